Context: an optimization exercise on an open-source flow, tuned for a short achievable clock period and few clock cycles. The choices shown serve that exercise and are no tape-out recipe. In this exercise RTL edits were held to simulation tests only and were not proved equivalent to the original. The runs stand in the order in which they began. Some may have run side by side, so a run need not build on the results above it, and the first need not be the original design. The series may have gaps, and a smaller design here may also do less where the tests do not look. Power figures rest on the tool's default switching activity, not on a simulated workload.

==> flow/design.v <==
module Registrador (
    input  wire        Clk,
    input  wire        Reset,
    input  wire        Load,
    input  wire [31:0] Entrada,
    output reg  [31:0] Saida
);
  always @(posedge Clk) begin
    if (Reset)
      Saida <= 32'b0;
    else if (Load)
      Saida <= Entrada;
  end
endmodule
module Instr_Reg (
    input  wire        Clk,
    input  wire        Reset,
    input  wire        Load_ir,
    input  wire [31:0] Entrada,
    output reg  [5:0]  Instr31_26,
    output reg  [4:0]  Instr25_21,
    output reg  [4:0]  Instr20_16,
    output reg  [15:0] Instr15_0
);
  always @(posedge Clk) begin
    if (Reset) begin
      Instr31_26 <= 6'b0;
      Instr25_21 <= 5'b0;
      Instr20_16 <= 5'b0;
      Instr15_0  <= 16'b0;
    end else if (Load_ir) begin
      Instr31_26 <= Entrada[31:26];
      Instr25_21 <= Entrada[25:21];
      Instr20_16 <= Entrada[20:16];
      Instr15_0  <= Entrada[15:0];
    end
  end
endmodule
module Banco_reg (
    input  wire        Clk,
    input  wire        Reset,
    input  wire        RegWrite,
    input  wire [4:0]  ReadReg1,
    input  wire [4:0]  ReadReg2,
    input  wire [4:0]  WriteReg,
    input  wire [31:0] WriteData,
    output wire [31:0] ReadData1,
    output wire [31:0] ReadData2
);
  reg [31:0] Cluster [0:31];
  integer i;
  assign ReadData1 = Cluster[ReadReg1];
  assign ReadData2 = Cluster[ReadReg2];
  always @(posedge Clk) begin
    if (Reset) begin
      for (i = 0; i < 32; i = i + 1)
        Cluster[i] <= 32'b0;
    end else if (RegWrite) begin
      Cluster[WriteReg] <= WriteData;
    end
  end
endmodule
module RegDesloc (
    input  wire        Clk,
    input  wire        Reset,
    input  wire [2:0]  Shift,
    input  wire [4:0]  N,
    input  wire [31:0] Entrada,
    output wire [31:0] Saida
);
  reg [31:0] temp;
  reg [4:0]  n_shift;
  assign Saida = temp;
  always @(posedge Clk) begin
    if (Reset) begin
      temp <= 32'b0;
    end else begin
      case (Shift)
        3'b001: begin
          temp    <= Entrada;
          n_shift <= N;
        end
        3'b010: temp <= temp << n_shift;
        3'b011: temp <= temp >> n_shift;
        3'b100: temp <= $signed(temp) >>> n_shift;
        3'b101: temp <= (temp >> n_shift) | (temp << (6'd32 - {1'b0, n_shift}));
        3'b110: temp <= (temp << n_shift) | (temp >> (6'd32 - {1'b0, n_shift}));
        default: temp <= temp;
      endcase
    end
  end
endmodule
module Ula32 (
    input  wire [31:0] A,
    input  wire [31:0] B,
    input  wire [2:0]  Seletor,
    output wire [31:0] S,
    output wire        Overflow,
    output wire        Negativo,
    output wire        z,
    output wire        Igual,
    output wire        Maior,
    output wire        Menor
);
  reg  [31:0] s_temp;
  reg  [31:0] novo_B;
  wire [31:0] soma_temp;
  wire [31:0] carry_temp;
  wire        overflow_temp;
  wire        igual_temp;
  always @(*) begin
    case (Seletor)
      3'b000: s_temp = A;
      3'b001: s_temp = soma_temp;
      3'b010: s_temp = soma_temp;
      3'b011: s_temp = A & B;
      3'b110: s_temp = A ^ B;
      3'b101: s_temp = ~A;
      3'b100: s_temp = soma_temp;
      default: s_temp = 32'b0;
    endcase
  end
  always @(*) begin
    case (Seletor)
      3'b001: novo_B = B;
      3'b100: novo_B = 32'd1;
      default: novo_B = ~B;
    endcase
  end
  assign S        = s_temp;
  assign Negativo = s_temp[31];
  assign z        = (s_temp == 32'b0);
  assign soma_temp[0]  = A[0] ^ novo_B[0] ^ Seletor[1];
  assign carry_temp[0] = (Seletor[1] & (A[0] | novo_B[0])) | (A[0] & novo_B[0]);
  genvar k;
  generate
    for (k = 1; k < 32; k = k + 1) begin : g_ripple
      assign soma_temp[k]  = A[k] ^ novo_B[k] ^ carry_temp[k-1];
      assign carry_temp[k] = (carry_temp[k-1] & (A[k] | novo_B[k])) | (A[k] & novo_B[k]);
    end
  endgenerate
  assign overflow_temp = carry_temp[31] ^ carry_temp[30];
  assign Overflow      = overflow_temp;
  assign igual_temp    = (soma_temp == 32'b0) ? ~overflow_temp : 1'b0;
  assign Igual         = igual_temp;
  assign Maior = ((~soma_temp[31] & ~overflow_temp) | (overflow_temp & ~A[31])) & ~igual_temp;
  assign Menor = (soma_temp[31] & ~overflow_temp) | (overflow_temp & A[31]);
endmodule
module cut_function(
  input wire [15:0] offset,
  output wire [5:0] funct
);
  assign funct = offset[5:0];
endmodule
module load_size(
  input wire[1:0] ls_crtl,
  input wire[31:0] data_in,
  output wire[31:0] data_out
);
  assign data_out = (ls_crtl == 2'b10) ? {24'b0, data_in[7:0]}               :
                    (ls_crtl == 2'b01) ? {16'b0, data_in[15:0]}              :
                    (ls_crtl == 2'b00) ? data_in                             :
                    32'b0;
endmodule
module mux_Iord_muxInSfht (
    input wire   [1:0]     selector,
    input wire   [31:0]    data_0,
    input wire   [31:0]    data_1,
    input wire   [31:0]    data_2,
    output wire  [31:0]    out_data
);
    assign out_data = (selector == 2'b00) ? data_0 :
                      (selector == 2'b01) ? data_1 :
                      (selector == 2'b10) ? data_2 :
                      32'b0;
endmodule
module mux_AluA (
    input wire                 selector,
    input wire     [31:0]      data_0,
    input wire     [31:0]      data_1,
    output wire    [31:0]      out_data
);
assign out_data = (selector) ? data_1 : data_0;
endmodule
module mux_aluB (
    input wire    [1:0]        selector,
    input wire    [31:0]       data_0,
    input wire    [31:0]       data_2,
    input wire    [31:0]       data_3,
    output wire   [31:0]       out_data
);
    assign out_data = (selector == 2'b00) ? data_0:
                      (selector == 2'b01) ? 32'b00000000000000000000000000000100 :
                      (selector == 2'b10) ? data_2:
                      (selector == 2'b11) ? data_3:
                      32'b0;
endmodule
module mux_error(
    input wire       [1:0]       selector,
    output wire      [31:0]      out_data
);
    assign out_data = (selector == 2'b00) ? 32'b00000000000000000000000011111101 :
                      (selector == 2'b01) ? 32'b00000000000000000000000011111110 :
                      (selector == 2'b10) ? 32'b00000000000000000000000011111111 :
                      32'b0;
endmodule
module mux_memToReg (
    input wire    [3:0]       selector,
    input wire    [31:0]      data_1,
    input wire    [31:0]      data_2,
    input wire    [31:0]      data_3,
    input wire    [31:0]      data_4,
    input wire    [31:0]      data_5,
    input wire    [31:0]      data_6,
    input wire    [31:0]      data_7,
    input wire    [31:0]      data_8,
    input wire    [31:0]      data_9,
    input wire    [31:0]      data_10,
    output wire   [31:0]      out_data
);
    assign out_data = (selector == 4'b0000) ? 32'b00000000000000000000000011100011 :
                      (selector == 4'b0001) ? data_1 :
                      (selector == 4'b0010) ? data_2 :
                      (selector == 4'b0011) ? data_3 :
                      (selector == 4'b0100) ? data_4 :
                      (selector == 4'b0101) ? data_5 :
                      (selector == 4'b0110) ? data_6 :
                      (selector == 4'b0111) ? data_7 :
                      (selector == 4'b1000) ? data_8 :
                      (selector == 4'b1001) ? data_9 :
                      (selector == 4'b1010) ? data_10 :
                      32'b0;
endmodule
module mux_muxShft (
    input wire      [1:0]       selector,
    input wire      [31:0]      data_0,
    input wire      [31:0]      data_2,
    input wire      [31:0]      data_3,
    output wire     [4:0]      out_data
);
    assign out_data = (selector == 2'b00) ? data_0[10:6]                         :
                      (selector == 2'b01) ? 5'b10000                             :
                      (selector == 2'b10) ? data_2[4:0]                          :
                      data_3[4:0];
endmodule
module mux_pcSource (
    input wire      [2:0]       selector,
    input wire      [31:0]      data_0,
    input wire      [31:0]      data_1,
    input wire      [31:0]      data_2,
    input wire      [31:0]      data_3,
    input wire      [31:0]      data_4,
    input wire      [31:0]      data_5,
    input wire      [31:0]      data_6,
    output wire     [31:0]      out_data
);
    assign out_data = (selector == 3'b000) ? data_0 :
                      (selector == 3'b001) ? data_1 :
                      (selector == 3'b010) ? data_2 :
                      (selector == 3'b011) ? data_3 :
                      (selector == 3'b100) ? data_4 :
                      (selector == 3'b101) ? data_5 :
                      data_6;
endmodule
module mux_regDst (
    input wire   [2:0]      selector,
    input wire   [4:0]      data_0,
    input wire   [4:0]      data_1,
    input wire   [4:0]      data_3,
    output wire  [4:0]      out_data
);
    assign out_data = (selector == 3'b000) ? data_0   :
                      (selector == 3'b001) ? data_1   :
                      (selector == 3'b010) ? 5'b11101 :
                      (selector == 3'b011) ? data_3   :
                      (selector == 3'b100) ? 5'b11111 :
                      5'b00000;
endmodule
module shift_left(
    input [31:0] data_in, 
    output [31:0] data_out
);
    assign data_out = data_in << 2;
endmodule
module shift_left_two(
  input wire [31:0] PC_in,
  input wire [4:0] RS,         
  input wire [4:0] RT,         
  input wire [15:0] OFFSET,   
  output wire [31:0] data_out
);
  wire [27:0] temp;
  assign temp = {2'b0, RS, RT, OFFSET} << 2;
  assign data_out = {PC_in[31:28], temp};
endmodule
module sign_xtend (
    input wire [15:0] Data_in,
    output wire [31:0] Data_out
);
    assign Data_out = (Data_in[15]) ? {{16{1'b1}}, Data_in} : {{16{1'b0}}, Data_in};
endmodule
module store_size(
  input wire[1:0] ss_crtl,
  input wire[31:0] data_in,
  output wire[31:0] data_out
);
  wire[31:0] mux_w1, mux_w2;
  assign data_out = (ss_crtl == 2'b10) ? {24'b0, data_in[7:0]}               :
                    (ss_crtl == 2'b01) ? {16'b0, data_in[15:0]}              :
                    (ss_crtl == 2'b00) ? data_in                             :
                    32'b0;
endmodule
module xtend_to_32(
    input wire Data_in,
    output wire [31:0] Data_out
);
    assign Data_out = {31'b0, Data_in};
endmodule
module multi_div (
    input wire              clk,
    input wire              set_md,
    input wire              reset,
    input wire  [31:0]      data_a,
    input wire  [31:0]      data_b,
    input wire              start,
    output wire [31:0]      out_high,
    output wire [31:0]      out_low,
    output wire             zero
);
    reg [31:0] result_high;  
    reg [31:0] result_low;  
    reg [6:0]  cycle_counter;  
    reg        zero_flag;
    reg [31:0] A;
    reg [31:0] M_negative;  
    reg        q_minus_one;  
    reg [64:0] mult_aux;  
    reg [31:0] M;  
    reg [31:0] Q;  
    reg [31:0] acumulator_div;  
    reg [63:0] div_aux;  
    reg [31:0] complemento_2_div;  
    reg [31:0] data_a_aux_div;  
    reg [31:0] data_b_aux_div;  
    reg inverter_quociente;  
    reg inverter_resto;  
    reg [31:0] dividendo;
    reg [31:0] divisor;
    reg [31:0] rh;  
    reg [31:0] rl;  
    reg        zf;  
    always @(posedge clk) begin
        if (reset || start == 1'b0) begin
            zero_flag <= 0;
            result_high <= 0;
            result_low <= 0;
            cycle_counter <= 0;
        end else begin
          rh = result_high;
          rl = result_low;
          zf = zero_flag;
          if (cycle_counter < 33) begin
            if (set_md) begin  
              if (cycle_counter == 0) begin
                if (data_b == 0) begin
                    zf = 1;
                end
                data_a_aux_div = data_a;
                data_b_aux_div = data_b;
                inverter_quociente = 0;  
                inverter_resto = 0;
                if(data_a[31] == 1 && data_b[31] == 1) begin  
                  data_a_aux_div = ~data_a + 1;
                  data_b_aux_div = ~data_b + 1;
                  inverter_resto = 1;
                end
                if(data_a[31] == 1 && data_b[31] == 0) begin  
                  data_a_aux_div = ~data_a + 1;
                  inverter_quociente = 1;  
                  inverter_resto = 1;  
                end
                if(data_a[31] == 0 && data_b[31] == 1) begin  
                  data_b_aux_div = ~data_b + 1;
                  inverter_quociente = 1;  
                end
                acumulator_div = 0;  
                dividendo = data_a_aux_div;  
                divisor = data_b_aux_div;  
                complemento_2_div = ~divisor + 1;  
              end else begin
                div_aux = {acumulator_div, dividendo};
                div_aux = div_aux << 1;  
                acumulator_div = div_aux[63:32];
                dividendo = div_aux[31:0];
                acumulator_div = acumulator_div + complemento_2_div;  
                if (acumulator_div[31] == 1) begin
                dividendo[0] = 0;
                acumulator_div = acumulator_div + divisor;  
                end else begin
                dividendo[0] = 1;
                end
                if (cycle_counter == 32) begin
                  if (inverter_quociente == 1) begin
                    rl = ~dividendo + 1;  
                  end else begin
                    rl = dividendo;  
                  end
                  if (inverter_resto == 1) begin
                    rh = ~acumulator_div + 1;  
                  end else begin
                    rh = acumulator_div;  
                  end
                end
              end
            end else begin  
              if (cycle_counter == 0) begin
                A = 0;  
                q_minus_one = 0;  
                M = data_a;  
                Q = data_b;  
                M_negative = ~M + 1;  
              end
              if (cycle_counter < 32) begin  
                if (Q[0] == q_minus_one) begin
                    A = A;
                end else if (Q[0] == 0 && q_minus_one == 1) begin
                    A = A + M;
                end else if (Q[0] == 1 && q_minus_one == 0) begin
                    A = A + M_negative;
                end
                mult_aux = {A, Q, q_minus_one};
                mult_aux = $signed(mult_aux) >>> 1;
                A = mult_aux[64:33];
                Q = mult_aux[32:1];
                q_minus_one = mult_aux[0];
                rh = A;
                rl = Q;
              end
            end
            cycle_counter <= cycle_counter + 1;
          end
          result_high <= rh;
          result_low <= rl;
          zero_flag <= zf;
        end
    end
    assign {out_high, out_low} = {result_high, result_low};
    assign zero = zero_flag;
endmodule
module crtl_unit(
  input wire clk,
  input wire reset,
  input wire [5:0] FUNCT,
  input wire [5:0] OPCODE,
  input wire eq,
  input wire gt,
  input wire overflow,
  input wire zero,
  output reg [1:0] crtl_error,
  output reg [1:0] crtl_iord,
  output reg [1:0] crtl_insfht, 
  output reg [1:0] crtl_ss,
  output reg crtl_memwrite,
  output reg crtl_irwrite,
  output reg [2:0] crtl_regdst,
  output reg [3:0] crtl_memtoreg,
  output reg crtl_regwrite,
  output reg crtl_ulasrca,
  output reg [1:0] crtl_ulasrcb,
  output reg [2:0] crtl_pcsource,
  output reg [1:0] crtl_ls,
  output reg [1:0] crtl_muxshf,
  output reg [2:0] crtl_aluop,
  output reg crtl_setmd,
  output reg crtl_pcwritecond,
  output reg crtl_pcwrite,
  output reg [2:0] crtl_sideshifter,
  output reg crtl_memDataRegWrite,
  output reg crtl_rega,
  output reg crtl_regb,
  output reg crtl_regaluout,
  output reg crtl_regepc,
  output reg crtl_reghigh,
  output reg crtl_reglow,
  output reg out_reset,
  output reg out_start
);
reg [5:0] STATE;  
reg [5:0] COUNTER;  
  parameter ST_COMMON = 6'b000000;
  parameter ST_ADDI = 6'b000001;
  parameter ST_ADDIU = 6'b000010;
  parameter ST_BEQ = 6'b000011;
  parameter ST_BNE = 6'b000100;
  parameter ST_BLE = 6'b000101;
  parameter ST_BGT = 6'b000110;
  parameter ST_SRAM = 6'b000111;
  parameter ST_LB = 6'b001000;
  parameter ST_LH = 6'b001001;
  parameter ST_LUI = 6'b001010;
  parameter ST_LW = 6'b001011;
  parameter ST_SB = 6'b001100;
  parameter ST_SH = 6'b001101;
  parameter ST_SLTI = 6'b001110;
  parameter ST_SW = 6'b001111;
  parameter ST_J = 6'b010000;
  parameter ST_JAL = 6'b010001; 
  parameter ST_ADD = 6'b010010;
  parameter ST_AND = 6'b010011;
  parameter ST_DIV = 6'b010100;
  parameter ST_MULT = 6'b010101;
  parameter ST_JR = 6'b010110;
  parameter ST_MFHI = 6'b010111;
  parameter ST_MFLO = 6'b011000;
  parameter ST_SLL = 6'b011001;
  parameter ST_SLLV = 6'b011010;
  parameter ST_SLT = 6'b011011;
  parameter ST_SRA = 6'b011100;
  parameter ST_SRAV = 6'b011101;
  parameter ST_SRL = 6'b011110;
  parameter ST_SUB = 6'b011111;
  parameter ST_BREAK = 6'b100000;
  parameter ST_RTE = 6'b100001;
  parameter ST_XCHG = 6'b100010;
  parameter ST_RESET = 6'b100011;
  parameter ST_OPERROR = 6'b100100;
  parameter ST_ZERO = 6'b100101;
  parameter ST_OVERFLOW = 6'b100110;
  parameter TIPO_R = 6'b000000;
  parameter ADDI = 6'b001000;
  parameter ADDIU = 6'b001001;
  parameter BEQ = 6'b000100;
  parameter BNE = 6'b000101;
  parameter BLE = 6'b000110;
  parameter BGT = 6'b000111;
  parameter SRAM = 6'b000001;
  parameter LB = 6'b100000;
  parameter LH = 6'b100001;
  parameter LUI = 6'b001111;
  parameter LW = 6'b100011;
  parameter SB = 6'b101000;
  parameter SH = 6'b101001;
  parameter SLTI = 6'b001010;
  parameter SW = 6'b101011;
  parameter J = 6'b000010;
  parameter JAL = 6'b000011;
  parameter ADD = 6'b100000;
  parameter AND = 6'b100100;
  parameter DIV = 6'b011010;
  parameter MULT = 6'b011000;
  parameter JR = 6'b001000;
  parameter MFHI = 6'b010000;
  parameter MFLO = 6'b010010;
  parameter SLL = 6'b000000;
  parameter SLLV = 6'b000100;
  parameter SLT = 6'b101010;
  parameter SRA = 6'b000011;
  parameter SRAV = 6'b000111;
  parameter SRL = 6'b000010;
  parameter SUB = 6'b100010;
  parameter BREAK = 6'b001101;
  parameter RTE = 6'b010011;
  parameter XCHG = 6'b000101;
always @(posedge clk) begin
  if (reset == 1'b1 || out_reset == 1'b1) begin
      if (reset == 1'b1) begin   
        STATE <= ST_RESET;
        crtl_ulasrca <= 1'b0;      
        crtl_ulasrcb <= 2'b00;         
        crtl_aluop <= 3'b000;                     
        crtl_pcsource <= 3'b000;     
        crtl_iord <= 2'b00;          
        crtl_memwrite <= 1'b0;       
        crtl_error <= 2'b00;
        crtl_insfht <= 2'b00;
        crtl_ss <= 2'b00;
        crtl_irwrite <= 1'b0;        
        crtl_regdst <= 3'b000;         
        crtl_memtoreg <= 4'b0000;      
        crtl_regwrite <= 1'b0;           
        crtl_ls <= 2'b00;
        crtl_muxshf <= 2'b00;
        crtl_setmd <= 1'b0;
        crtl_pcwritecond <= 1'b0;
        crtl_pcwrite <= 1'b0;        
        crtl_sideshifter <= 3'b000;
        crtl_memDataRegWrite <= 1'b0;
        crtl_rega <= 1'b0;             
        crtl_regb <= 1'b0;             
        crtl_regaluout <= 1'b0;        
        crtl_regepc <= 1'b0;
        crtl_reghigh <= 1'b0;
        crtl_reglow <= 1'b0;
        out_reset <= 1'b1;
        out_start <= 0;
        COUNTER <= 0;
      end
      else begin
        STATE <= ST_COMMON;
        crtl_ulasrca <= 1'b0;          
        crtl_ulasrcb <= 2'b00;         
        crtl_aluop <= 3'b000;                     
        crtl_pcsource <= 3'b000;     
        crtl_iord <= 2'b00;          
        crtl_memwrite <= 1'b0;       
        crtl_error <= 2'b00;
        crtl_insfht <= 2'b00;
        crtl_ss <= 2'b00;
        crtl_irwrite <= 1'b0;        
        crtl_regdst <= 3'b000;         
        crtl_memtoreg <= 4'b0000;      
        crtl_regwrite <= 1'b0;           
        crtl_ls <= 2'b00;
        crtl_muxshf <= 2'b00;
        crtl_setmd <= 1'b0;
        crtl_pcwritecond <= 1'b0;
        crtl_pcwrite <= 1'b0;        
        crtl_sideshifter <= 3'b000;
        crtl_memDataRegWrite <= 1'b0;
        crtl_rega <= 1'b0;             
        crtl_regb <= 1'b0;             
        crtl_regaluout <= 1'b0;        
        crtl_regepc <= 1'b0;
        crtl_reghigh <= 1'b0;
        crtl_reglow <= 1'b0;
        out_reset <= 1'b0;
        out_start <= 0;
        COUNTER <= 0;
      end
  end
  else begin
    case (STATE)
      ST_COMMON: begin
        if (COUNTER == 6'b000000 || COUNTER == 6'b000001 ) begin
          STATE <= ST_COMMON;
          crtl_ulasrca <= 1'b0;         
          crtl_ulasrcb <= 2'b01;        
          crtl_aluop <= 3'b001;         
          crtl_pcsource <= 3'b000;      
          crtl_iord <= 2'b00;           
          crtl_memwrite <= 1'b0;        
          crtl_error <= 2'b00;
          crtl_insfht <= 2'b00;
          crtl_ss <= 2'b00;
          crtl_irwrite <= 1'b1;
          crtl_regdst <= 3'b000;
          crtl_memtoreg <= 4'b0000;
          crtl_regwrite <= 1'b0;
          crtl_ls <= 2'b00;
          crtl_muxshf <= 2'b00;
          crtl_setmd <= 1'b0;
          crtl_pcwritecond <= 1'b0;
          crtl_pcwrite <= 1'b0;
          crtl_sideshifter <= 3'b000;
          crtl_memDataRegWrite <= 1'b0;
          crtl_rega <= 1'b0;
          crtl_regb <= 1'b0;
          crtl_regaluout <= 1'b0;
          crtl_regepc <= 1'b0;
          crtl_reghigh <= 1'b0;
          crtl_reglow <= 1'b0;
          out_start <= 0;
          COUNTER <= COUNTER + 1;
        end
        else if (COUNTER == 6'b000010) begin
          STATE <= ST_COMMON;
          crtl_ulasrca <= 1'b0;         
          crtl_ulasrcb <= 2'b01;        
          crtl_aluop <= 3'b001;         
          crtl_pcsource <= 3'b000;      
          crtl_iord <= 2'b00;           
          crtl_memwrite <= 1'b0;        
          crtl_error <= 2'b00;
          crtl_insfht <= 2'b00;
          crtl_ss <= 2'b00;
          crtl_irwrite <= 1'b1;         
          crtl_regdst <= 3'b000;
          crtl_memtoreg <= 4'b0000;
          crtl_regwrite <= 1'b0;
          crtl_ls <= 2'b00;
          crtl_muxshf <= 2'b00;
          crtl_setmd <= 1'b0;
          crtl_pcwritecond <= 1'b0;
          crtl_pcwrite <= 1'b1;         
          crtl_sideshifter <= 3'b000;
          crtl_memDataRegWrite <= 1'b0;
          crtl_rega <= 1'b0;
          crtl_regb <= 1'b0;
          crtl_regaluout <= 1'b0;
          crtl_regepc <= 1'b0;
          crtl_reghigh <= 1'b0;
          crtl_reglow <= 1'b0;
          out_start <= 0;
          COUNTER <= COUNTER + 1;
        end
        else if (COUNTER == 6'b000011) begin
          case (OPCODE)
            ADDI: STATE <= ST_ADDI;
            ADDIU: STATE <= ST_ADDIU;
            BEQ: STATE <= ST_BEQ;
            BNE: STATE <= ST_BNE;
            BLE: STATE <= ST_BLE;
            BGT: STATE <= ST_BGT;
            SRAM: STATE <= ST_SRAM;
            LB: STATE <= ST_LB;
            LH: STATE <= ST_LH;
            LUI: STATE <= ST_LUI;
            LW: STATE <= ST_LW;
            SB: STATE <= ST_SB;
            SH: STATE <= ST_SH;
            SLTI: STATE <= ST_SLTI;
            SW: STATE <= ST_SW;
            J: STATE <= ST_J;
            JAL: STATE <= ST_JAL;
            TIPO_R: begin
              case(FUNCT)
              ADD: STATE <= ST_ADD;
              AND: STATE <= ST_AND;
              DIV: STATE <= ST_DIV;
              MULT: STATE <= ST_MULT;
              JR: STATE <= ST_JR;
              MFHI: STATE <= ST_MFHI;
              MFLO: STATE <= ST_MFLO;
              SLL: STATE <= ST_SLL;
              SLLV: STATE <= ST_SLLV;
              SLT: STATE <= ST_SLT;
              SRA: STATE <= ST_SRA;
              SRAV: STATE <= ST_SRAV;
              SRL: STATE <= ST_SRL;
              SUB: STATE <= ST_SUB;
              BREAK: STATE <= ST_BREAK;
              RTE: STATE <= ST_RTE;
              XCHG: STATE <= ST_XCHG;
              default: STATE <= ST_OPERROR;
              endcase
            end
            default: STATE <= ST_OPERROR;
          endcase
          crtl_ulasrca <= 1'b0;        
          crtl_ulasrcb <= 2'b00;         
          crtl_aluop <= 3'b000;          
          crtl_pcsource <= 3'b000;     
          crtl_iord <= 2'b00;          
          crtl_memwrite <= 1'b0;       
          crtl_error <= 2'b00;
          crtl_insfht <= 2'b00;
          crtl_ss <= 2'b00;
          crtl_irwrite <= 1'b0;         
          crtl_regdst <= 3'b000;
          crtl_memtoreg <= 4'b0000;
          crtl_regwrite <= 1'b0;
          crtl_ls <= 2'b00;
          crtl_muxshf <= 2'b00;
          crtl_setmd <= 1'b0;
          crtl_pcwritecond <= 1'b0;
          crtl_pcwrite <= 1'b0;         
          crtl_sideshifter <= 3'b000;
          crtl_memDataRegWrite <= 1'b0;
          crtl_rega <= 1'b0;
          crtl_regb <= 1'b0;
          crtl_regaluout <= 1'b0;
          crtl_regepc <= 1'b0;
          crtl_reghigh <= 1'b0;
          crtl_reglow <= 1'b0;
          out_start <= 0;
          COUNTER <= 6'b000000;
        end
      end
      ST_ADD: begin
        if (COUNTER == 6'b000000) begin
          STATE <= ST_ADD;
          crtl_ulasrca <= 1'b0;            
          crtl_ulasrcb <= 2'b00;            
          crtl_aluop <= 3'b000;          
          crtl_pcsource <= 3'b000;     
          crtl_iord <= 2'b00;          
          crtl_memwrite <= 1'b0;       
          crtl_error <= 2'b00;
          crtl_insfht <= 2'b00;
          crtl_ss <= 2'b00;
          crtl_irwrite <= 1'b0;        
          crtl_regdst <= 3'b000;
          crtl_memtoreg <= 4'b0000;
          crtl_regwrite <= 1'b0;          
          crtl_ls <= 2'b00;
          crtl_muxshf <= 2'b00;
          crtl_setmd <= 1'b0;
          crtl_pcwritecond <= 1'b0;
          crtl_pcwrite <= 1'b0;        
          crtl_sideshifter <= 3'b000;
          crtl_memDataRegWrite <= 1'b0;
          crtl_rega <= 1'b1;              
          crtl_regb <= 1'b1;              
          crtl_regaluout <= 1'b0;
          crtl_regepc <= 1'b0;
          crtl_reghigh <= 1'b0;
          crtl_reglow <= 1'b0;
          COUNTER <= COUNTER + 1;
        end
        else if (COUNTER == 6'b000001) begin
          STATE <= ST_ADD;
          crtl_ulasrca <= 1'b1;          
          crtl_ulasrcb <= 2'b00;          
          crtl_aluop <= 3'b001;            
          crtl_pcsource <= 3'b000;     
          crtl_iord <= 2'b00;          
          crtl_memwrite <= 1'b0;       
          crtl_error <= 2'b00;
          crtl_insfht <= 2'b00;
          crtl_ss <= 2'b00;
          crtl_irwrite <= 1'b0;        
          crtl_regdst <= 3'b000;
          crtl_memtoreg <= 4'b0000;
          crtl_regwrite <= 1'b0;          
          crtl_ls <= 2'b00;
          crtl_muxshf <= 2'b00;
          crtl_setmd <= 1'b0;
          crtl_pcwritecond <= 1'b0;
          crtl_pcwrite <= 1'b0;        
          crtl_sideshifter <= 3'b000;
          crtl_memDataRegWrite <= 1'b0;
          crtl_rega <= 1'b0;              
          crtl_regb <= 1'b0;              
          crtl_regaluout <= 1'b1;         
          crtl_regepc <= 1'b0;
          crtl_reghigh <= 1'b0;
          crtl_reglow <= 1'b0;
          COUNTER <= COUNTER + 1;
        end else if (overflow) begin
          STATE <= ST_OVERFLOW;
          COUNTER <= 0;
        end
        else if (COUNTER == 6'b000010) begin
          STATE <= ST_COMMON;
          crtl_ulasrca <= 1'b1;          
          crtl_ulasrcb <= 2'b00;         
          crtl_aluop <=3'b001;                     
          crtl_pcsource <= 3'b000;     
          crtl_iord <= 2'b00;          
          crtl_memwrite <= 1'b0;       
          crtl_error <= 2'b00;
          crtl_insfht <= 2'b00;
          crtl_ss <= 2'b00;
          crtl_irwrite <= 1'b0;        
          crtl_regdst <= 3'b011;          
          crtl_memtoreg <= 4'b0010;       
          crtl_regwrite <= 1'b1;          
          crtl_ls <= 2'b00;
          crtl_muxshf <= 2'b00;
          crtl_setmd <= 1'b0;
          crtl_pcwritecond <= 1'b0;
          crtl_pcwrite <= 1'b0;        
          crtl_sideshifter <= 3'b000;
          crtl_memDataRegWrite <= 1'b0;
          crtl_rega <= 1'b0;             
          crtl_regb <= 1'b0;             
          crtl_regaluout <= 1'b0;         
          crtl_regepc <= 1'b0;
          crtl_reghigh <= 1'b0;
          crtl_reglow <= 1'b0;
          COUNTER <= 0;
        end
      end
      ST_RTE: begin
        if (COUNTER == 6'b000000) begin  
          STATE <= ST_RTE;
          crtl_ulasrca <= 1'b0;          
          crtl_ulasrcb <= 2'b00;         
          crtl_aluop <= 3'b000;                     
          crtl_pcsource <= 3'b001;         
          crtl_iord <= 2'b00;          
          crtl_memwrite <= 1'b0;       
          crtl_error <= 2'b00;
          crtl_insfht <= 2'b00;
          crtl_ss <= 2'b00;
          crtl_irwrite <= 1'b0;        
          crtl_regdst <= 3'b000;         
          crtl_memtoreg <= 4'b0000;      
          crtl_regwrite <= 1'b0;           
          crtl_ls <= 2'b00;
          crtl_muxshf <= 2'b00;
          crtl_setmd <= 1'b0;
          crtl_pcwritecond <= 1'b0;
          crtl_pcwrite <= 1'b1;             
          crtl_sideshifter <= 3'b000;
          crtl_memDataRegWrite <= 1'b0;
          crtl_rega <= 1'b0;             
          crtl_regb <= 1'b0;             
          crtl_regaluout <= 1'b0;        
          crtl_regepc <= 1'b0;
          crtl_reghigh <= 1'b0;
          crtl_reglow <= 1'b0;
          COUNTER <= COUNTER + 1;
        end else if (COUNTER == 6'b000001) begin
          STATE <= ST_COMMON;
          crtl_ulasrca <= 1'b0;        
          crtl_ulasrcb <= 2'b00;        
          crtl_aluop <= 3'b000;          
          crtl_pcsource <= 3'b000;     
          crtl_iord <= 2'b00;          
          crtl_memwrite <= 1'b0;       
          crtl_error <= 2'b00;
          crtl_insfht <= 2'b00;
          crtl_ss <= 2'b00;
          crtl_irwrite <= 1'b0;        
          crtl_regdst <= 3'b000;
          crtl_memtoreg <= 4'b0000;
          crtl_regwrite <= 1'b0;
          crtl_ls <= 2'b00;
          crtl_muxshf <= 2'b00;
          crtl_setmd <= 1'b0;
          crtl_pcwritecond <= 1'b0;
          crtl_pcwrite <= 1'b0;        
          crtl_sideshifter <= 3'b000;
          crtl_memDataRegWrite <= 1'b0;
          crtl_rega <= 1'b0;
          crtl_regb <= 1'b0;
          crtl_regaluout <= 1'b0;
          crtl_regepc <= 1'b0;
          crtl_reghigh <= 1'b0;
          crtl_reglow <= 1'b0;
          COUNTER <= 0;
        end
      end 
      ST_SUB: begin
        if (COUNTER == 6'b000000) begin
          STATE <= ST_SUB;
          crtl_ulasrca <= 1'b0;          
          crtl_ulasrcb <= 2'b00;         
          crtl_aluop <= 3'b000;                     
          crtl_pcsource <= 3'b000;     
          crtl_iord <= 2'b00;          
          crtl_memwrite <= 1'b0;       
          crtl_error <= 2'b00;
          crtl_insfht <= 2'b00;
          crtl_ss <= 2'b00;
          crtl_irwrite <= 1'b0;        
          crtl_regdst <= 3'b000;         
          crtl_memtoreg <= 4'b0000;      
          crtl_regwrite <= 1'b0;               
          crtl_ls <= 2'b00;
          crtl_muxshf <= 2'b00;
          crtl_setmd <= 1'b0;
          crtl_pcwritecond <= 1'b0;
          crtl_pcwrite <= 1'b0;        
          crtl_sideshifter <= 3'b000;
          crtl_memDataRegWrite <= 1'b0;
          crtl_rega <= 1'b1;                    
          crtl_regb <= 1'b1;                    
          crtl_regaluout <= 1'b0;        
          crtl_regepc <= 1'b0;
          crtl_reghigh <= 1'b0;
          crtl_reglow <= 1'b0;
          COUNTER <= COUNTER + 1;
        end else if (COUNTER == 6'b000001) begin
          STATE <= ST_SUB;
          crtl_ulasrca <= 1'b1;             
          crtl_ulasrcb <= 2'b00;            
          crtl_aluop <= 3'b010;             
          crtl_pcsource <= 3'b000;         
          crtl_iord <= 2'b00;          
          crtl_memwrite <= 1'b0;       
          crtl_error <= 2'b00;
          crtl_insfht <= 2'b00;
          crtl_ss <= 2'b00;
          crtl_irwrite <= 1'b0;        
          crtl_regdst <= 3'b000;         
          crtl_memtoreg <= 4'b0000;      
          crtl_regwrite <= 1'b0;           
          crtl_ls <= 2'b00;
          crtl_muxshf <= 2'b00;
          crtl_setmd <= 1'b0;
          crtl_pcwritecond <= 1'b0;
          crtl_pcwrite <= 1'b0;        
          crtl_sideshifter <= 3'b000;
          crtl_memDataRegWrite <= 1'b0;
          crtl_rega <= 1'b0;                
          crtl_regb <= 1'b0;                
          crtl_regaluout <= 1'b1;           
          crtl_regepc <= 1'b0;
          crtl_reghigh <= 1'b0;
          crtl_reglow <= 1'b0;
          COUNTER <= COUNTER + 1;
        end else if (overflow) begin
          STATE <= ST_OVERFLOW;
          COUNTER <= 0;
        end else if (COUNTER == 6'b000010) begin
          STATE <= ST_COMMON;
          crtl_ulasrca <= 1'b1;          
          crtl_ulasrcb <= 2'b00;        
          crtl_aluop <= 3'b000;                     
          crtl_pcsource <= 3'b000;     
          crtl_iord <= 2'b00;          
          crtl_memwrite <= 1'b0;       
          crtl_error <= 2'b00;
          crtl_insfht <= 2'b00;
          crtl_ss <= 2'b00;
          crtl_irwrite <= 1'b0;        
          crtl_regdst <= 3'b011;          
          crtl_memtoreg <= 4'b0010;       
          crtl_regwrite <= 1'b1;          
          crtl_ls <= 2'b00;
          crtl_muxshf <= 2'b00;
          crtl_setmd <= 1'b0;
          crtl_pcwritecond <= 1'b0;
          crtl_pcwrite <= 1'b0;        
          crtl_sideshifter <= 3'b000;
          crtl_memDataRegWrite <= 1'b0;
          crtl_rega <= 1'b0;             
          crtl_regb <= 1'b0;             
          crtl_regaluout <= 1'b0;         
          crtl_regepc <= 1'b0;
          crtl_reghigh <= 1'b0;
          crtl_reglow <= 1'b0;
          COUNTER <= 0;
        end
      end
      ST_AND: begin
        if (COUNTER == 6'b000000) begin
          STATE <= ST_AND;
          crtl_ulasrca <= 1'b0;          
          crtl_ulasrcb <= 2'b00;         
          crtl_aluop <= 3'b000;                     
          crtl_pcsource <= 3'b000;     
          crtl_iord <= 2'b00;          
          crtl_memwrite <= 1'b0;       
          crtl_error <= 2'b00;
          crtl_insfht <= 2'b00;
          crtl_ss <= 2'b00;
          crtl_irwrite <= 1'b0;        
          crtl_regdst <= 3'b000;         
          crtl_memtoreg <= 4'b0000;      
          crtl_regwrite <= 1'b0;               
          crtl_ls <= 2'b00;
          crtl_muxshf <= 2'b00;
          crtl_setmd <= 1'b0;
          crtl_pcwritecond <= 1'b0;
          crtl_pcwrite <= 1'b0;        
          crtl_sideshifter <= 3'b000;
          crtl_memDataRegWrite <= 1'b0;
          crtl_rega <= 1'b1;                    
          crtl_regb <= 1'b1;                    
          crtl_regaluout <= 1'b0;        
          crtl_regepc <= 1'b0;
          crtl_reghigh <= 1'b0;
          crtl_reglow <= 1'b0;
          COUNTER <= COUNTER + 1;
        end else if (COUNTER == 6'b000001) begin
          STATE <= ST_AND;
          crtl_ulasrca <= 1'b1;             
          crtl_ulasrcb <= 2'b00;            
          crtl_aluop <= 3'b011;             
          crtl_pcsource <= 3'b000;         
          crtl_iord <= 2'b00;          
          crtl_memwrite <= 1'b0;       
          crtl_error <= 2'b00;
          crtl_insfht <= 2'b00;
          crtl_ss <= 2'b00;
          crtl_irwrite <= 1'b0;        
          crtl_regdst <= 3'b000;         
          crtl_memtoreg <= 4'b0000;      
          crtl_regwrite <= 1'b0;           
          crtl_ls <= 2'b00;
          crtl_muxshf <= 2'b00;
          crtl_setmd <= 1'b0;
          crtl_pcwritecond <= 1'b0;
          crtl_pcwrite <= 1'b0;        
          crtl_sideshifter <= 3'b000;
          crtl_memDataRegWrite <= 1'b0;
          crtl_rega <= 1'b0;                
          crtl_regb <= 1'b0;                
          crtl_regaluout <= 1'b1;           
          crtl_regepc <= 1'b0;
          crtl_reghigh <= 1'b0;
          crtl_reglow <= 1'b0;
          COUNTER <= COUNTER + 1;
        end else if (COUNTER == 6'b000010) begin
          STATE <= ST_COMMON;
          crtl_ulasrca <= 1'b1;          
          crtl_ulasrcb <= 2'b00;        
          crtl_aluop <= 3'b000;                     
          crtl_pcsource <= 3'b000;     
          crtl_iord <= 2'b00;          
          crtl_memwrite <= 1'b0;       
          crtl_error <= 2'b00;
          crtl_insfht <= 2'b00;
          crtl_ss <= 2'b00;
          crtl_irwrite <= 1'b0;        
          crtl_regdst <= 3'b011;          
          crtl_memtoreg <= 4'b0010;       
          crtl_regwrite <= 1'b1;          
          crtl_ls <= 2'b00;
          crtl_muxshf <= 2'b00;
          crtl_setmd <= 1'b0;
          crtl_pcwritecond <= 1'b0;
          crtl_pcwrite <= 1'b0;        
          crtl_sideshifter <= 3'b000;
          crtl_memDataRegWrite <= 1'b0;
          crtl_rega <= 1'b0;             
          crtl_regb <= 1'b0;             
          crtl_regaluout <= 1'b0;         
          crtl_regepc <= 1'b0;
          crtl_reghigh <= 1'b0;
          crtl_reglow <= 1'b0;
          COUNTER <= 0;
        end
      end
      ST_XCHG: begin
        if(COUNTER == 6'b000000) begin
          STATE <= ST_XCHG;
          crtl_ulasrca <= 1'b0;        
          crtl_ulasrcb <= 2'b00;      
          crtl_aluop <= 3'b000;         
          crtl_pcsource <= 3'b000;    
          crtl_iord <= 2'b00;         
          crtl_memwrite <= 1'b0;      
          crtl_error <= 2'b00;
          crtl_insfht <= 2'b00;
          crtl_ss <= 2'b00;
          crtl_irwrite <= 1'b0;       
          crtl_regdst <= 3'b000;
          crtl_memtoreg <= 4'b0000;
          crtl_regwrite <= 1'b0;              
          crtl_ls <= 2'b00;
          crtl_muxshf <= 2'b00;
          crtl_setmd <= 1'b0;
          crtl_pcwritecond <= 1'b0;
          crtl_pcwrite <= 1'b0;       
          crtl_sideshifter <= 3'b000;
          crtl_memDataRegWrite <= 1'b0;
          crtl_rega <= 1'b1;                   
          crtl_regb <= 1'b1;                   
          crtl_regaluout <= 1'b0;
          crtl_regepc <= 1'b0;
          crtl_reghigh <= 1'b0;
          crtl_reglow <= 1'b0;
          COUNTER <= COUNTER + 1;
        end else if (COUNTER == 6'b000001) begin
          STATE <= ST_XCHG;
          crtl_ulasrca <= 1'b0;        
          crtl_ulasrcb <= 2'b00;        
          crtl_aluop <= 3'b000;          
          crtl_pcsource <= 3'b000;     
          crtl_iord <= 2'b00;          
          crtl_memwrite <= 1'b0;       
          crtl_error <= 2'b00;
          crtl_insfht <= 2'b00;
          crtl_ss <= 2'b00;
          crtl_irwrite <= 1'b0;        
          crtl_regdst <= 3'b000;                
          crtl_memtoreg <= 4'b0100;             
          crtl_regwrite <= 1'b1;                
          crtl_ls <= 2'b00;
          crtl_muxshf <= 2'b00;
          crtl_setmd <= 1'b0;
          crtl_pcwritecond <= 1'b0;
          crtl_pcwrite <= 1'b0;        
          crtl_sideshifter <= 3'b000;
          crtl_memDataRegWrite <= 1'b0;
          crtl_rega <= 1'b0;                    
          crtl_regb <= 1'b0;                    
          crtl_regaluout <= 1'b0;
          crtl_regepc <= 1'b0;
          crtl_reghigh <= 1'b0;
          crtl_reglow <= 1'b0;
          COUNTER <= COUNTER + 1;
        end else if (COUNTER == 6'b000010) begin
          STATE <= ST_COMMON;
          crtl_ulasrca <= 1'b0;        
          crtl_ulasrcb <= 2'b00;        
          crtl_aluop <= 3'b000;          
          crtl_pcsource <= 3'b000;     
          crtl_iord <= 2'b00;          
          crtl_memwrite <= 1'b0;       
          crtl_error <= 2'b00;
          crtl_insfht <= 2'b00;
          crtl_ss <= 2'b00;
          crtl_irwrite <= 1'b0;        
          crtl_regdst <= 3'b001;              
          crtl_memtoreg <= 4'b0001;           
          crtl_regwrite <= 1'b1;              
          crtl_ls <= 2'b00;
          crtl_muxshf <= 2'b00;
          crtl_setmd <= 1'b0;
          crtl_pcwritecond <= 1'b0;
          crtl_pcwrite <= 1'b0;        
          crtl_sideshifter <= 3'b000;
          crtl_memDataRegWrite <= 1'b0;
          crtl_rega <= 1'b0;
          crtl_regb <= 1'b0;
          crtl_regaluout <= 1'b0;
          crtl_regepc <= 1'b0;
          crtl_reghigh <= 1'b0;
          crtl_reglow <= 1'b0;
          COUNTER <= 0;
        end
      end
      ST_BREAK: begin
        if(COUNTER == 6'b000000) begin
          STATE <= ST_BREAK;
          crtl_ulasrca <= 1'b0;               
          crtl_ulasrcb <= 2'b01;              
          crtl_aluop <= 3'b010;               
          crtl_pcsource <= 3'b000;            
          crtl_iord <= 2'b00;          
          crtl_memwrite <= 1'b0;       
          crtl_error <= 2'b00;
          crtl_insfht <= 2'b00;
          crtl_ss <= 2'b00;
          crtl_irwrite <= 1'b0;        
          crtl_regdst <= 3'b000;
          crtl_memtoreg <= 4'b0000;
          crtl_regwrite <= 1'b0;
          crtl_ls <= 2'b00;
          crtl_muxshf <= 2'b00;
          crtl_setmd <= 1'b0;
          crtl_pcwritecond <= 1'b0;
          crtl_pcwrite <= 1'b1;                 
          crtl_sideshifter <= 3'b000;
          crtl_memDataRegWrite <= 1'b0;
          crtl_rega <= 1'b0;
          crtl_regb <= 1'b0;
          crtl_regaluout <= 1'b0;
          crtl_regepc <= 1'b0;
          crtl_reghigh <= 1'b0;
          crtl_reglow <= 1'b0;
          COUNTER <= COUNTER+1;
        end else if(COUNTER == 6'b000001) begin
            STATE <= ST_COMMON;
            crtl_pcwrite <= 1'b0;                 
            COUNTER <= 0;
        end
      end
      ST_JR: begin
        if(COUNTER == 6'b000000) begin
          STATE <= ST_JR;
          crtl_ulasrca <= 1'b0;      
          crtl_ulasrcb <= 2'b00;         
          crtl_aluop <= 3'b000;                     
          crtl_pcsource <= 3'b000;     
          crtl_iord <= 2'b00;          
          crtl_memwrite <= 1'b0;       
          crtl_error <= 2'b00;
          crtl_insfht <= 2'b00;
          crtl_ss <= 2'b00;
          crtl_irwrite <= 1'b0;        
          crtl_regdst <= 3'b000;         
          crtl_memtoreg <= 4'b0000;      
          crtl_regwrite <= 1'b0;     
          crtl_ls <= 2'b00;
          crtl_muxshf <= 2'b00;
          crtl_setmd <= 1'b0;
          crtl_pcwritecond <= 1'b0;
          crtl_pcwrite <= 1'b0;        
          crtl_sideshifter <= 3'b000;
          crtl_memDataRegWrite <= 1'b0;
          crtl_rega <= 1'b1;         
          crtl_regb <= 1'b0;             
          crtl_regaluout <= 1'b0;        
          crtl_regepc <= 1'b0;
          crtl_reghigh <= 1'b0;
          crtl_reglow <= 1'b0;
          COUNTER <= COUNTER + 1;       
        end
        else if(COUNTER == 6'b000001) begin
          STATE <= ST_JR;
          crtl_ulasrca <= 1'b0;      
          crtl_ulasrcb <= 2'b00;         
          crtl_aluop <= 3'b000;                     
          crtl_pcsource <= 3'b011;   
          crtl_iord <= 2'b00;          
          crtl_memwrite <= 1'b0;       
          crtl_error <= 2'b00;
          crtl_insfht <= 2'b00;
          crtl_ss <= 2'b00;
          crtl_irwrite <= 1'b0;        
          crtl_regdst <= 3'b000;         
          crtl_memtoreg <= 4'b0000;      
          crtl_regwrite <= 1'b0;        
          crtl_ls <= 2'b00;
          crtl_muxshf <= 2'b00;
          crtl_setmd <= 1'b0;
          crtl_pcwritecond <= 1'b0;
          crtl_pcwrite <= 1'b1;      
          crtl_sideshifter <= 3'b000;
          crtl_memDataRegWrite <= 1'b0;
          crtl_rega <= 1'b0;         
          crtl_regb <= 1'b0;             
          crtl_regaluout <= 1'b0;        
          crtl_regepc <= 1'b0;
          crtl_reghigh <= 1'b0;
          crtl_reglow <= 1'b0;
          COUNTER <= COUNTER+1;      
        end else if(COUNTER == 6'b000010) begin
          STATE <= ST_COMMON;
          COUNTER <= 0;
        end
      end
      ST_MFHI: begin
        if(COUNTER == 6'b000000) begin
          STATE <= ST_COMMON;
          crtl_ulasrca <= 1'b0;      
          crtl_ulasrcb <= 2'b00;         
          crtl_aluop <= 3'b000;                     
          crtl_pcsource <= 3'b000;     
          crtl_iord <= 2'b00;          
          crtl_memwrite <= 1'b0;       
          crtl_error <= 2'b00;
          crtl_insfht <= 2'b00;
          crtl_ss <= 2'b00;
          crtl_irwrite <= 1'b0;        
          crtl_regdst <= 3'b011;          
          crtl_memtoreg <= 4'b0111;       
          crtl_regwrite <= 1'b1;          
          crtl_ls <= 2'b00;
          crtl_muxshf <= 2'b00;
          crtl_setmd <= 1'b0;
          crtl_pcwritecond <= 1'b0;
          crtl_pcwrite <= 1'b0;        
          crtl_sideshifter <= 3'b000;
          crtl_memDataRegWrite <= 1'b0;
          crtl_rega <= 1'b0;             
          crtl_regb <= 1'b0;             
          crtl_regaluout <= 1'b0;        
          crtl_regepc <= 1'b0;
          crtl_reghigh <= 1'b0;
          crtl_reglow <= 1'b0;
          COUNTER <= 0;
        end
      end
      ST_MFLO: begin
        if(COUNTER == 6'b000000) begin
          STATE <= ST_COMMON;
          crtl_ulasrca <= 1'b0;      
          crtl_ulasrcb <= 2'b00;         
          crtl_aluop <= 3'b000;                     
          crtl_pcsource <= 3'b000;     
          crtl_iord <= 2'b00;          
          crtl_memwrite <= 1'b0;       
          crtl_error <= 2'b00;
          crtl_insfht <= 2'b00;
          crtl_ss <= 2'b00;
          crtl_irwrite <= 1'b0;        
          crtl_regdst <= 3'b011;           
          crtl_memtoreg <= 4'b1000;        
          crtl_regwrite <= 1'b1;           
          crtl_ls <= 2'b00;
          crtl_muxshf <= 2'b00;
          crtl_setmd <= 1'b0;
          crtl_pcwritecond <= 1'b0;
          crtl_pcwrite <= 1'b0;        
          crtl_sideshifter <= 3'b000;
          crtl_memDataRegWrite <= 1'b0;
          crtl_rega <= 1'b0;             
          crtl_regb <= 1'b0;             
          crtl_regaluout <= 1'b0;        
          crtl_regepc <= 1'b0;
          crtl_reghigh <= 1'b0;
          crtl_reglow <= 1'b0;
          COUNTER <= 0;
        end
      end
      ST_MULT: begin
        if(COUNTER == 6'b000000) begin
          STATE <= ST_MULT;
          crtl_ulasrca <= 1'b0;        
          crtl_ulasrcb <= 2'b00;        
          crtl_aluop <= 3'b000;          
          crtl_pcsource <= 3'b000;     
          crtl_iord <= 2'b00;          
          crtl_memwrite <= 1'b0;       
          crtl_error <= 2'b00;
          crtl_insfht <= 2'b00;
          crtl_ss <= 2'b00;
          crtl_irwrite <= 1'b0;        
          crtl_regdst <= 3'b000;
          crtl_memtoreg <= 4'b0000;
          crtl_regwrite <= 1'b0;            
          crtl_ls <= 2'b00;
          crtl_muxshf <= 2'b00;
          crtl_setmd <= 1'b0;
          crtl_pcwritecond <= 1'b0;
          crtl_pcwrite <= 1'b0;        
          crtl_sideshifter <= 3'b000;
          crtl_memDataRegWrite <= 1'b0;
          crtl_rega <= 1'b1;                
          crtl_regb <= 1'b1;                
          crtl_regaluout <= 1'b0;
          crtl_regepc <= 1'b0;
          crtl_reghigh <= 1'b0;
          crtl_reglow <= 1'b0;
          out_start <= 1'b0;                
          COUNTER <= COUNTER + 1;
        end else if (COUNTER < 6'b100001) begin
          STATE <= ST_MULT;
          crtl_ulasrca <= 1'b0;        
          crtl_ulasrcb <= 2'b00;        
          crtl_aluop <= 3'b000;          
          crtl_pcsource <= 3'b000;     
          crtl_iord <= 2'b00;          
          crtl_memwrite <= 1'b0;       
          crtl_error <= 2'b00;
          crtl_insfht <= 2'b00;
          crtl_ss <= 2'b00;
          crtl_irwrite <= 1'b0;        
          crtl_regdst <= 3'b000;
          crtl_memtoreg <= 4'b0000;
          crtl_regwrite <= 1'b0;
          crtl_ls <= 2'b00;
          crtl_muxshf <= 2'b00;
          crtl_setmd <= 1'b0;               
          crtl_pcwritecond <= 1'b0;
          crtl_pcwrite <= 1'b0;        
          crtl_sideshifter <= 3'b000;
          crtl_memDataRegWrite <= 1'b0;
          crtl_rega <= 1'b0;                 
          crtl_regb <= 1'b0;                 
          crtl_regaluout <= 1'b0;
          crtl_regepc <= 1'b0;
          crtl_reghigh <= 1'b1;
          crtl_reglow <= 1'b1;
          out_start <= 1'b1;                 
          COUNTER <= COUNTER + 1;
        end else if (COUNTER == 6'b100001) begin
          STATE <= ST_COMMON;
          crtl_ulasrca <= 1'b0;        
          crtl_ulasrcb <= 2'b00;        
          crtl_aluop <= 3'b000;          
          crtl_pcsource <= 3'b000;     
          crtl_iord <= 2'b00;          
          crtl_memwrite <= 1'b0;       
          crtl_error <= 2'b00;
          crtl_insfht <= 2'b00;
          crtl_ss <= 2'b00;
          crtl_irwrite <= 1'b0;        
          crtl_regdst <= 3'b000;
          crtl_memtoreg <= 4'b0000;
          crtl_regwrite <= 1'b0;
          crtl_ls <= 2'b00;
          crtl_muxshf <= 2'b00;
          crtl_setmd <= 1'b0;
          crtl_pcwritecond <= 1'b0;
          crtl_pcwrite <= 1'b0;        
          crtl_sideshifter <= 3'b000;
          crtl_memDataRegWrite <= 1'b0;
          crtl_rega <= 1'b0;
          crtl_regb <= 1'b0;             
          crtl_regaluout <= 1'b0;
          crtl_regepc <= 1'b0;
          crtl_reghigh <= 1'b1;             
          crtl_reglow <= 1'b1;              
          out_start <= 1'b0;                
          COUNTER <= 0;
        end
      end
      ST_DIV: begin
        if (COUNTER == 6'b000000) begin
          STATE <= ST_DIV;
          crtl_ulasrca <= 1'b0;        
          crtl_ulasrcb <= 2'b00;        
          crtl_aluop <= 3'b000;          
          crtl_pcsource <= 3'b000;     
          crtl_iord <= 2'b00;          
          crtl_memwrite <= 1'b0;       
          crtl_error <= 2'b00;
          crtl_insfht <= 2'b00;
          crtl_ss <= 2'b00;
          crtl_irwrite <= 1'b0;        
          crtl_regdst <= 3'b000;
          crtl_memtoreg <= 4'b0000;
          crtl_regwrite <= 1'b0;              
          crtl_ls <= 2'b00;
          crtl_muxshf <= 2'b00;
          crtl_setmd <= 1'b0;
          crtl_pcwritecond <= 1'b0;
          crtl_pcwrite <= 1'b0;        
          crtl_sideshifter <= 3'b000;
          crtl_memDataRegWrite <= 1'b0;
          crtl_rega <= 1'b1;                  
          crtl_regb <= 1'b1;                  
          crtl_regaluout <= 1'b0;
          crtl_regepc <= 1'b0;
          crtl_reghigh <= 1'b0;
          crtl_reglow <= 1'b0;
          COUNTER <= COUNTER + 1;
        end else if (zero) begin
          STATE <= ST_ZERO;
          out_start <= 1'b0;
          COUNTER <= 0;
        end else if (COUNTER < 6'b100010) begin
          STATE <= ST_DIV;
          crtl_ulasrca <= 1'b0;        
          crtl_ulasrcb <= 2'b00;        
          crtl_aluop <= 3'b000;          
          crtl_pcsource <= 3'b000;     
          crtl_iord <= 2'b00;          
          crtl_memwrite <= 1'b0;       
          crtl_error <= 2'b00;
          crtl_insfht <= 2'b00;
          crtl_ss <= 2'b00;
          crtl_irwrite <= 1'b0;        
          crtl_regdst <= 3'b000;
          crtl_memtoreg <= 4'b0000;
          crtl_regwrite <= 1'b0;
          crtl_ls <= 2'b00;
          crtl_muxshf <= 2'b00;
          crtl_setmd <= 1'b1;             
          crtl_pcwritecond <= 1'b0;
          crtl_pcwrite <= 1'b0;        
          crtl_sideshifter <= 3'b000;
          crtl_memDataRegWrite <= 1'b0;
          crtl_rega <= 1'b0;              
          crtl_regb <= 1'b0;              
          crtl_regaluout <= 1'b0;
          crtl_regepc <= 1'b0;
          crtl_reghigh <= 1'b1;
          crtl_reglow <= 1'b1;
          out_start <= 1'b1;                 
          COUNTER <= COUNTER + 1;
        end else if (COUNTER == 6'b100010) begin
          STATE <= ST_COMMON;
          crtl_ulasrca <= 1'b0;        
          crtl_ulasrcb <= 2'b00;        
          crtl_aluop <= 3'b000;          
          crtl_pcsource <= 3'b000;     
          crtl_iord <= 2'b00;          
          crtl_memwrite <= 1'b0;       
          crtl_error <= 2'b00;
          crtl_insfht <= 2'b00;
          crtl_ss <= 2'b00;
          crtl_irwrite <= 1'b0;        
          crtl_regdst <= 3'b000;
          crtl_memtoreg <= 4'b0000;
          crtl_regwrite <= 1'b0;
          crtl_ls <= 2'b00;
          crtl_muxshf <= 2'b00;
          crtl_setmd <= 1'b0;
          crtl_pcwritecond <= 1'b0;
          crtl_pcwrite <= 1'b0;        
          crtl_sideshifter <= 3'b000;
          crtl_memDataRegWrite <= 1'b0;
          crtl_rega <= 1'b0;
          crtl_regb <= 1'b0;
          crtl_regaluout <= 1'b0;
          crtl_regepc <= 1'b0;
          crtl_reghigh <= 1'b1;             
          crtl_reglow <= 1'b1;              
          out_start <= 1'b0;                 
          COUNTER <= 0;
        end
      end
      ST_SLT:begin
        if(COUNTER == 6'b000000) begin
          STATE <= ST_SLT;
          crtl_ulasrca <= 1'b0;        
          crtl_ulasrcb <= 2'b00;        
          crtl_aluop <= 3'b000;          
          crtl_pcsource <= 3'b000;     
          crtl_iord <= 2'b00;          
          crtl_memwrite <= 1'b0;       
          crtl_error <= 2'b00;
          crtl_insfht <= 2'b00;
          crtl_ss <= 2'b00;
          crtl_irwrite <= 1'b0;        
          crtl_regdst <= 3'b000;
          crtl_memtoreg <= 4'b0000;
          crtl_regwrite <= 1'b0;              
          crtl_ls <= 2'b00;
          crtl_muxshf <= 2'b00;
          crtl_setmd <= 1'b0;
          crtl_pcwritecond <= 1'b0;
          crtl_pcwrite <= 1'b0;        
          crtl_sideshifter <= 3'b000;
          crtl_memDataRegWrite <= 1'b0;
          crtl_rega <= 1'b1;                  
          crtl_regb <= 1'b1;                  
          crtl_regaluout <= 1'b0;
          crtl_regepc <= 1'b0;
          crtl_reghigh <= 1'b0;
          crtl_reglow <= 1'b0;
          COUNTER <= COUNTER + 1;
        end else if (COUNTER == 6'b000001) begin
          STATE <= ST_COMMON;
          crtl_ulasrca <= 1'b1;           
          crtl_ulasrcb <= 2'b00;          
          crtl_aluop <= 3'b111;           
          crtl_pcsource <= 3'b000;     
          crtl_iord <= 2'b00;          
          crtl_memwrite <= 1'b0;       
          crtl_error <= 2'b00;
          crtl_insfht <= 2'b00;
          crtl_ss <= 2'b00;
          crtl_irwrite <= 1'b0;        
          crtl_regdst <= 3'b011;          
          crtl_memtoreg <= 4'b0110;       
          crtl_regwrite <= 1'b1;          
          crtl_ls <= 2'b00;
          crtl_muxshf <= 2'b00;
          crtl_setmd <= 1'b0;
          crtl_pcwritecond <= 1'b0;
          crtl_pcwrite <= 1'b0;        
          crtl_sideshifter <= 3'b000;
          crtl_memDataRegWrite <= 1'b0;
          crtl_rega <= 1'b0;              
          crtl_regb <= 1'b0;              
          crtl_regaluout <= 1'b0;
          crtl_regepc <= 1'b0;
          crtl_reghigh <= 1'b0;
          crtl_reglow <= 1'b0;
          COUNTER <= 0;
        end
      end 
      ST_LB:begin
        if (COUNTER == 6'b000000) begin
          STATE <= ST_LB;
          crtl_ulasrca <= 1'b0;        
          crtl_ulasrcb <= 2'b00;        
          crtl_aluop <= 3'b000;          
          crtl_pcsource <= 3'b000;     
          crtl_iord <= 2'b00;          
          crtl_memwrite <= 1'b0;       
          crtl_error <= 2'b00;
          crtl_insfht <= 2'b00;
          crtl_ss <= 2'b00;
          crtl_irwrite <= 1'b0;        
          crtl_regdst <= 3'b000;
          crtl_memtoreg <= 4'b0000;
          crtl_regwrite <= 1'b0;           
          crtl_ls <= 2'b00;
          crtl_muxshf <= 2'b00;
          crtl_setmd <= 1'b0;
          crtl_pcwritecond <= 1'b0;
          crtl_pcwrite <= 1'b0;        
          crtl_sideshifter <= 3'b000;
          crtl_memDataRegWrite <= 1'b0;
          crtl_rega <= 1'b1;              
          crtl_regb <= 1'b0;
          crtl_regaluout <= 1'b0;
          crtl_regepc <= 1'b0;
          crtl_reghigh <= 1'b0;
          crtl_reglow <= 1'b0;
          COUNTER <= COUNTER + 1;
        end else if (COUNTER == 6'b000001) begin
          STATE <= ST_LB;
          crtl_ulasrca <= 1'b1;           
          crtl_ulasrcb <= 2'b10;          
          crtl_aluop <= 3'b001;           
          crtl_pcsource <= 3'b000;     
          crtl_iord <= 2'b00;          
          crtl_memwrite <= 1'b0;       
          crtl_error <= 2'b00;
          crtl_insfht <= 2'b00;
          crtl_ss <= 2'b00;
          crtl_irwrite <= 1'b0;        
          crtl_regdst <= 3'b000;
          crtl_memtoreg <= 4'b0000;
          crtl_regwrite <= 1'b0;
          crtl_ls <= 2'b00;
          crtl_muxshf <= 2'b00;
          crtl_setmd <= 1'b0;
          crtl_pcwritecond <= 1'b0;
          crtl_pcwrite <= 1'b0;        
          crtl_sideshifter <= 3'b000;
          crtl_memDataRegWrite <= 1'b0;
          crtl_rega <= 1'b0;                
          crtl_regb <= 1'b0;
          crtl_regaluout <= 1'b1;           
          crtl_regepc <= 1'b0;
          crtl_reghigh <= 1'b0;
          crtl_reglow <= 1'b0;
          COUNTER <= COUNTER + 1;
        end else if (COUNTER == 6'b000010 || COUNTER == 6'b000011) begin
          STATE <= ST_LB;
          crtl_ulasrca <= 1'b0;        
          crtl_ulasrcb <= 2'b00;        
          crtl_aluop <= 3'b000;          
          crtl_pcsource <= 3'b000;     
          crtl_iord <= 2'b10;           
          crtl_memwrite <= 1'b0;        
          crtl_error <= 2'b00;
          crtl_insfht <= 2'b00;
          crtl_ss <= 2'b00;
          crtl_irwrite <= 1'b0;        
          crtl_regdst <= 3'b000;
          crtl_memtoreg <= 4'b0000;
          crtl_regwrite <= 1'b0;
          crtl_ls <= 2'b00;
          crtl_muxshf <= 2'b00;
          crtl_setmd <= 1'b0;
          crtl_pcwritecond <= 1'b0;
          crtl_pcwrite <= 1'b0;        
          crtl_sideshifter <= 3'b000;
          crtl_memDataRegWrite <= 1'b0;
          crtl_rega <= 1'b0;
          crtl_regb <= 1'b0;
          crtl_regaluout <= 1'b0;         
          crtl_regepc <= 1'b0;
          crtl_reghigh <= 1'b0;
          crtl_reglow <= 1'b0;
          COUNTER <= COUNTER + 1;
        end else if (COUNTER == 6'b000100) begin
          STATE <= ST_LB;
          crtl_ulasrca <= 1'b0;        
          crtl_ulasrcb <= 2'b00;        
          crtl_aluop <= 3'b000;          
          crtl_pcsource <= 3'b000;     
          crtl_iord <= 2'b00;          
          crtl_memwrite <= 1'b0;       
          crtl_error <= 2'b00;
          crtl_insfht <= 2'b00;
          crtl_ss <= 2'b00;
          crtl_irwrite <= 1'b0;        
          crtl_regdst <= 3'b000;
          crtl_memtoreg <= 4'b0000;
          crtl_regwrite <= 1'b0;
          crtl_ls <= 2'b00;
          crtl_muxshf <= 2'b00;
          crtl_setmd <= 1'b0;
          crtl_pcwritecond <= 1'b0;
          crtl_pcwrite <= 1'b0;        
          crtl_sideshifter <= 3'b000;
          crtl_memDataRegWrite <= 1'b1;       
          crtl_rega <= 1'b0;
          crtl_regb <= 1'b0;
          crtl_regaluout <= 1'b0;
          crtl_regepc <= 1'b0;
          crtl_reghigh <= 1'b0;
          crtl_reglow <= 1'b0;
          COUNTER <= COUNTER + 1;
        end else if (COUNTER == 6'b000101) begin
          STATE <= ST_COMMON;
          crtl_ulasrca <= 1'b0;        
          crtl_ulasrcb <= 2'b00;        
          crtl_aluop <= 3'b000;          
          crtl_pcsource <= 3'b000;     
          crtl_iord <= 2'b00;          
          crtl_memwrite <= 1'b0;       
          crtl_error <= 2'b00;
          crtl_insfht <= 2'b00;
          crtl_ss <= 2'b00;
          crtl_irwrite <= 1'b0;        
          crtl_regdst <= 3'b000;                
          crtl_memtoreg <= 4'b1010;
          crtl_regwrite <= 1'b1;                
          crtl_ls <= 2'b10;                     
          crtl_muxshf <= 2'b00;
          crtl_setmd <= 1'b0;
          crtl_pcwritecond <= 1'b0;
          crtl_pcwrite <= 1'b0;        
          crtl_sideshifter <= 3'b000;
          crtl_memDataRegWrite <= 1'b0;         
          crtl_rega <= 1'b0;
          crtl_regb <= 1'b0;
          crtl_regaluout <= 1'b0;
          crtl_regepc <= 1'b0;
          crtl_reghigh <= 1'b0;
          crtl_reglow <= 1'b0;
          COUNTER <= 0;
        end
      end
      ST_SRAM: begin
        if(COUNTER == 6'b000000) begin
          STATE <= ST_SRAM;
          crtl_ulasrca <= 1'b0;      
          crtl_ulasrcb <= 2'b00;         
          crtl_aluop <= 3'b000;                     
          crtl_pcsource <= 3'b000;     
          crtl_iord <= 2'b00;          
          crtl_memwrite <= 1'b0;       
          crtl_error <= 2'b00;
          crtl_insfht <= 2'b00;
          crtl_ss <= 2'b00;
          crtl_irwrite <= 1'b0;        
          crtl_regdst <= 3'b000;         
          crtl_memtoreg <= 4'b0000;      
          crtl_regwrite <= 1'b0;    
          crtl_ls <= 2'b00;
          crtl_muxshf <= 2'b00;
          crtl_setmd <= 1'b0;
          crtl_pcwritecond <= 1'b0;
          crtl_pcwrite <= 1'b0;        
          crtl_sideshifter <= 3'b000;
          crtl_memDataRegWrite <= 1'b0;
          crtl_rega <= 1'b1;        
          crtl_regb <= 1'b1;        
          crtl_regaluout <= 1'b0;        
          crtl_regepc <= 1'b0;
          crtl_reghigh <= 1'b0;
          crtl_reglow <= 1'b0;
          COUNTER <= COUNTER+1;
        end
        else if (COUNTER == 6'b000001) begin
          STATE <= ST_SRAM;
          crtl_ulasrca <= 1'b1;       
          crtl_ulasrcb <= 2'b10;      
          crtl_aluop <= 3'b001;       
          crtl_pcsource <= 3'b000;     
          crtl_iord <= 2'b00;          
          crtl_memwrite <= 1'b0;       
          crtl_error <= 2'b00;
          crtl_insfht <= 2'b00;
          crtl_ss <= 2'b00;
          crtl_irwrite <= 1'b0;        
          crtl_regdst <= 3'b000;         
          crtl_memtoreg <= 4'b0000;      
          crtl_regwrite <= 1'b0;         
          crtl_ls <= 2'b00;
          crtl_muxshf <= 2'b00;
          crtl_setmd <= 1'b0;
          crtl_pcwritecond <= 1'b0;
          crtl_pcwrite <= 1'b0;        
          crtl_sideshifter <= 3'b000;
          crtl_memDataRegWrite <= 1'b0;
          crtl_rega <= 1'b0;        
          crtl_regb <= 1'b0;        
          crtl_regaluout <= 1'b1;   
          crtl_regepc <= 1'b0;
          crtl_reghigh <= 1'b0;
          crtl_reglow <= 1'b0;
          COUNTER <= COUNTER+1;
        end
        else if(COUNTER == 6'b000010) begin
          STATE <= ST_SRAM;
          crtl_ulasrca <= 1'b1;     
          crtl_ulasrcb <= 2'b10;        
          crtl_aluop <= 3'b001;               
          crtl_pcsource <= 3'b000;     
          crtl_iord <= 2'b10;       
          crtl_memwrite <= 1'b0;    
          crtl_error <= 2'b00;
          crtl_insfht <= 2'b00;
          crtl_ss <= 2'b00;
          crtl_irwrite <= 1'b0;        
          crtl_regdst <= 3'b000;         
          crtl_memtoreg <= 4'b0000;      
          crtl_regwrite <= 1'b0;         
          crtl_ls <= 2'b00;
          crtl_muxshf <= 2'b00;
          crtl_setmd <= 1'b0;
          crtl_pcwritecond <= 1'b0;
          crtl_pcwrite <= 1'b0;        
          crtl_sideshifter <= 3'b000;
          crtl_memDataRegWrite <= 1'b0;
          crtl_rega <= 1'b0;       
          crtl_regb <= 1'b0;       
          crtl_regaluout <= 1'b0;       
          crtl_regepc <= 1'b0;
          crtl_reghigh <= 1'b0;
          crtl_reglow <= 1'b0;
          COUNTER <= COUNTER+1;
        end
        else if(COUNTER == 6'b000011) begin
          STATE <= ST_SRAM;
          crtl_ulasrca <= 1'b1;     
          crtl_ulasrcb <= 2'b10;        
          crtl_aluop <= 3'b001;               
          crtl_pcsource <= 3'b000;     
          crtl_iord <= 2'b00;       
          crtl_memwrite <= 1'b0;    
          crtl_error <= 2'b00;
          crtl_insfht <= 2'b00;
          crtl_ss <= 2'b00;
          crtl_irwrite <= 1'b0;        
          crtl_regdst <= 3'b000;         
          crtl_memtoreg <= 4'b0000;      
          crtl_regwrite <= 1'b0;         
          crtl_ls <= 2'b00;
          crtl_muxshf <= 2'b00;
          crtl_setmd <= 1'b0;
          crtl_pcwritecond <= 1'b0;
          crtl_pcwrite <= 1'b0;        
          crtl_sideshifter <= 3'b000;
          crtl_memDataRegWrite <= 1'b1;    
          crtl_rega <= 1'b0;       
          crtl_regb <= 1'b0;       
          crtl_regaluout <= 1'b0;       
          crtl_regepc <= 1'b0;
          crtl_reghigh <= 1'b0;
          crtl_reglow <= 1'b0;
          COUNTER <= COUNTER+1;
        end
        else if(COUNTER == 6'b000100) begin
          STATE <= ST_SRAM;
          crtl_ulasrca <= 1'b1;     
          crtl_ulasrcb <= 2'b10;        
          crtl_aluop <= 3'b001;               
          crtl_pcsource <= 3'b000;     
          crtl_iord <= 2'b00;         
          crtl_memwrite <= 1'b0;       
          crtl_error <= 2'b00;
          crtl_insfht <= 2'b00;
          crtl_ss <= 2'b00;
          crtl_irwrite <= 1'b0;        
          crtl_regdst <= 3'b000;         
          crtl_memtoreg <= 4'b0000;      
          crtl_regwrite <= 1'b0;         
          crtl_ls <= 2'b00;
          crtl_muxshf <= 2'b00;
          crtl_setmd <= 1'b0;
          crtl_pcwritecond <= 1'b0;
          crtl_pcwrite <= 1'b0;        
          crtl_sideshifter <= 3'b000;
          crtl_memDataRegWrite <= 1'b1;    
          crtl_rega <= 1'b0;       
          crtl_regb <= 1'b0;       
          crtl_regaluout <= 1'b0;       
          crtl_regepc <= 1'b0;
          crtl_reghigh <= 1'b0;
          crtl_reglow <= 1'b0;
          COUNTER <= COUNTER+1;
        end
        else if(COUNTER == 6'b000101) begin
          STATE <= ST_SRAM;
          crtl_ulasrca <= 1'b1;     
          crtl_ulasrcb <= 2'b10;        
          crtl_aluop <= 3'b001;               
          crtl_pcsource <= 3'b000;     
          crtl_iord <= 2'b00;         
          crtl_memwrite <= 1'b0;       
          crtl_error <= 2'b00;
          crtl_insfht <= 2'b10;    
          crtl_ss <= 2'b00;
          crtl_irwrite <= 1'b0;        
          crtl_regdst <= 3'b000;         
          crtl_memtoreg <= 4'b0000;      
          crtl_regwrite <= 1'b0;         
          crtl_ls <= 2'b00;
          crtl_muxshf <= 2'b11;     
          crtl_setmd <= 1'b0;
          crtl_pcwritecond <= 1'b0;
          crtl_pcwrite <= 1'b0;        
          crtl_sideshifter <= 3'b001;  
          crtl_memDataRegWrite <= 1'b0;  
          crtl_rega <= 1'b0;       
          crtl_regb <= 1'b0;       
          crtl_regaluout <= 1'b0;       
          crtl_regepc <= 1'b0;
          crtl_reghigh <= 1'b0;
          crtl_reglow <= 1'b0;
          COUNTER <= COUNTER+1;
        end
          else if(COUNTER == 6'b000110) begin
          STATE <= ST_SRAM;
          crtl_ulasrca <= 1'b1;     
          crtl_ulasrcb <= 2'b10;        
          crtl_aluop <= 3'b001;               
          crtl_pcsource <= 3'b000;     
          crtl_iord <= 2'b00;         
          crtl_memwrite <= 1'b0;       
          crtl_error <= 2'b00;
          crtl_insfht <= 2'b10;    
          crtl_ss <= 2'b00;
          crtl_irwrite <= 1'b0;        
          crtl_regdst <= 3'b000;         
          crtl_memtoreg <= 4'b0000;      
          crtl_regwrite <= 1'b0;         
          crtl_ls <= 2'b00;
          crtl_muxshf <= 2'b11;    
          crtl_setmd <= 1'b0;
          crtl_pcwritecond <= 1'b0;
          crtl_pcwrite <= 1'b0;        
          crtl_sideshifter <= 3'b100;  
          crtl_memDataRegWrite <= 1'b0;  
          crtl_rega <= 1'b0;       
          crtl_regb <= 1'b0;       
          crtl_regaluout <= 1'b0;       
          crtl_regepc <= 1'b0;
          crtl_reghigh <= 1'b0;
          crtl_reglow <= 1'b0;
          COUNTER <= COUNTER+1;
        end
          else if(COUNTER == 6'b000111) begin
          STATE <= ST_COMMON;
          crtl_ulasrca <= 1'b1;     
          crtl_ulasrcb <= 2'b10;        
          crtl_aluop <= 3'b001;               
          crtl_pcsource <= 3'b000;     
          crtl_iord <= 2'b00;         
          crtl_memwrite <= 1'b0;       
          crtl_error <= 2'b00;
          crtl_insfht <= 2'b10;   
          crtl_ss <= 2'b00;
          crtl_irwrite <= 1'b0;        
          crtl_regdst <= 3'b000;     
          crtl_memtoreg <= 4'b0011;  
          crtl_regwrite <= 1'b1;     
          crtl_ls <= 2'b00;
          crtl_muxshf <= 2'b11;   
          crtl_setmd <= 1'b0;
          crtl_pcwritecond <= 1'b0;
          crtl_pcwrite <= 1'b0;        
          crtl_sideshifter <= 3'b000; 
          crtl_memDataRegWrite <= 1'b0;  
          crtl_rega <= 1'b0;       
          crtl_regb <= 1'b0;       
          crtl_regaluout <= 1'b0;       
          crtl_regepc <= 1'b0;
          crtl_reghigh <= 1'b0;
          crtl_reglow <= 1'b0;
          COUNTER <= 0;
        end
      end
      ST_BEQ: begin
        if(COUNTER == 6'b000000) begin
          STATE <= ST_BEQ;
          crtl_ulasrca <= 1'b0;       
          crtl_ulasrcb <= 2'b11;      
          crtl_aluop <= 3'b001;       
          crtl_pcsource <= 3'b000;     
          crtl_iord <= 2'b00;          
          crtl_memwrite <= 1'b0;       
          crtl_error <= 2'b00;
          crtl_insfht <= 2'b00;
          crtl_ss <= 2'b00;
          crtl_irwrite <= 1'b0;        
          crtl_regdst <= 3'b000;         
          crtl_memtoreg <= 4'b0000;      
          crtl_regwrite <= 1'b0;      
          crtl_ls <= 2'b00;
          crtl_muxshf <= 2'b00;
          crtl_setmd <= 1'b0;
          crtl_pcwritecond <= 1'b0;
          crtl_pcwrite <= 1'b0;        
          crtl_sideshifter <= 3'b000;
          crtl_memDataRegWrite <= 1'b0;
          crtl_rega <= 1'b1;         
          crtl_regb <= 1'b1;         
          crtl_regaluout <= 1'b1;    
          crtl_regepc <= 1'b0;
          crtl_reghigh <= 1'b0;
          crtl_reglow <= 1'b0;
          COUNTER <= COUNTER+1;
        end
        else if(COUNTER == 6'b000001) begin
          STATE <= ST_BEQ;
          crtl_ulasrca <= 1'b1;       
          crtl_ulasrcb <= 2'b00;      
          crtl_aluop <= 3'b111;       
          crtl_pcsource <= 3'b000;     
          crtl_iord <= 2'b00;          
          crtl_memwrite <= 1'b0;       
          crtl_error <= 2'b00;
          crtl_insfht <= 2'b00;
          crtl_ss <= 2'b00;
          crtl_irwrite <= 1'b0;        
          crtl_regdst <= 3'b000;         
          crtl_memtoreg <= 4'b0000;      
          crtl_regwrite <= 1'b0;          
          crtl_ls <= 2'b00;
          crtl_muxshf <= 2'b00;
          crtl_setmd <= 1'b0;
          crtl_pcwritecond <= 1'b0;
          crtl_pcwrite <= 1'b0;        
          crtl_sideshifter <= 3'b000;
          crtl_memDataRegWrite <= 1'b0;
          crtl_rega <= 1'b0;         
          crtl_regb <= 1'b0;         
          crtl_regaluout <= 1'b0;    
          crtl_regepc <= 1'b0;
          crtl_reghigh <= 1'b0;
          crtl_reglow <= 1'b0;
          COUNTER <= COUNTER+1;
        end
        else if(COUNTER == 6'b000010 && eq == 0) begin
          STATE <= ST_COMMON;
          crtl_ulasrca <= 1'b1;       
          crtl_ulasrcb <= 2'b00;      
          crtl_aluop <= 3'b111;       
          crtl_pcsource <= 3'b000;     
          crtl_iord <= 2'b00;          
          crtl_memwrite <= 1'b0;       
          crtl_error <= 2'b00;
          crtl_insfht <= 2'b00;
          crtl_ss <= 2'b00;
          crtl_irwrite <= 1'b0;        
          crtl_regdst <= 3'b000;         
          crtl_memtoreg <= 4'b0000;      
          crtl_regwrite <= 1'b0;          
          crtl_ls <= 2'b00;
          crtl_muxshf <= 2'b00;
          crtl_setmd <= 1'b0;
          crtl_pcwritecond <= 1'b0;
          crtl_pcwrite <= 1'b0;        
          crtl_sideshifter <= 3'b000;
          crtl_memDataRegWrite <= 1'b0;
          crtl_rega <= 1'b0;         
          crtl_regb <= 1'b0;         
          crtl_regaluout <= 1'b0;    
          crtl_regepc <= 1'b0;
          crtl_reghigh <= 1'b0;
          crtl_reglow <= 1'b0;
          COUNTER <= 0;
        end
        else if(COUNTER == 6'b000010 && eq == 1) begin
          STATE <= ST_BEQ;
          crtl_ulasrca <= 1'b1;      
          crtl_ulasrcb <= 2'b00;        
          crtl_aluop <= 3'b111;         
          crtl_pcsource <= 3'b010;      
          crtl_iord <= 2'b00;          
          crtl_memwrite <= 1'b0;       
          crtl_error <= 2'b00;
          crtl_insfht <= 2'b00;
          crtl_ss <= 2'b00;
          crtl_irwrite <= 1'b0;        
          crtl_regdst <= 3'b000;         
          crtl_memtoreg <= 4'b0000;      
          crtl_regwrite <= 1'b0;          
          crtl_ls <= 2'b00;
          crtl_muxshf <= 2'b00;
          crtl_setmd <= 1'b0;
          crtl_pcwritecond <= 1'b0;
          crtl_pcwrite <= 1'b1;        
          crtl_sideshifter <= 3'b000;
          crtl_memDataRegWrite <= 1'b0;
          crtl_rega <= 1'b0;            
          crtl_regb <= 1'b0;            
          crtl_regaluout <= 1'b0;    
          crtl_regepc <= 1'b0;
          crtl_reghigh <= 1'b0;
          crtl_reglow <= 1'b0;
          COUNTER <= COUNTER +1;
        end
       else if(COUNTER == 6'b000011 && eq == 1) begin
          STATE <= ST_COMMON;
          crtl_ulasrca <= 1'b1;      
          crtl_ulasrcb <= 2'b00;        
          crtl_aluop <= 3'b111;         
          crtl_pcsource <= 3'b010;      
          crtl_iord <= 2'b00;          
          crtl_memwrite <= 1'b0;       
          crtl_error <= 2'b00;
          crtl_insfht <= 2'b00;
          crtl_ss <= 2'b00;
          crtl_irwrite <= 1'b0;        
          crtl_regdst <= 3'b000;         
          crtl_memtoreg <= 4'b0000;      
          crtl_regwrite <= 1'b0;          
          crtl_ls <= 2'b00;
          crtl_muxshf <= 2'b00;
          crtl_setmd <= 1'b0;
          crtl_pcwritecond <= 1'b0;
          crtl_pcwrite <= 1'b1;        
          crtl_sideshifter <= 3'b000;
          crtl_memDataRegWrite <= 1'b0;
          crtl_rega <= 1'b0;            
          crtl_regb <= 1'b0;            
          crtl_regaluout <= 1'b0;    
          crtl_regepc <= 1'b0;
          crtl_reghigh <= 1'b0;
          crtl_reglow <= 1'b0;
          COUNTER <= 0;
        end
      end
      ST_ADDI: begin
        if (COUNTER == 6'b000000) begin
          STATE <= ST_ADDI;
          crtl_ulasrca <= 1'b0;        
          crtl_ulasrcb <= 2'b00;        
          crtl_aluop <= 3'b000;          
          crtl_pcsource <= 3'b000;     
          crtl_iord <= 2'b00;          
          crtl_memwrite <= 1'b0;       
          crtl_error <= 2'b00;
          crtl_insfht <= 2'b00;
          crtl_ss <= 2'b00;
          crtl_irwrite <= 1'b0;        
          crtl_regdst <= 3'b000;
          crtl_memtoreg <= 4'b0000;
          crtl_regwrite <= 1'b0;            
          crtl_ls <= 1'b0;
          crtl_muxshf <= 2'b00;
          crtl_setmd <= 1'b0;
          crtl_pcwritecond <= 1'b0;
          crtl_pcwrite <= 1'b0;        
          crtl_sideshifter <= 3'b000;
          crtl_memDataRegWrite <= 1'b0;
          crtl_rega <= 1'b1;                
          crtl_regb <= 1'b0;
          crtl_regaluout <= 1'b0;
          crtl_regepc <= 1'b0;
          crtl_reghigh <= 1'b0;
          crtl_reglow <= 1'b0;
          COUNTER <= COUNTER + 1;
        end else if (COUNTER == 6'b000001) begin
          STATE <= ST_ADDI;
          crtl_ulasrca <= 1'b1;        
          crtl_ulasrcb <= 2'b10;        
          crtl_aluop <= 3'b001;             
          crtl_pcsource <= 3'b000;     
          crtl_iord <= 2'b00;          
          crtl_memwrite <= 1'b0;       
          crtl_error <= 2'b00;
          crtl_insfht <= 2'b00;
          crtl_ss <= 2'b00;
          crtl_irwrite <= 1'b0;        
          crtl_regdst <= 3'b000;
          crtl_memtoreg <= 4'b0000;
          crtl_regwrite <= 1'b0;           
          crtl_ls <= 1'b0;
          crtl_muxshf <= 2'b00;
          crtl_setmd <= 1'b0;
          crtl_pcwritecond <= 1'b0;
          crtl_pcwrite <= 1'b0;        
          crtl_sideshifter <= 3'b000;
          crtl_memDataRegWrite <= 1'b0;
          crtl_rega <= 1'b0;                 
          crtl_regb <= 1'b0;
          crtl_regaluout <= 1'b1;            
          crtl_regepc <= 1'b0;
          crtl_reghigh <= 1'b0;
          crtl_reglow <= 1'b0;
          COUNTER <= COUNTER + 1;
        end else if (overflow) begin
          STATE <= ST_OVERFLOW;
          COUNTER <= 0;
        end else if (COUNTER == 6'b000010) begin
          STATE <= ST_COMMON;
          crtl_ulasrca <= 1'b1;        
          crtl_ulasrcb <= 2'b10;        
          crtl_aluop <= 3'b001;             
          crtl_pcsource <= 3'b000;     
          crtl_iord <= 2'b00;          
          crtl_memwrite <= 1'b0;       
          crtl_error <= 2'b00;
          crtl_insfht <= 2'b00;
          crtl_ss <= 2'b00;
          crtl_irwrite <= 1'b0;        
          crtl_regdst <= 3'b000;          
          crtl_memtoreg <= 4'b0010;       
          crtl_regwrite <= 1'b1;          
          crtl_ls <= 1'b0;
          crtl_muxshf <= 2'b00;
          crtl_setmd <= 1'b0;
          crtl_pcwritecond <= 1'b0;
          crtl_pcwrite <= 1'b0;        
          crtl_sideshifter <= 3'b000;
          crtl_memDataRegWrite <= 1'b0;
          crtl_rega <= 1'b0;     
          crtl_regb <= 1'b0;
          crtl_regaluout <= 1'b0;            
          crtl_regepc <= 1'b0;
          crtl_reghigh <= 1'b0;
          crtl_reglow <= 1'b0;
          COUNTER <= 0;
        end 
      end
      ST_BNE: begin
        if(COUNTER == 6'b000000) begin
          STATE <= ST_BNE;
          crtl_ulasrca <= 1'b0;               
          crtl_ulasrcb <= 2'b11;              
          crtl_aluop <= 3'b001;               
          crtl_pcsource <= 3'b000;     
          crtl_iord <= 2'b00;          
          crtl_memwrite <= 1'b0;       
          crtl_error <= 2'b00;
          crtl_insfht <= 2'b00;
          crtl_ss <= 2'b00;
          crtl_irwrite <= 1'b0;        
          crtl_regdst <= 3'b000;
          crtl_memtoreg <= 4'b0000;
          crtl_regwrite <= 1'b0;              
          crtl_ls <= 1'b0;
          crtl_muxshf <= 2'b00;
          crtl_setmd <= 1'b0;
          crtl_pcwritecond <= 1'b0;
          crtl_pcwrite <= 1'b0;        
          crtl_sideshifter <= 3'b000;
          crtl_memDataRegWrite <= 1'b0;
          crtl_rega <= 1'b1;                
          crtl_regb <= 1'b1;                
          crtl_regaluout <= 1'b1;           
          crtl_regepc <= 1'b0;
          crtl_reghigh <= 1'b0;
          crtl_reglow <= 1'b0;
          COUNTER <= COUNTER + 1;
        end else if (COUNTER == 6'b000001) begin
          STATE <= ST_BNE;
          crtl_ulasrca <= 1'b1;               
          crtl_ulasrcb <= 2'b00;              
          crtl_aluop <= 3'b111;               
          crtl_pcsource <= 3'b000;     
          crtl_iord <= 2'b00;          
          crtl_memwrite <= 1'b0;       
          crtl_error <= 2'b00;
          crtl_insfht <= 2'b00;
          crtl_ss <= 2'b00;
          crtl_irwrite <= 1'b0;        
          crtl_regdst <= 3'b000;
          crtl_memtoreg <= 4'b0000;
          crtl_regwrite <= 1'b0;
          crtl_ls <= 1'b0;
          crtl_muxshf <= 2'b00;
          crtl_setmd <= 1'b0;
          crtl_pcwritecond <= 1'b0;
          crtl_pcwrite <= 1'b0;        
          crtl_sideshifter <= 3'b000;
          crtl_memDataRegWrite <= 1'b0;
          crtl_rega <= 1'b0;                
          crtl_regb <= 1'b0;                
          crtl_regaluout <= 1'b0;           
          crtl_regepc <= 1'b0;
          crtl_reghigh <= 1'b0;
          crtl_reglow <= 1'b0;
          COUNTER <= COUNTER + 1;
        end else if (COUNTER == 6'b000010 && eq == 0) begin
          STATE <= ST_BNE;
          crtl_ulasrca <= 1'b0;        
          crtl_ulasrcb <= 2'b00;        
          crtl_aluop <= 3'b000;          
          crtl_pcsource <= 3'b010;            
          crtl_iord <= 2'b00;          
          crtl_memwrite <= 1'b0;       
          crtl_error <= 2'b00;
          crtl_insfht <= 2'b00;
          crtl_ss <= 2'b00;
          crtl_irwrite <= 1'b0;        
          crtl_regdst <= 3'b000;
          crtl_memtoreg <= 4'b0000;
          crtl_regwrite <= 1'b0;
          crtl_ls <= 1'b0;
          crtl_muxshf <= 2'b00;
          crtl_setmd <= 1'b0;
          crtl_pcwritecond <= 1'b0;
          crtl_pcwrite <= 1'b1;                 
          crtl_sideshifter <= 3'b000;
          crtl_memDataRegWrite <= 1'b0;
          crtl_rega <= 1'b0;
          crtl_regb <= 1'b0;
          crtl_regaluout <= 1'b0;
          crtl_regepc <= 1'b0;
          crtl_reghigh <= 1'b0;
          crtl_reglow <= 1'b0;
          COUNTER <= COUNTER+1;
        end else if (COUNTER == 6'b000011 && eq == 0) begin
          STATE <= ST_COMMON;
          crtl_ulasrca <= 1'b0;        
          crtl_ulasrcb <= 2'b00;        
          crtl_aluop <= 3'b000;          
          crtl_pcsource <= 3'b010;            
          crtl_iord <= 2'b00;          
          crtl_memwrite <= 1'b0;       
          crtl_error <= 2'b00;
          crtl_insfht <= 2'b00;
          crtl_ss <= 2'b00;
          crtl_irwrite <= 1'b0;        
          crtl_regdst <= 3'b000;
          crtl_memtoreg <= 4'b0000;
          crtl_regwrite <= 1'b0;
          crtl_ls <= 1'b0;
          crtl_muxshf <= 2'b00;
          crtl_setmd <= 1'b0;
          crtl_pcwritecond <= 1'b0;
          crtl_pcwrite <= 1'b1;                 
          crtl_sideshifter <= 3'b000;
          crtl_memDataRegWrite <= 1'b0;
          crtl_rega <= 1'b0;
          crtl_regb <= 1'b0;
          crtl_regaluout <= 1'b0;
          crtl_regepc <= 1'b0;
          crtl_reghigh <= 1'b0;
          crtl_reglow <= 1'b0;
          COUNTER <= 0;
        end else if (COUNTER == 6'b000010 && eq == 1) begin
          STATE <= ST_COMMON;
          crtl_ulasrca <= 1'b0;        
          crtl_ulasrcb <= 2'b00;        
          crtl_aluop <= 3'b000;          
          crtl_pcsource <= 3'b000;     
          crtl_iord <= 2'b00;          
          crtl_memwrite <= 1'b0;       
          crtl_error <= 2'b00;
          crtl_insfht <= 2'b00;
          crtl_ss <= 2'b00;
          crtl_irwrite <= 1'b0;        
          crtl_regdst <= 3'b000;
          crtl_memtoreg <= 4'b0000;
          crtl_regwrite <= 1'b0;
          crtl_ls <= 1'b0;
          crtl_muxshf <= 2'b00;
          crtl_setmd <= 1'b0;
          crtl_pcwritecond <= 1'b0;
          crtl_pcwrite <= 1'b0;        
          crtl_sideshifter <= 3'b000;
          crtl_memDataRegWrite <= 1'b0;
          crtl_rega <= 1'b0;
          crtl_regb <= 1'b0;
          crtl_regaluout <= 1'b0;
          crtl_regepc <= 1'b0;
          crtl_reghigh <= 1'b0;
          crtl_reglow <= 1'b0;
          COUNTER <= 0;
        end
      end
      ST_BLE: begin
        if (COUNTER == 6'b000000) begin
          STATE <= ST_BLE;
          crtl_ulasrca <= 1'b0;               
          crtl_ulasrcb <= 2'b11;              
          crtl_aluop <= 3'b001;               
          crtl_pcsource <= 3'b000;     
          crtl_iord <= 2'b00;          
          crtl_memwrite <= 1'b0;       
          crtl_error <= 2'b00;
          crtl_insfht <= 2'b00;
          crtl_ss <= 2'b00;
          crtl_irwrite <= 1'b0;        
          crtl_regdst <= 3'b000;
          crtl_memtoreg <= 4'b0000;
          crtl_regwrite <= 1'b0;              
          crtl_ls <= 1'b0;
          crtl_muxshf <= 2'b00;
          crtl_setmd <= 1'b0;
          crtl_pcwritecond <= 1'b0;
          crtl_pcwrite <= 1'b0;        
          crtl_sideshifter <= 3'b000;
          crtl_memDataRegWrite <= 1'b0;
          crtl_rega <= 1'b1;                  
          crtl_regb <= 1'b1;                  
          crtl_regaluout <= 1'b1;             
          crtl_regepc <= 1'b0;
          crtl_reghigh <= 1'b0;
          crtl_reglow <= 1'b0;
          COUNTER <= COUNTER + 1;
        end else if (COUNTER == 6'b000001) begin
          STATE <= ST_BLE;
          crtl_ulasrca <= 1'b1;             
          crtl_ulasrcb <= 2'b00;            
          crtl_aluop <= 3'b111;             
          crtl_pcsource <= 3'b000;     
          crtl_iord <= 2'b00;          
          crtl_memwrite <= 1'b0;       
          crtl_error <= 2'b00;
          crtl_insfht <= 2'b00;
          crtl_ss <= 2'b00;
          crtl_irwrite <= 1'b0;        
          crtl_regdst <= 3'b000;
          crtl_memtoreg <= 4'b0000;
          crtl_regwrite <= 1'b0;
          crtl_ls <= 1'b0;
          crtl_muxshf <= 2'b00;
          crtl_setmd <= 1'b0;
          crtl_pcwritecond <= 1'b0;
          crtl_pcwrite <= 1'b0;        
          crtl_sideshifter <= 3'b000;
          crtl_memDataRegWrite <= 1'b0;
          crtl_rega <= 1'b0;              
          crtl_regb <= 1'b0;              
          crtl_regaluout <= 1'b0;         
          crtl_regepc <= 1'b0;
          crtl_reghigh <= 1'b0;
          crtl_reglow <= 1'b0;
          COUNTER <= COUNTER + 1;
        end else if (COUNTER == 6'b000010 && gt == 0) begin
          STATE <= ST_BLE;
          crtl_ulasrca <= 1'b0;        
          crtl_ulasrcb <= 2'b00;        
          crtl_aluop <= 3'b000;          
          crtl_pcsource <= 3'b010;            
          crtl_iord <= 2'b00;          
          crtl_memwrite <= 1'b0;       
          crtl_error <= 2'b00;
          crtl_insfht <= 2'b00;
          crtl_ss <= 2'b00;
          crtl_irwrite <= 1'b0;        
          crtl_regdst <= 3'b000;
          crtl_memtoreg <= 4'b0000;
          crtl_regwrite <= 1'b0;
          crtl_ls <= 1'b0;
          crtl_muxshf <= 2'b00;
          crtl_setmd <= 1'b0;
          crtl_pcwritecond <= 1'b0;
          crtl_pcwrite <= 1'b1;               
          crtl_sideshifter <= 3'b000;
          crtl_memDataRegWrite <= 1'b0;
          crtl_rega <= 1'b0;
          crtl_regb <= 1'b0;
          crtl_regaluout <= 1'b0;
          crtl_regepc <= 1'b0;
          crtl_reghigh <= 1'b0;
          crtl_reglow <= 1'b0;
          COUNTER <=COUNTER+1;
        end else if(COUNTER == 6'b000011) begin
            STATE <= ST_COMMON;
            COUNTER <= 0;
        end else if (COUNTER == 6'b000010 && gt == 1) begin
          STATE <= ST_COMMON;
          crtl_ulasrca <= 1'b0;        
          crtl_ulasrcb <= 2'b00;        
          crtl_aluop <= 3'b000;          
          crtl_pcsource <= 3'b000;     
          crtl_iord <= 2'b00;          
          crtl_memwrite <= 1'b0;       
          crtl_error <= 2'b00;
          crtl_insfht <= 2'b00;
          crtl_ss <= 2'b00;
          crtl_irwrite <= 1'b0;        
          crtl_regdst <= 3'b000;
          crtl_memtoreg <= 4'b0000;
          crtl_regwrite <= 1'b0;
          crtl_ls <= 1'b0;
          crtl_muxshf <= 2'b00;
          crtl_setmd <= 1'b0;
          crtl_pcwritecond <= 1'b0;
          crtl_pcwrite <= 1'b0;        
          crtl_sideshifter <= 3'b000;
          crtl_memDataRegWrite <= 1'b0;
          crtl_rega <= 1'b0;
          crtl_regb <= 1'b0;
          crtl_regaluout <= 1'b0;
          crtl_regepc <= 1'b0;
          crtl_reghigh <= 1'b0;
          crtl_reglow <= 1'b0;
          COUNTER <= 0;
        end
      end
      ST_BGT: begin
        if (COUNTER == 6'b000000) begin
          STATE <= ST_BGT;
          crtl_ulasrca <= 1'b0;               
          crtl_ulasrcb <= 2'b11;              
          crtl_aluop <= 3'b001;               
          crtl_pcsource <= 3'b000;     
          crtl_iord <= 2'b00;          
          crtl_memwrite <= 1'b0;       
          crtl_error <= 2'b00;
          crtl_insfht <= 2'b00;
          crtl_ss <= 2'b00;
          crtl_irwrite <= 1'b0;        
          crtl_regdst <= 3'b000;
          crtl_memtoreg <= 4'b0000;
          crtl_regwrite <= 1'b0;              
          crtl_ls <= 1'b0;
          crtl_muxshf <= 2'b00;
          crtl_setmd <= 1'b0;
          crtl_pcwritecond <= 1'b0;
          crtl_pcwrite <= 1'b0;        
          crtl_sideshifter <= 3'b000;
          crtl_memDataRegWrite <= 1'b0;
          crtl_rega <= 1'b1;                  
          crtl_regb <= 1'b1;                  
          crtl_regaluout <= 1'b1;             
          crtl_regepc <= 1'b0;
          crtl_reghigh <= 1'b0;
          crtl_reglow <= 1'b0;
          COUNTER <= COUNTER + 1;
        end else if (COUNTER == 6'b000001) begin
          STATE <= ST_BGT;
          crtl_ulasrca <= 1'b1;             
          crtl_ulasrcb <= 2'b00;            
          crtl_aluop <= 3'b111;             
          crtl_pcsource <= 3'b000;     
          crtl_iord <= 2'b00;          
          crtl_memwrite <= 1'b0;       
          crtl_error <= 2'b00;
          crtl_insfht <= 2'b00;
          crtl_ss <= 2'b00;
          crtl_irwrite <= 1'b0;        
          crtl_regdst <= 3'b000;
          crtl_memtoreg <= 4'b0000;
          crtl_regwrite <= 1'b0;
          crtl_ls <= 1'b0;
          crtl_muxshf <= 2'b00;
          crtl_setmd <= 1'b0;
          crtl_pcwritecond <= 1'b0;
          crtl_pcwrite <= 1'b0;        
          crtl_sideshifter <= 3'b000;
          crtl_memDataRegWrite <= 1'b0;
          crtl_rega <= 1'b0;              
          crtl_regb <= 1'b0;              
          crtl_regaluout <= 1'b0;         
          crtl_regepc <= 1'b0;
          crtl_reghigh <= 1'b0;
          crtl_reglow <= 1'b0;
          COUNTER <= COUNTER + 1;
        end else if (COUNTER == 6'b000010 && gt == 1) begin
          STATE <= ST_BGT;
          crtl_ulasrca <= 1'b0;        
          crtl_ulasrcb <= 2'b00;        
          crtl_aluop <= 3'b000;          
          crtl_pcsource <= 3'b010;            
          crtl_iord <= 2'b00;          
          crtl_memwrite <= 1'b0;       
          crtl_error <= 2'b00;
          crtl_insfht <= 2'b00;
          crtl_ss <= 2'b00;
          crtl_irwrite <= 1'b0;        
          crtl_regdst <= 3'b000;
          crtl_memtoreg <= 4'b0000;
          crtl_regwrite <= 1'b0;
          crtl_ls <= 1'b0;
          crtl_muxshf <= 2'b00;
          crtl_setmd <= 1'b0;
          crtl_pcwritecond <= 1'b0;
          crtl_pcwrite <= 1'b1;               
          crtl_sideshifter <= 3'b000;
          crtl_memDataRegWrite <= 1'b0;
          crtl_rega <= 1'b0;
          crtl_regb <= 1'b0;
          crtl_regaluout <= 1'b0;
          crtl_regepc <= 1'b0;
          crtl_reghigh <= 1'b0;
          crtl_reglow <= 1'b0;
          COUNTER <= COUNTER+1;
        end else if(COUNTER == 6'b000011) begin
          STATE <= ST_COMMON;
          COUNTER <= 0;
        end else if (COUNTER == 6'b000010 && gt == 0) begin
          STATE <= ST_COMMON;
          crtl_ulasrca <= 1'b0;        
          crtl_ulasrcb <= 2'b00;        
          crtl_aluop <= 3'b000;          
          crtl_pcsource <= 3'b000;     
          crtl_iord <= 2'b00;          
          crtl_memwrite <= 1'b0;       
          crtl_error <= 2'b00;
          crtl_insfht <= 2'b00;
          crtl_ss <= 2'b00;
          crtl_irwrite <= 1'b0;        
          crtl_regdst <= 3'b000;
          crtl_memtoreg <= 4'b0000;
          crtl_regwrite <= 1'b0;
          crtl_ls <= 1'b0;
          crtl_muxshf <= 2'b00;
          crtl_setmd <= 1'b0;
          crtl_pcwritecond <= 1'b0;
          crtl_pcwrite <= 1'b0;        
          crtl_sideshifter <= 3'b000;
          crtl_memDataRegWrite <= 1'b0;
          crtl_rega <= 1'b0;
          crtl_regb <= 1'b0;
          crtl_regaluout <= 1'b0;
          crtl_regepc <= 1'b0;
          crtl_reghigh <= 1'b0;
          crtl_reglow <= 1'b0;
          COUNTER <= 0;
        end
      end
      ST_ADDIU: begin
        if (COUNTER == 6'b000000) begin
          STATE <= ST_ADDIU;
          crtl_ulasrca <= 1'b0;        
          crtl_ulasrcb <= 2'b00;        
          crtl_aluop <= 3'b000;          
          crtl_pcsource <= 3'b000;     
          crtl_iord <= 2'b00;          
          crtl_memwrite <= 1'b0;       
          crtl_error <= 2'b00;
          crtl_insfht <= 2'b00;
          crtl_ss <= 2'b00;
          crtl_irwrite <= 1'b0;        
          crtl_regdst <= 3'b000;
          crtl_memtoreg <= 4'b0000;
          crtl_regwrite <= 1'b0;            
          crtl_ls <= 1'b0;
          crtl_muxshf <= 2'b00;
          crtl_setmd <= 1'b0;
          crtl_pcwritecond <= 1'b0;
          crtl_pcwrite <= 1'b0;        
          crtl_sideshifter <= 3'b000;
          crtl_memDataRegWrite <= 1'b0;
          crtl_rega <= 1'b1;                
          crtl_regb <= 1'b0;
          crtl_regaluout <= 1'b0;
          crtl_regepc <= 1'b0;
          crtl_reghigh <= 1'b0;
          crtl_reglow <= 1'b0;
          COUNTER <= COUNTER + 1;
        end else if (COUNTER == 6'b000001) begin
          STATE <= ST_ADDIU;
          crtl_ulasrca <= 1'b1;        
          crtl_ulasrcb <= 2'b10;        
          crtl_aluop <= 3'b001;             
          crtl_pcsource <= 3'b000;     
          crtl_iord <= 2'b00;          
          crtl_memwrite <= 1'b0;       
          crtl_error <= 2'b00;
          crtl_insfht <= 2'b00;
          crtl_ss <= 2'b00;
          crtl_irwrite <= 1'b0;        
          crtl_regdst <= 3'b000;
          crtl_memtoreg <= 4'b0000;
          crtl_regwrite <= 1'b0;           
          crtl_ls <= 1'b0;
          crtl_muxshf <= 2'b00;
          crtl_setmd <= 1'b0;
          crtl_pcwritecond <= 1'b0;
          crtl_pcwrite <= 1'b0;        
          crtl_sideshifter <= 3'b000;
          crtl_memDataRegWrite <= 1'b0;
          crtl_rega <= 1'b0;                 
          crtl_regb <= 1'b0;
          crtl_regaluout <= 1'b1;            
          crtl_regepc <= 1'b0;
          crtl_reghigh <= 1'b0;
          crtl_reglow <= 1'b0;
          COUNTER <= COUNTER + 1;
        end else if (COUNTER == 6'b000010) begin
          STATE <= ST_COMMON;
          crtl_ulasrca <= 1'b1;        
          crtl_ulasrcb <= 2'b10;        
          crtl_aluop <= 3'b001;             
          crtl_pcsource <= 3'b000;     
          crtl_iord <= 2'b00;          
          crtl_memwrite <= 1'b0;       
          crtl_error <= 2'b00;
          crtl_insfht <= 2'b00;
          crtl_ss <= 2'b00;
          crtl_irwrite <= 1'b0;        
          crtl_regdst <= 3'b000;          
          crtl_memtoreg <= 4'b0010;       
          crtl_regwrite <= 1'b1;          
          crtl_ls <= 1'b0;
          crtl_muxshf <= 2'b00;
          crtl_setmd <= 1'b0;
          crtl_pcwritecond <= 1'b0;
          crtl_pcwrite <= 1'b0;        
          crtl_sideshifter <= 3'b000;
          crtl_memDataRegWrite <= 1'b0;
          crtl_rega <= 1'b0;     
          crtl_regb <= 1'b0;
          crtl_regaluout <= 1'b0;            
          crtl_regepc <= 1'b0;
          crtl_reghigh <= 1'b0;
          crtl_reglow <= 1'b0;
          COUNTER <= 0;
        end 
      end
      ST_LH:begin
        if (COUNTER == 6'b000000) begin
          STATE <= ST_LH;
          crtl_ulasrca <= 1'b0;        
          crtl_ulasrcb <= 2'b00;        
          crtl_aluop <= 3'b000;          
          crtl_pcsource <= 3'b000;     
          crtl_iord <= 2'b00;          
          crtl_memwrite <= 1'b0;       
          crtl_error <= 2'b00;
          crtl_insfht <= 2'b00;
          crtl_ss <= 2'b00;
          crtl_irwrite <= 1'b0;        
          crtl_regdst <= 3'b000;
          crtl_memtoreg <= 4'b0000;
          crtl_regwrite <= 1'b0;           
          crtl_ls <= 2'b00;
          crtl_muxshf <= 2'b00;
          crtl_setmd <= 1'b0;
          crtl_pcwritecond <= 1'b0;
          crtl_pcwrite <= 1'b0;        
          crtl_sideshifter <= 3'b000;
          crtl_memDataRegWrite <= 1'b0;
          crtl_rega <= 1'b1;              
          crtl_regb <= 1'b0;
          crtl_regaluout <= 1'b0;
          crtl_regepc <= 1'b0;
          crtl_reghigh <= 1'b0;
          crtl_reglow <= 1'b0;
          COUNTER <= COUNTER + 1;
        end else if (COUNTER == 6'b000001) begin
          STATE <= ST_LH;
          crtl_ulasrca <= 1'b1;           
          crtl_ulasrcb <= 2'b10;          
          crtl_aluop <= 3'b001;           
          crtl_pcsource <= 3'b000;     
          crtl_iord <= 2'b00;          
          crtl_memwrite <= 1'b0;       
          crtl_error <= 2'b00;
          crtl_insfht <= 2'b00;
          crtl_ss <= 2'b00;
          crtl_irwrite <= 1'b0;        
          crtl_regdst <= 3'b000;
          crtl_memtoreg <= 4'b0000;
          crtl_regwrite <= 1'b0;
          crtl_ls <= 2'b00;
          crtl_muxshf <= 2'b00;
          crtl_setmd <= 1'b0;
          crtl_pcwritecond <= 1'b0;
          crtl_pcwrite <= 1'b0;        
          crtl_sideshifter <= 3'b000;
          crtl_memDataRegWrite <= 1'b0;
          crtl_rega <= 1'b0;                
          crtl_regb <= 1'b0;
          crtl_regaluout <= 1'b1;           
          crtl_regepc <= 1'b0;
          crtl_reghigh <= 1'b0;
          crtl_reglow <= 1'b0;
          COUNTER <= COUNTER + 1;
        end else if (COUNTER == 6'b000010 || COUNTER == 6'b000011) begin
          STATE <= ST_LH;
          crtl_ulasrca <= 1'b0;        
          crtl_ulasrcb <= 2'b00;        
          crtl_aluop <= 3'b000;          
          crtl_pcsource <= 3'b000;     
          crtl_iord <= 2'b10;           
          crtl_memwrite <= 1'b0;        
          crtl_error <= 2'b00;
          crtl_insfht <= 2'b00;
          crtl_ss <= 2'b00;
          crtl_irwrite <= 1'b0;        
          crtl_regdst <= 3'b000;
          crtl_memtoreg <= 4'b0000;
          crtl_regwrite <= 1'b0;
          crtl_ls <= 2'b00;
          crtl_muxshf <= 2'b00;
          crtl_setmd <= 1'b0;
          crtl_pcwritecond <= 1'b0;
          crtl_pcwrite <= 1'b0;        
          crtl_sideshifter <= 3'b000;
          crtl_memDataRegWrite <= 1'b0;
          crtl_rega <= 1'b0;
          crtl_regb <= 1'b0;
          crtl_regaluout <= 1'b0;         
          crtl_regepc <= 1'b0;
          crtl_reghigh <= 1'b0;
          crtl_reglow <= 1'b0;
          COUNTER <= COUNTER + 1;
        end else if (COUNTER == 6'b000100) begin
          STATE <= ST_LH;
          crtl_ulasrca <= 1'b0;        
          crtl_ulasrcb <= 2'b00;        
          crtl_aluop <= 3'b000;          
          crtl_pcsource <= 3'b000;     
          crtl_iord <= 2'b00;          
          crtl_memwrite <= 1'b0;       
          crtl_error <= 2'b00;
          crtl_insfht <= 2'b00;
          crtl_ss <= 2'b00;
          crtl_irwrite <= 1'b0;        
          crtl_regdst <= 3'b000;
          crtl_memtoreg <= 4'b0000;
          crtl_regwrite <= 1'b0;
          crtl_ls <= 2'b00;
          crtl_muxshf <= 2'b00;
          crtl_setmd <= 1'b0;
          crtl_pcwritecond <= 1'b0;
          crtl_pcwrite <= 1'b0;        
          crtl_sideshifter <= 3'b000;
          crtl_memDataRegWrite <= 1'b1;       
          crtl_rega <= 1'b0;
          crtl_regb <= 1'b0;
          crtl_regaluout <= 1'b0;
          crtl_regepc <= 1'b0;
          crtl_reghigh <= 1'b0;
          crtl_reglow <= 1'b0;
          COUNTER <= COUNTER + 1;
        end else if (COUNTER == 6'b000101) begin
          STATE <= ST_COMMON;
          crtl_ulasrca <= 1'b0;        
          crtl_ulasrcb <= 2'b00;        
          crtl_aluop <= 3'b000;          
          crtl_pcsource <= 3'b000;     
          crtl_iord <= 2'b00;          
          crtl_memwrite <= 1'b0;       
          crtl_error <= 2'b00;
          crtl_insfht <= 2'b00;
          crtl_ss <= 2'b00;
          crtl_irwrite <= 1'b0;        
          crtl_regdst <= 3'b000;                
          crtl_memtoreg <= 4'b1010;
          crtl_regwrite <= 1'b1;                
          crtl_ls <= 2'b01;                     
          crtl_muxshf <= 2'b00;
          crtl_setmd <= 1'b0;
          crtl_pcwritecond <= 1'b0;
          crtl_pcwrite <= 1'b0;        
          crtl_sideshifter <= 3'b000;
          crtl_memDataRegWrite <= 1'b0;         
          crtl_rega <= 1'b0;
          crtl_regb <= 1'b0;
          crtl_regaluout <= 1'b0;
          crtl_regepc <= 1'b0;
          crtl_reghigh <= 1'b0;
          crtl_reglow <= 1'b0;
          COUNTER <= 0;
        end
      end
      ST_LW:begin
        if (COUNTER == 6'b000000) begin
          STATE <= ST_LW;
          crtl_ulasrca <= 1'b0;        
          crtl_ulasrcb <= 2'b00;        
          crtl_aluop <= 3'b000;          
          crtl_pcsource <= 3'b000;     
          crtl_iord <= 2'b00;          
          crtl_memwrite <= 1'b0;       
          crtl_error <= 2'b00;
          crtl_insfht <= 2'b00;
          crtl_ss <= 2'b00;
          crtl_irwrite <= 1'b0;        
          crtl_regdst <= 3'b000;
          crtl_memtoreg <= 4'b0000;
          crtl_regwrite <= 1'b0;           
          crtl_ls <= 2'b00;
          crtl_muxshf <= 2'b00;
          crtl_setmd <= 1'b0;
          crtl_pcwritecond <= 1'b0;
          crtl_pcwrite <= 1'b0;        
          crtl_sideshifter <= 3'b000;
          crtl_memDataRegWrite <= 1'b0;
          crtl_rega <= 1'b1;              
          crtl_regb <= 1'b0;
          crtl_regaluout <= 1'b0;
          crtl_regepc <= 1'b0;
          crtl_reghigh <= 1'b0;
          crtl_reglow <= 1'b0;
          COUNTER <= COUNTER + 1;
        end else if (COUNTER == 6'b000001) begin
          STATE <= ST_LW;
          crtl_ulasrca <= 1'b1;           
          crtl_ulasrcb <= 2'b10;          
          crtl_aluop <= 3'b001;           
          crtl_pcsource <= 3'b000;     
          crtl_iord <= 2'b00;          
          crtl_memwrite <= 1'b0;       
          crtl_error <= 2'b00;
          crtl_insfht <= 2'b00;
          crtl_ss <= 2'b00;
          crtl_irwrite <= 1'b0;        
          crtl_regdst <= 3'b000;
          crtl_memtoreg <= 4'b0000;
          crtl_regwrite <= 1'b0;
          crtl_ls <= 2'b00;
          crtl_muxshf <= 2'b00;
          crtl_setmd <= 1'b0;
          crtl_pcwritecond <= 1'b0;
          crtl_pcwrite <= 1'b0;        
          crtl_sideshifter <= 3'b000;
          crtl_memDataRegWrite <= 1'b0;
          crtl_rega <= 1'b0;                
          crtl_regb <= 1'b0;
          crtl_regaluout <= 1'b1;           
          crtl_regepc <= 1'b0;
          crtl_reghigh <= 1'b0;
          crtl_reglow <= 1'b0;
          COUNTER <= COUNTER + 1;
        end else if (COUNTER == 6'b000010 || COUNTER == 6'b000011) begin
          STATE <= ST_LW;
          crtl_ulasrca <= 1'b0;        
          crtl_ulasrcb <= 2'b00;        
          crtl_aluop <= 3'b000;          
          crtl_pcsource <= 3'b000;     
          crtl_iord <= 2'b10;           
          crtl_memwrite <= 1'b0;        
          crtl_error <= 2'b00;
          crtl_insfht <= 2'b00;
          crtl_ss <= 2'b00;
          crtl_irwrite <= 1'b0;        
          crtl_regdst <= 3'b000;
          crtl_memtoreg <= 4'b0000;
          crtl_regwrite <= 1'b0;
          crtl_ls <= 2'b00;
          crtl_muxshf <= 2'b00;
          crtl_setmd <= 1'b0;
          crtl_pcwritecond <= 1'b0;
          crtl_pcwrite <= 1'b0;        
          crtl_sideshifter <= 3'b000;
          crtl_memDataRegWrite <= 1'b0;
          crtl_rega <= 1'b0;
          crtl_regb <= 1'b0;
          crtl_regaluout <= 1'b0;         
          crtl_regepc <= 1'b0;
          crtl_reghigh <= 1'b0;
          crtl_reglow <= 1'b0;
          COUNTER <= COUNTER + 1;
        end else if (COUNTER == 6'b000100) begin
          STATE <= ST_LW;
          crtl_ulasrca <= 1'b0;        
          crtl_ulasrcb <= 2'b00;        
          crtl_aluop <= 3'b000;          
          crtl_pcsource <= 3'b000;     
          crtl_iord <= 2'b00;          
          crtl_memwrite <= 1'b0;       
          crtl_error <= 2'b00;
          crtl_insfht <= 2'b00;
          crtl_ss <= 2'b00;
          crtl_irwrite <= 1'b0;        
          crtl_regdst <= 3'b000;
          crtl_memtoreg <= 4'b0000;
          crtl_regwrite <= 1'b0;
          crtl_ls <= 2'b00;
          crtl_muxshf <= 2'b00;
          crtl_setmd <= 1'b0;
          crtl_pcwritecond <= 1'b0;
          crtl_pcwrite <= 1'b0;        
          crtl_sideshifter <= 3'b000;
          crtl_memDataRegWrite <= 1'b1;       
          crtl_rega <= 1'b0;
          crtl_regb <= 1'b0;
          crtl_regaluout <= 1'b0;
          crtl_regepc <= 1'b0;
          crtl_reghigh <= 1'b0;
          crtl_reglow <= 1'b0;
          COUNTER <= COUNTER + 1;
        end else if (COUNTER == 6'b000101) begin
          STATE <= ST_COMMON;
          crtl_ulasrca <= 1'b0;        
          crtl_ulasrcb <= 2'b00;        
          crtl_aluop <= 3'b000;          
          crtl_pcsource <= 3'b000;     
          crtl_iord <= 2'b00;          
          crtl_memwrite <= 1'b0;       
          crtl_error <= 2'b00;
          crtl_insfht <= 2'b00;
          crtl_ss <= 2'b00;
          crtl_irwrite <= 1'b0;        
          crtl_regdst <= 3'b000;                
          crtl_memtoreg <= 4'b1010;
          crtl_regwrite <= 1'b1;                
          crtl_ls <= 2'b00;                     
          crtl_muxshf <= 2'b00;
          crtl_setmd <= 1'b0;
          crtl_pcwritecond <= 1'b0;
          crtl_pcwrite <= 1'b0;        
          crtl_sideshifter <= 3'b000;
          crtl_memDataRegWrite <= 1'b0;         
          crtl_rega <= 1'b0;
          crtl_regb <= 1'b0;
          crtl_regaluout <= 1'b0;
          crtl_regepc <= 1'b0;
          crtl_reghigh <= 1'b0;
          crtl_reglow <= 1'b0;
          COUNTER <= 0;
        end
      end
      ST_LUI: begin
        if (COUNTER == 6'b000000) begin
          STATE <= ST_LUI;
          crtl_ulasrca <= 1'b0;        
          crtl_ulasrcb <= 2'b00;        
          crtl_aluop <= 3'b000;          
          crtl_pcsource <= 3'b000;     
          crtl_iord <= 2'b00;          
          crtl_memwrite <= 1'b0;       
          crtl_error <= 2'b00;
          crtl_insfht <= 2'b01;             
          crtl_ss <= 2'b00;
          crtl_irwrite <= 1'b0;        
          crtl_regdst <= 3'b000;
          crtl_memtoreg <= 4'b0000;
          crtl_regwrite <= 1'b0;
          crtl_ls <= 1'b0;
          crtl_muxshf <= 2'b01;
          crtl_setmd <= 1'b0;
          crtl_pcwritecond <= 1'b0;
          crtl_pcwrite <= 1'b0;        
          crtl_sideshifter <= 3'b001;       
          crtl_memDataRegWrite <= 1'b0;
          crtl_rega <= 1'b0;
          crtl_regb <= 1'b0;
          crtl_regaluout <= 1'b0;
          crtl_regepc <= 1'b0;
          crtl_reghigh <= 1'b0;
          crtl_reglow <= 1'b0;
          COUNTER <= COUNTER + 1;
        end else if (COUNTER == 6'b000001) begin
          STATE <= ST_LUI;
          crtl_ulasrca <= 1'b0;        
          crtl_ulasrcb <= 2'b00;        
          crtl_aluop <= 3'b000;          
          crtl_pcsource <= 3'b000;     
          crtl_iord <= 2'b00;          
          crtl_memwrite <= 1'b0;       
          crtl_error <= 2'b00;
          crtl_insfht <= 2'b01;         
          crtl_ss <= 2'b00;
          crtl_irwrite <= 1'b0;        
          crtl_regdst <= 3'b000;
          crtl_memtoreg <= 4'b0000;
          crtl_regwrite <= 1'b0;
          crtl_ls <= 1'b0;
          crtl_muxshf <= 2'b01;         
          crtl_setmd <= 1'b0;
          crtl_pcwritecond <= 1'b0;
          crtl_pcwrite <= 1'b0;        
          crtl_sideshifter <= 3'b010;    
          crtl_memDataRegWrite <= 1'b0;
          crtl_rega <= 1'b0;
          crtl_regb <= 1'b0;
          crtl_regaluout <= 1'b0;
          crtl_regepc <= 1'b0;
          crtl_reghigh <= 1'b0;
          crtl_reglow <= 1'b0;
          COUNTER <= COUNTER + 1;
        end else if (COUNTER == 6'b000010) begin
          STATE <= ST_COMMON;
          crtl_ulasrca <= 1'b0;        
          crtl_ulasrcb <= 2'b00;        
          crtl_aluop <= 3'b000;          
          crtl_pcsource <= 3'b000;     
          crtl_iord <= 2'b00;          
          crtl_memwrite <= 1'b0;       
          crtl_error <= 2'b00;
          crtl_insfht <= 2'b00;
          crtl_ss <= 2'b00;
          crtl_irwrite <= 1'b0;        
          crtl_regdst <= 3'b000;            
          crtl_memtoreg <= 4'b0011;         
          crtl_regwrite <= 1'b1;            
          crtl_ls <= 1'b0;
          crtl_muxshf <= 2'b00;
          crtl_setmd <= 1'b0;
          crtl_pcwritecond <= 1'b0;
          crtl_pcwrite <= 1'b0;        
          crtl_sideshifter <= 3'b000;       
          crtl_memDataRegWrite <= 1'b0;
          crtl_rega <= 1'b0;
          crtl_regb <= 1'b0;
          crtl_regaluout <= 1'b0;
          crtl_regepc <= 1'b0;
          crtl_reghigh <= 1'b0;
          crtl_reglow <= 1'b0;
          COUNTER <= 0;
        end
      end
      ST_SB: begin
        if (COUNTER == 6'b000000) begin
          STATE <= ST_SB;
          crtl_ulasrca <= 1'b0;        
          crtl_ulasrcb <= 2'b00;        
          crtl_aluop <= 3'b000;          
          crtl_pcsource <= 3'b000;     
          crtl_iord <= 2'b00;          
          crtl_memwrite <= 1'b0;       
          crtl_error <= 2'b00;
          crtl_insfht <= 2'b00;
          crtl_ss <= 2'b00;
          crtl_irwrite <= 1'b0;        
          crtl_regdst <= 3'b000;
          crtl_memtoreg <= 4'b0000;
          crtl_regwrite <= 1'b0;              
          crtl_ls <= 1'b0;
          crtl_muxshf <= 2'b00;
          crtl_setmd <= 1'b0;
          crtl_pcwritecond <= 1'b0;
          crtl_pcwrite <= 1'b0;        
          crtl_sideshifter <= 3'b000;
          crtl_memDataRegWrite <= 1'b0;
          crtl_rega <= 1'b1;                  
          crtl_regb <= 1'b1;                  
          crtl_regaluout <= 1'b0;
          crtl_regepc <= 1'b0;
          crtl_reghigh <= 1'b0;
          crtl_reglow <= 1'b0;
          COUNTER <= COUNTER + 1;
        end else if (COUNTER == 6'b000001) begin
          STATE <= ST_SB;
          crtl_ulasrca <= 1'b1;             
          crtl_ulasrcb <= 2'b10;            
          crtl_aluop <= 3'b001;             
          crtl_pcsource <= 3'b000;     
          crtl_iord <= 2'b00;          
          crtl_memwrite <= 1'b0;       
          crtl_error <= 2'b00;
          crtl_insfht <= 2'b00;
          crtl_ss <= 2'b00;
          crtl_irwrite <= 1'b0;        
          crtl_regdst <= 3'b000;
          crtl_memtoreg <= 4'b0000;
          crtl_regwrite <= 1'b0;
          crtl_ls <= 1'b0;
          crtl_muxshf <= 2'b00;
          crtl_setmd <= 1'b0;
          crtl_pcwritecond <= 1'b0;
          crtl_pcwrite <= 1'b0;        
          crtl_sideshifter <= 3'b000;
          crtl_memDataRegWrite <= 1'b0;
          crtl_rega <= 1'b0;                  
          crtl_regb <= 1'b0;                  
          crtl_regaluout <= 1'b1;             
          crtl_regepc <= 1'b0;
          crtl_reghigh <= 1'b0;
          crtl_reglow <= 1'b0;
          COUNTER <= COUNTER + 1;
        end else if (COUNTER == 6'b000010) begin
          STATE <= ST_SB;
          crtl_ulasrca <= 1'b0;        
          crtl_ulasrcb <= 2'b00;        
          crtl_aluop <= 3'b000;          
          crtl_pcsource <= 3'b000;     
          crtl_iord <= 2'b10;               
          crtl_memwrite <= 1'b1;            
          crtl_error <= 2'b00;
          crtl_insfht <= 2'b00;
          crtl_ss <= 2'b10;                 
          crtl_irwrite <= 1'b0;            
          crtl_regdst <= 3'b000;
          crtl_memtoreg <= 4'b0000;
          crtl_regwrite <= 1'b0;
          crtl_ls <= 1'b0;
          crtl_muxshf <= 2'b00;
          crtl_setmd <= 1'b0;
          crtl_pcwritecond <= 1'b0;
          crtl_pcwrite <= 1'b0;        
          crtl_sideshifter <= 3'b000;
          crtl_memDataRegWrite <= 1'b0;
          crtl_rega <= 1'b0;
          crtl_regb <= 1'b0;
          crtl_regaluout <= 1'b0;              
          crtl_regepc <= 1'b0;
          crtl_reghigh <= 1'b0;
          crtl_reglow <= 1'b0;
          COUNTER <= COUNTER + 1;
        end else if (COUNTER == 6'b000011) begin
          STATE <= ST_COMMON;
          crtl_ulasrca <= 1'b0;        
          crtl_ulasrcb <= 2'b00;        
          crtl_aluop <= 3'b000;          
          crtl_pcsource <= 3'b000;     
          crtl_iord <= 2'b00;          
          crtl_memwrite <= 1'b0;       
          crtl_error <= 2'b00;
          crtl_insfht <= 2'b00;
          crtl_ss <= 2'b00;
          crtl_irwrite <= 1'b0;        
          crtl_regdst <= 3'b000;
          crtl_memtoreg <= 4'b0000;
          crtl_regwrite <= 1'b0;
          crtl_ls <= 1'b0;
          crtl_muxshf <= 2'b00;
          crtl_setmd <= 1'b0;
          crtl_pcwritecond <= 1'b0;
          crtl_pcwrite <= 1'b0;        
          crtl_sideshifter <= 3'b000;
          crtl_memDataRegWrite <= 1'b0;
          crtl_rega <= 1'b0;
          crtl_regb <= 1'b0;
          crtl_regaluout <= 1'b0;
          crtl_regepc <= 1'b0;
          crtl_reghigh <= 1'b0;
          crtl_reglow <= 1'b0;
          COUNTER <= 0;
        end
      end
      ST_SH: begin
        if (COUNTER == 6'b000000) begin
          STATE <= ST_SH;
          crtl_ulasrca <= 1'b0;        
          crtl_ulasrcb <= 2'b00;        
          crtl_aluop <= 3'b000;          
          crtl_pcsource <= 3'b000;     
          crtl_iord <= 2'b00;          
          crtl_memwrite <= 1'b0;       
          crtl_error <= 2'b00;
          crtl_insfht <= 2'b00;
          crtl_ss <= 2'b00;
          crtl_irwrite <= 1'b0;        
          crtl_regdst <= 3'b000;
          crtl_memtoreg <= 4'b0000;
          crtl_regwrite <= 1'b0;              
          crtl_ls <= 1'b0;
          crtl_muxshf <= 2'b00;
          crtl_setmd <= 1'b0;
          crtl_pcwritecond <= 1'b0;
          crtl_pcwrite <= 1'b0;        
          crtl_sideshifter <= 3'b000;
          crtl_memDataRegWrite <= 1'b0;
          crtl_rega <= 1'b1;                  
          crtl_regb <= 1'b1;                  
          crtl_regaluout <= 1'b0;
          crtl_regepc <= 1'b0;
          crtl_reghigh <= 1'b0;
          crtl_reglow <= 1'b0;
          COUNTER <= COUNTER + 1;
        end else if (COUNTER == 6'b000001) begin
          STATE <= ST_SH;
          crtl_ulasrca <= 1'b1;             
          crtl_ulasrcb <= 2'b10;            
          crtl_aluop <= 3'b001;             
          crtl_pcsource <= 3'b000;     
          crtl_iord <= 2'b00;          
          crtl_memwrite <= 1'b0;       
          crtl_error <= 2'b00;
          crtl_insfht <= 2'b00;
          crtl_ss <= 2'b00;
          crtl_irwrite <= 1'b0;        
          crtl_regdst <= 3'b000;
          crtl_memtoreg <= 4'b0000;
          crtl_regwrite <= 1'b0;
          crtl_ls <= 1'b0;
          crtl_muxshf <= 2'b00;
          crtl_setmd <= 1'b0;
          crtl_pcwritecond <= 1'b0;
          crtl_pcwrite <= 1'b0;        
          crtl_sideshifter <= 3'b000;
          crtl_memDataRegWrite <= 1'b0;
          crtl_rega <= 1'b0;                  
          crtl_regb <= 1'b0;                  
          crtl_regaluout <= 1'b1;             
          crtl_regepc <= 1'b0;
          crtl_reghigh <= 1'b0;
          crtl_reglow <= 1'b0;
          COUNTER <= COUNTER + 1;
        end else if (COUNTER == 6'b000010) begin
          STATE <= ST_SH;
          crtl_ulasrca <= 1'b0;        
          crtl_ulasrcb <= 2'b00;        
          crtl_aluop <= 3'b000;          
          crtl_pcsource <= 3'b000;     
          crtl_iord <= 2'b10;               
          crtl_memwrite <= 1'b1;            
          crtl_error <= 2'b00;
          crtl_insfht <= 2'b00;
          crtl_ss <= 2'b01;                 
          crtl_irwrite <= 1'b0;            
          crtl_regdst <= 3'b000;
          crtl_memtoreg <= 4'b0000;
          crtl_regwrite <= 1'b0;
          crtl_ls <= 1'b0;
          crtl_muxshf <= 2'b00;
          crtl_setmd <= 1'b0;
          crtl_pcwritecond <= 1'b0;
          crtl_pcwrite <= 1'b0;        
          crtl_sideshifter <= 3'b000;
          crtl_memDataRegWrite <= 1'b0;
          crtl_rega <= 1'b0;
          crtl_regb <= 1'b0;
          crtl_regaluout <= 1'b0;              
          crtl_regepc <= 1'b0;
          crtl_reghigh <= 1'b0;
          crtl_reglow <= 1'b0;
          COUNTER <= COUNTER + 1;
        end else if (COUNTER == 6'b000011) begin
          STATE <= ST_COMMON;
          crtl_ulasrca <= 1'b0;        
          crtl_ulasrcb <= 2'b00;        
          crtl_aluop <= 3'b000;          
          crtl_pcsource <= 3'b000;     
          crtl_iord <= 2'b00;          
          crtl_memwrite <= 1'b0;       
          crtl_error <= 2'b00;
          crtl_insfht <= 2'b00;
          crtl_ss <= 2'b00;
          crtl_irwrite <= 1'b0;        
          crtl_regdst <= 3'b000;
          crtl_memtoreg <= 4'b0000;
          crtl_regwrite <= 1'b0;
          crtl_ls <= 1'b0;
          crtl_muxshf <= 2'b00;
          crtl_setmd <= 1'b0;
          crtl_pcwritecond <= 1'b0;
          crtl_pcwrite <= 1'b0;        
          crtl_sideshifter <= 3'b000;
          crtl_memDataRegWrite <= 1'b0;
          crtl_rega <= 1'b0;
          crtl_regb <= 1'b0;
          crtl_regaluout <= 1'b0;
          crtl_regepc <= 1'b0;
          crtl_reghigh <= 1'b0;
          crtl_reglow <= 1'b0;
          COUNTER <= 0;
        end
      end
      ST_SW: begin
        if (COUNTER == 6'b000000) begin
          STATE <= ST_SW;
          crtl_ulasrca <= 1'b0;        
          crtl_ulasrcb <= 2'b00;        
          crtl_aluop <= 3'b000;          
          crtl_pcsource <= 3'b000;     
          crtl_iord <= 2'b00;          
          crtl_memwrite <= 1'b0;       
          crtl_error <= 2'b00;
          crtl_insfht <= 2'b00;
          crtl_ss <= 2'b00;
          crtl_irwrite <= 1'b0;        
          crtl_regdst <= 3'b000;
          crtl_memtoreg <= 4'b0000;
          crtl_regwrite <= 1'b0;              
          crtl_ls <= 1'b0;
          crtl_muxshf <= 2'b00;
          crtl_setmd <= 1'b0;
          crtl_pcwritecond <= 1'b0;
          crtl_pcwrite <= 1'b0;        
          crtl_sideshifter <= 3'b000;
          crtl_memDataRegWrite <= 1'b0;
          crtl_rega <= 1'b1;                  
          crtl_regb <= 1'b1;                  
          crtl_regaluout <= 1'b0;
          crtl_regepc <= 1'b0;
          crtl_reghigh <= 1'b0;
          crtl_reglow <= 1'b0;
          COUNTER <= COUNTER + 1;
        end else if (COUNTER == 6'b000001) begin
          STATE <= ST_SW;
          crtl_ulasrca <= 1'b1;             
          crtl_ulasrcb <= 2'b10;            
          crtl_aluop <= 3'b001;             
          crtl_pcsource <= 3'b000;     
          crtl_iord <= 2'b00;          
          crtl_memwrite <= 1'b0;       
          crtl_error <= 2'b00;
          crtl_insfht <= 2'b00;
          crtl_ss <= 2'b00;
          crtl_irwrite <= 1'b0;        
          crtl_regdst <= 3'b000;
          crtl_memtoreg <= 4'b0000;
          crtl_regwrite <= 1'b0;
          crtl_ls <= 1'b0;
          crtl_muxshf <= 2'b00;
          crtl_setmd <= 1'b0;
          crtl_pcwritecond <= 1'b0;
          crtl_pcwrite <= 1'b0;        
          crtl_sideshifter <= 3'b000;
          crtl_memDataRegWrite <= 1'b0;
          crtl_rega <= 1'b0;                  
          crtl_regb <= 1'b0;                  
          crtl_regaluout <= 1'b1;             
          crtl_regepc <= 1'b0;
          crtl_reghigh <= 1'b0;
          crtl_reglow <= 1'b0;
          COUNTER <= COUNTER + 1;
        end else if (COUNTER == 6'b000010) begin
          STATE <= ST_SW;
          crtl_ulasrca <= 1'b0;        
          crtl_ulasrcb <= 2'b00;        
          crtl_aluop <= 3'b000;          
          crtl_pcsource <= 3'b000;     
          crtl_iord <= 2'b10;               
          crtl_memwrite <= 1'b1;            
          crtl_error <= 2'b00;
          crtl_insfht <= 2'b00;
          crtl_ss <= 2'b00;                 
          crtl_irwrite <= 1'b0;            
          crtl_regdst <= 3'b000;
          crtl_memtoreg <= 4'b0000;
          crtl_regwrite <= 1'b0;
          crtl_ls <= 1'b0;
          crtl_muxshf <= 2'b00;
          crtl_setmd <= 1'b0;
          crtl_pcwritecond <= 1'b0;
          crtl_pcwrite <= 1'b0;        
          crtl_sideshifter <= 3'b000;
          crtl_memDataRegWrite <= 1'b0;
          crtl_rega <= 1'b0;
          crtl_regb <= 1'b0;
          crtl_regaluout <= 1'b0;              
          crtl_regepc <= 1'b0;
          crtl_reghigh <= 1'b0;
          crtl_reglow <= 1'b0;
          COUNTER <= COUNTER + 1;
        end else if (COUNTER == 6'b000011) begin
          STATE <= ST_COMMON;
          crtl_ulasrca <= 1'b0;        
          crtl_ulasrcb <= 2'b00;        
          crtl_aluop <= 3'b000;          
          crtl_pcsource <= 3'b000;     
          crtl_iord <= 2'b00;          
          crtl_memwrite <= 1'b0;       
          crtl_error <= 2'b00;
          crtl_insfht <= 2'b00;
          crtl_ss <= 2'b00;
          crtl_irwrite <= 1'b0;        
          crtl_regdst <= 3'b000;
          crtl_memtoreg <= 4'b0000;
          crtl_regwrite <= 1'b0;
          crtl_ls <= 1'b0;
          crtl_muxshf <= 2'b00;
          crtl_setmd <= 1'b0;
          crtl_pcwritecond <= 1'b0;
          crtl_pcwrite <= 1'b0;        
          crtl_sideshifter <= 3'b000;
          crtl_memDataRegWrite <= 1'b0;
          crtl_rega <= 1'b0;
          crtl_regb <= 1'b0;
          crtl_regaluout <= 1'b0;
          crtl_regepc <= 1'b0;
          crtl_reghigh <= 1'b0;
          crtl_reglow <= 1'b0;
          COUNTER <= 0;
        end
      end
      ST_SLTI: begin
        if (COUNTER == 6'b000000) begin
          STATE <= ST_SLTI;
          crtl_ulasrca <= 1'b0;        
          crtl_ulasrcb <= 2'b00;        
          crtl_aluop <= 3'b000;          
          crtl_pcsource <= 3'b000;     
          crtl_iord <= 2'b00;          
          crtl_memwrite <= 1'b0;       
          crtl_error <= 2'b00;
          crtl_insfht <= 2'b00;
          crtl_ss <= 2'b00;
          crtl_irwrite <= 1'b0;        
          crtl_regdst <= 3'b000;
          crtl_memtoreg <= 4'b0110;
          crtl_regwrite <= 1'b1;            
          crtl_ls <= 1'b0;
          crtl_muxshf <= 2'b00;
          crtl_setmd <= 1'b0;
          crtl_pcwritecond <= 1'b0;
          crtl_pcwrite <= 1'b0;        
          crtl_sideshifter <= 3'b000;
          crtl_memDataRegWrite <= 1'b0;
          crtl_rega <= 1'b1;                  
          crtl_regb <= 1'b0;
          crtl_regaluout <= 1'b0;
          crtl_regepc <= 1'b0;
          crtl_reghigh <= 1'b0;
          crtl_reglow <= 1'b0;
          COUNTER <= COUNTER + 1;
        end else if (COUNTER == 6'b000001) begin
          STATE <= ST_COMMON;
          crtl_ulasrca <= 1'b1;             
          crtl_ulasrcb <= 2'b10;            
          crtl_aluop <= 3'b111;             
          crtl_pcsource <= 3'b000;     
          crtl_iord <= 2'b00;          
          crtl_memwrite <= 1'b0;       
          crtl_error <= 2'b00;
          crtl_insfht <= 2'b00;
          crtl_ss <= 2'b00;
          crtl_irwrite <= 1'b0;        
          crtl_regdst <= 3'b000;            
          crtl_memtoreg <= 4'b0110;        
          crtl_regwrite <= 1'b1;            
          crtl_ls <= 1'b0;
          crtl_muxshf <= 2'b00;
          crtl_setmd <= 1'b0;
          crtl_pcwritecond <= 1'b0;
          crtl_pcwrite <= 1'b0;        
          crtl_sideshifter <= 3'b000;
          crtl_memDataRegWrite <= 1'b0;
          crtl_rega <= 1'b0;                
          crtl_regb <= 1'b0;
          crtl_regaluout <= 1'b0;
          crtl_regepc <= 1'b0;
          crtl_reghigh <= 1'b0;
          crtl_reglow <= 1'b0;
          COUNTER <= 0;
        end
      end
      ST_J: begin
        if (COUNTER == 6'b000000) begin
          STATE <= ST_J;
          crtl_ulasrca <= 1'b0;        
          crtl_ulasrcb <= 2'b00;        
          crtl_aluop <= 3'b000;          
          crtl_pcsource <= 3'b100;            
          crtl_iord <= 2'b00;          
          crtl_memwrite <= 1'b0;       
          crtl_error <= 2'b00;
          crtl_insfht <= 2'b00;
          crtl_ss <= 2'b00;
          crtl_irwrite <= 1'b0;                       
          crtl_regdst <= 3'b000;
          crtl_memtoreg <= 4'b0000;
          crtl_regwrite <= 1'b0;
          crtl_ls <= 1'b0;
          crtl_muxshf <= 2'b00;
          crtl_setmd <= 1'b0;
          crtl_pcwritecond <= 1'b0;
          crtl_pcwrite <= 1'b1;               
          crtl_sideshifter <= 3'b000;
          crtl_memDataRegWrite <= 1'b0;
          crtl_rega <= 1'b0;
          crtl_regb <= 1'b0;
          crtl_regaluout <= 1'b0;
          crtl_regepc <= 1'b0;
          crtl_reghigh <= 1'b0;
          crtl_reglow <= 1'b0;
          COUNTER <= COUNTER+1;
        end else if(COUNTER == 6'b000001) begin
          STATE <= ST_COMMON;
          COUNTER <= 0;
        end
      end
      ST_JAL:begin
        if (COUNTER == 6'b000000) begin
          STATE <= ST_JAL;
          crtl_ulasrca <= 1'b0;        
          crtl_ulasrcb <= 2'b00;        
          crtl_aluop <= 3'b000;          
          crtl_pcsource <= 3'b100;          
          crtl_iord <= 2'b00;          
          crtl_memwrite <= 1'b0;       
          crtl_error <= 2'b00;
          crtl_insfht <= 2'b00;
          crtl_ss <= 2'b00;
          crtl_irwrite <= 1'b0;        
          crtl_regdst <= 3'b000;
          crtl_memtoreg <= 4'b0000;
          crtl_regwrite <= 1'b0;
          crtl_ls <= 1'b0;
          crtl_muxshf <= 2'b00;
          crtl_setmd <= 1'b0;
          crtl_pcwritecond <= 1'b0;
          crtl_pcwrite <= 1'b1;             
          crtl_sideshifter <= 3'b000;
          crtl_memDataRegWrite <= 1'b0;
          crtl_rega <= 1'b0;
          crtl_regb <= 1'b0;
          crtl_regaluout <= 1'b1;           
          crtl_regepc <= 1'b0;
          crtl_reghigh <= 1'b0;
          crtl_reglow <= 1'b0;
          COUNTER <= COUNTER + 1;
        end else if (COUNTER == 6'b000001) begin
          STATE <= ST_COMMON;
          crtl_ulasrca <= 1'b0;        
          crtl_ulasrcb <= 2'b00;        
          crtl_aluop <= 3'b000;          
          crtl_pcsource <= 3'b000;     
          crtl_iord <= 2'b00;          
          crtl_memwrite <= 1'b0;       
          crtl_error <= 2'b00;
          crtl_insfht <= 2'b00;
          crtl_ss <= 2'b00;
          crtl_irwrite <= 1'b0;        
          crtl_regdst <= 3'b100;            
          crtl_memtoreg <= 4'b0010;         
          crtl_regwrite <= 1'b1;            
          crtl_ls <= 1'b0;
          crtl_muxshf <= 2'b00;
          crtl_setmd <= 1'b0;
          crtl_pcwritecond <= 1'b0;
          crtl_pcwrite <= 1'b0;        
          crtl_sideshifter <= 3'b000;
          crtl_memDataRegWrite <= 1'b0;
          crtl_rega <= 1'b0;
          crtl_regb <= 1'b0;
          crtl_regaluout <= 1'b0;         
          crtl_regepc <= 1'b0;
          crtl_reghigh <= 1'b0;
          crtl_reglow <= 1'b0;
          COUNTER <= 0;
        end
      end
      ST_SRA:begin
        if (COUNTER == 6'b000000) begin
          STATE <= ST_SRA;
          crtl_ulasrca <= 1'b0;        
          crtl_ulasrcb <= 2'b00;        
          crtl_aluop <= 3'b000;          
          crtl_pcsource <= 3'b000;     
          crtl_iord <= 2'b00;          
          crtl_memwrite <= 1'b0;       
          crtl_error <= 2'b00;
          crtl_insfht <= 2'b00;
          crtl_ss <= 2'b00;
          crtl_irwrite <= 1'b0;        
          crtl_regdst <= 3'b000;
          crtl_memtoreg <= 4'b0000;
          crtl_regwrite <= 1'b0;            
          crtl_ls <= 1'b0;
          crtl_muxshf <= 2'b00;
          crtl_setmd <= 1'b0;
          crtl_pcwritecond <= 1'b0;
          crtl_pcwrite <= 1'b0;        
          crtl_sideshifter <= 3'b000;
          crtl_memDataRegWrite <= 1'b0;
          crtl_rega <= 1'b0;                
          crtl_regb <= 1'b1;                
          crtl_regaluout <= 1'b0;
          crtl_regepc <= 1'b0;
          crtl_reghigh <= 1'b0;
          crtl_reglow <= 1'b0;
          COUNTER <= COUNTER + 1;
        end else if (COUNTER == 6'b000001) begin
          STATE <= ST_SRA;
          crtl_ulasrca <= 1'b0;        
          crtl_ulasrcb <= 2'b00;        
          crtl_aluop <= 3'b000;          
          crtl_pcsource <= 3'b000;     
          crtl_iord <= 2'b00;          
          crtl_memwrite <= 1'b0;       
          crtl_error <= 2'b00;
          crtl_insfht <= 2'b10;               
          crtl_ss <= 2'b00;
          crtl_irwrite <= 1'b0;        
          crtl_regdst <= 3'b000;
          crtl_memtoreg <= 4'b0000;
          crtl_regwrite <= 1'b0;
          crtl_ls <= 1'b0;
          crtl_muxshf <= 2'b00;               
          crtl_setmd <= 1'b0;
          crtl_pcwritecond <= 1'b0;
          crtl_pcwrite <= 1'b0;        
          crtl_sideshifter <= 3'b001;         
          crtl_memDataRegWrite <= 1'b0;
          crtl_rega <= 1'b0;
          crtl_regb <= 1'b0;                  
          crtl_regaluout <= 1'b0;
          crtl_regepc <= 1'b0;
          crtl_reghigh <= 1'b0;
          crtl_reglow <= 1'b0;
          COUNTER <= COUNTER + 1;
        end else if (COUNTER == 6'b000010) begin
          STATE <= ST_SRA;
          crtl_ulasrca <= 1'b0;        
          crtl_ulasrcb <= 2'b00;        
          crtl_aluop <= 3'b000;          
          crtl_pcsource <= 3'b000;     
          crtl_iord <= 2'b00;          
          crtl_memwrite <= 1'b0;       
          crtl_error <= 2'b00;
          crtl_insfht <= 2'b00;
          crtl_ss <= 2'b00;
          crtl_irwrite <= 1'b0;        
          crtl_regdst <= 3'b000;
          crtl_memtoreg <= 4'b0000;
          crtl_regwrite <= 1'b0;
          crtl_ls <= 1'b0;
          crtl_muxshf <= 2'b00;             
          crtl_setmd <= 1'b0;
          crtl_pcwritecond <= 1'b0;
          crtl_pcwrite <= 1'b0;        
          crtl_sideshifter <= 3'b011;       
          crtl_memDataRegWrite <= 1'b0;
          crtl_rega <= 1'b0;
          crtl_regb <= 1'b0;
          crtl_regaluout <= 1'b0;
          crtl_regepc <= 1'b0;
          crtl_reghigh <= 1'b0;
          crtl_reglow <= 1'b0;
          COUNTER <= COUNTER + 1;
        end else if (COUNTER == 6'b000011) begin
          STATE <= ST_COMMON;
          crtl_ulasrca <= 1'b0;        
          crtl_ulasrcb <= 2'b00;        
          crtl_aluop <= 3'b000;          
          crtl_pcsource <= 3'b000;     
          crtl_iord <= 2'b00;          
          crtl_memwrite <= 1'b0;       
          crtl_error <= 2'b00;
          crtl_insfht <= 2'b00;
          crtl_ss <= 2'b00;
          crtl_irwrite <= 1'b0;        
          crtl_regdst <= 3'b011;            
          crtl_memtoreg <= 4'b0011;         
          crtl_regwrite <= 1'b1;            
          crtl_ls <= 1'b0;
          crtl_muxshf <= 2'b00;
          crtl_setmd <= 1'b0;
          crtl_pcwritecond <= 1'b0;
          crtl_pcwrite <= 1'b0;        
          crtl_sideshifter <= 3'b000;
          crtl_memDataRegWrite <= 1'b0;
          crtl_rega <= 1'b0;
          crtl_regb <= 1'b0;
          crtl_regaluout <= 1'b0;
          crtl_regepc <= 1'b0;
          crtl_reghigh <= 1'b0;
          crtl_reglow <= 1'b0;
          COUNTER <= 0;
        end
      end
      ST_SRL: begin
        if (COUNTER == 6'b000000) begin
          STATE <= ST_SRL;
          crtl_ulasrca <= 1'b0;        
          crtl_ulasrcb <= 2'b00;        
          crtl_aluop <= 3'b000;          
          crtl_pcsource <= 3'b000;     
          crtl_iord <= 2'b00;          
          crtl_memwrite <= 1'b0;       
          crtl_error <= 2'b00;
          crtl_insfht <= 2'b00;
          crtl_ss <= 2'b00;
          crtl_irwrite <= 1'b0;        
          crtl_regdst <= 3'b000;
          crtl_memtoreg <= 4'b0000;
          crtl_regwrite <= 1'b0;            
          crtl_ls <= 1'b0;
          crtl_muxshf <= 2'b00;
          crtl_setmd <= 1'b0;
          crtl_pcwritecond <= 1'b0;
          crtl_pcwrite <= 1'b0;        
          crtl_sideshifter <= 3'b000;
          crtl_memDataRegWrite <= 1'b0;
          crtl_rega <= 1'b0;                
          crtl_regb <= 1'b1;                
          crtl_regaluout <= 1'b0;
          crtl_regepc <= 1'b0;
          crtl_reghigh <= 1'b0;
          crtl_reglow <= 1'b0;
          COUNTER <= COUNTER + 1;
        end else if (COUNTER == 6'b000001) begin
          STATE <= ST_SRL;
          crtl_ulasrca <= 1'b0;        
          crtl_ulasrcb <= 2'b00;        
          crtl_aluop <= 3'b000;          
          crtl_pcsource <= 3'b000;     
          crtl_iord <= 2'b00;          
          crtl_memwrite <= 1'b0;       
          crtl_error <= 2'b00;
          crtl_insfht <= 2'b10;               
          crtl_ss <= 2'b00;
          crtl_irwrite <= 1'b0;        
          crtl_regdst <= 3'b000;
          crtl_memtoreg <= 4'b0000;
          crtl_regwrite <= 1'b0;
          crtl_ls <= 1'b0;
          crtl_muxshf <= 2'b00;               
          crtl_setmd <= 1'b0;
          crtl_pcwritecond <= 1'b0;
          crtl_pcwrite <= 1'b0;        
          crtl_sideshifter <= 3'b001;         
          crtl_memDataRegWrite <= 1'b0;
          crtl_rega <= 1'b0;
          crtl_regb <= 1'b0;                  
          crtl_regaluout <= 1'b0;
          crtl_regepc <= 1'b0;
          crtl_reghigh <= 1'b0;
          crtl_reglow <= 1'b0;
          COUNTER <= COUNTER + 1;
        end else if (COUNTER == 6'b000010) begin
          STATE <= ST_SRL;
          crtl_ulasrca <= 1'b0;        
          crtl_ulasrcb <= 2'b00;        
          crtl_aluop <= 3'b000;          
          crtl_pcsource <= 3'b000;     
          crtl_iord <= 2'b00;          
          crtl_memwrite <= 1'b0;       
          crtl_error <= 2'b00;
          crtl_insfht <= 2'b00;
          crtl_ss <= 2'b00;
          crtl_irwrite <= 1'b0;        
          crtl_regdst <= 3'b000;
          crtl_memtoreg <= 4'b0000;
          crtl_regwrite <= 1'b0;
          crtl_ls <= 1'b0;
          crtl_muxshf <= 2'b00;             
          crtl_setmd <= 1'b0;
          crtl_pcwritecond <= 1'b0;
          crtl_pcwrite <= 1'b0;        
          crtl_sideshifter <= 3'b011;       
          crtl_memDataRegWrite <= 1'b0;
          crtl_rega <= 1'b0;
          crtl_regb <= 1'b0;
          crtl_regaluout <= 1'b0;
          crtl_regepc <= 1'b0;
          crtl_reghigh <= 1'b0;
          crtl_reglow <= 1'b0;
          COUNTER <= COUNTER + 1;
        end else if (COUNTER == 6'b000011) begin
          STATE <= ST_COMMON;
          crtl_ulasrca <= 1'b0;        
          crtl_ulasrcb <= 2'b00;        
          crtl_aluop <= 3'b000;          
          crtl_pcsource <= 3'b000;     
          crtl_iord <= 2'b00;          
          crtl_memwrite <= 1'b0;       
          crtl_error <= 2'b00;
          crtl_insfht <= 2'b00;
          crtl_ss <= 2'b00;
          crtl_irwrite <= 1'b0;        
          crtl_regdst <= 3'b011;            
          crtl_memtoreg <= 4'b0011;         
          crtl_regwrite <= 1'b1;            
          crtl_ls <= 1'b0;
          crtl_muxshf <= 2'b00;
          crtl_setmd <= 1'b0;
          crtl_pcwritecond <= 1'b0;
          crtl_pcwrite <= 1'b0;        
          crtl_sideshifter <= 3'b000;
          crtl_memDataRegWrite <= 1'b0;
          crtl_rega <= 1'b0;
          crtl_regb <= 1'b0;
          crtl_regaluout <= 1'b0;
          crtl_regepc <= 1'b0;
          crtl_reghigh <= 1'b0;
          crtl_reglow <= 1'b0;
          COUNTER <= 0;
        end
      end
      ST_SLL: begin
        if (COUNTER == 6'b000000) begin
          STATE <= ST_SLL;
          crtl_ulasrca <= 1'b0;        
          crtl_ulasrcb <= 2'b00;        
          crtl_aluop <= 3'b000;          
          crtl_pcsource <= 3'b000;     
          crtl_iord <= 2'b00;          
          crtl_memwrite <= 1'b0;       
          crtl_error <= 2'b00;
          crtl_insfht <= 2'b00;
          crtl_ss <= 2'b00;
          crtl_irwrite <= 1'b0;        
          crtl_regdst <= 3'b000;
          crtl_memtoreg <= 4'b0000;
          crtl_regwrite <= 1'b0;            
          crtl_ls <= 1'b0;
          crtl_muxshf <= 2'b00;
          crtl_setmd <= 1'b0;
          crtl_pcwritecond <= 1'b0;
          crtl_pcwrite <= 1'b0;        
          crtl_sideshifter <= 3'b000;
          crtl_memDataRegWrite <= 1'b0;
          crtl_rega <= 1'b0;                
          crtl_regb <= 1'b1;                
          crtl_regaluout <= 1'b0;
          crtl_regepc <= 1'b0;
          crtl_reghigh <= 1'b0;
          crtl_reglow <= 1'b0;
          COUNTER <= COUNTER + 1;
        end else if (COUNTER == 6'b000001) begin
          STATE <= ST_SLL;
          crtl_ulasrca <= 1'b0;        
          crtl_ulasrcb <= 2'b00;        
          crtl_aluop <= 3'b000;          
          crtl_pcsource <= 3'b000;     
          crtl_iord <= 2'b00;          
          crtl_memwrite <= 1'b0;       
          crtl_error <= 2'b00;
          crtl_insfht <= 2'b10;               
          crtl_ss <= 2'b00;
          crtl_irwrite <= 1'b0;        
          crtl_regdst <= 3'b000;
          crtl_memtoreg <= 4'b0000;
          crtl_regwrite <= 1'b0;
          crtl_ls <= 1'b0;
          crtl_muxshf <= 2'b00;               
          crtl_setmd <= 1'b0;
          crtl_pcwritecond <= 1'b0;
          crtl_pcwrite <= 1'b0;        
          crtl_sideshifter <= 3'b001;         
          crtl_memDataRegWrite <= 1'b0;
          crtl_rega <= 1'b0;
          crtl_regb <= 1'b0;                  
          crtl_regaluout <= 1'b0;
          crtl_regepc <= 1'b0;
          crtl_reghigh <= 1'b0;
          crtl_reglow <= 1'b0;
          COUNTER <= COUNTER + 1;
        end else if (COUNTER == 6'b000010) begin
          STATE <= ST_SLL;
          crtl_ulasrca <= 1'b0;        
          crtl_ulasrcb <= 2'b00;        
          crtl_aluop <= 3'b000;          
          crtl_pcsource <= 3'b000;     
          crtl_iord <= 2'b00;          
          crtl_memwrite <= 1'b0;       
          crtl_error <= 2'b00;
          crtl_insfht <= 2'b00;
          crtl_ss <= 2'b00;
          crtl_irwrite <= 1'b0;        
          crtl_regdst <= 3'b000;
          crtl_memtoreg <= 4'b0000;
          crtl_regwrite <= 1'b0;
          crtl_ls <= 1'b0;
          crtl_muxshf <= 2'b00;             
          crtl_setmd <= 1'b0;
          crtl_pcwritecond <= 1'b0;
          crtl_pcwrite <= 1'b0;        
          crtl_sideshifter <= 3'b010;       
          crtl_memDataRegWrite <= 1'b0;
          crtl_rega <= 1'b0;
          crtl_regb <= 1'b0;
          crtl_regaluout <= 1'b0;
          crtl_regepc <= 1'b0;
          crtl_reghigh <= 1'b0;
          crtl_reglow <= 1'b0;
          COUNTER <= COUNTER + 1;
        end else if (COUNTER == 6'b000011) begin
          STATE <= ST_COMMON;
          crtl_ulasrca <= 1'b0;        
          crtl_ulasrcb <= 2'b00;        
          crtl_aluop <= 3'b000;          
          crtl_pcsource <= 3'b000;     
          crtl_iord <= 2'b00;          
          crtl_memwrite <= 1'b0;       
          crtl_error <= 2'b00;
          crtl_insfht <= 2'b00;
          crtl_ss <= 2'b00;
          crtl_irwrite <= 1'b0;        
          crtl_regdst <= 3'b011;            
          crtl_memtoreg <= 4'b0011;         
          crtl_regwrite <= 1'b1;            
          crtl_ls <= 1'b0;
          crtl_muxshf <= 2'b00;
          crtl_setmd <= 1'b0;
          crtl_pcwritecond <= 1'b0;
          crtl_pcwrite <= 1'b0;        
          crtl_sideshifter <= 3'b000;
          crtl_memDataRegWrite <= 1'b0;
          crtl_rega <= 1'b0;
          crtl_regb <= 1'b0;
          crtl_regaluout <= 1'b0;
          crtl_regepc <= 1'b0;
          crtl_reghigh <= 1'b0;
          crtl_reglow <= 1'b0;
          COUNTER <= 0;
        end
      end
      ST_SLLV: begin
        if (COUNTER == 6'b000000) begin
          STATE <= ST_SLLV;
          crtl_ulasrca <= 1'b0;        
          crtl_ulasrcb <= 2'b00;        
          crtl_aluop <= 3'b000;          
          crtl_pcsource <= 3'b000;     
          crtl_iord <= 2'b00;          
          crtl_memwrite <= 1'b0;       
          crtl_error <= 2'b00;
          crtl_insfht <= 2'b00;
          crtl_ss <= 2'b00;
          crtl_irwrite <= 1'b0;        
          crtl_regdst <= 3'b000;
          crtl_memtoreg <= 4'b0000;
          crtl_regwrite <= 1'b0;            
          crtl_ls <= 1'b0;
          crtl_muxshf <= 2'b00;
          crtl_setmd <= 1'b0;
          crtl_pcwritecond <= 1'b0;
          crtl_pcwrite <= 1'b0;        
          crtl_sideshifter <= 3'b000;
          crtl_memDataRegWrite <= 1'b0;
          crtl_rega <= 1'b1;                 
          crtl_regb <= 1'b1;                
          crtl_regaluout <= 1'b0;
          crtl_regepc <= 1'b0;
          crtl_reghigh <= 1'b0;
          crtl_reglow <= 1'b0;
          COUNTER <= COUNTER + 1;
        end else if (COUNTER == 6'b000001) begin
          STATE <= ST_SLLV;
          crtl_ulasrca <= 1'b0;        
          crtl_ulasrcb <= 2'b00;        
          crtl_aluop <= 3'b000;          
          crtl_pcsource <= 3'b000;     
          crtl_iord <= 2'b00;          
          crtl_memwrite <= 1'b0;       
          crtl_error <= 2'b00;
          crtl_insfht <= 2'b00;               
          crtl_ss <= 2'b00;
          crtl_irwrite <= 1'b0;        
          crtl_regdst <= 3'b000;
          crtl_memtoreg <= 4'b0000;
          crtl_regwrite <= 1'b0;
          crtl_ls <= 1'b0;
          crtl_muxshf <= 2'b10;               
          crtl_setmd <= 1'b0;
          crtl_pcwritecond <= 1'b0;
          crtl_pcwrite <= 1'b0;        
          crtl_sideshifter <= 3'b001;         
          crtl_memDataRegWrite <= 1'b0;
          crtl_rega <= 1'b0;                  
          crtl_regb <= 1'b0;                  
          crtl_regaluout <= 1'b0;
          crtl_regepc <= 1'b0;
          crtl_reghigh <= 1'b0;
          crtl_reglow <= 1'b0;
          COUNTER <= COUNTER + 1;
        end else if (COUNTER == 6'b000010) begin
          STATE <= ST_SLLV;
          crtl_ulasrca <= 1'b0;        
          crtl_ulasrcb <= 2'b00;        
          crtl_aluop <= 3'b000;          
          crtl_pcsource <= 3'b000;     
          crtl_iord <= 2'b00;          
          crtl_memwrite <= 1'b0;       
          crtl_error <= 2'b00;
          crtl_insfht <= 2'b00;
          crtl_ss <= 2'b00;
          crtl_irwrite <= 1'b0;        
          crtl_regdst <= 3'b000;
          crtl_memtoreg <= 4'b0000;
          crtl_regwrite <= 1'b0;
          crtl_ls <= 1'b0;
          crtl_muxshf <= 2'b10;             
          crtl_setmd <= 1'b0;
          crtl_pcwritecond <= 1'b0;
          crtl_pcwrite <= 1'b0;        
          crtl_sideshifter <= 3'b010;       
          crtl_memDataRegWrite <= 1'b0;
          crtl_rega <= 1'b0;
          crtl_regb <= 1'b0;
          crtl_regaluout <= 1'b0;
          crtl_regepc <= 1'b0;
          crtl_reghigh <= 1'b0;
          crtl_reglow <= 1'b0;
          COUNTER <= COUNTER + 1;
        end else if (COUNTER == 6'b000011) begin
          STATE <= ST_COMMON;
          crtl_ulasrca <= 1'b0;        
          crtl_ulasrcb <= 2'b00;        
          crtl_aluop <= 3'b000;          
          crtl_pcsource <= 3'b000;     
          crtl_iord <= 2'b00;          
          crtl_memwrite <= 1'b0;       
          crtl_error <= 2'b00;
          crtl_insfht <= 2'b00;
          crtl_ss <= 2'b00;
          crtl_irwrite <= 1'b0;        
          crtl_regdst <= 3'b011;            
          crtl_memtoreg <= 4'b0011;         
          crtl_regwrite <= 1'b1;            
          crtl_ls <= 1'b0;
          crtl_muxshf <= 2'b00;
          crtl_setmd <= 1'b0;
          crtl_pcwritecond <= 1'b0;
          crtl_pcwrite <= 1'b0;        
          crtl_sideshifter <= 3'b000;
          crtl_memDataRegWrite <= 1'b0;
          crtl_rega <= 1'b0;
          crtl_regb <= 1'b0;
          crtl_regaluout <= 1'b0;
          crtl_regepc <= 1'b0;
          crtl_reghigh <= 1'b0;
          crtl_reglow <= 1'b0;
          COUNTER <= 0;
        end
      end
      ST_SRAV: begin
        if (COUNTER == 6'b000000) begin
          STATE <= ST_SRAV;
          crtl_ulasrca <= 1'b0;        
          crtl_ulasrcb <= 2'b00;        
          crtl_aluop <= 3'b000;          
          crtl_pcsource <= 3'b000;     
          crtl_iord <= 2'b00;          
          crtl_memwrite <= 1'b0;       
          crtl_error <= 2'b00;
          crtl_insfht <= 2'b00;
          crtl_ss <= 2'b00;
          crtl_irwrite <= 1'b0;        
          crtl_regdst <= 3'b000;
          crtl_memtoreg <= 4'b0000;
          crtl_regwrite <= 1'b0;            
          crtl_ls <= 1'b0;
          crtl_muxshf <= 2'b00;
          crtl_setmd <= 1'b0;
          crtl_pcwritecond <= 1'b0;
          crtl_pcwrite <= 1'b0;        
          crtl_sideshifter <= 3'b000;
          crtl_memDataRegWrite <= 1'b0;
          crtl_rega <= 1'b1;                 
          crtl_regb <= 1'b1;                
          crtl_regaluout <= 1'b0;
          crtl_regepc <= 1'b0;
          crtl_reghigh <= 1'b0;
          crtl_reglow <= 1'b0;
          COUNTER <= COUNTER + 1;
        end else if (COUNTER == 6'b000001) begin
          STATE <= ST_SRAV;
          crtl_ulasrca <= 1'b0;        
          crtl_ulasrcb <= 2'b00;        
          crtl_aluop <= 3'b000;          
          crtl_pcsource <= 3'b000;     
          crtl_iord <= 2'b00;          
          crtl_memwrite <= 1'b0;       
          crtl_error <= 2'b00;
          crtl_insfht <= 2'b00;               
          crtl_ss <= 2'b00;
          crtl_irwrite <= 1'b0;        
          crtl_regdst <= 3'b000;
          crtl_memtoreg <= 4'b0000;
          crtl_regwrite <= 1'b0;
          crtl_ls <= 1'b0;
          crtl_muxshf <= 2'b10;               
          crtl_setmd <= 1'b0;
          crtl_pcwritecond <= 1'b0;
          crtl_pcwrite <= 1'b0;        
          crtl_sideshifter <= 3'b001;         
          crtl_memDataRegWrite <= 1'b0;
          crtl_rega <= 1'b0;                  
          crtl_regb <= 1'b0;                  
          crtl_regaluout <= 1'b0;
          crtl_regepc <= 1'b0;
          crtl_reghigh <= 1'b0;
          crtl_reglow <= 1'b0;
          COUNTER <= COUNTER + 1;
        end else if (COUNTER == 6'b000010) begin
          STATE <= ST_SRAV;
          crtl_ulasrca <= 1'b0;        
          crtl_ulasrcb <= 2'b00;        
          crtl_aluop <= 3'b000;          
          crtl_pcsource <= 3'b000;     
          crtl_iord <= 2'b00;          
          crtl_memwrite <= 1'b0;       
          crtl_error <= 2'b00;
          crtl_insfht <= 2'b00;
          crtl_ss <= 2'b00;
          crtl_irwrite <= 1'b0;        
          crtl_regdst <= 3'b000;
          crtl_memtoreg <= 4'b0000;
          crtl_regwrite <= 1'b0;
          crtl_ls <= 1'b0;
          crtl_muxshf <= 2'b10;             
          crtl_setmd <= 1'b0;
          crtl_pcwritecond <= 1'b0;
          crtl_pcwrite <= 1'b0;        
          crtl_sideshifter <= 3'b100;       
          crtl_memDataRegWrite <= 1'b0;
          crtl_rega <= 1'b0;
          crtl_regb <= 1'b0;
          crtl_regaluout <= 1'b0;
          crtl_regepc <= 1'b0;
          crtl_reghigh <= 1'b0;
          crtl_reglow <= 1'b0;
          COUNTER <= COUNTER + 1;
        end else if (COUNTER == 6'b000011) begin
          STATE <= ST_COMMON;
          crtl_ulasrca <= 1'b0;        
          crtl_ulasrcb <= 2'b00;        
          crtl_aluop <= 3'b000;          
          crtl_pcsource <= 3'b000;     
          crtl_iord <= 2'b00;          
          crtl_memwrite <= 1'b0;       
          crtl_error <= 2'b00;
          crtl_insfht <= 2'b00;
          crtl_ss <= 2'b00;
          crtl_irwrite <= 1'b0;        
          crtl_regdst <= 3'b011;            
          crtl_memtoreg <= 4'b0011;         
          crtl_regwrite <= 1'b1;            
          crtl_ls <= 1'b0;
          crtl_muxshf <= 2'b00;
          crtl_setmd <= 1'b0;
          crtl_pcwritecond <= 1'b0;
          crtl_pcwrite <= 1'b0;        
          crtl_sideshifter <= 3'b000;
          crtl_memDataRegWrite <= 1'b0;
          crtl_rega <= 1'b0;
          crtl_regb <= 1'b0;
          crtl_regaluout <= 1'b0;
          crtl_regepc <= 1'b0;
          crtl_reghigh <= 1'b0;
          crtl_reglow <= 1'b0;
          COUNTER <= 0;
        end
      end
      ST_OPERROR: begin
        if (COUNTER == 6'b000000) begin
          STATE <= ST_OPERROR;
          crtl_ulasrca <= 1'b0;             
          crtl_ulasrcb <= 2'b01;            
          crtl_aluop <= 3'b010;             
          crtl_pcsource <= 3'b000;     
          crtl_iord <= 2'b00;          
          crtl_memwrite <= 1'b0;       
          crtl_error <= 2'b00;
          crtl_insfht <= 2'b00;      
          crtl_ss <= 2'b00;
          crtl_irwrite <= 1'b0;        
          crtl_regdst <= 3'b000;
          crtl_memtoreg <= 4'b0000;
          crtl_regwrite <= 1'b0;
          crtl_ls <= 1'b0;
          crtl_muxshf <= 2'b00;
          crtl_setmd <= 1'b0;
          crtl_pcwritecond <= 1'b0;
          crtl_pcwrite <= 1'b0;        
          crtl_sideshifter <= 3'b000;
          crtl_memDataRegWrite <= 1'b0;
          crtl_rega <= 1'b0;
          crtl_regb <= 1'b0;
          crtl_regaluout <= 1'b0;
          crtl_regepc <= 1'b1;                 
          crtl_reghigh <= 1'b0;
          crtl_reglow <= 1'b0;
          COUNTER <= COUNTER + 1;
        end else if (COUNTER == 6'b000001) begin
          STATE <= ST_OPERROR;
          crtl_ulasrca <= 1'b0;        
          crtl_ulasrcb <= 2'b00;        
          crtl_aluop <= 3'b000;          
          crtl_pcsource <= 3'b000;     
          crtl_iord <= 2'b01;           
          crtl_memwrite <= 1'b0;       
          crtl_error <= 2'b00;          
          crtl_insfht <= 2'b00;
          crtl_ss <= 2'b00;
          crtl_irwrite <= 1'b0;        
          crtl_regdst <= 3'b000;
          crtl_memtoreg <= 4'b0000;
          crtl_regwrite <= 1'b0;
          crtl_ls <= 1'b0;
          crtl_muxshf <= 2'b00;
          crtl_setmd <= 1'b0;
          crtl_pcwritecond <= 1'b0;
          crtl_pcwrite <= 1'b0;        
          crtl_sideshifter <= 3'b000;
          crtl_memDataRegWrite <= 1'b0;
          crtl_rega <= 1'b0;
          crtl_regb <= 1'b0;
          crtl_regaluout <= 1'b0;
          crtl_regepc <= 1'b0;
          crtl_reghigh <= 1'b0;
          crtl_reglow <= 1'b0;
          COUNTER <= COUNTER + 1;
        end else if (COUNTER == 6'b000010 || COUNTER == 6'b000011) begin
          STATE <= ST_OPERROR;
          crtl_ulasrca <= 1'b0;        
          crtl_ulasrcb <= 2'b00;        
          crtl_aluop <= 3'b000;          
          crtl_pcsource <= 3'b000;     
          crtl_iord <= 2'b01;         
          crtl_memwrite <= 1'b0;      
          crtl_error <= 2'b00;        
          crtl_insfht <= 2'b00;
          crtl_ss <= 2'b00;
          crtl_irwrite <= 1'b0;        
          crtl_regdst <= 3'b000;
          crtl_memtoreg <= 4'b0000;
          crtl_regwrite <= 1'b0;
          crtl_ls <= 1'b0;
          crtl_muxshf <= 2'b00;
          crtl_setmd <= 1'b0;
          crtl_pcwritecond <= 1'b0;
          crtl_pcwrite <= 1'b0;        
          crtl_sideshifter <= 3'b000;
          crtl_memDataRegWrite <= 1'b0;
          crtl_rega <= 1'b0;
          crtl_regb <= 1'b0;
          crtl_regaluout <= 1'b0;
          crtl_regepc <= 1'b0;
          crtl_reghigh <= 1'b0;
          crtl_reglow <= 1'b0;
          COUNTER <= COUNTER + 1;
        end else if (COUNTER == 6'b000100) begin
          STATE <= ST_OPERROR;
          crtl_ulasrca <= 1'b0;        
          crtl_ulasrcb <= 2'b00;        
          crtl_aluop <= 3'b000;          
          crtl_pcsource <= 3'b000;     
          crtl_iord <= 2'b00;          
          crtl_memwrite <= 1'b0;       
          crtl_error <= 2'b00;
          crtl_insfht <= 2'b00;
          crtl_ss <= 2'b00;
          crtl_irwrite <= 1'b0;        
          crtl_regdst <= 3'b000;
          crtl_memtoreg <= 4'b0000;
          crtl_regwrite <= 1'b0;
          crtl_ls <= 1'b0;
          crtl_muxshf <= 2'b00;
          crtl_setmd <= 1'b0;
          crtl_pcwritecond <= 1'b0;
          crtl_pcwrite <= 1'b0;        
          crtl_sideshifter <= 3'b000;
          crtl_memDataRegWrite <= 1'b1;           
          crtl_rega <= 1'b0;
          crtl_regb <= 1'b0;
          crtl_regaluout <= 1'b0;
          crtl_regepc <= 1'b0;
          crtl_reghigh <= 1'b0;
          crtl_reglow <= 1'b0;
          COUNTER <= COUNTER + 1;
        end else if (COUNTER == 6'b000101) begin
          STATE <= ST_OPERROR;
          crtl_ulasrca <= 1'b0;        
          crtl_ulasrcb <= 2'b00;        
          crtl_aluop <= 3'b000;          
          crtl_pcsource <= 3'b101;     
          crtl_iord <= 2'b00;          
          crtl_memwrite <= 1'b0;       
          crtl_error <= 2'b00;
          crtl_insfht <= 2'b00;
          crtl_ss <= 2'b00;
          crtl_irwrite <= 1'b0;        
          crtl_regdst <= 3'b000;
          crtl_memtoreg <= 4'b0000;
          crtl_regwrite <= 1'b0;
          crtl_ls <= 2'b10;             
          crtl_muxshf <= 2'b00;
          crtl_setmd <= 1'b0;
          crtl_pcwritecond <= 1'b0;
          crtl_pcwrite <= 1'b1;         
          crtl_sideshifter <= 3'b000;
          crtl_memDataRegWrite <= 1'b0;
          crtl_rega <= 1'b0;
          crtl_regb <= 1'b0;
          crtl_regaluout <= 1'b0;
          crtl_regepc <= 1'b0;
          crtl_reghigh <= 1'b0;
          crtl_reglow <= 1'b0;
          COUNTER <= COUNTER + 1;
        end else if (COUNTER == 6'b000110) begin
          STATE <= ST_COMMON;
          crtl_ulasrca <= 1'b0;        
          crtl_ulasrcb <= 2'b00;        
          crtl_aluop <= 3'b000;          
          crtl_pcsource <= 3'b000;     
          crtl_iord <= 2'b00;          
          crtl_memwrite <= 1'b0;       
          crtl_error <= 2'b00;
          crtl_insfht <= 2'b00;
          crtl_ss <= 2'b00;
          crtl_irwrite <= 1'b0;        
          crtl_regdst <= 3'b000;
          crtl_memtoreg <= 4'b0000;
          crtl_regwrite <= 1'b0;
          crtl_ls <= 2'b00;
          crtl_muxshf <= 2'b00;
          crtl_setmd <= 1'b0;
          crtl_pcwritecond <= 1'b0;
          crtl_pcwrite <= 1'b0;        
          crtl_sideshifter <= 3'b000;
          crtl_memDataRegWrite <= 1'b0;
          crtl_rega <= 1'b0;
          crtl_regb <= 1'b0;
          crtl_regaluout <= 1'b0;
          crtl_regepc <= 1'b0;
          crtl_reghigh <= 1'b0;
          crtl_reglow <= 1'b0;
          COUNTER <= 0;
        end
      end
      ST_ZERO: begin
        if (COUNTER == 6'b000000) begin
          STATE <= ST_ZERO;
          crtl_ulasrca <= 1'b0;             
          crtl_ulasrcb <= 2'b01;            
          crtl_aluop <= 3'b010;             
          crtl_pcsource <= 3'b000;     
          crtl_iord <= 2'b00;          
          crtl_memwrite <= 1'b0;       
          crtl_error <= 2'b00;
          crtl_insfht <= 2'b00;      
          crtl_ss <= 2'b00;
          crtl_irwrite <= 1'b0;        
          crtl_regdst <= 3'b000;
          crtl_memtoreg <= 4'b0000;
          crtl_regwrite <= 1'b0;
          crtl_ls <= 1'b0;
          crtl_muxshf <= 2'b00;
          crtl_setmd <= 1'b0;
          crtl_pcwritecond <= 1'b0;
          crtl_pcwrite <= 1'b0;        
          crtl_sideshifter <= 3'b000;
          crtl_memDataRegWrite <= 1'b0;
          crtl_rega <= 1'b0;
          crtl_regb <= 1'b0;
          crtl_regaluout <= 1'b0;
          crtl_regepc <= 1'b1;                 
          crtl_reghigh <= 1'b0;
          crtl_reglow <= 1'b0;
          COUNTER <= COUNTER + 1;
        end else if (COUNTER == 6'b000001) begin
          STATE <= ST_ZERO;
          crtl_ulasrca <= 1'b0;        
          crtl_ulasrcb <= 2'b00;        
          crtl_aluop <= 3'b000;          
          crtl_pcsource <= 3'b000;     
          crtl_iord <= 2'b01;           
          crtl_memwrite <= 1'b0;       
          crtl_error <= 2'b10;          
          crtl_insfht <= 2'b00;
          crtl_ss <= 2'b00;
          crtl_irwrite <= 1'b0;        
          crtl_regdst <= 3'b000;
          crtl_memtoreg <= 4'b0000;
          crtl_regwrite <= 1'b0;
          crtl_ls <= 2'b00;
          crtl_muxshf <= 2'b00;
          crtl_setmd <= 1'b0;
          crtl_pcwritecond <= 1'b0;
          crtl_pcwrite <= 1'b0;        
          crtl_sideshifter <= 3'b000;
          crtl_memDataRegWrite <= 1'b0;
          crtl_rega <= 1'b0;
          crtl_regb <= 1'b0;
          crtl_regaluout <= 1'b0;
          crtl_regepc <= 1'b0;
          crtl_reghigh <= 1'b0;
          crtl_reglow <= 1'b0;
          COUNTER <= COUNTER + 1;
        end else if (COUNTER == 6'b000010 || COUNTER == 6'b000011) begin
          STATE <= ST_ZERO;
          crtl_ulasrca <= 1'b0;        
          crtl_ulasrcb <= 2'b00;        
          crtl_aluop <= 3'b000;          
          crtl_pcsource <= 3'b000;     
          crtl_iord <= 2'b01;         
          crtl_memwrite <= 1'b0;      
          crtl_error <= 2'b10;        
          crtl_insfht <= 2'b00;
          crtl_ss <= 2'b00;
          crtl_irwrite <= 1'b0;        
          crtl_regdst <= 3'b000;
          crtl_memtoreg <= 4'b0000;
          crtl_regwrite <= 1'b0;
          crtl_ls <= 2'b00;
          crtl_muxshf <= 2'b00;
          crtl_setmd <= 1'b0;
          crtl_pcwritecond <= 1'b0;
          crtl_pcwrite <= 1'b0;        
          crtl_sideshifter <= 3'b000;
          crtl_memDataRegWrite <= 1'b0;
          crtl_rega <= 1'b0;
          crtl_regb <= 1'b0;
          crtl_regaluout <= 1'b0;
          crtl_regepc <= 1'b0;
          crtl_reghigh <= 1'b0;
          crtl_reglow <= 1'b0;
          COUNTER <= COUNTER + 1;
        end else if (COUNTER == 6'b000100) begin
          STATE <= ST_ZERO;
          crtl_ulasrca <= 1'b0;        
          crtl_ulasrcb <= 2'b00;        
          crtl_aluop <= 3'b000;          
          crtl_pcsource <= 3'b000;     
          crtl_iord <= 2'b00;          
          crtl_memwrite <= 1'b0;       
          crtl_error <= 2'b00;
          crtl_insfht <= 2'b00;
          crtl_ss <= 2'b00;
          crtl_irwrite <= 1'b0;        
          crtl_regdst <= 3'b000;
          crtl_memtoreg <= 4'b0000;
          crtl_regwrite <= 1'b0;
          crtl_ls <= 2'b00;
          crtl_muxshf <= 2'b00;
          crtl_setmd <= 1'b0;
          crtl_pcwritecond <= 1'b0;
          crtl_pcwrite <= 1'b0;        
          crtl_sideshifter <= 3'b000;
          crtl_memDataRegWrite <= 1'b1;           
          crtl_rega <= 1'b0;
          crtl_regb <= 1'b0;
          crtl_regaluout <= 1'b0;
          crtl_regepc <= 1'b0;
          crtl_reghigh <= 1'b0;
          crtl_reglow <= 1'b0;
          COUNTER <= COUNTER + 1;
        end else if (COUNTER == 6'b000101) begin
          STATE <= ST_ZERO;
          crtl_ulasrca <= 1'b0;        
          crtl_ulasrcb <= 2'b00;        
          crtl_aluop <= 3'b000;          
          crtl_pcsource <= 3'b101;     
          crtl_iord <= 2'b00;          
          crtl_memwrite <= 1'b0;       
          crtl_error <= 2'b00;
          crtl_insfht <= 2'b00;
          crtl_ss <= 2'b00;
          crtl_irwrite <= 1'b0;        
          crtl_regdst <= 3'b000;
          crtl_memtoreg <= 4'b0000;
          crtl_regwrite <= 1'b0;
          crtl_ls <= 2'b10;             
          crtl_muxshf <= 2'b00;
          crtl_setmd <= 1'b0;
          crtl_pcwritecond <= 1'b0;
          crtl_pcwrite <= 1'b1;         
          crtl_sideshifter <= 3'b000;
          crtl_memDataRegWrite <= 1'b0;
          crtl_rega <= 1'b0;
          crtl_regb <= 1'b0;
          crtl_regaluout <= 1'b0;
          crtl_regepc <= 1'b0;
          crtl_reghigh <= 1'b0;
          crtl_reglow <= 1'b0;
          COUNTER <= COUNTER + 1;
        end else if (COUNTER == 6'b000110) begin
          STATE <= ST_COMMON;
          crtl_ulasrca <= 1'b0;        
          crtl_ulasrcb <= 2'b00;        
          crtl_aluop <= 3'b000;          
          crtl_pcsource <= 3'b000;     
          crtl_iord <= 2'b00;          
          crtl_memwrite <= 1'b0;       
          crtl_error <= 2'b00;
          crtl_insfht <= 2'b00;
          crtl_ss <= 2'b00;
          crtl_irwrite <= 1'b0;        
          crtl_regdst <= 3'b000;
          crtl_memtoreg <= 4'b0000;
          crtl_regwrite <= 1'b0;
          crtl_ls <= 2'b00;
          crtl_muxshf <= 2'b00;
          crtl_setmd <= 1'b0;
          crtl_pcwritecond <= 1'b0;
          crtl_pcwrite <= 1'b0;        
          crtl_sideshifter <= 3'b000;
          crtl_memDataRegWrite <= 1'b0;
          crtl_rega <= 1'b0;
          crtl_regb <= 1'b0;
          crtl_regaluout <= 1'b0;
          crtl_regepc <= 1'b0;
          crtl_reghigh <= 1'b0;
          crtl_reglow <= 1'b0;
          COUNTER <= 0;
        end
      end
      ST_OVERFLOW: begin
        if (COUNTER == 6'b000000) begin
          STATE <= ST_OVERFLOW;
          crtl_ulasrca <= 1'b0;             
          crtl_ulasrcb <= 2'b01;            
          crtl_aluop <= 3'b010;             
          crtl_pcsource <= 3'b000;     
          crtl_iord <= 2'b00;          
          crtl_memwrite <= 1'b0;       
          crtl_error <= 2'b00;
          crtl_insfht <= 2'b00;      
          crtl_ss <= 2'b00;
          crtl_irwrite <= 1'b0;        
          crtl_regdst <= 3'b000;
          crtl_memtoreg <= 4'b0000;
          crtl_regwrite <= 1'b0;
          crtl_ls <= 1'b0;
          crtl_muxshf <= 2'b00;
          crtl_setmd <= 1'b0;
          crtl_pcwritecond <= 1'b0;
          crtl_pcwrite <= 1'b0;        
          crtl_sideshifter <= 3'b000;
          crtl_memDataRegWrite <= 1'b0;
          crtl_rega <= 1'b0;
          crtl_regb <= 1'b0;
          crtl_regaluout <= 1'b0;
          crtl_regepc <= 1'b1;                 
          crtl_reghigh <= 1'b0;
          crtl_reglow <= 1'b0;
          COUNTER <= COUNTER + 1;
        end else if (COUNTER == 6'b000001) begin
          STATE <= ST_OVERFLOW;
          crtl_ulasrca <= 1'b0;        
          crtl_ulasrcb <= 2'b00;        
          crtl_aluop <= 3'b000;          
          crtl_pcsource <= 3'b000;     
          crtl_iord <= 2'b01;           
          crtl_memwrite <= 1'b0;       
          crtl_error <= 2'b01;          
          crtl_insfht <= 2'b00;
          crtl_ss <= 2'b00;
          crtl_irwrite <= 1'b0;        
          crtl_regdst <= 3'b000;
          crtl_memtoreg <= 4'b0000;
          crtl_regwrite <= 1'b0;
          crtl_ls <= 2'b00;
          crtl_muxshf <= 2'b00;
          crtl_setmd <= 1'b0;
          crtl_pcwritecond <= 1'b0;
          crtl_pcwrite <= 1'b0;        
          crtl_sideshifter <= 3'b000;
          crtl_memDataRegWrite <= 1'b0;
          crtl_rega <= 1'b0;
          crtl_regb <= 1'b0;
          crtl_regaluout <= 1'b0;
          crtl_regepc <= 1'b0;
          crtl_reghigh <= 1'b0;
          crtl_reglow <= 1'b0;
          COUNTER <= COUNTER + 1;
        end else if (COUNTER == 6'b000010 || COUNTER == 6'b000011) begin
          STATE <= ST_OVERFLOW;
          crtl_ulasrca <= 1'b0;        
          crtl_ulasrcb <= 2'b00;        
          crtl_aluop <= 3'b000;          
          crtl_pcsource <= 3'b000;     
          crtl_iord <= 2'b01;         
          crtl_memwrite <= 1'b0;      
          crtl_error <= 2'b01;        
          crtl_insfht <= 2'b00;
          crtl_ss <= 2'b00;
          crtl_irwrite <= 1'b0;        
          crtl_regdst <= 3'b000;
          crtl_memtoreg <= 4'b0000;
          crtl_regwrite <= 1'b0;
          crtl_ls <= 2'b00;
          crtl_muxshf <= 2'b00;
          crtl_setmd <= 1'b0;
          crtl_pcwritecond <= 1'b0;
          crtl_pcwrite <= 1'b0;        
          crtl_sideshifter <= 3'b000;
          crtl_memDataRegWrite <= 1'b0;
          crtl_rega <= 1'b0;
          crtl_regb <= 1'b0;
          crtl_regaluout <= 1'b0;
          crtl_regepc <= 1'b0;
          crtl_reghigh <= 1'b0;
          crtl_reglow <= 1'b0;
          COUNTER <= COUNTER + 1;
        end else if (COUNTER == 6'b000100) begin
          STATE <= ST_OVERFLOW;
          crtl_ulasrca <= 1'b0;        
          crtl_ulasrcb <= 2'b00;        
          crtl_aluop <= 3'b000;          
          crtl_pcsource <= 3'b000;     
          crtl_iord <= 2'b00;          
          crtl_memwrite <= 1'b0;       
          crtl_error <= 2'b00;
          crtl_insfht <= 2'b00;
          crtl_ss <= 2'b00;
          crtl_irwrite <= 1'b0;        
          crtl_regdst <= 3'b000;
          crtl_memtoreg <= 4'b0000;
          crtl_regwrite <= 1'b0;
          crtl_ls <= 2'b00;
          crtl_muxshf <= 2'b00;
          crtl_setmd <= 1'b0;
          crtl_pcwritecond <= 1'b0;
          crtl_pcwrite <= 1'b0;        
          crtl_sideshifter <= 3'b000;
          crtl_memDataRegWrite <= 1'b1;           
          crtl_rega <= 1'b0;
          crtl_regb <= 1'b0;
          crtl_regaluout <= 1'b0;
          crtl_regepc <= 1'b0;
          crtl_reghigh <= 1'b0;
          crtl_reglow <= 1'b0;
          COUNTER <= COUNTER + 1;
        end else if (COUNTER == 6'b000101) begin
          STATE <= ST_OVERFLOW;
          crtl_ulasrca <= 1'b0;        
          crtl_ulasrcb <= 2'b00;        
          crtl_aluop <= 3'b000;          
          crtl_pcsource <= 3'b101;     
          crtl_iord <= 2'b00;          
          crtl_memwrite <= 1'b0;       
          crtl_error <= 2'b00;
          crtl_insfht <= 2'b00;
          crtl_ss <= 2'b00;
          crtl_irwrite <= 1'b0;        
          crtl_regdst <= 3'b000;
          crtl_memtoreg <= 4'b0000;
          crtl_regwrite <= 1'b0;
          crtl_ls <= 2'b10;             
          crtl_muxshf <= 2'b00;
          crtl_setmd <= 1'b0;
          crtl_pcwritecond <= 1'b0;
          crtl_pcwrite <= 1'b1;         
          crtl_sideshifter <= 3'b000;
          crtl_memDataRegWrite <= 1'b0;
          crtl_rega <= 1'b0;
          crtl_regb <= 1'b0;
          crtl_regaluout <= 1'b0;
          crtl_regepc <= 1'b0;
          crtl_reghigh <= 1'b0;
          crtl_reglow <= 1'b0;
          COUNTER <= COUNTER + 1;
        end else if (COUNTER == 6'b000110) begin
          STATE <= ST_COMMON;
          crtl_ulasrca <= 1'b0;        
          crtl_ulasrcb <= 2'b00;        
          crtl_aluop <= 3'b000;          
          crtl_pcsource <= 3'b000;     
          crtl_iord <= 2'b00;          
          crtl_memwrite <= 1'b0;       
          crtl_error <= 2'b00;
          crtl_insfht <= 2'b00;
          crtl_ss <= 2'b00;
          crtl_irwrite <= 1'b0;        
          crtl_regdst <= 3'b000;
          crtl_memtoreg <= 4'b0000;
          crtl_regwrite <= 1'b0;
          crtl_ls <= 2'b00;
          crtl_muxshf <= 2'b00;
          crtl_setmd <= 1'b0;
          crtl_pcwritecond <= 1'b0;
          crtl_pcwrite <= 1'b0;        
          crtl_sideshifter <= 3'b000;
          crtl_memDataRegWrite <= 1'b0;
          crtl_rega <= 1'b0;
          crtl_regb <= 1'b0;
          crtl_regaluout <= 1'b0;
          crtl_regepc <= 1'b0;
          crtl_reghigh <= 1'b0;
          crtl_reglow <= 1'b0;
          COUNTER <= 0;
        end
      end
    endcase
  end
end
endmodule
module cpu_unit(
  input wire clk,
  input wire rst,
  output wire [31:0] mem_addr,
  output wire        mem_wr,
  output wire [31:0] mem_wdata,
  input  wire [31:0] mem_rdata
);
  wire [1:0] crtl_error;
  wire [1:0] crtl_iord;
  wire [1:0] crtl_insfht; 
  wire [1:0] crtl_ss;
  wire crtl_memwrite;
  wire crtl_irwrite;
  wire [2:0] crtl_regdst;
  wire [3:0] crtl_memtoreg;
  wire crtl_regwrite;
  wire crtl_ulasrca;
  wire [1:0] crtl_ulasrcb;
  wire [2:0] crtl_pcsource;
  wire [1:0] crtl_ls;
  wire [1:0] crtl_muxshf;
  wire crtl_setmd;
  wire crtl_pcwritecond;
  wire crtl_pcwrite;
  wire out_start;
  wire out_reset;
  wire [2:0] crtl_sideshifter;
  wire crtl_memDataRegWrite;
  wire crtl_rega;
  wire crtl_regb;
  wire crtl_regaluout;
  wire crtl_regepc;
  wire crtl_reghigh;
  wire crtl_reglow;
  wire PC_w;
  wire [31:0] MUX_PC_SOURCE_out;
  wire [31:0] PC_out;
  wire [31:0] MUX_error_out;
  wire [31:0] MUX_iord_out;
  wire [31:0] ALU_out;
  wire [31:0] STORE_SIZE_out;
  wire [31:0] MEM_out;
  wire [31:0] REG_A_out;
  wire [31:0] REG_B_out;
  wire [5:0] OPCODE;           
  wire [4:0] RS;               
  wire [4:0] RT;               
  wire [15:0] OFFSET;          
  wire [4:0] MUX_REG_DST_out;
  wire [31:0] MUX_MEM_TO_REG_out;
  wire [31:0] REG_DES_out;
  wire [31:0] MEM_DATA_REG_out; 
  wire [31:0] XTEND_TO_32_out;
  wire [31:0] REG_HIGH_out;
  wire [31:0] REG_LOW_out;
  wire [31:0] LOAD_SIZE_out;
  wire [31:0] READ_DATA_A_out;
  wire [31:0] READ_DATA_B_out;
  wire [31:0] MUX_ULA_A_out;
  wire [31:0] MUX_ULA_B_out;
  wire [31:0] XTEND_out;
  wire [31:0] SHIFT_LEFT_out;
  wire [31:0] SHIFT_LEFT_TWO_out;
  wire [31:0] EPC_out;
  wire [4:0] MUX_MUXSHFT_out;
  wire [31:0] MUX_INSFHT_out;
  wire [31:0] MULTI_DIV_HIGH_out;
  wire [31:0] MULTI_DIV_LOW_out;
  wire zero;
  wire [5:0] FUNCT;
  wire [2:0] crtl_aluop;
  wire [31:0] ULA_RESULT;  
  wire ULA_OVERFLOW;  
  wire ULA_NEGATIVO;  
  wire ULA_ZERO;  
  wire ULA_EQ;  
  wire ULA_GT;  
  wire ULA_LT;  
  crtl_unit CRTL_UNIT_(
    clk, 
    rst, 
    FUNCT,
    OPCODE, 
    ULA_EQ, 
    ULA_GT,
    ULA_OVERFLOW,
    zero,
    crtl_error,
    crtl_iord,
    crtl_insfht, 
    crtl_ss,
    crtl_memwrite,
    crtl_irwrite,
    crtl_regdst,
    crtl_memtoreg,
    crtl_regwrite,
    crtl_ulasrca,
    crtl_ulasrcb,
    crtl_pcsource,
    crtl_ls,
    crtl_muxshf,
    crtl_aluop,
    crtl_setmd,
    crtl_pcwritecond,
    crtl_pcwrite,
    crtl_sideshifter,
    crtl_memDataRegWrite,
    crtl_rega,
    crtl_regb,
    crtl_regaluout,
    crtl_regepc,
    crtl_reghigh,
    crtl_reglow,
    out_reset,
    out_start
    );
  assign PC_w = (crtl_pcwrite || (ULA_ZERO && crtl_pcwritecond));
  cut_function CUT_FUNCTION_(OFFSET, FUNCT);
  Registrador PC_(clk, out_reset, PC_w, MUX_PC_SOURCE_out, PC_out);   
  mux_error MUX_ERROR_(crtl_error, MUX_error_out);   
  mux_Iord_muxInSfht MUX_IORD_(crtl_iord, PC_out, MUX_error_out, ALU_out, MUX_iord_out);
  assign mem_addr  = MUX_iord_out;
  assign mem_wr    = crtl_memwrite;
  assign mem_wdata = STORE_SIZE_out;
  assign MEM_out   = mem_rdata;
  store_size STORE_SIZE_(crtl_ss, REG_B_out, STORE_SIZE_out); 
  Instr_Reg IR_(clk, out_reset, crtl_irwrite, MEM_out, OPCODE, RS, RT, OFFSET);  
  mux_regDst MUX_REG_DST_(crtl_regdst, RT, RS, OFFSET[15:11], MUX_REG_DST_out); 
  mux_memToReg MUX_MEM_TO_REG_(crtl_memtoreg, REG_B_out , ALU_out, REG_DES_out, REG_A_out, MEM_DATA_REG_out, XTEND_TO_32_out, REG_HIGH_out, REG_LOW_out , PC_out, LOAD_SIZE_out, MUX_MEM_TO_REG_out);
  Registrador MEM_DATA_REG_(clk, out_reset, crtl_memDataRegWrite,  MEM_out, MEM_DATA_REG_out);
  Banco_reg REG_BASE_(clk, out_reset, crtl_regwrite, RS, RT, MUX_REG_DST_out, MUX_MEM_TO_REG_out, READ_DATA_A_out, READ_DATA_B_out);
  Registrador REG_A_(clk, out_reset, crtl_rega, READ_DATA_A_out, REG_A_out);
  Registrador REG_B_(clk, out_reset, crtl_regb, READ_DATA_B_out, REG_B_out);
  mux_AluA MUX_ULA_A_(crtl_ulasrca, PC_out, REG_A_out, MUX_ULA_A_out);
  mux_aluB MUX_ULA_B_(crtl_ulasrcb, REG_B_out, XTEND_out, SHIFT_LEFT_out, MUX_ULA_B_out);
  sign_xtend XTEND_(OFFSET, XTEND_out);
  shift_left SHIFT_LEFT_(XTEND_out, SHIFT_LEFT_out);   
  Ula32 ULA_(MUX_ULA_A_out, MUX_ULA_B_out, crtl_aluop, ULA_RESULT, ULA_OVERFLOW, ULA_NEGATIVO, ULA_ZERO, ULA_EQ, ULA_GT, ULA_LT);
  shift_left_two SHIFT_LEFT_TWO_(PC_out, RS, RT, OFFSET, SHIFT_LEFT_TWO_out);
  xtend_to_32 XTEND_TO_32_(ULA_LT, XTEND_TO_32_out);
  Registrador REG_ALU_OUT_(clk, out_reset, crtl_regaluout, ULA_RESULT, ALU_out);
  Registrador REG_EPC_(clk, out_reset, crtl_regepc, ULA_RESULT, EPC_out);
  mux_pcSource MUX_PC_SOURCE_(crtl_pcsource, ULA_RESULT, EPC_out, ALU_out, REG_A_out, SHIFT_LEFT_TWO_out, LOAD_SIZE_out, MEM_DATA_REG_out, MUX_PC_SOURCE_out);
  load_size LOAD_SIZE_(crtl_ls, MEM_DATA_REG_out, LOAD_SIZE_out);
  mux_muxShft MUX_MUXSHFT_(crtl_muxshf, {16'b0, OFFSET}, REG_B_out, MEM_DATA_REG_out, MUX_MUXSHFT_out);
  mux_Iord_muxInSfht MUX_INSFHT_(crtl_insfht, REG_A_out, XTEND_out, REG_B_out , MUX_INSFHT_out);
  RegDesloc REG_DES_(clk, out_reset, crtl_sideshifter, MUX_MUXSHFT_out, MUX_INSFHT_out, REG_DES_out);
  Registrador REG_HIGH_(clk, out_reset, crtl_reghigh, MULTI_DIV_HIGH_out, REG_HIGH_out);
  Registrador REG_LOW_(clk, out_reset, crtl_reglow, MULTI_DIV_LOW_out, REG_LOW_out);
  multi_div MULTI_DIV_(clk, crtl_setmd, out_reset, REG_A_out, REG_B_out, out_start, MULTI_DIV_HIGH_out, MULTI_DIV_LOW_out, zero);
endmodule
==> flow/run.sh <==
#!/bin/bash
# synth_recipe.tcl (not shown) runs the flow's synth.tcl, then flattens the netlist and writes it again
# the make line also repeats each setting of config.mk as NAME=value (left out here)
make -C /OpenROAD-flow-scripts/flow DESIGN_CONFIG=/design/flow/config.mk WORK_HOME=/design/flow/orfs CLKGATE_MAP_FILE= SYNTH_SCRIPT=/design/flow/synth_recipe.tcl finish
==> flow/config.mk <==
export PLATFORM = sky130hd
export DESIGN_NAME = cpu_unit
export DESIGN_NICKNAME = cpu_unit
export VERILOG_FILES = /design/flow/design.v
export SDC_FILE = /design/flow/constraint.sdc
export NUM_CORES = 4
export LEC_CHECK = 0
export CAP_MARGIN = 20
export CORE_MARGIN = 2
export CORE_UTILIZATION = 40
export PLACE_DENSITY = 0.6
export SLEW_MARGIN = 20
==> flow/constraint.sdc <==
create_clock -name core_clock -period 15.0 [get_ports {clk}]
set_input_delay 3.0000 -clock core_clock [delete_from_list [all_inputs] [get_ports {clk}]]
set_output_delay 3.0000 -clock core_clock [all_outputs]
set_load 0.01 [all_outputs]
==> flow_summary.yaml, run 1 <==
worst_setup_path:
  path_class: "reg2reg"
  worstPathMaxFanout: 4
  rr_startpoint: "CRTL_UNIT_.crtl_aluop[0]"
  slowest_stage: "or4bb_1"
  crit_arrival_ns: 15.34
  r2r-end: "CRTL_UNIT_.crtl_error[1]"
  critPathLaunchType: "register"
  crit_path_frequent_cell: "fa_2"
  cp-end-kind: "register"
  max_stage_delay_ns: 0.55
  cp-startpoint: "CRTL_UNIT_.crtl_aluop[0]"
  reg2reg_slack_ns: 0.44
  cp.required_ns: 15.78
  r2r_cells: 58
  crit_end: "CRTL_UNIT_.crtl_error[1]"
power:
  static-leakage-power_nw: 41.3
  p_sw_mw: 8.41
  pwr-share-seq: 0.295
  peakVddDrop_v: 0.000109
  clkPwrFrac: 0.252
  power_density_nw_per_um2: 164
  p_sw_frac: 0.418
  power_frac_comb: 0.452
  p_int_mw: 11.7
detailed_routing:
  drc: 0
  via_per_inst: 6.65
  vias: 95100
  routedWlPerCell_um: 35.3
  finalWirelength_um: 505000
  drt-initial-drc-count: 14300
  ant_nets: 0
  dr.pass1.iters: 11
finish:
  area_growth_pct: 11.5
  finalNetCount: 10800
  fin_cells: 14300
  drive_gt1_frac: 0.164
  fin_util: 0.448
logic_synthesis:
  synthesis.area_sq_um: 110000
  netlist_top_cells_area: "edfxtp_1 (35%), mux4_2 (13%), dfxtp_1 (8.2%)"
  yosys_warnings: 7
  async_reset_ff_frac: 0
  synth_top_area_cell: "edfxtp_1"
  synth_top_cells_by_count: "nor2_1 (2028), edfxtp_1 (1293), nand2_1 (963)"
  syn-instance-count: 10800
  synth_cell_types: 105
  ys_ff_latch: 1742
  ys_seq_area_frac: 0.436
  yosys_most_used_dff: "edfxtp_1"
  yosysMostFrequentCell: "nor2_1"
  yosysTopAreaCellShare: 0.354
  syn_area_per_cell_sq_um: 10.2
  synth_fp_nets: 11000
  synth_edf_count: 1293
cts:
  htreeDepth: 4
  cts_tree: "yes"
  root_buffer: "clkbuf_16"
  clock_path_buffers: 4
  cts.sinks: 1742
  clk_pin_slew_worst_paths_ns: 0.06
  clkLatencyLatePin_ns: 0.95
  cts_made_buffers: 202
timing:
  hold_viol: 0
  finalMaxSlewViolations: 0
  rsz0062_at_grt: "no"
  worst_pin_slew_ns: 1.20
  fin_ws_ns: 0.441
  whs_ns: 0.455
  maxSlewHeadroom: 0.193
  finalSetupViolations: 0
  fin_worst_skew_ns: 0.0979
  min_period_ns: 14.56
  period_share: 0.971
  timing.fmax_mhz: 68.7
  final.setup.tns_ns: 0
floorplan:
  die_w_um: 528
  io_pins: 99
  coreArea_sq_um: 273000
  initial_core_util: 0.401
  die_area_sq_um: 279000
  row_count: 192
  die_y_um: 528
worst_hold_path:
  hp-class: "reg2reg"
global_route:
  grt_max_degree: 161
  grt_pass1_wl_um: 705000
  grt_pass1_vias: 90700
  antenna_found_initial: 24
  grt.overflow.total: 0
  grt_util_all_layers: 0.353
place:
  post-place-ws_ns: -0.546
  io_buffers: 98
  post-dp-hpwl_um: 339000
  dp.cells: 13900
  gp_congestion: 1.02
run:
  max_cap_viol_count: 0
status:
  outcome: "finished clean"
[power groups by stage]
stage,Clock [mW],Combinational [mW],Sequential [mW]
2_1_floorplan,0,5.54,5.82
3_3_place_gp,0,8.59,6.01
3_5_place_dp,0,8.66,6.03
4_1_cts,5.09,8.74,5.93
5_1_grt,5.27,9.52,5.97
6_report,5.07,9.10,5.94
[metrics by stage]
step                area, sq um  total power [mW]
global route             122000              20.8
detailed placement       116000              14.7
CTS                      122000              19.8
floorplan                110000              11.4
global placement         115000              14.6
finish                   122000              20.1
[worst min-delay path by stage]
stage / start / to / slack (ns) / cells past startpoint
5_1_grt: MULTI_DIV_.result_low[11] / MULTI_DIV_.result_low[11] / 0.48 / 2
3_5_place_dp: MULTI_DIV_.result_low[5] / MULTI_DIV_.result_low[5] / 0.45 / 2
6_report: MULTI_DIV_.result_low[5] / MULTI_DIV_.result_low[5] / 0.45 / 2
2_1_floorplan: REG_B_.Saida[0] / MULTI_DIV_.complemento_2_div[0] / 0.40 / 0
4_1_cts: MULTI_DIV_.result_low[5] / MULTI_DIV_.result_low[5] / 0.46 / 2
3_3_place_gp: MULTI_DIV_.result_low[9] / MULTI_DIV_.result_low[9] / 0.44 / 2
[final cells by class]
class | count | area [sq um]
antenna | 5 | 12.5
clock buffer | 256 | 5450
clock inverter | 111 | 1130
fill | 25700 | 151000
inverter | 122 | 458
multi-input combinational | 7941 | 58500
sequential | 1742 | 47900
tap | 3589 | 4490
timing repair buffer | 544 | 4440
[cells by family after synthesis]
group                      share of synthesized area
and+or+nand+nor                                0.148
AOI/OAI and AO/OA                              0.136
DFF                                            0.436
muxes                                          0.192
buffers and inverters                         0.0378
xor gates and xnor gates                      0.0229
adders and majority gates                     0.0270
[timing repair]
item	CTS	global route
hold buffers	0	0
pin swaps	8	20
setup buffers	5	2
cloned	0	1
resized for setup	24	16
setup endpoints to repair	53	56
[placed cells by master (no fill, tap or decap), drive strengths merged, types with 121 or more instances in the layout]
cell	n
a211oi	201
a21oi	666
buf	439
clkbuf	263
dfxtp	449
edfxtp	1293
ha	178
inv	121
mux2i	553
mux4	653
nand2	964
nand3	141
nor2	2029
nor3	133
o21ai	583
xnor2	147
xor2	140
[sequential cells by signal (all words and copies together), names as in the netlist, 16 cells and up, named ones only]
register                      flops
REG_BASE_.Cluster              1024
MEM_DATA_REG_.Saida              32
MULTI_DIV_.A                     32
MULTI_DIV_.M                     32
MULTI_DIV_.M_negative            32
MULTI_DIV_.Q                     32
MULTI_DIV_.complemento_2_div     32
MULTI_DIV_.dividendo             32
MULTI_DIV_.result_high           32
MULTI_DIV_.result_low            32
PC_.Saida                        32
REG_ALU_OUT_.Saida               32
REG_A_.Saida                     32
REG_B_.Saida                     32
REG_DES_.temp                    32
REG_EPC_.Saida                   32
REG_HIGH_.Saida                  32
REG_LOW_.Saida                   32
MULTI_DIV_.acumulator_div        31
MULTI_DIV_.divisor               31
IR_.Instr15_0                    16
[routing by layer]
layer  vias up  share of wire  GRT usage
met5         -        0.00029          0
met4        20          0.075      0.223
met3      1419           0.11     0.0778
met2      6582           0.44      0.535
met1     47500           0.37      0.459
li1      39600              -          -
[worst max-delay path: cells and delay by family (launching register included)]
family	cells	cell delay (ns)
and+or+nand+nor	12	2.06
DFF	1	0.37
buffers and inverters	9	0.97
adders and majority gates	32	10.16
AOI/OAI and AO/OA	5	0.88
Testbench counts, summed over its fixed seeds: cycles 72,419.
==> run 2: changes to the inputs <==
==> flow/design.v (replaced) <==
module cpu_unit(
  input  wire        clk,
  input  wire        rst,
  output wire [31:0] mem_addr,
  output wire        mem_wr,
  output wire [31:0] mem_wdata,
  input  wire [31:0] mem_rdata
);
  localparam K_NONE = 2'd0, K_FETCH = 2'd1, K_LOAD = 2'd2, K_EXC = 2'd3;
  localparam S_RUN = 3'd0, S_EXCW = 3'd1, S_EXCR = 3'd2, S_HANG = 3'd3, S_EXC0 = 3'd4;
  localparam QD = 5;
  reg  [31:0] maddr;
  reg         mwr;
  reg  [31:0] mwd;
  assign mem_addr  = maddr;
  assign mem_wr    = mwr;
  assign mem_wdata = mwd;
  reg  [1:0]  q0k, q1k, q2k;         
  reg  [31:0] q0pc, q1pc, q2pc;
  reg  [31:0] fq_i [0:QD-1];          
  reg  [31:0] fq_p [0:QD-1];
  reg  [31:0] fq_p4[0:QD-1];
  reg  [31:0] fq_sa[0:QD-1];          
  reg  [31:0] fq_sb[0:QD-1];
  reg  [2:0]  fq_n;
  reg  [31:0] lfa;                    
  reg         lfa_iss;
  reg  [2:0]  st;
  reg  [7:0]  exc_byte;
  reg  [1:0]  exc_cause;              
  reg         stc;                    
  reg  [7:0]  st_a;
  reg  [31:0] st_pc4;
  reg         rl_v;                   
  reg  [11:0] rl_pc;
  reg         ldp;                    
  reg  [4:0]  ld_rt;
  reg  [1:0]  ld_ty;                  
  reg  [31:0] ld_b;
  reg         mdr_v;
  reg  [31:0] mdr;
  reg  [31:0] HI, LO, EPC;
  reg         md_busy;
  reg  [31:0] rf [0:31];
  reg         e_v;
  reg  [31:0] e_pc, e_pc4, e_A, e_B;
  reg  [15:0] e_imm;
  reg  [4:0]  e_sh, e_dst, e_rs, e_rt;
  reg         e_wr, e_add, e_sub, e_and, e_slt, e_slti, e_lui, e_sll, e_srl, e_sllv, e_srav;
  reg         e_mfhi, e_mflo, e_mult, e_div, e_jal, e_xchg, e_addi, e_ld, e_st, e_inv;
  reg         e_useimm, e_dosub;
  reg  [1:0]  e_ldty, e_stty;
  wire [31:0] IR  = fq_i[0];
  wire [31:0] PC  = fq_p[0];
  wire [31:0] PC4 = fq_p4[0];
  wire        hv  = (fq_n != 3'd0);
  wire [5:0]  op  = IR[31:26];
  wire [4:0]  rs  = IR[25:21];
  wire [4:0]  rt  = IR[20:16];
  wire [4:0]  rd  = IR[15:11];
  wire [5:0]  fn  = IR[5:0];
  wire [15:0] imm = IR[15:0];
  wire is_r    = (op == 6'h00);
  wire i_sll   = is_r & (fn == 6'h00);
  wire i_srl   = is_r & (fn == 6'h02);
  wire i_sra   = is_r & (fn == 6'h03);
  wire i_sllv  = is_r & (fn == 6'h04);
  wire i_xchg  = is_r & (fn == 6'h05);
  wire i_srav  = is_r & (fn == 6'h07);
  wire i_jr    = is_r & (fn == 6'h08);
  wire i_brk   = is_r & (fn == 6'h0d);
  wire i_mfhi  = is_r & (fn == 6'h10);
  wire i_mflo  = is_r & (fn == 6'h12);
  wire i_rte   = is_r & (fn == 6'h13);
  wire i_mult  = is_r & (fn == 6'h18);
  wire i_div   = is_r & (fn == 6'h1a);
  wire i_add   = is_r & (fn == 6'h20);
  wire i_sub   = is_r & (fn == 6'h22);
  wire i_and   = is_r & (fn == 6'h24);
  wire i_slt   = is_r & (fn == 6'h2a);
  wire i_sram  = (op == 6'h01);
  wire i_j     = (op == 6'h02);
  wire i_jal   = (op == 6'h03);
  wire i_beq   = (op == 6'h04);
  wire i_bne   = (op == 6'h05);
  wire i_ble   = (op == 6'h06);
  wire i_bgt   = (op == 6'h07);
  wire i_addi  = (op == 6'h08);
  wire i_addiu = (op == 6'h09);
  wire i_slti  = (op == 6'h0a);
  wire i_lui   = (op == 6'h0f);
  wire i_lb    = (op == 6'h20);
  wire i_lh    = (op == 6'h21);
  wire i_lw    = (op == 6'h23);
  wire i_sb    = (op == 6'h28);
  wire i_sh    = (op == 6'h29);
  wire i_sw    = (op == 6'h2b);
  wire r_valid = i_sll | i_srl | i_sra | i_sllv | i_xchg | i_srav | i_jr | i_brk |
                 i_mfhi | i_mflo | i_rte | i_mult | i_div | i_add | i_sub | i_and | i_slt;
  wire i_inv   = is_r ? ~r_valid :
                 ~(i_sram | i_j | i_jal | i_beq | i_bne | i_ble | i_bgt | i_addi | i_addiu |
                   i_slti | i_lui | i_lb | i_lh | i_lw | i_sb | i_sh | i_sw);
  wire i_load  = i_lb | i_lh | i_lw | i_sram;
  wire i_store = i_sb | i_sh | i_sw;
  wire i_br    = i_beq | i_bne | i_ble | i_bgt;
  wire i_rdop  = i_br | i_jr | i_rte | i_brk | i_j;    
  wire uses_rs = i_add | i_sub | i_and | i_slt | i_sllv | i_srav | i_xchg | i_jr | i_mult |
                 i_div | i_sram | i_br | i_addi | i_addiu | i_slti | i_lb | i_lh | i_lw | i_store;
  wire uses_rt = i_add | i_sub | i_and | i_slt | i_sll | i_srl | i_sra | i_sllv | i_srav |
                 i_xchg | i_mult | i_div | i_sram | i_br | i_store;
  wire wr_rd   = i_add | i_sub | i_and | i_slt | i_sll | i_srl | i_sra | i_sllv | i_srav |
                 i_mfhi | i_mflo;
  wire wr_rt   = i_addi | i_addiu | i_slti | i_lui | i_xchg;
  wire [4:0] dst = i_jal ? 5'd31 : (wr_rd ? rd : rt);
  wire wr_p1   = wr_rd | wr_rt | i_jal;                
  wire wr_a    = wr_p1 | i_load;                       
  wire [4:0] dsta = i_load ? rt : dst;
  reg  [31:0] A_rf, B_rf;
  integer ri;
  always @(*) begin
    A_rf = 32'd0;
    B_rf = 32'd0;
    for (ri = 0; ri < 32; ri = ri + 1) begin
      A_rf = A_rf | ({32{fq_sa[0][ri]}} & rf[ri]);
      B_rf = B_rf | ({32{fq_sb[0][ri]}} & rf[ri]);
    end
  end
  wire [31:0] in_sa = 32'd1 << mem_rdata[25:21];
  wire [31:0] in_sb = 32'd1 << mem_rdata[20:16];
  wire        p1_v  = e_v & e_wr;
  wire        p2_ld = mdr_v;
  wire        p2_x  = e_v & e_xchg;
  wire [31:0] res;
  wire [31:0] ldv;
  wire f1a = p1_v & (e_dst == rs);
  wire f1b = p1_v & (e_dst == rt);
  wire f2a = (p2_ld & (ld_rt == rs)) | (p2_x & (e_rs == rs));
  wire f2b = (p2_ld & (ld_rt == rt)) | (p2_x & (e_rs == rt));
  wire [31:0] wd2 = p2_ld ? ldv : e_B;
  wire [31:0] A_cap = f1a ? res : f2a ? wd2 : A_rf;
  wire [31:0] B_cap = f1b ? res : f2b ? wd2 : B_rf;
  wire eld     = e_v & e_ld;
  wire ld_busy = ldp & ~mdr_v;
  wire rd_ld_haz = (ld_busy & ((uses_rs & (rs == ld_rt)) | (uses_rt & (rt == ld_rt)) |
                               (wr_a & (dsta == ld_rt)))) |
                   (eld & ((uses_rs & (rs == e_rt)) | (uses_rt & (rt == e_rt)) |
                           (wr_a & (dsta == e_rt))));
  wire rd_dep  = (f1a | f2a) & uses_rs | (f1b | f2b) & uses_rt |
                 (ldp & ((uses_rs & (rs == ld_rt)) | (uses_rt & (rt == ld_rt)))) |
                 (eld & ((uses_rs & (rs == e_rt)) | (uses_rt & (rt == e_rt))));
  wire        b_eq   = (A_rf == B_rf);
  wire        b_gt   = ($signed(A_rf) > $signed(B_rf));
  wire        b_take = (i_beq & b_eq) | (i_bne & ~b_eq) | (i_ble & ~b_gt) | (i_bgt & b_gt);
  wire [31:0] br_t   = PC4 + {{14{imm[15]}}, imm, 2'b00};
  wire        imm0   = (imm == 16'd0);
  wire        b_hang = ~b_eq & (B_rf == PC4 - 32'd1) & (PC4 != 32'h80000000);
  wire [31:0] e_sext = {{16{e_imm[15]}}, e_imm};
  wire [31:0] opb    = e_useimm ? e_sext : e_B;
  wire [31:0] opb2   = e_dosub ? ~opb : opb;
  wire [31:0] sum    = e_A + opb2 + {31'd0, e_dosub};
  wire        ovf    = (e_A[31] == opb2[31]) & (sum[31] != e_A[31]);
  wire        lt     = sum[31] ^ ovf;
  wire        sh_var = e_sllv | e_srav;
  wire [31:0] sh_in  = sh_var ? e_A : e_B;
  wire [4:0]  sh_n   = sh_var ? e_B[4:0] : e_sh;
  wire [31:0] shl    = sh_in << sh_n;
  wire [31:0] shr    = sh_in >> sh_n;
  wire [31:0] sha    = $signed(sh_in) >>> sh_n;
  reg  [31:0] res_r;
  always @(*) begin
    case (1'b1)
      e_and:           res_r = e_A & e_B;
      e_slt | e_slti:  res_r = {31'd0, lt};
      e_lui:           res_r = {e_imm, 16'd0};
      e_sll | e_sllv:  res_r = shl;
      e_srl:           res_r = shr;
      e_srav:          res_r = sha;
      e_mfhi:          res_r = HI;
      e_mflo:          res_r = LO;
      e_jal:           res_r = e_pc4;
      e_xchg:          res_r = e_A;
      default:         res_r = sum;
    endcase
  end
  assign res = res_r;
  function ovl;
    input [11:0] p;
    input [7:0]  wb;
    reg   [7:0]  pb;
    begin
      pb  = p[11:4];
      ovl = (pb == wb) | (pb + 8'd1 == wb) | (pb - 8'd1 == wb);
    end
  endfunction
  reg kill_any;
  integer k;
  always @(*) begin
    kill_any = rl_v & ovl(rl_pc, st_a);
    for (k = 0; k < QD; k = k + 1)
      if (k < fq_n && ovl(fq_p[k][11:0], st_a)) kill_any = 1'b1;
    if (q1k == K_FETCH && ovl(q1pc[11:0], st_a)) kill_any = 1'b1;
    if (q2k == K_FETCH && ovl(q2pc[11:0], st_a)) kill_any = 1'b1;
  end
  wire kill = stc & kill_any;
  wire ex_haz  = ((e_mfhi | e_mflo | e_mult | e_div) & md_busy) |
                 (e_ld & ldp & ~mdr_v) | (e_xchg & mdr_v);
  wire ex_go   = e_v & (st == S_RUN) & ~ex_haz;    
  wire ex_fire = ex_go & ~kill;
  wire divz    = e_div & (e_B == 32'd0);
  wire exc     = e_inv | ((e_add | e_sub | e_addi) & ovf) | divz;
  wire f_exc   = ex_fire & exc;
  wire f_ld    = ex_fire & e_ld;
  wire f_st    = ex_fire & e_st;
  wire f_mult  = ex_fire & e_mult;
  wire f_div   = ex_fire & e_div & ~divz;
  wire ex_free = ~e_v | ex_go;
  wire rd_ok   = hv & (st == S_RUN);
  wire rd_ret  = rd_ok & i_rdop & ~rd_dep & ~(i_bne & imm0 & e_v);    
  wire rd_hang = rd_ret & i_bne & imm0 & b_hang & ~kill;
  wire rd_adv  = rd_ok & ~i_rdop & ex_free & ~rd_ld_haz;
  wire r_br    = rd_ret & i_br & b_take & ~(i_bne & imm0);
  wire r_jr    = rd_ret & i_jr;
  wire r_rte   = rd_ret & i_rte;
  wire r_brk   = rd_ret & i_brk;
  wire rd_red  = r_br | r_jr | r_rte | r_brk;
  wire exc_red   = (st == S_EXCR);
  wire redir     = kill | exc_red | rd_red;
  wire flush_ex  = kill | f_exc;                  
  wire flush_q   = kill | f_exc | exc_red | rd_red | rd_hang;    
  wire        arr_f = (q2k == K_FETCH);
  wire        arr_j = arr_f & ((mem_rdata[31:26] == 6'h02) | (mem_rdata[31:26] == 6'h03));
  wire [31:0] q2pc4 = q2pc + 32'd4;
  wire [31:0] j_t   = {q2pc4[31:28], mem_rdata[25:0], 2'b00};
  wire        j_red = arr_j & ~flush_q;
  wire [31:0] seq   = lfa_iss ? (lfa + 32'd4) : lfa;
  reg  [31:0] ftgt_o;
  always @(*) begin
    if (kill)                ftgt_o = st_pc4;
    else if (exc_red)        ftgt_o = {24'd0, exc_byte};
    else if (r_jr)           ftgt_o = A_rf;
    else if (r_rte)          ftgt_o = EPC;
    else if (r_brk)          ftgt_o = PC;
    else if (j_red)          ftgt_o = j_t;
    else                     ftgt_o = seq;
  end
  wire        br_sel = r_br & ~kill & ~exc_red;
  wire [31:0] ftgt   = br_sel ? br_t : ftgt_o;
  wire [2:0] inflight = {2'b0, q0k == K_FETCH} + {2'b0, q1k == K_FETCH} + {2'b0, q2k == K_FETCH};
  wire       cap_ok   = ({1'b0, fq_n} + {1'b0, inflight}) < 4'd5;
  wire       port_dat = f_ld | f_st | (st == S_EXC0);
  wire       issue    = ~port_dat & (redir | ((st == S_RUN) & cap_ok));
  wire push = arr_f & ~flush_q & (st == S_RUN);
  wire pop  = rd_ret | rd_adv;
  reg         md_div;
  reg  [2:0]  md_ph;
  reg  [2:0]  mu_k;
  reg  [63:0] mu_a;            
  reg  [63:0] mu_an;           
  reg  [31:0] mu_b;            
  reg         mu_bp;           
  reg  [63:0] mu_s, mu_c;      
  reg         mu_ci;           
  reg  [31:0] mu_lo;
  reg         dv_na, dv_nb;
  reg  [31:0] dv_a, dv_b;
  reg  [31:0] dv_r, dv_d, dv_q;
  reg  [5:0]  dv_n;
  wire [8:0]  mu_bb = {mu_b[7:0], mu_bp};
  reg  [63:0] mu_row [0:3];
  reg  [63:0] mu_neg;
  integer mi;
  always @(*) begin
    mu_neg = 64'd0;
    for (mi = 0; mi < 4; mi = mi + 1) begin
      case (mu_bb[2*mi +: 3])
        3'b001, 3'b010: mu_row[mi] = mu_a << (2*mi);
        3'b011:         mu_row[mi] = mu_a << (2*mi + 1);
        3'b100:         mu_row[mi] = mu_an << (2*mi + 1);
        3'b101, 3'b110: mu_row[mi] = mu_an << (2*mi);
        default:        mu_row[mi] = 64'd0;
      endcase
      mu_neg[2*mi]     = mu_bb[2*mi+2] & (mu_bb[2*mi+1] ^ mu_bb[2*mi]);
      mu_neg[2*mi + 1] = mu_bb[2*mi+2] & ~mu_bb[2*mi+1] & ~mu_bb[2*mi];
    end
  end
  function [127:0] csa;
    input [63:0] x, y, z;
    begin
      csa[63:0]   = x ^ y ^ z;
      csa[127:64] = {((x[62:0] & y[62:0]) | (x[62:0] & z[62:0]) | (y[62:0] & z[62:0])), 1'b0};
    end
  endfunction
  wire [127:0] mu_l1a = csa(mu_row[0], mu_row[1], mu_row[2]);
  wire [63:0]  mu_negs = (mu_k[1:0] == 2'd0) ? mu_neg : (mu_k[1:0] == 2'd1) ? (mu_neg << 8) :
                         (mu_k[1:0] == 2'd2) ? (mu_neg << 16) : (mu_neg << 24);
  wire [63:0]  mu_keep = (mu_k == 3'd0) ? 64'hffff_ffff_ffff_ffff :
                         (mu_k == 3'd1) ? 64'hffff_ffff_ffff_ff00 :
                         (mu_k == 3'd2) ? 64'hffff_ffff_ffff_0000 :
                         (mu_k == 3'd3) ? 64'hffff_ffff_ff00_0000 : 64'hffff_ffff_0000_0000;
  wire [63:0]  mu_sk  = mu_s & mu_keep;
  wire [63:0]  mu_ck  = mu_c & mu_keep;
  wire [127:0] mu_l1b = csa(mu_row[3], mu_negs, mu_sk);
  wire [127:0] mu_l2  = csa(mu_l1a[63:0], mu_l1a[127:64], mu_l1b[63:0]);
  wire [127:0] mu_l3  = csa(mu_l2[63:0], mu_l2[127:64], mu_l1b[127:64]);
  wire [127:0] mu_l4  = csa(mu_l3[63:0], mu_l3[127:64], mu_ck);
  wire [63:0]  mu_sn  = mu_l4[63:0];
  wire [63:0]  mu_cn  = mu_l4[127:64];
  reg  [7:0]   mu_bs, mu_bc;
  always @(*) begin
    case (mu_k[1:0])
      2'd1: begin mu_bs = mu_s[7:0];   mu_bc = mu_c[7:0];   end
      2'd2: begin mu_bs = mu_s[15:8];  mu_bc = mu_c[15:8];  end
      2'd3: begin mu_bs = mu_s[23:16]; mu_bc = mu_c[23:16]; end
      default: begin mu_bs = mu_s[31:24]; mu_bc = mu_c[31:24]; end
    endcase
  end
  wire [8:0]   mu_byte = {1'b0, mu_bs} + {1'b0, mu_bc} + {8'd0, mu_ci};
  function [5:0] clz32;
    input [31:0] x;
    integer j;
    reg found;
    begin
      clz32 = 6'd32;
      found = 1'b0;
      for (j = 31; j >= 0; j = j - 1)
        if (!found && x[j]) begin
          clz32 = 31 - j;
          found = 1'b1;
        end
    end
  endfunction
  wire [5:0]  dv_ca = clz32(dv_a);
  wire [5:0]  dv_cb = clz32(dv_b);
  wire [5:0]  dv_s  = dv_cb - dv_ca;
  wire [32:0] dv_s1 = {1'b0, dv_r} - {1'b0, dv_d};
  wire        dv_g1 = ~dv_s1[32];
  wire [31:0] dv_r1 = dv_g1 ? dv_s1[31:0] : dv_r;
  wire [31:0] dv_d1 = dv_d >> 1;
  wire [31:0] ld_sra = $signed(ld_b) >>> mdr[4:0];
  assign ldv = (ld_ty == 2'd0) ? mdr :
               (ld_ty == 2'd1) ? {16'd0, mdr[15:0]} :
               (ld_ty == 2'd2) ? {24'd0, mdr[7:0]} : ld_sra;
  wire        we1 = ex_fire & ~exc & e_wr;
  wire        we2 = mdr_v | (ex_fire & e_xchg);
  wire [4:0]  wa2 = mdr_v ? ld_rt : e_rs;
  integer i;
  always @(posedge clk) begin
    if (rst) begin
      for (i = 0; i < 32; i = i + 1) rf[i] <= 32'd0;
    end else begin
      for (i = 0; i < 32; i = i + 1) begin
        if (we1 && e_dst == i) rf[i] <= res;
        else if (we2 && wa2 == i) rf[i] <= wd2;
      end
    end
  end
  always @(posedge clk) begin
    if (rst) begin
      maddr   <= 32'd0;
      mwr     <= 1'b0;
      mwd     <= 32'd0;
      q0k     <= K_FETCH;
      q0pc    <= 32'd0;
      q1k     <= K_NONE;
      q2k     <= K_NONE;
      q1pc    <= 32'd0;
      q2pc    <= 32'd0;
      fq_n    <= 3'd0;
      lfa     <= 32'd0;
      lfa_iss <= 1'b1;
      st      <= S_RUN;
      stc     <= 1'b0;
      rl_v    <= 1'b0;
      ldp     <= 1'b0;
      mdr_v   <= 1'b0;
      HI      <= 32'd0;
      LO      <= 32'd0;
      EPC     <= 32'd0;
      md_busy <= 1'b0;
      e_v     <= 1'b0;
    end else begin
      mwr <= 1'b0;
      stc <= 1'b0;
      if (f_ld) begin
        maddr <= sum;
        q0k   <= K_LOAD;
        q0pc  <= e_pc;
      end else if (f_st) begin
        maddr  <= sum;
        mwr    <= 1'b1;
        mwd    <= (e_stty == 2'd2) ? {24'd0, e_B[7:0]} :
                  (e_stty == 2'd1) ? {16'd0, e_B[15:0]} : e_B;
        q0k    <= K_NONE;
        stc    <= 1'b1;
        st_a   <= sum[11:4];
        st_pc4 <= e_pc4;
      end else if (st == S_EXC0) begin
        maddr <= {24'd0, 6'b111111, exc_cause};
        q0k   <= K_EXC;
      end else if (issue) begin
        maddr <= ftgt;
        q0k   <= K_FETCH;
        q0pc  <= ftgt;
      end else begin
        q0k   <= K_NONE;
      end
      lfa     <= ftgt;
      lfa_iss <= issue;
      q1k  <= ((flush_q | j_red) && q0k == K_FETCH) ? K_NONE : q0k;
      q1pc <= q0pc;
      q2k  <= ((flush_q | j_red) && q1k == K_FETCH) ? K_NONE : q1k;
      q2pc <= q1pc;
      if (flush_q) begin
        fq_n <= 3'd0;
      end else begin
        fq_n <= fq_n + {2'b0, push} - {2'b0, pop};
      end
      for (i = 0; i < QD; i = i + 1) begin
        if (pop) begin
          if (i + 1 < fq_n) begin
            fq_i[i]  <= fq_i[i+1 < QD ? i+1 : i];
            fq_p[i]  <= fq_p[i+1 < QD ? i+1 : i];
            fq_p4[i] <= fq_p4[i+1 < QD ? i+1 : i];
            fq_sa[i] <= fq_sa[i+1 < QD ? i+1 : i];
            fq_sb[i] <= fq_sb[i+1 < QD ? i+1 : i];
          end else if (i + 1 == fq_n) begin
            fq_i[i]  <= mem_rdata;
            fq_p[i]  <= q2pc;
            fq_p4[i] <= q2pc4;
            fq_sa[i] <= in_sa;
            fq_sb[i] <= in_sb;
          end
        end else if (i == fq_n) begin
          fq_i[i]  <= mem_rdata;
          fq_p[i]  <= q2pc;
          fq_p4[i] <= q2pc4;
          fq_sa[i] <= in_sa;
          fq_sb[i] <= in_sb;
        end
      end
      rl_v  <= pop;
      rl_pc <= PC[11:0];
      if (flush_ex)
        e_v <= 1'b0;
      else if (rd_adv)
        e_v <= 1'b1;
      else if (ex_fire)
        e_v <= 1'b0;
      if (rd_adv) begin
        e_pc     <= PC;
        e_pc4    <= PC4;
        e_A      <= A_cap;
        e_B      <= B_cap;
        e_imm    <= imm;
        e_sh     <= IR[10:6];
        e_dst    <= dst;
        e_rs     <= rs;
        e_rt     <= rt;
        e_wr     <= wr_p1;
        e_add    <= i_add;
        e_sub    <= i_sub;
        e_and    <= i_and;
        e_slt    <= i_slt;
        e_slti   <= i_slti;
        e_lui    <= i_lui;
        e_sll    <= i_sll;
        e_srl    <= i_srl | i_sra;
        e_sllv   <= i_sllv;
        e_srav   <= i_srav;
        e_mfhi   <= i_mfhi;
        e_mflo   <= i_mflo;
        e_mult   <= i_mult;
        e_div    <= i_div;
        e_jal    <= i_jal;
        e_xchg   <= i_xchg;
        e_addi   <= i_addi;
        e_ld     <= i_load;
        e_st     <= i_store;
        e_inv    <= i_inv;
        e_useimm <= i_addi | i_addiu | i_slti | i_load | i_store;
        e_dosub  <= i_sub | i_slt | i_slti;
        e_ldty   <= i_lw ? 2'd0 : i_lh ? 2'd1 : i_lb ? 2'd2 : 2'd3;
        e_stty   <= i_sw ? 2'd0 : i_sh ? 2'd1 : 2'd2;
      end
      case (st)
        S_EXCW: if (q2k == K_EXC) begin
                  exc_byte <= mem_rdata[7:0];
                  st <= S_EXCR;
                end
        S_EXCR: st <= S_RUN;
        default: ;
      endcase
      if (f_exc) begin
        st        <= S_EXC0;
        EPC       <= e_pc;
        exc_cause <= e_inv ? 2'd1 : divz ? 2'd3 : 2'd2;
      end
      if (st == S_EXC0) st <= S_EXCW;
      if (rd_hang) st <= S_HANG;
      if (q2k == K_LOAD) begin
        mdr   <= mem_rdata;
        mdr_v <= 1'b1;
      end else begin
        mdr_v <= 1'b0;
      end
      if (mdr_v) ldp <= 1'b0;
      if (f_ld) begin
        ldp   <= 1'b1;
        ld_rt <= e_rt;
        ld_ty <= e_ldty;
        ld_b  <= e_B;
      end
      if (ex_fire & divz) begin
        HI <= 32'd0;
        LO <= 32'd0;
      end
      if (f_mult) begin
        md_busy <= 1'b1;
        md_div  <= 1'b0;
        mu_k    <= 3'd0;
        mu_a    <= (e_A == 32'h80000000) ? 64'h0000_0000_8000_0000 : {{32{e_A[31]}}, e_A};
        mu_an   <= (e_A == 32'h80000000) ? 64'hffff_ffff_7fff_ffff : ~{{32{e_A[31]}}, e_A};
        mu_b    <= e_B;
        mu_bp   <= 1'b0;
        mu_s    <= 64'd0;
        mu_c    <= 64'd0;
        mu_ci   <= 1'b0;
      end else if (f_div) begin
        md_busy <= 1'b1;
        md_div  <= 1'b1;
        md_ph   <= 3'd1;
        dv_na   <= e_A[31];
        dv_nb   <= e_B[31];
        dv_a    <= e_A[31] ? (32'd0 - e_A) : e_A;
        dv_b    <= e_B[31] ? (32'd0 - e_B) : e_B;
      end else if (md_busy && !md_div) begin
        if (mu_k == 3'd5) begin
          HI      <= mu_s[63:32] + mu_c[63:32] + {31'd0, mu_ci};
          LO      <= mu_lo;
          md_busy <= 1'b0;
        end else begin
          if (mu_k != 3'd4) begin
            mu_s  <= mu_sn;
            mu_c  <= mu_cn;
          end
          mu_a  <= mu_a << 8;
          mu_an <= mu_an << 8;
          mu_b  <= mu_b >> 8;
          mu_bp <= mu_b[7];
          if (mu_k != 3'd0) begin
            mu_ci <= mu_byte[8];
            mu_lo <= {mu_byte[7:0], mu_lo[31:8]};
          end
          mu_k  <= mu_k + 3'd1;
        end
      end else if (md_busy && md_div) begin
        case (md_ph)
          3'd0: begin
            dv_a  <= dv_na ? (32'd0 - dv_a) : dv_a;
            dv_b  <= dv_nb ? (32'd0 - dv_b) : dv_b;
            md_ph <= 3'd1;
          end
          3'd1: begin
            dv_r  <= dv_a;
            dv_q  <= 32'd0;
            dv_d  <= dv_b << dv_s[4:0];
            dv_n  <= (dv_a < dv_b) ? 6'd0 : (dv_s + 6'd1);
            md_ph <= 3'd2;
          end
          3'd2: begin
            if (dv_n == 6'd0) begin
              HI      <= dv_na ? (32'd0 - dv_r) : dv_r;
              LO      <= (dv_na ^ dv_nb) ? (32'd0 - dv_q) : dv_q;
              md_busy <= 1'b0;
            end else begin
              dv_r <= dv_r1;
              dv_q <= {dv_q[30:0], dv_g1};
              dv_d <= dv_d1;
              dv_n <= dv_n - 6'd1;
            end
          end
          default: ;
        endcase
      end
    end
  end
endmodule
--- a/flow/config.mk
+++ b/flow/config.mk
@@ -5,8 +5,11 @@
 export SDC_FILE = /design/flow/constraint.sdc
 export NUM_CORES = 4
 export LEC_CHECK = 0
+export ABC_CLOCK_PERIOD_IN_PS = 4000
 export CAP_MARGIN = 20
 export CORE_MARGIN = 2
-export CORE_UTILIZATION = 40
-export PLACE_DENSITY = 0.6
+export CORE_UTILIZATION = 25
+export PLACE_DENSITY = 0.35
+export SETUP_SLACK_MARGIN = 5
 export SLEW_MARGIN = 20
+export TNS_END_PERCENT = 5
==> flow_summary.yaml, run 2 <==
finish:
  n_fill_cell: 71400
  final_common_cell: "nand2_1"
  finalNetCount: 18300
  drive_gt1_frac: 0.101
  final_cell_mix: "nand2_1 (2180), nor2_1 (1837), edfxtp_1 (1596)"
  largest_reg_flops: 1024
  largest_register: "rf"
  area_growth_pct: 14.6
place:
  post-dp-hpwl_um: 693000
  io_buffers: 98
  post-place-ws_ns: 7.33
  gp_congestion: 0.958
floorplan:
  die_area_sq_um: 690000
  coreArea_sq_um: 681000
  initial_core_util: 0.251
  die_y_um: 831
  row_count: 303
  io_pins: 99
  die_w_um: 831
logic_synthesis:
  syn_area_per_cell_sq_um: 9.26
  yosysMostFrequentCell: "nand2_1"
  syn-instance-count: 18400
  netlist_top_cells_area: "edfxtp_1 (28%), dfxtp_1 (16%), a211oi_1 (5.9%)"
  synthesis.area_sq_um: 171000
  yosys_most_used_dff: "edfxtp_1"
  synth_top_area_cell: "edfxtp_1"
  ys_ff_latch: 2927
  synth_top_cells_by_count: "nand2_1 (2201), nor2_1 (1884), edfxtp_1 (1596)"
  ys_seq_area_frac: 0.437
  yosys_warnings: 8
  synth_cell_types: 105
  async_reset_ff_frac: 0
  synth_edf_count: 1596
  synth_fp_nets: 19000
  yosysTopAreaCellShare: 0.281
worst_setup_path:
  crit_arrival_ns: 8.75
  path_class: "reg2reg"
  cp-end-kind: "register"
  reg2reg_slack_ns: 7.24
  worstPathMaxFanout: 29
  cp.required_ns: 15.99
  critPathLaunchType: "register"
detailed_routing:
  drc: 0
  dr.pass1.iters: 11
  via_per_inst: 5.82
  vias: 158000
  finalWirelength_um: 1020000
  ant_nets: 0
  routedWlPerCell_um: 37.5
  drt-initial-drc-count: 23200
power:
  power_frac_comb: 0.443
  p_sw_frac: 0.462
  p_sw_mw: 17.6
  pwr-share-seq: 0.304
  peakVddDrop_v: 0.000114
  p_int_mw: 20.5
  power_density_nw_per_um2: 194
  static-leakage-power_nw: 70.2
  clkPwrFrac: 0.252
cts:
  cts.sinks: 2927
  clkLatencyLatePin_ns: 1.09
  root_buffer: "clkbuf_16"
  cts_made_buffers: 376
  post_cts_resized: 0
  htreeDepth: 5
  holdBufCountCts: 0
  post_cts_buffers: 0
  clock_path_buffers: 4
  clk_pin_slew_worst_paths_ns: 0.06
  cts_tree: "yes"
worst_hold_path:
  hp-class: "reg2reg"
timing:
  finalMaxSlewViolations: 0
  fin_worst_skew_ns: 0.0732
  rsz0062_at_grt: "no"
  min_period_ns: 7.76
  final.setup.tns_ns: 0
  hold_viol: 0
  worst_pin_slew_ns: 1.31
  finalSetupViolations: 0
  maxSlewHeadroom: 0.124
  period_share: 0.517
  timing.fmax_mhz: 129
  fin_ws_ns: 7.24
global_route:
  antenna_found_initial: 104
  grt_util_all_layers: 0.281
  grt_pass1_vias: 147000
  grt_max_degree: 163
  grt.overflow.total: 0
  grt_pass1_wl_um: 1360000
run:
  max_cap_viol_count: 0
status:
  outcome: "finished clean"
## run 2: changes by cell type in the layout (fill, tap and decap cells not counted), sizes merged, moves of 278 or more
cell / delta
a211oi: +1132
nand2: +1238
o22ai: +343
dfxtp: +882
inv: +506
a22oi: +812
mux4: -565
clkbuf: +278
edfxtp: +303
## run 2: metrics by stage
stage / hold WS, ns / utilization / cell area (sq um) / instances / power [mW]
after CTS: 0.433 / 0.287 / 196000 / 27000 / 37.8
after global placement: 0.410 / 0.268 / 183000 / 26300 / 28.2
final: 0.434 / 0.287 / 196000 / 27100 / 38.1
after global routing: 0.433 / 0.287 / 196000 / 27000 / 39.4
after floorplan: 0.400 / - / 171000 / 18400 / 20.3
after detailed placement: 0.420 / 0.268 / 183000 / 26300 / 28.1
## run 2: cell families (layout without fill, tap and decap cells)
family,after synthesis,in the layout,synth area share
mux,755,755,0.0523
simple gates,5705,5705,0.147
flops,2927,2927,0.437
other cells,0,51,0
buf+inv,2424,2028,0.0546
compound gates,5426,5426,0.222
fa+ha+maj,578,578,0.0545
xor+xnor,622,622,0.0322
## run 2: layout make-up
type	count	area, sq um	share of cell area
inverters	618	2330	0.0119
diodes	51	128	0.000652
well taps	8997	11300	0.0575
flip-flops and latches	2927	74600	0.381
repair buffers	715	5840	0.0298
clock buffers	541	11000	0.0560
multi-input cells	13100	88800	0.454
clock inverters	154	1820	0.00928
## run 2: path summary, 6_finish.rpt
kind | from | endpoint | depth (start not counted)
setup / recovery | fq_sa[0][11] | maddr[8] | 20
hold / removal | e_ldty[0] | ld_ty[0] | 0
setup reg to reg | fq_sa[0][11] | maddr[8] | 20
hold reg to reg | e_ldty[0] | ld_ty[0] | 0
## run 2: power by group through the flow
stage	combinational, mW	sequential [mW]	clock, mW
global placement	16.5	11.7	0
floorplan	9.18	11.1	0
global route	17.7	11.6	10.1
CTS	16.5	11.5	9.78
detailed placement	16.4	11.7	0
finish	16.9	11.6	9.61
## run 2: worst max-delay path, cell delays in order, from the launching register on
cell	delay [ns]
edfxtp_1	0.83
buf_4	0.54
a221oi_1	0.37
nand3_1	0.12
or4_1	0.88
ha_1	0.46
nand4_1	0.15
nor3_1	0.35
nand2_1	0.26
or3_1	0.46
or2_1	0.31
nand2_1	0.10
mux2i_1	0.16
nor3_1	0.73
a2111oi_2	0.16
nand2_2	0.12
buf_4	0.42
mux2_2	0.25
nor2_1	0.04
o41ai_1	0.56
o221a_2	0.28
## run 2: layer usage
metal,wire (um),share of wire,global-route usage
met5,373,0.00037,0.00103
met4,55200,0.054,0.124
met3,88000,0.087,0.0590
met2,426000,0.42,0.415
met1,446000,0.44,0.394
Testbench counts for the RTL of run 2, summed over its fixed seeds: cycles 14,118.
==> run 3: changes to the inputs <==
==> flow/flow/run.sh (new file) <==
#!/bin/bash
set -euo pipefail
export SETUP_SLACK_MARGIN=10
bash standard.sh > standard.log 2>&1
==> flow/standard.sh (new file) <==
#!/bin/bash
# synth_recipe.tcl (not shown) runs the flow's synth.tcl, then flattens the netlist and writes it again
# the make line also repeats each setting of config.mk as NAME=value (left out here)
make -C /OpenROAD-flow-scripts/flow DESIGN_CONFIG=/design/flow/config.mk WORK_HOME=/design/flow/orfs CLKGATE_MAP_FILE= SYNTH_SCRIPT=/design/flow/synth_recipe.tcl "${@:-finish}"
--- a/flow/config.mk
+++ b/flow/config.mk
@@ -10,6 +10,5 @@
 export CORE_MARGIN = 2
 export CORE_UTILIZATION = 25
 export PLACE_DENSITY = 0.35
-export SETUP_SLACK_MARGIN = 5
 export SLEW_MARGIN = 20
 export TNS_END_PERCENT = 5
removed: flow/run.sh
==> flow_summary.yaml, run 3 <==
floorplan:
  coreArea_sq_um: 681000
  die_y_um: 831
  die_area_sq_um: 690000
  die_w_um: 831
  row_count: 303
  io_pins: 99
  initial_core_util: 0.251
finish:
  fin_util: 0.300
  multi_input_area_sq_um: 90700
  fin_cells: 27500
  largest_reg_flops: 1024
  drive_gt1_frac: 0.135
  regArea_sq_um: 74600
  finalNetCount: 18800
  largest_register: "rf"
  final_cell_mix: "nand2_1 (2164), nor2_1 (1829), edfxtp_1 (1596)"
  final_common_cell: "nand2_1"
  n_fill_cell: 71000
  area_growth_pct: 19.4
detailed_routing:
  routedWlPerCell_um: 38.1
  ant_nets: 0
  finalWirelength_um: 1050000
  dr.pass1.iters: 13
  drt-initial-drc-count: 24700
  via_per_inst: 5.89
  vias: 162000
  drc: 0
power:
  static-leakage-power_nw: 73.8
  power_density_nw_per_um2: 195
  peakVddDrop_v: 0.000123
worst_setup_path:
  critPathLaunchType: "register"
  cp.required_ns: 16.05
  worstPathMaxFanout: 22
  path_class: "reg2reg"
  crit_arrival_ns: 7.06
  cp-end-kind: "register"
cts:
  cts.sinks: 2927
  clock_path_buffers: 4
  clkLatencyLatePin_ns: 1.15
  htreeDepth: 5
  root_buffer: "clkbuf_16"
  cts_tree: "yes"
  cts_made_buffers: 377
  clk_pin_slew_worst_paths_ns: 0.07
timing:
  period_share: 0.401
  rsz0062_at_grt: "yes"
  worst_pin_slew_ns: 1.29
  final.setup.tns_ns: 0
  finalMaxSlewViolations: 0
  fin_worst_skew_ns: 0.0977
  maxSlewHeadroom: 0.130
  timing.fmax_mhz: 166
  hold_viol: 0
  min_period_ns: 6.01
  finalSetupViolations: 0
  fin_ws_ns: 8.99
logic_synthesis:
  async_reset_ff_frac: 0
  synth_top_area_cell: "edfxtp_1"
  synth_fp_nets: 19000
  synth_edf_count: 1596
  ys_seq_area_frac: 0.437
  netlist_top_cells_area: "edfxtp_1 (28%), dfxtp_1 (16%), a211oi_1 (5.9%)"
  yosysTopAreaCellShare: 0.281
  syn-instance-count: 18400
  yosysMostFrequentCell: "nand2_1"
  ys_ff_latch: 2927
  synthesis.area_sq_um: 171000
  synth_top_cells_by_count: "nand2_1 (2201), nor2_1 (1884), edfxtp_1 (1596)"
  synth_cell_types: 105
  syn_area_per_cell_sq_um: 9.26
  yosys_most_used_dff: "edfxtp_1"
  yosys_warnings: 8
place:
  post-place-ws_ns: 7.20
  post-dp-hpwl_um: 685000
  io_buffers: 98
  gp_congestion: 0.959
  dp.cells: 26400
global_route:
  grt_pass1_wl_um: 1390000
  grt_max_degree: 169
  grt.overflow.total: 0
  grt_util_all_layers: 0.288
  grt_pass1_vias: 150000
  antenna_found_initial: 104
worst_hold_path:
  hp-class: "reg2reg"
status:
  outcome: "finished clean"
run:
  max_cap_viol_count: 0
## run 3: cell count changes in the layout (fill, tap and decap cells not counted), moves of 26 or more
cell / change
or4_1: -41
o21ai_0: -26
buf_12: +89
buf_16: +49
clkbuf_1: +46
buf_8: +38
buf_6: +101
buf_4: +123
or4_4: +41
## run 3: power by group
| group | internal, mW | switching (mW) | total, mW |
|---|---|---|---|
| logic | 5.88 | 13.0 | 18.9 |
| clock network | 5.33 | 4.07 | 9.39 |
| registers | 10.3 | 1.23 | 11.5 |
## run 3: cell type report
cell class,count,share of cell area
Timing Repair inverter,1,0.0000429
Tap cell,8997,0.0552
Timing Repair Buffer,1149,0.0616
Clock inverter,135,0.00796
Sequential cell,2927,0.366
Multi-Input combinational cell,13100,0.445
Antenna cell,47,0.000577
Clock buffer,564,0.0527
Inverter,618,0.0115
## run 3: through the flow
step	power, mW	cell area [sq um]	hold WS [ns]
final	39.8	204000	0.419
after global routing	41.1	204000	0.441
after CTS	39.0	202000	0.421
after detailed placement	27.9	183000	0.411
after global placement	28.0	183000	0.407
after floorplan	20.1	171000	0.400
## run 3: worst paths after layout
check / from / end / slack (ns) / cells past startpoint
max: fq_sb[0][28] / fq_n[1] / 8.99 / 25
min: e_ldty[0] / ld_ty[0] / 0.42 / 0
max reg2reg: fq_sb[0][28] / fq_n[1] / 8.99 / 25
min reg2reg: e_ldty[0] / ld_ty[0] / 0.42 / 0
## run 3: cells by family after synthesis
| kind of cell | after synthesis | synth area share |
|---|---|---|
| simple gates | 5705 | 0.147 |
| compound gates | 5426 | 0.222 |
| flops | 2927 | 0.437 |
| buf+inv | 2424 | 0.0546 |
| mux | 755 | 0.0523 |
| xor+xnor | 622 | 0.0322 |
| fa+ha+maj | 578 | 0.0545 |
## run 3: routing by layer
metal  vias up  global-route usage  part of all wire
li1      67900                   -                 -
met1     82000               0.395              0.43
met2      9824               0.419              0.41
met3      2550              0.0726             0.095
met4        42               0.145             0.063
met5         -             0.00241           0.00046
## run 3: repair_timing
action / 4_1_cts / 5_1_grt
endpoints found under the hold margin: 0 / 0
pin swaps: 121 / 60
resized for setup: 750 / 107
setup buffers: 283 / 80
gates cloned: 52 / 16
endpoints found under the setup margin: 3796 / 3621
hold buffers: 0 / 0
## run 3: worst max-delay path: stages (launching register included)
cell and delay (ns):
edfxtp_1 0.35, buf_6 0.42, buf_4 0.53, a22oi_1 0.14, nand2_1 0.12, nor3_1 0.06
nand2_1 0.34, inv_1 0.19, ha_4 0.33, nand4_1 0.18, nor4_2 0.23, nand2_2 0.17
or3_4 0.39, or2_4 0.29, nor2_2 0.10, or4_4 0.15, nor3_4 0.06, a211oi_2 0.30
nand3_4 0.18, or2_4 0.31, ha_4 0.26, inv_2 0.04, ha_4 0.15, fa_2 0.53
inv_2 0.03, nor2_2 0.06

==> afterwards: timing with drivers on the ports <==
The results above use ideal ports. As a check the final layouts listed here were re-extracted and re-timed, cells and wires unchanged. Step 1 assumes that a clkbuf_16 drives the clock port and a buf_2 every other input. Step 2 also shifts input and output timing later by t, the mid clock arrival at the registers, as if the neighbouring blocks saw the same clock. Three values: no drivers, after step 1, after step 2; two values: the first two.
run | t (ns) | slack for setup (ns) | worst setup path at the end | worst register clock-pin slew, ns
run 1 | 0.982 | 0.441 / 0.441 / 0.441 | register to register | 0.07 / 0.07
run 2 | 1.179 | 7.244 / 7.244 / 7.244 | register to register | 0.07 / 0.07
run 3 | 1.202 | 8.987 / 8.987 / 8.401 | input to register | 0.09 / 0.09
After both steps setup and hold are still met in every run listed. For run 3, which loses most, drivers alone change the setup slack by 0.000 ns; drivers and shift together by -0.586 ns.
